This is an optimization exercise on Yosys and OpenROAD, whose aim is small area, not a production implementation. Where RTL was checked, it was by simulation tests only, not by an equivalence proof against the original. Order is by start time. A run may have started before the one above it ended, and the first run may already hold edits. Some runs may be left out. An edit can pass the tests and still lose a function that they never use. No functional check of the RTL was part of runs 2 and 3. Power figures rest on the tool's default switching activity, not on a simulated workload.

==> flow/config.mk <==
export PLATFORM = sky130hd
export DESIGN_NAME = Game_Top
export DESIGN_NICKNAME = Game_Top
export VERILOG_FILES = /design/flow/design.v
export SDC_FILE = /design/flow/constraint.sdc
export NUM_CORES = 4
export LEC_CHECK = 0
export CAP_MARGIN = 20
export CELL_PAD_IN_SITES_DETAIL_PLACEMENT = 1
export CORE_MARGIN = 2
export CORE_UTILIZATION = 25
export PLACE_DENSITY = 0.35
export SLEW_MARGIN = 20
==> flow/constraint.sdc <==
create_clock -name core_clock -period 20.0 [get_ports {clk}]
set_input_delay 4.0000 -clock core_clock [delete_from_list [all_inputs] [get_ports {clk}]]
set_output_delay 4.0000 -clock core_clock [all_outputs]
set_load 0.01 [all_outputs]
==> flow/design.v <==
module Colon (
  input [6:0] x,
  input [5:0] y,
  output out
);
localparam GREEN = 16'h07E0;
localparam ORANGE = 16'hFFE0;  
localparam RED = 16'hF800;
localparam BLACK = 16'h0000;
localparam PURPLE = 16'hF81F;
localparam YELLOW = 16'hFC00;    
localparam BLUE = 16'h001F;
localparam WHITE = 16'hFFFF;
localparam CYAN = 16'hF81F;
localparam MAGENTA = 16'hF81F;
localparam BROWN = 16'h8204;
localparam SKYBLUE = 16'h5FFF;
parameter X = 0;
parameter Y = 0;
assign out = ((x >= X + 5 && x <= X + 6 ) && (y >= Y + 4 && y <= Y + 5)) || ((x >= X + 5 && x <= X + 6 ) && (y >= Y + 7 && y <= Y + 8));
endmodule
module Number (
  input [6:0] x,
  input [5:0] y,
  input [3:0] n,
  output out
);
localparam GREEN = 16'h07E0;
localparam ORANGE = 16'hFFE0;  
localparam RED = 16'hF800;
localparam BLACK = 16'h0000;
localparam PURPLE = 16'hF81F;
localparam YELLOW = 16'hFC00;    
localparam BLUE = 16'h001F; localparam WHITE = 16'hFFFF;
localparam CYAN = 16'hF81F;
localparam MAGENTA = 16'hF81F;
localparam BROWN = 16'h8204;
localparam SKYBLUE = 16'h5FFF;
parameter X = 0;
parameter Y = 0;
    wire zero = ((x >= X + 3 && x <= X + 7) && (y >= Y + 3 && y <= Y + 4)) || ((x >= X + 3 && x <= X+ 4) && (y >= Y + 3 && y <= Y + 10)) || ((x >= X + 3 && x <= X + 7) && (y >= Y + 9 && y <= Y + 10)) || ((x >= X + 6 && x <= X + 7) && (y >= Y + 3  && y <= Y + 10));
    wire one = ((x >= X + 6 && x <= X + 7)  && (y >= Y + 3 && y <= Y + 10));
    wire two = ((x >= X + 3 && x <= X + 7) && (y >= Y + 3 && y <= Y + 4)) || ((x >= X + 3 && x <= X + 7) && (y >= Y + 9 && y <= Y + 10)) || ((x >= X + 3 && x <= X + 7) && (y >= Y + 6 && y <= Y + 7)) || ((x >= X + 6 && x <= X + 7) && (y == Y + 5)) || ((x >= X + 3 && x <= X + 4) && (y == Y + 8));
    wire three = ((x >= X + 3 && x <= X + 7) && (y >= Y + 3 && y <= Y + 4)) || ((x >= X + 4 && x <= X + 7) && (y >= Y + 6 && y <= Y + 7)) || ((x >= X + 3 && x <= X + 7) && (y >= Y + 9 && y <= Y + 10)) || ((x >= X + 6 && x <= X + 7) && (y == Y + 5)) || ((x >= X + 6 && x <= X + 7) && (y == Y + 8));
    wire four = ((x >= X + 3 && x <= X + 4) && (y >= Y + 3 && y <= Y + 7)) || ((x >= X + 6 && x <= X + 7) && (y >= Y + 3 && y <= Y + 10)) || ((x >= X +3 && x <= X + 7) && (y >= Y + 6 && y <= Y + 7));
    wire five = ((x >= X + 3 && x <= X + 7) && (y >= Y + 3 && y <= Y + 4)) || ((x >= X + 3 && x <= X + 7) && (y >= Y + 9 && y <= Y + 10)) || ((x >= X + 3 && x <= X + 7) && (y >= Y + 6 && y <= Y + 7)) || ((x >= X + 6 && x <= X + 7) && (y == Y + 8)) || ((x >= X + 3 && x <= X + 4) && (y == Y + 5));
    wire six = ((x >= X + 3 && x <= X + 7) && (y >= Y + 3 && y <= Y + 4)) || ((x >= X + 3 && x <= X + 7) && (y >= Y + 9 && y <= Y + 10)) || ((x >= X + 3 && x <= X + 7) && (y >= Y + 6 && y <= Y + 7)) || ((x >= X + 6 && x <= X + 7) && (y == Y + 8)) || ((x >= X + 3 && x <= X + 4) && (y == Y + 5)) || ((x >= X + 3 && x <= X + 4) && (y == Y + 8));
    wire seven = ((x >= X + 6 && x <= X + 7) && (y >= Y + 3 && y <= Y + 10)) || ((x >= X + 3 && x <= X + 7) && (y >= Y + 3 && y <= Y + 4));
    wire eight = ((x >= X + 3 && x <= X + 7) && (y >= Y + 3 && y <= Y + 4)) || ((x >= X + 3 && x <= X + 7) && (y >= Y + 6 && y <= Y + 7)) || ((x >= X + 3 && x <= X + 7) && (y >= Y + 9 && y <= Y + 10)) || ((x >= X + 3 && x <= X + 4) && (y >= Y + 3 && y <= Y + 10)) || ((x >= X + 6 && x <= X + 7) && (y >= Y + 3 && y <= Y + 10));
    wire nine = ((x >= X + 6 && x <= X + 7) && (y >= Y + 3 && y <= Y + 10)) || ((x >= X + 3 && x <= X + 7) && (y >= Y + 3 && y <= Y + 4)) || ((x >= X + 3 && x <= X + 7) && (y >= Y + 6 && y <= Y + 7)) || ((x >= X + 3 && x <= X + 4) && (y >= Y + 3 && y <= Y + 7));
	assign out =  (  (zero && n == 4'd0) || (one && n == 4'd1) || (two && n == 4'd2) || (three && n == 4'd3) || (four && n == 4'd4) ||
                   (five && n == 4'd5) || (six && n == 4'd6) || (seven && n == 4'd7) || (eight && n == 4'd8) || (nine && n == 4'd9) );
endmodule
module Title(
  input [6:0] x,
  input [5:0] y,
  output reg [15:0] oled_data
);
localparam GREEN = 16'h07E0;
localparam ORANGE = 16'hFFE0;  
localparam RED = 16'hF800;
localparam BLACK = 16'h0000;
localparam PURPLE = 16'hF81F;
localparam YELLOW = 16'hFC00;    
localparam BLUE = 16'h001F;
localparam WHITE = 16'hFFFF;
localparam CYAN = 16'hF81F;
localparam MAGENTA = 16'hF81F;
localparam BROWN = 16'h8204;
localparam SKYBLUE = 16'h5FFF;
    wire FLASHING_CHAIR =((x == 20) && (y >= 28 && y <= 32)) || ((x >= 21 && x <= 23) && (y == 28)) || ((x >= 21 && x <= 22) && (y == 30)) ||
                         ((x == 25) && (y >= 28 && y <= 32)) || ((x >=26 && x <= 28) && (y == 32)) || 
                         ((x == 30) && (y >= 29 && y <= 32)) || ((x >= 31 && x <= 32) && (y == 28)) || ((x >= 31 && x <= 32) && (y == 30)) || ((x == 33) && (y >= 29 && y <= 32)) ||
                         ((x >= 36 && x <= 38) && (y == 28)) || ((x == 35) && (y == 29)) || ((x >= 36 && x <= 37) && (y == 30))  || ((x == 38) && (y == 31)) || ((x >= 35 && x <= 37) && (y == 32)) ||
                         ((x == 40) && (y >= 28 && y <= 32)) || ((x >= 41 && x <= 42) && (y == 30)) || ((x == 43) && (y >= 28 && y <= 32)) ||
                         ((x >= 45 && x <= 47) && (y == 28)) || ((x == 46) && (y >= 28 && y <= 32)) ||
                         ((x == 49) && (y >= 28 && y <= 32)) || ((x == 50) && (y == 29)) || ((x == 51) && (y == 30)) || ((x == 52) && (y >= 28 && y <= 32)) ||
                         ((x == 54) && (y >= 29 && y <= 31)) || ((x >= 55 && x <= 56) && (y == 28)) || ((x >= 55 && x <= 56) && (y == 32)) || ((x == 57) && (y >= 30 && y <= 31)) || ((x == 56) && (y == 30)) ||
                         ((x == 64) && (y == 29)) || ((x >= 62 && x <= 63) && (y == 28)) || ((x == 61) && (y >= 29 && y <= 31)) || ((x >= 62 && x <= 63) && (y == 32)) || ((x == 64) && (y == 31)) ||
                         ((x == 66) && (y >= 28 && y <= 32)) || ((x >= 67 && x <= 68) && (y == 30)) || ((x == 69) && (y >= 28 && y <= 32)) ||
                         ((x == 71) && (y >= 29 && y <= 32)) || ((x >= 72 && x <= 73) && (y == 28)) || ((x == 74) && (y >= 29 && y <= 32)) || ((x >= 72 && x <= 73) && (y == 30)) ||
                         ((x >= 76 && x <= 78) && (y == 28)) || ((x == 77) && (y >= 28 && y <= 32)) || ((x >= 76 && x <= 78) && (y == 32)) ||
                         ((x == 80) && (y >= 28 && y <= 32)) || ((x >= 81 && x <= 82) && (y == 28)) || ((x == 83) && (y == 29)) || ((x >= 81 && x <= 82) && (y == 30)) || ((x == 82) && (y == 31)) || ((x == 83) && (y == 32));
    wire GAME_CONTROL = ((x == 18) && (y == 42)) || ((x == 19) && (y == 43)) || ((x == 18) && (y == 44)) ||
                        ((x >= 22 && x <= 23) && (y == 41)) || ((x == 21) && (y >= 42 && y <= 44)) || ((x >= 22 && x <= 23) && (y == 45)) || ((x == 24) && (y >= 43 && y <= 44)) || ((x >= 23 && x <= 24) && (y == 43)) ||
                        ((x >= 27 && x <= 28) && (y == 41)) || ((x == 26) && (y >= 42 && y <= 45)) || ((x >= 26 && x <= 29) && (y == 43)) || ((x == 29) && (y >= 42 && y <= 45)) ||
                        ((x == 31) && (y >= 41 && y <= 45)) || ((x == 32) && (y == 42)) || ((x == 33) && (y == 43)) || ((x == 34) && (y == 42)) || ((x == 35) && (y >= 41 && y <= 45)) ||
                        ((x == 37) && (y >= 41 && y <= 45)) || ((x >= 37 && x <= 40) && (y == 41)) || ((x >= 37 && x <= 39) && (y == 43)) || ((x >= 37 && x <= 40) && (y == 45)) ||
                        ((x == 44) && (y >= 42 && y <= 44)) || ((x >=45 && x <= 46) && (y == 41)) || ((x >= 45 && x <= 46) && (y == 45)) || ((x == 47) && (y == 44)) || ((x == 47) && (y == 42)) ||
                        ((x == 49) && (y >= 42 && y <= 44)) || ((x >= 50 && x <= 51) && (y == 41)) || ((x == 52) && (y >= 42 && y <= 44)) || ((x >= 50 && x <= 51) && (y == 45)) ||
                        ((x == 54) && (y >= 41 && y <= 45)) || ((x == 55) && (y == 42)) || ((x == 56) && (y == 43)) || ((x == 57) && (y >= 41 && y <= 45)) ||
                        ((x >= 59 && x <= 63) && (y == 41)) || ((x == 61) && (y >= 41 && y <= 45)) ||
                        ((x == 65) && (y >= 41 && y <= 45)) || ((x >= 65 && x <= 67) && (y == 41)) || ((x == 68) && (y ==42)) || ((x == 67) && (y == 44)) || ((x >= 65 && x <= 67) && (y == 43)) || ((x == 68) && (y == 45)) ||
                        ((x >= 71 && x <= 72) && (y == 41)) || ((x == 70) && (y >= 42 && y <= 44)) || ((x >= 71 && x <= 72) && (y == 45)) || ((x == 73) && (y >= 42 && y <= 44)) ||
                        ((x == 75) && (y >= 41 && y <= 45)) || ((x >= 75 && x <= 78) && (y == 45)) ||
                        ((x == 81) && (y == 42)) || ((x == 80) && (y == 43)) || ((x == 81) && (y == 44));    
    wire blink = ((x == 12) && (y == 22)) || ((x == 16) && (y == 22)) ||
                 ((x == 12) && (y == 26)) || ((x == 13) && (y >= 25 && y <= 27)) || ((x == 14) && (y >= 24 && y <= 28)) || ((x == 15) && (y >= 25 && y <= 27)) || ((x == 16) && (y == 26)) ||
                 ((x == 12) && (y == 30)) || ((x == 16) && (y == 30)) ||
                 ((x == 12) && (y == 34)) || ((x == 13) && (y >= 33 && y <= 35)) || ((x == 14) && (y >= 32 && y <= 36)) || ((x == 15) && (y >= 33 && y <= 35)) || ((x == 16) && (y == 34)) ||
                 ((x == 12) && (y == 38)) || ((x == 16) && (y == 38)) ||
                 ((x == 20) && (y == 22)) || ((x == 21) && (y >= 21 && y <= 23)) || ((x == 22) && (y >= 20 && y <= 24)) || ((x == 23) && (y >= 21 && y <= 24)) || ((x == 24) && (y == 22)) ||
                 ((x == 26) && (y == 20)) || ((x == 26) && (y == 24)) ||
                 ((x == 28) && (y == 22)) || ((x == 29) && (y >= 21 && y <= 23)) || ((x == 30) && (y >= 20 && y <= 24)) || ((x == 31) && (y >= 21 && y <= 24)) || ((x == 32) && (y == 22)) ||
                 ((x == 34) && (y == 20)) || ((x == 34) && (y == 24));
    wire arrow1 = ((x == 86) && (y == 57)) || ((x == 87) && (y == 58)) || ((x == 86) && (y == 59)) ||
                  ((x == 89) && (y == 57)) || ((x == 90) && (y == 58)) || ((x == 89) && (y == 59)) ||
                  ((x == 92) && (y == 57)) || ((x == 93) && (y == 58)) || ((x == 92) && (y == 59));    
    always @ (*) begin
    oled_data = WHITE;
        if (FLASHING_CHAIR || GAME_CONTROL || blink) begin
            oled_data = BLACK;
        end
        else if (arrow1) begin
            oled_data = RED;
        end
    end 
endmodule
module Controls_1(
  input [6:0] x,
  input [5:0] y,
  output reg [15:0] oled_data
);
localparam GREEN = 16'h07E0;
localparam ORANGE = 16'hFFE0;  
localparam RED = 16'hF800;
localparam BLACK = 16'h0000;
localparam PURPLE = 16'hF81F;
localparam YELLOW = 16'hFC00;    
localparam BLUE = 16'h001F;
localparam WHITE = 16'hFFFF;
localparam CYAN = 16'hF81F;
localparam MAGENTA = 16'hF81F;
localparam BROWN = 16'h8204;
localparam SKYBLUE = 16'h5FFF;
    wire S1 = ((x >= 20 && x <= 21) && (y >= 5 && y <= 7)) || ((x >= 22 && x <= 23) && (y == 5)) || ((x >= 22 && x <= 23) && (y >= 7 && y <= 9)) || ((x >= 20 && x <= 21) && (y == 9)) ||
              ((x >= 25 && x <= 26) && (y >= 5 && y <= 9)) || ((x >= 27 && x <= 28) && (y == 5)) || ((x == 27) && (y == 7)) || ((x >= 27 && x <= 28) && (y == 9)) ||
              ((x >= 30 && x <= 33) && (y == 5)) || ((x >= 31 && x <= 32) && (y >= 5 && y <= 9)) ||
              ((x >= 35 && x <= 38) && (y == 5)) || ((x >= 36 && x <= 37) && (y >= 5 && y <= 9)) ||
              ((x >= 40 && x <= 43) && (y == 5)) || ((x >= 41 && x <= 42) && (y >= 5 && y <= 9)) || ((x >= 40 && x <= 43) && (y == 9)) ||
              ((x >= 45 && x <= 46) && (y >= 5 && y <= 9)) || ((x == 47) && (y == 5)) || ((x == 48) && (y >= 5 && y <= 9)) ||
              ((x >= 50 && x <= 51) && (y >= 5 && y <= 9)) || ((x >= 52 && x <= 53) && (y == 5)) || ((x == 52) && (y == 9)) || ((x == 53) && (y >= 7 && y <= 9)) ||
              ((x >= 57 && x <= 58) && (y >= 5 && y <= 9)) || ((x == 59) && (y == 5)) || ((x == 60) && (y >= 5 && y <= 9)) ||
              ((x >= 62 && x <= 63) && (y >= 5 && y <= 9)) || ((x == 64) && (y == 5)) || ((x == 64) && (y == 9)) || ((x == 65) && (y >= 5 && y <= 9)) ||
              ((x == 68) && (y == 9)) ||
              ((x == 73) && (y == 6)) || ((x >= 74 && x <= 75) && (y >= 5 && y <= 9)) || ((x == 73) && (y == 9)) || ((x == 76) && (y == 9));
    wire xrange_3tier_ob = x >= 43 && x <= 53;
    wire xrange_3tier_ib = x >= 47 && x <= 49;
    wire xrange_mid_ib_L = x >= 33 && x <= 35;
    wire xrange_mid_ib_R = x >= 61 && x <= 63;
    wire yrange_top_ob = y >= 18 && y <= 26;
    wire yrange_top_ib = y >= 21 && y <= 23;
    wire yrange_mid_ob = y >= 29 && y <= 37;
    wire yrange_mid_ib = y >= 32 && y <= 34; 
    wire yrange_bottom_ob = y >= 40 && y <= 48;
    wire yrange_bottom_ib = y >= 43 && y <= 45;
    wire BUTTONS = ((x == 43) && (yrange_top_ob)) || ((x == 53) && (yrange_top_ob)) || ((xrange_3tier_ob) && (y == 18)) || ((xrange_3tier_ob) && (y == 26)) ||
                   ((x == 45) && (y == 20)) || ((x == 45) && (y == 24)) || ((x == 51) && (y == 20)) || ((x == 51) && (y == 24)) ||
                   ((x == 47) && (yrange_top_ib)) || ((x == 49) && (yrange_top_ib)) || ((xrange_3tier_ib) && (y == 21)) || ((xrange_3tier_ib) && (y == 23)) ||
                   ((x == 48) && (y == 22)) ||      
                   ((x == 43) && (yrange_mid_ob)) || ((x == 53) && (yrange_mid_ob)) || ((xrange_3tier_ob) && (y == 29)) || ((xrange_3tier_ob) && (y == 37)) ||     
                   ((x == 45) && (y == 31)) || ((x == 45) && (y == 35)) || ((x == 51) && (y == 31)) || ((x == 51) && (y == 35)) ||
                   ((x == 47) && (yrange_mid_ib)) || ((x == 49) && (yrange_mid_ib)) || ((xrange_3tier_ib) && (y == 32)) || ((xrange_3tier_ib) && (y == 34)) ||
                   ((x == 48) && (y == 33)) ||
                   ((x == 43) && (yrange_bottom_ob)) || ((x == 53) && (yrange_bottom_ob)) || ((xrange_3tier_ob) && (y == 40)) || ((xrange_3tier_ob) && (y == 48)) ||
                   ((x == 45) && (y == 42)) || ((x == 45) && (y == 46)) || ((x == 51) && (y == 42)) || ((x == 51) && (y == 46)) ||
                   ((x == 47) && (yrange_bottom_ib)) || ((x == 49) && (yrange_bottom_ib)) || ((xrange_3tier_ib) && (y == 43)) || ((xrange_3tier_ib) && (y == 45)) ||      
                   ((x == 48) && (y == 44)) ||
                   ((x == 29) && (yrange_mid_ob)) || ((x == 39) && (yrange_mid_ob)) || ((x >= 29 && x <= 39) && (y == 29)) || ((x >= 29 && x <= 39) && (y == 37)) ||     
                   ((x == 31) && (y == 31)) || ((x == 31) && (y == 35)) || ((x == 37) && (y == 31)) || ((x == 37) && (y == 35)) ||
                   ((x == 33) && (yrange_mid_ib)) || ((x == 35) && (yrange_mid_ib)) || ((xrange_mid_ib_L) && (y == 32)) || ((xrange_mid_ib_L) && (y == 34)) ||      
                   ((x == 34) && (y == 33)) ||
                   ((x == 57) && (yrange_mid_ob)) || ((x == 67) && (yrange_mid_ob)) || ((x >= 57 && x <= 67) && (y == 29)) || ((x >= 57 && x <= 67) && (y == 37)) ||
                   ((x == 59) && (y == 31)) || ((x == 59) && (y == 35)) || ((x == 65) && (y == 31)) || ((x == 65) && (y == 35)) ||
                   ((x == 61) && (yrange_mid_ib)) || ((x == 63) && (yrange_mid_ib)) || ((xrange_mid_ib_R) && (y == 32)) || ((xrange_mid_ib_R) && (y == 34)) ||
                   ((x == 62) && (y == 33));      
    wire ENTER = ((x == 54) && (y == 38)) || ((x == 55) && (y == 39)) || ((x == 56) && (y == 40)) || ((x == 57) && (y == 41)) || ((x == 58) && (y == 44)) || ((x == 58) && (y == 42)) || 
                 ((x == 59) && (y >= 43 && y <= 44)) || ((x == 60) && (y >= 42 && y <= 44)) ||
                 ((x == 61) && (y >= 45 && y <= 49)) || ((x >= 61 && x <= 64) && (y == 45)) || ((x >= 61 && x <= 63) && (y == 47)) || ((x >= 61 && x <= 64) && (y == 49)) ||
                 ((x == 66) && (y >= 45 && y <= 49)) || ((x == 67) && (y == 46)) || ((x == 68) && (y == 47)) || ((x == 69) && (y >= 45 && y <= 49)) ||
                 ((x >= 71 && x <= 75) && (y == 45)) || ((x == 73) && (y >= 45 && y <= 49)) ||
                 ((x == 77) && (y >= 45 && y <= 49)) || ((x >= 77 && x <= 80) && (y == 45)) || ((x >= 77 && x <= 79) && (y == 47)) || ((x >= 77 && x <= 80) && (y == 49)) ||
                 ((x == 82) && (y >= 45 && y <= 49)) || ((x >= 82 && x <= 84) && (y == 45)) || ((x == 85) && (y == 46)) || ((x >= 82 && x <= 84) && (y == 47)) || ((x == 84) && (y == 48)) || ((x == 85) && (y == 49));
    wire NEXT = ((x == 62) && (y >= 24 && y <= 28)) || ((x >= 62 && x <= 67) && (y == 24)) || ((x == 68) && (y >= 22 && y <= 26)) || ((x == 69) && (y >= 23 && y <= 25)) || ((x == 70) && (y == 24)) ||
                ((x == 72) && (y >= 21 && y <= 25)) || ((x == 73) && (y == 22)) || ((x == 74) && (y == 23)) || ((x == 75) && (y >= 21 && y <= 25)) || 
                ((x == 77) && (y >= 21 && y <= 25)) || ((x >= 77 && x <= 80) && (y == 21)) || ((x >= 77 && x <= 79) && (y == 23)) || ((x >= 77 && x <= 80) && (y == 25)) ||
                ((x == 82) && (y >= 21 && y <= 22)) || ((x == 82) && (y >= 24 && y <= 25)) || ((x >= 83 && x <= 84) && (y == 23)) || ((x == 85) && (y >= 21 && y <= 22)) || ((x == 85) && (y >= 24 && y <= 25)) ||
                ((x >= 87 && x <= 91) && (y == 21)) || ((x == 89) && (y >= 21 && y <= 25));
    wire GRAB_CHAIR = ((x == 34) && (y >= 24 && y <= 29)) || ((x >= 29 && x <= 34) && (y == 24)) || ((x == 28) && (y >= 22 && y <= 26)) || ((x == 27) && (y >= 23 && y <= 25)) || ((x == 26) && (y == 24)) ||
                      ((x >= 6 && x <= 7) && (y == 21)) || ((x == 5) && (y >= 22 && y <= 24)) || ((x >= 6 && x <= 7) && (y == 25)) || ((x == 8) && (y >= 23 && y <= 24)) || ((x == 7) && (y == 23)) ||
                      ((x == 10) && (y >= 21 && y <= 25)) || ((x >= 10 && x <= 12) && (y == 21)) || ((x == 13) && (y == 22)) || ((x >= 11 && x <= 12) && (y == 23)) || ((x == 12) && (y == 24)) || ((x == 13) && (y == 25)) ||
                      ((x == 15) && (y >= 22 && y <= 25)) || ((x >= 16 && x <= 17) && (y == 21)) || ((x >= 15 && x <= 18) && (y == 23)) || ((x == 18) && (y >= 22 && y <= 25)) ||
                      ((x == 20) && (y >= 21 && y <= 25)) || ((x >= 20 && x <= 22) && (y == 21)) || ((x == 23) && (y == 22)) || ((x >= 20 && x <= 22) && (y == 23)) || ((x == 23) && (y == 24)) || ((x >= 20 && x <= 22) && (y == 25)) ||  
                      ((x == 8) && (y == 28)) || ((x >= 6 && x <= 7) && (y == 27)) || ((x == 5) && (y >= 28 && y <= 30)) || ((x >= 6 && x <= 7) && (y == 31)) || ((x == 8) && (y == 30)) ||
                      ((x == 10) && (y >= 27 && y <= 31)) || ((x >= 10 && x <= 13) && (y == 29)) || ((x == 13) && (y >= 27 && y <= 31)) ||
                      ((x == 15) && (y >= 28 && y <= 31)) || ((x >= 16 && x <= 17) && (y == 27)) || ((x == 18) && (y >= 28 && y <= 31)) || ((x >= 15 && x <= 18) && (y == 29)) ||
                      ((x >= 20 && x <= 22) && (y == 27)) || ((x == 21) && (y >= 27 && y <= 31)) || ((x >= 20 && x <= 22) && (y == 31)) ||
                      ((x == 24) && (y >= 27 && y <= 31)) || ((x >= 24 && x <= 26) && (y == 27)) || ((x == 27) && (y == 28)) || ((x >= 24 && x <= 26) && (y == 29)) || ((x == 26) && (y == 30)) || ((x == 27) && (y == 31));
    wire arrow2 = ((x == 86) && (y == 57)) || ((x == 87) && (y == 58)) || ((x == 86) && (y == 59)) ||
                  ((x == 89) && (y == 57)) || ((x == 90) && (y == 58)) || ((x == 89) && (y == 59)) ||
                  ((x == 92) && (y == 57)) || ((x == 93) && (y == 58)) || ((x == 92) && (y == 59));   
    always @ (*) begin
    oled_data = WHITE;
        if (S1 || BUTTONS || ENTER || NEXT || GRAB_CHAIR) begin
            oled_data = BLACK;
        end
        else if (arrow2) begin
            oled_data = RED;
        end
    end 
endmodule 
module Mic_Start(
  input [6:0] x,
  input [5:0] y,
  output reg [15:0] oled_data
);
localparam GREEN = 16'h07E0;
localparam ORANGE = 16'hFFE0;  
localparam RED = 16'hF800;
localparam BLACK = 16'h0000;
localparam PURPLE = 16'hF81F;
localparam YELLOW = 16'hFC00;    
localparam BLUE = 16'h001F;
localparam WHITE = 16'hFFFF;
localparam CYAN = 16'hF81F;
localparam MAGENTA = 16'hF81F;
localparam BROWN = 16'h8204;
localparam SKYBLUE = 16'h5FFF;    
localparam LIGHTGREEN = 16'hAFE5;
localparam DARKGREEN = 16'h632C;
    wire MIC_vLine = ((x == 27) && (y >= 34 && y <= 43)) || 
                     ((x == 28) && (y >= 32 && y <= 33)) ||
                     ((x == 29) && (y >= 30 && y <= 31)) || 
                     ((x == 34) && (y >= 26 && y <= 28)) ||
                     ((x >= 36 && x <= 37) && (y >= 30 && y <= 33)) || 
                     ((x == 36) && (y >= 33 && y <= 36)) ||
                     ((x == 35) && (y >= 37 && y <= 43)) ||
                     ((x == 38) && (y >= 26 && y <= 29)) ||
                     ((x == 46) && (y >= 22 && y <= 25));
    wire MIC_Body = 
                        ((x >= 30 && x <= 31) && (y == 29)) ||
                        ((x >= 30 && x <= 32) && (y == 31)) ||
                        ((x == 32) && (y == 28)) ||
                        ((x == 33) && (y == 27)) ||
                        ((x >= 33 && x <= 34) && (y == 30)) ||
                        ((x == 35) && (y == 26)) ||
                        ((x >= 35 && x <= 38) && (y == 29)) ||
                        ((x >= 36 && x <= 37) && (y == 25)) ||
                        ((x == 38) && (y == 24)) ||
                        ((x == 39) && (y == 23)) ||
                        ((x >= 39 && x <= 40) && (y == 28)) ||
                        ((x == 40) && (y == 22)) ||
                        ((x == 40) && (y == 24)) ||
                        ((x >= 41 && x <= 45) && (y == 21)) ||
                        ((x == 41) && (y == 25)) ||
                        ((x == 41 && x <= 43) && (y == 27)) ||
                        ((x == 42) && (y == 26)) ||
                        ((x >= 44 && x <= 45) && (y == 26));
    wire color_Mic_LG = ((x == 30) && (y == 30)) ||
                     ((x == 32) && (y == 29)) ||
                     ((x == 33) && (y == 28)) ||
                     ((x == 38) && (y == 25)) ||
                     ((x == 39) && (y == 24)) ||
                     ((x == 39) && (y == 27)) ||
                     ((x == 40) && (y == 26)) ||
                     ((x == 41) && (y == 23)) ||
                     ((x == 42) && (y == 22)) ||
                     ((x == 43) && (y == 26)) ||
                     ((x == 44) && (y == 25)) ||
                     ((x == 44) && (y == 22)) ||
                     ((x == 45) && (y == 22)) ||              
                     ((x == 45) && (y == 23));
    wire color_Mic_DG = ((x >= 31 && x <= 32) && (y == 30)) ||
                        ((x >= 33 && x <= 34) && (y == 29)) ||
                        ((x == 35) && (y >= 27 && y <= 28)) ||
                        ((x >= 36 && x <= 37) && (y >= 26 && y <= 28)) ||
                        ((x == 39) && (y >= 25 && y <= 26)) ||
                        ((x == 40) && (y == 25)) ||
                        ((x == 40) && (y == 27)) ||
                        ((x == 41) && (y == 26)) ||
                        ((x == 40) && (y == 23)) || 
                        ((x == 41) && (y == 22)) ||
                        ((x == 43) && (y == 22)) ||
                        ((x == 44) && (y >= 23 && y <= 24)) ||
                        ((x == 45) && (y >= 24 && y <= 25)) ||              
                        ((x >= 42 && x <= 43) && (y >= 23 && y <= 25)) ||                 
                        ((x == 41) && (y == 24));
    wire MIC_TEST = ((x == 47) && (y >= 30 && y <= 34)) || ((x == 48) && (y >= 29 && y <= 35)) || ((x == 49) && (y == 29)) || ((x == 49) && (y == 35)) || ((x == 51) && (y == 31)) || ((x == 50) && (y == 32)) || ((x == 52) && (y == 32)) || ((x >= 50 && x <= 52) && (y == 30)) || ((x >= 50 && x <= 52) && (y >= 33 && y <= 34)) || ((x == 53) && (y == 35)) || ((x >= 52 && x <= 53) && (y == 29)) || ((x == 54) && (y >= 30 && y <= 34)) ||
                    ((x == 56) && (y == 56)) || ((x == 56) && (y == 34)) || ((x == 57) && (y >= 29 && y <= 35)) || ((x == 58) && (y >= 31 && y <= 33)) || ((x == 60) && (y >= 31 && y <= 33)) || ((x >= 58 && x <= 60) && (y == 29)) || ((x >= 58 && x <= 60) && (y == 35)) || ((x == 61) && (y == 30)) || ((x == 61) && (y == 34)) ||
                    ((x == 63) && (y >= 31 && y <= 33))  || ((x == 64) && (y >= 30 && y <= 34)) || ((x == 65) && (y >= 29 && y <= 30)) || ((x == 65) && (y >= 34 && y <= 35)) || ((x >= 66 && x <= 67) && (y == 29)) || ((x >= 66 && x <= 67) && (y ==35)) || ((x == 68) && (y == 30)) || ((x == 68) && (y == 34)) || ((x == 66) && (y >= 31 && y <= 33)) || ((x == 67) && (y == 31)) || ((x == 67) && (y == 33)) ||
                    ((x == 47) && (y == 38)) || ((x == 48) && (y >= 37 && y <= 39)) || ((x >= 49 && x <= 53) && (y == 37)) || ((x == 54) && (y == 38)) || ((x == 53) && (y == 39)) || ((x == 52) && (y >= 39 && y <= 42)) || ((x == 51) && (y == 43)) || ((x >= 49 && x <= 50) && (y >= 39 && y <= 42)) ||
                    ((x == 56) && (y >= 38 && y <= 42)) || ((x == 57) && (y >= 37 && y <= 43)) || ((x >= 58 && x <= 61) && (y == 37)) || ((x >= 58 && x <= 61) && (y == 43)) || ((x == 62) && (y == 38)) || ((x == 62) && (y == 42)) || ((x == 61) && (y >= 39 && y <= 41)) || ((x >= 59 && x <= 60) && (y == 39)) || ((x >= 59 && x <= 60) && (y == 41)) ||
                    ((x == 64) && (y == 39)) || ((x == 64) && (y == 42)) || ((x == 65) && (y >= 38 && y <= 43)) || ((x == 66) && (y == 38)) || ((x >= 66 && x <= 69) && (y == 37)) || ((x == 70) && (y == 38)) || ((x >=67 && x <= 69) && (y == 39)) || ((x == 69) && (y == 40)) || ((x == 70) && (y == 41)) || ((x == 69) && (y == 42)) || ((x >= 66 && x <= 68) && (y == 43)) || ((x >= 66 && x <= 68) && (y == 41)) || ((x == 66) && (y == 40)) ||
                    ((x == 72) && (y == 38)) || ((x == 73) && (y >= 37 && y <= 39)) || ((x >= 74 && x <= 78) && (y == 37)) || ((x == 79) && (y == 38)) || ((x == 78) && (y == 39)) || ((x == 77) && (y >= 39 && y <= 42)) || ((x == 76) && (y == 43)) || ((x >= 74 && x <= 75) && (y >= 40 && y <= 42));   
    always @ (*) begin
    oled_data = WHITE;
        if (MIC_vLine || MIC_TEST || MIC_Body) begin
            oled_data = BLACK;
        end
        else if (color_Mic_LG) begin
            oled_data = LIGHTGREEN;
        end
        else if (color_Mic_DG) begin
            oled_data = DARKGREEN;
        end
    end  
endmodule
module Mic_Volume(
  input [6:0] x,
  input [5:0] y,
  input [1:0] theme_sw,
  input [4:0] volume,
  output reg [15:0] oled_data
);
localparam GREEN = 16'h07E0;
localparam ORANGE = 16'hFFE0;  
localparam RED = 16'hF800;
localparam BLACK = 16'h0000;
localparam WHITE = 16'hFFFF;
localparam BLUE = 16'h001F;
localparam SKYBLUE = 16'h5FFF;
localparam PURPLE = 16'hF81F;
localparam CYAN = 16'hF81F;
localparam MAGENTA = 16'hF81F;
localparam BROWN = 16'h8204;
localparam YELLOW = 16'hFC00;    
wire xrange_bar = (x >= 18 && x <= 77); 
wire green_bottom_bar = xrange_bar && (y >= 42 && y <= 46);
wire orange_bottom_bar = xrange_bar && (y >= 37 && y <= 41);
wire red_bottom_bar = xrange_bar && (y >= 32 && y <= 36);
wire red_top_bar = xrange_bar && (y >= 27 && y <= 31);
wire orange_top_bar = xrange_bar && (y >= 22 && y <= 26);    
wire green_top_bar = xrange_bar && (y >= 17 && y <= 21);
reg [15:0] green;
reg [15:0] orange;
reg [15:0] red;
reg [15:0] black;
wire [6:0] active_bars;
assign active_bars = { (volume == 0), (volume >= 1), (volume >= 3), (volume >= 6), (volume >= 9), (volume >= 12), (volume >= 14) };
always @ (*) begin
  case (theme_sw)
    2'b00: begin
             green = GREEN;
             orange = ORANGE;
             red = RED;
             black = BLACK;
           end
    2'b01: begin
             green = PURPLE;
             orange = BLUE;
             red = YELLOW;
             black = WHITE;
           end
    2'b10: begin
             green = ORANGE;
             orange = GREEN;
             red = CYAN;
             black = BLUE;
           end
    2'b11: begin
             green = BROWN;
             orange = MAGENTA;
             red = BLUE; 
             black = SKYBLUE;
           end
  endcase
  oled_data = black;
  if (active_bars[0] && green_top_bar) begin
    oled_data = green;
  end 
  else if (active_bars[5] && green_bottom_bar) begin
    oled_data = green;
  end 
  else if ( active_bars[1] && orange_top_bar) begin
    oled_data = orange;
  end 
  else if (active_bars[4] && orange_bottom_bar) begin
    oled_data = orange;
  end 
  else if (active_bars[2] && red_top_bar) begin
    oled_data = red;
  end 
  else if (active_bars[3] && red_bottom_bar) begin
    oled_data = red;  
  end 
  else if (active_bars[6] && (green_top_bar || green_bottom_bar)) begin
    oled_data = green;
  end 
  else if (active_bars[6] && (orange_top_bar || orange_bottom_bar)) begin
    oled_data = orange;
  end 
  else if (active_bars[6] && (red_top_bar || red_bottom_bar)) begin
    oled_data = red;
  end 
end
endmodule
module Record_Start(
  input [6:0] x,
  input [5:0] y,
  output reg [15:0] oled_data
);
localparam GREEN = 16'h07E0;
localparam ORANGE = 16'hFFE0;  
localparam RED = 16'hF800;
localparam BLACK = 16'h0000;
localparam PURPLE = 16'hF81F;
localparam YELLOW = 16'hFC00;    
localparam BLUE = 16'h001F;
localparam WHITE = 16'hFFFF;
localparam CYAN = 16'hF81F;
localparam MAGENTA = 16'hF81F;
localparam BROWN = 16'h8204;
localparam SKYBLUE = 16'h5FFF;
    wire Hand = ((x >= 34 && x <= 52) && (y >= 7 && y <= 8)) || ((x >= 34 && x <= 35) && (y >= 7 && y <= 12)) || ((x >= 51 && x <= 52) && (y >= 7 && y <= 12)) || 
                ((x >= 32 && x <= 33) && (y >= 13 && y <= 18)) || ((x >= 30 && x <= 31) && (y >= 19 && y <= 31)) || ((x >= 32 && x <= 33) && (y >= 32 && y <= 33)) ||
                ((x >= 34 && x <= 37) && (y >= 34 && y <= 35)) || ((x >= 36 && x <= 37) && (y >= 29 && y <= 35)) || ((x >= 38 && x <= 43) && (y >= 36 && y <= 37)) ||
                ((x >= 42 && x <= 43) && (y >= 30 && y <= 37)) || ((x >= 44 && x <= 49) && (y >= 38 && y <= 39)) || ((x >= 48 && x <= 49) && (y >= 30 && y <= 47)) || 
                ((x >= 50 && x <= 52) && (y >= 48 && y <= 49)) || ((x >= 53 && x <= 54) && (y >= 25 && y <= 47)) || ((x >= 53 && x <= 58) && (y >= 30 && y <= 31)) ||
                ((x >= 59 && x <= 60) && (y >= 25 && y <= 29)) || ((x >= 57 && x <= 58) && (y >= 21 && y <= 24)) || ((x >= 55 && x <= 56) && (y >= 17 && y <= 20)) ||
                ((x >= 53 && x <= 54) && (y >= 13 && y <= 16));
    wire pushbtn = ((x >= 46 && x <= 56) && (y == 53)) || ((x == 45) && (y == 54)) || ((x == 57) && (y == 54)) || ((x == 58) && (y >= 55 && y <= 59)) || 
                   ((x == 44) && (y >= 55 && y <= 59)) || ((x == 43) && (y == 59)) || ((x == 59) && (y == 59)) || ((x == 43) && (y == 60)) || 
                   ((x == 59) && (y == 60)) || ((x == 44) && (y == 61)) || ((x == 58) && (y == 61)) || ((x >= 45 && x <= 57) && (y == 62));
    wire pushbtnbar1 = ((x >= 45 && x<= 57) && (y >= 55 && y <= 59));
    wire pushbtnbar2 = ((x >= 46 && x<= 56) && (y == 54));
    wire PRESS = ((x == 3) && (y >= 12 && y <= 16)) || ((x >= 3 && x <= 5) && (y == 12)) || ((x == 6) && (y == 13)) || ((x >= 3 && x <= 5) && (y == 14)) ||
                 ((x == 8) && (y >= 12 && y <= 16)) || ((x >= 8 && x <= 10) && (y == 12)) || ((x == 11) && (y == 13)) || ((x >= 8 && x <= 10) && (y == 14)) || ((x == 10) && (y == 15)) || ((x == 11) && (y == 16)) ||
                 ((x == 13) && (y >= 12 && y <= 16 )) || ((x >= 13 && x <= 16) && (y == 12)) || ((x >= 13 && x <= 15) && (y == 14)) || ((x >= 13 && x <= 16) && (y == 16)) ||
                 ((x >= 19 && x <= 21) && (y == 12)) || ((x == 18) && (y == 13)) || ((x >= 19 && x <= 20) && (y == 14)) || ((x == 21) && (y == 15)) || ((x >= 18 && x <= 20) && (y == 16)) ||
                 ((x >= 24 && x <= 26) && (y == 12)) || ((x == 23) && (y == 13)) || ((x >= 24 && x <= 25) && (y == 14)) || ((x == 26) && (y == 15)) || ((x >= 23 && x <= 25) && (y == 16));
    wire HOLD = ((x == 3) && (y >= 24 && y <= 28)) || ((x >= 3 && x <= 6) && (y == 26)) || ((x == 6) && (y >= 24 && y <= 28)) || 
                ((x == 8) && (y >= 25 && y <= 27)) || ((x >= 9 && x <= 10) && (y == 24)) || ((x >= 9 && x <= 10) && (y == 28)) || ((x == 11) && (y >= 25 && y <= 27)) ||
                ((x == 13) && (y >= 24 && y <= 28)) || ((x >= 13 && x <= 16) && (y == 28)) ||
                ((x == 18) && (y >= 24 && y <= 28)) || ((x >= 18 && x <= 20) && (y == 24)) || ((x == 21) && (y >= 25 && y <= 27)) || ((x >= 18 && x <= 20) && (y == 28));
    wire ctr_btn = ((x == 61) && (y >= 56 && y <= 58)) || ((x >= 62 && x <= 63) && (y == 55)) || ((x >= 62 && x <= 63) && (y == 59)) || ((x == 64) && (y == 56)) || ((x == 64) && (y == 58)) ||
                   ((x >= 66 && x <= 70) && (y == 55)) || ((x == 68) && (y >= 55 && y <= 59)) ||
                   ((x == 72) && (y >= 55 && y <= 59)) || ((x >= 72 && x <= 74) && (y == 55)) || ((x == 75) && (y == 56)) || ((x >= 72 && x <= 74) && (y == 57)) || ((x == 74) && (y == 58)) || ((x == 75) && (y == 59)) ||
                   ((x == 79) && (y >= 55 && y <= 59)) || ((x >= 79 && x <= 81) && (y == 55)) || ((x == 82) && (y == 56)) || ((x >= 79 && x <= 81) && (y == 57)) ||  ((x == 82) && (y == 58)) || ((x >= 79 && x <= 81) && (y == 59)) ||  
                   ((x >= 84 && x< 88) && (y == 55)) || ((x == 86) && (y >= 55 && y <= 59)) ||
                   ((x == 90) && (y >= 55 && y <= 59)) || ((x == 91) && (y == 56)) || ((x == 92) && (y == 57)) || ((x == 93) && (y >= 55 && y <= 59));
    always @ (*) begin
    oled_data = WHITE;
        if (Hand || pushbtn || PRESS || HOLD || ctr_btn) begin
            oled_data = BLACK;
        end
        else if (pushbtnbar2) begin
            oled_data = SKYBLUE;
        end
        else if (pushbtnbar1) begin
            oled_data = BLUE;
        end
    end  
endmodule
module Record_Speak(
  input [6:0] x,
  input [5:0] y,
  input [79:0] volume,
  output reg [15:0] oled_data
);
localparam GREEN = 16'h07E0;
localparam ORANGE = 16'hFFE0;  
localparam RED = 16'hF800;
localparam BLACK = 16'h0000;
localparam PURPLE = 16'hF81F;
localparam YELLOW = 16'hFC00;    
localparam BLUE = 16'h001F;
localparam WHITE = 16'hFFFF;
localparam CYAN = 16'hF81F;
localparam MAGENTA = 16'hF81F;
localparam BROWN = 16'h8204;
localparam SKYBLUE = 16'h5FFF;
    wire SPEAK = ((x >= 4 && x <= 6) && (y == 36)) || ((x == 3) && (y == 37)) || ((x >= 4 && x <= 5) && (y == 38)) || ((x == 6) && (y == 39)) || ((x >= 3 && x <= 5) && (y == 40)) ||  
                 ((x == 8) && (y >= 36 && y <= 40)) || ((x >= 8 && x <= 10) && (y == 36)) || ((x == 11) && (y == 37)) || ((x >= 8 && x <=10) && (y == 38)) ||
                 ((x == 13) && (y >= 36 && y <= 40)) || ((x >= 13 && x <= 16) && (y == 36)) || ((x >= 13 && x <= 15) && (y == 38)) || ((x >= 13 && x <= 16) && (y == 40)) ||
                 ((x == 18) && (y >= 37 && y <= 40)) || ((x >= 19 && x <= 20) && (y == 36)) || ((x >= 18 && x <= 21) && (y == 38)) || ((x == 21) && (y >= 37 && y <= 40)) ||
                 ((x == 23) && (y >= 36 && y <= 40)) || ((x == 24) && (y == 38)) || ((x == 25) && (y == 37)) || ((x == 26) && (y == 36)) || ((x == 25) && (y == 39)) || ((x == 26) && (y == 40)); 
    wire AND = ((x >= 31 && x <= 34) && (y == 40)) || ((x == 30) && (y == 39)) || ((x == 33) && (y == 39)) || ((x == 34) && (y == 38)) || ((x == 32) && (y == 38)) || ((x == 32) && (y == 36)) || ((x == 31) && (y >= 37 && y <= 38)) || ((x == 33) && (y >= 36 && y <= 37));  
    wire RELEASE = ((x == 3) && (y >= 48 && y <= 52)) || ((x >= 3 && x <= 5) && (y == 48)) || ((x == 6) && (y == 49)) || ((x >= 3 && x <= 5) && (y == 50)) || ((x == 5) && (y == 51)) || ((x == 6) && (y == 52)) ||  
                   ((x == 8) && (y >= 48 && y <= 52)) || ((x >= 8 && x <= 11) && (y == 48)) || ((x >= 8 && x <= 10) && (y == 50)) || ((x >= 8 && x <= 11) && (y == 52)) ||
                   ((x == 13) && (y >= 48 && y <= 52)) || ((x >= 13 && x <= 16) && (y == 52)) ||
                   ((x == 18) && (y >= 48 && y <= 52)) || ((x >= 18 && x <= 21) && (y == 48)) || ((x >= 18 && x <= 20) && (y == 50)) || ((x >= 18 && x <= 21) && (y == 52)) ||
                   ((x == 23) && (y >= 49 && y <= 52)) || ((x >= 24 && x <= 25) && (y == 48)) || ((x >= 23 && x <= 26) && (y == 50)) || ((x == 26) && (y >= 49 && y <= 52)) ||
                   ((x >= 29 && x <= 31) && (y == 48)) || ((x == 28) && (y == 49)) || ((x >= 29 && x <= 30) && (y == 50)) || ((x == 31) && (y == 51)) || ((x >= 28 && x <= 30) && (y == 52)) ||
                   ((x == 33) && (y >= 48 && y <= 52)) || ((x >= 33 && x <= 36) && (y == 48)) || ((x >= 33 && x <= 35) && (y == 50)) || ((x >= 33 && x <= 36) && (y == 52));    
    wire xrange [15:0];
    assign xrange[0] = (x >= 43 && x <= 44);
    assign xrange[1] = (x >= 46 && x <= 47);
    assign xrange[2] = (x >= 49 && x <= 50);
    assign xrange[3] = (x >= 52 && x <= 53);
    assign xrange[4] = (x >= 55 && x <= 56);
    assign xrange[5] = (x >= 58 && x <= 59);
    assign xrange[6] = (x >= 61 && x <= 62);
    assign xrange[7] = (x >= 64 && x <= 65);
    assign xrange[8] = (x >= 67 && x <= 68);
    assign xrange[9] = (x >= 70 && x <= 71);
    assign xrange[10] = (x >= 73 && x <= 74);
    assign xrange[11] = (x >= 76 && x <= 77);
    assign xrange[12] = (x >= 79 && x <= 80);
    assign xrange[13] = (x >= 82 && x <= 83);
    assign xrange[14] = (x >= 85 && x <= 86);
    assign xrange[15] = (x >= 88 && x <= 89);
    wire yrange [15:0];
    assign yrange[0] = (y >= 51 && y <= 52); 
    assign yrange[1] = (y >= 48 && y <= 49);
    assign yrange[2] = (y >= 45 && y <= 46);
    assign yrange[3] = (y >= 42 && y <= 43);
    assign yrange[4] = (y >= 39 && y <= 40);
    assign yrange[5] = (y >= 36 && y <= 37);
    assign yrange[6] = (y >= 33 && y <= 34);
    assign yrange[7] = (y >= 30 && y <= 31);
    assign yrange[8] = (y >= 27 && y <= 28);
    assign yrange[9] = (y >= 24 && y <= 25);
    assign yrange[10] = (y >= 21 && y <= 22);
    assign yrange[11] = (y >= 18 && y <= 19);
    assign yrange[12] = (y >= 15 && y <= 16);
    assign yrange[13] = (y >= 12 && y <= 13);
    assign yrange[14] = (y >= 9 && y <= 10);
    assign yrange[15] = (y >= 6 && y <= 7);
  integer i;
  integer j;
  always @ (*) begin
    oled_data = WHITE;
    if (SPEAK || AND || RELEASE) begin
        oled_data = BLACK;
    end
    for (i = 0; i < 16; i = i + 1) begin   
      for (j = 0; j < 16; j = j + 1) begin  
        if (volume[(i*5) +: 5] >= j && xrange[i] && yrange[j]) begin
          if (j <= 1) begin
            oled_data = BROWN;
          end else if (j <= 3) begin
            oled_data = RED;
          end else if (j <= 5) begin
            oled_data = YELLOW;
          end else if (j <= 7) begin
            oled_data = ORANGE;
          end else if (j <= 9) begin
            oled_data = GREEN;
          end else if (j <= 11) begin
            oled_data = SKYBLUE;
          end else if (j <= 13) begin
            oled_data = BLUE;
          end else begin
            oled_data = PURPLE;
          end
        end
      end
    end
  end
endmodule
module Game_Start(
  input [6:0] x,
  input [5:0] y,
  input [2:0] cnt,
  output reg [15:0] oled_data
);
localparam GREEN = 16'h07E0;
localparam ORANGE = 16'hFFE0;  
localparam RED = 16'hF800;
localparam BLACK = 16'h0000;
localparam PURPLE = 16'hF81F;
localparam YELLOW = 16'hFC00;    
localparam BLUE = 16'h001F;
localparam WHITE = 16'hFFFF;
localparam CYAN = 16'hF81F;
localparam MAGENTA = 16'hF81F;
localparam BROWN = 16'h8204;
localparam SKYBLUE = 16'h5FFF;
localparam LIGHTGREEN = 16'hAFE5;
    wire LOADING_GAME = ((x == 10) && (y >= 17 && y <= 21)) || ((x >= 10 && x <= 13) && (y == 21)) ||
                        ((x == 15) && (y >= 18 && y <= 20)) || ((x >= 16 && x <= 17) && (y == 17)) || ((x == 18) && (y >= 18 && y <= 20)) || ((x >= 16 && x <= 17) && (y == 21)) ||
                        ((x == 20) && (y >= 18 && y <= 21)) || ((x >= 21 && x <= 22) && (y == 17)) || ((x >= 20 && x <= 23) && (y == 19)) || ((x == 23) && (y >= 18 && y <= 21)) ||
                        ((x == 25) && (y >= 17 && y <= 21)) || ((x >= 25 && x <= 27) && (y == 17)) ||  ((x >= 25 && x <= 27) && (y == 21)) || ((x == 28) && (y >= 18 && y <= 20)) ||
                        ((x >= 30 && x <= 32) && (y == 17)) || ((x == 31) && (y >= 17 && y <= 21)) || ((x >= 30 && x <= 32) && (y == 21)) ||
                        ((x == 34) && (y >= 17 && y <= 21)) || ((x == 35) && (y == 18)) || ((x == 36) && (y == 19)) || ((x == 37) && (y >= 17 && y <= 21)) ||
                        ((x == 39) && (y >= 18 && y <= 20)) || ((x >= 40 && x <= 41) && (y == 17)) || ((x >= 40 && x <= 41) && (y == 21)) || ((x == 42) && (y >= 19 && y <= 20)) || ((x >= 41 && x <= 42) && (y == 19)) ||  
                        ((x == 46) && (y >= 18 && y <= 20)) || ((x >= 47 && x <= 48) && (y == 17)) || ((x >= 47 && x <= 48) && (y == 21)) || ((x == 49) && (y >= 19 && y <= 20)) || ((x >= 48 && x <= 49) && (y == 19)) ||  
                        ((x == 51) && (y >= 18 && y <= 21)) || ((x >= 52 && x <= 53) && (y == 17)) || ((x >= 51 && x <= 54) && (y == 19)) || ((x == 54) && (y >= 18 && y <= 21)) ||
                        ((x == 56) && (y >= 17 && y <= 21)) || ((x == 57) && (y == 18)) || ((x == 58) && (y == 19)) || ((x == 59) && (y == 18)) || ((x == 60) && (y >= 17 && y <= 21)) ||
                        ((x == 62) && (y >= 17 && y <= 21)) || ((x >= 62 && x <= 65) && (y == 17)) || ((x >= 62 && x <= 64) && (y == 19)) || ((x >= 62 && x <= 65) && (y == 21));
    wire LOADING_BAR_OB = ((x >= 10 && x <= 12) && (y >= 29 && y <= 46)) || ((x >= 87 && x <= 89) && (y >= 29 && y <= 46)) ||
                          ((x >= 13 && x <= 86) && (y >= 26 && y <= 28)) || ((x >= 13 && x <= 86) && (y >= 47 && y <= 49));
    wire LOADING_BAR_1 = (x >= 14 && x <= 30) && (y >= 30 && y <= 45);
    wire LOADING_BAR_2 = (x >= 32 && x <= 49) && (y >= 30 && y <= 45);
    wire LOADING_BAR_3 = (x >= 51 && x <= 67) && (y >= 30 && y <= 45);
    wire LOADING_BAR_4 = (x >= 69 && x <= 85) && (y >= 30 && y <= 45);
    wire rule =  ((x >= 12 && x <= 13) && (y == 51)) || ((x >= 10 && x <= 11) && (y >= 51 && y <= 55)) || ((x >= 12 && x <= 13) && (y == 55)) || ((x == 13) && (y >= 53 && y <= 55)) ||
                 ((x >= 15 && x <= 16) && (y >= 51 && y <= 55)) || ((x == 17) && (y == 51)) || ((x == 17 ) && (y == 53)) || ((x == 18) && (y >= 51 && y <= 52)) || ((x == 18) && (y >= 54 && y <= 55)) ||
                 ((x >= 20 && x <= 21) && (y >= 51 && y <= 55)) || ((x == 22) && (y == 51)) || ((x == 22 ) && (y == 53)) || ((x == 23) && (y >= 51 && y <= 55)) ||
                 ((x >= 25 && x <= 26) && (y >= 51 && y <= 55)) || ((x == 27) && (y == 51)) || ((x == 27 ) && (y == 53)) || ((x == 27 ) && (y == 55)) || ((x == 28 ) && (y == 52)) || ((x == 28) && (y == 54)) ||
                 ((x >= 32 && x <= 35) && (y == 51)) || ((x >= 33 && x <= 34) && (y >= 51 && y <= 55)) ||
                 ((x >= 37 && x <= 38) && (y >= 51 && y <= 55)) || ((x == 39) && (y == 53)) || ((x == 40) && (y >= 51 && y <= 55)) || 
                 ((x >= 42 && x <= 43) && (y >= 51 && y <= 55)) || ((x == 44) && (y == 53)) || ((x >= 44 && x <= 45) && (y == 51)) || ((x >= 44 && x <= 45) && (y == 55)) || 
                 ((x == 49) && (y >= 52 && y <= 54)) || ((x == 50) && (y >= 51 && y <= 55)) || ((x >= 51 && x <= 52) && (y == 51)) || ((x >= 51 && x <= 52) && (y == 55)) || 
                 ((x >= 54 && x <= 55) && (y >= 51 && y <= 55)) || ((x == 56) && (y == 53)) || ((x == 57 )&& (y >= 51 && y <= 55)) ||
                 ((x >= 59 && x <= 60) && (y >= 51 && y <= 55)) || ((x == 61) && (y == 51)) || ((x == 61 ) && (y == 53)) || ((x == 62) && (y >= 51 && y <= 55)) ||
                 ((x >= 64 && x <= 67) && (y == 51)) || ((x >= 64 && x <= 67) && (y == 55)) || ((x >= 65 && x <= 66) && (y >= 51 && y < 55)) || 
                 ((x >= 69 && x <= 70) && (y >= 51 && y <= 55)) || ((x == 71 ) && (y == 51)) || ((x == 71 ) && (y == 53)) || ((x == 72) && (y >= 51 && y <= 52)) || ((x == 72) && (y >= 54 && y <= 55)) ||     
                 ((x >= 76 && x <= 77) && (y >= 51 && y <= 55)) || ((x == 78 ) && (y == 51)) || ((x == 78 ) && (y == 53)) || ((x == 78 ) && (y == 55)) || ((x == 79 ) && (y == 52)) || ((x == 79) && (y == 54)) ||
                 ((x == 81) && (y >= 51 && y <= 53)) || ((x == 82) && (y == 53)) || ((x >= 83 && x <= 84) && (y >= 51 && y <= 55)) ||
                 ((x >= 10 && x <= 13) && (y == 57)) || ((x >= 10 && x <= 13) && (y == 61)) || ((x >= 11 && x <= 12) && (y >= 57 && y <= 61)) ||
                 ((x >= 15 && x <= 18) && (y == 57)) || ((x >= 16 && x <= 17) && (y >= 57 && y <= 61)) ||
                 ((x >= 22 && x <= 23) && (y >= 57 && y <= 59)) || ((x >= 24 && x <= 25) && (y == 57)) || ((x >= 24 && x <= 25) && (y >= 59 && y <= 61)) || ((x >= 22 && x <= 23) && (y == 61)) ||
                 ((x >= 27 && x <= 30) && (y == 57)) || ((x >= 28 && x <= 29) && (y >= 57 && y <= 61)) || 
                 ((x >= 32 && x <= 33) && (y >= 57 && y <= 61)) || ((x == 34) && (y == 57)) || ((x == 34) && (y == 61)) || ((x == 35) && (y >= 57 && y <= 61)) || 
                 ((x >= 37 && x <= 38) && (y >= 57 && y <= 61)) || ((x == 39) && (y == 57)) || ((x == 39) && (y == 59)) || ((x == 40) && (y >= 57 && y <= 59)) ||
                 ((x >= 42 && x <= 43) && (y >= 57 && y <= 59)) || ((x >= 44 && x <= 45) && (y == 57)) || ((x >= 44 && x <= 45) && (y >= 59 && y <= 61)) || ((x >= 42 && x <= 43) && (y == 61)) ||
                 ((x >= 49 && x <= 50) && (y >= 57 && y <= 61)) || ((x >= 51 && x <= 52) && (y == 57)) || ((x == 51) && (y == 59)) ||
                 ((x >= 54 && x <= 55) && (y >= 57 && y <= 61)) || ((x >= 56 && x <= 57) && (y == 61)) ||
                 ((x >= 59 && x <= 60) && (y >= 57 && y <= 61)) || ((x == 61) && (y == 57)) || ((x == 61) && (y == 59)) || ((x == 62) && (y >= 57 && y <= 61)) ||
                 ((x >= 64 && x <= 65) && (y >= 57 && y <= 59)) || ((x >= 66 && x <= 67) && (y == 57)) || ((x >= 66 && x <= 67) && (y >= 59 && y <= 61)) || ((x >= 64 && x <= 65) && (y == 61)) ||
                 ((x >= 69 && x <= 70) && (y >= 57 && y <= 61)) || ((x == 71) && (y == 59)) || ((x == 72) && (y >= 57 && y <= 61)) || 
                 ((x >= 74 && x <= 77) && (y == 57)) || ((x >= 74 && x <= 77) && (y == 61)) || ((x >= 75 && x <= 76) && (y >= 57 && y <= 61)) ||
                 ((x >= 79 && x <= 80) && (y >= 57 && y <= 61)) || ((x == 81) && (y == 57)) || ((x == 82) && (y >= 57 && y <= 61)) ||
                 ((x >= 84 && x <= 85) && (y >= 57 && y <= 61)) || ((x == 86) && (y == 57)) || ((x == 86) && (y == 61)) || ((x == 87) && (y == 57)) || ((x == 87) && (y >= 59 && y <= 61));
    always @ (*) begin
    oled_data = WHITE;
        if (LOADING_GAME || LOADING_BAR_OB) begin
            oled_data = BLACK;
        end
        else if ((LOADING_BAR_1 && cnt == 3'd1) || (LOADING_BAR_2 && cnt == 3'd2) || (LOADING_BAR_3 && cnt == 3'd3) || (LOADING_BAR_4 && cnt == 3'd4)) begin
            oled_data = LIGHTGREEN; 
        end
        else if (rule) begin
            oled_data = RED;
        end
    end 
endmodule
module Game_Play(
  input clk,
  input rst,
  input en,
  input [6:0] x,
  input [5:0] y,
  input active,
  output reg [15:0] oled_data
);
reg [15:0] oled_background_data;
localparam GREEN = 16'h07E0;
localparam ORANGE = 16'hFFE0;  
localparam RED = 16'hF800;
localparam BLACK = 16'h0000;
localparam PURPLE = 16'hF81F;
localparam YELLOW = 16'hFC00;    
localparam BLUE = 16'h001F;
localparam WHITE = 16'hFFFF;
localparam CYAN = 16'hF81F;
localparam MAGENTA = 16'hF81F;
localparam BROWN = 16'h8204;
localparam SKYBLUE = 16'h5FFF;
    wire xrange_bar1 = (x >= 35 && x <= 62);
    wire yrange_stick1 = (y >= 12 && y <= 21);
    wire xrange_bar2 = (x >= 30 && x <= 67);
    wire yrange_stick2 = (y >= 37 && y <= 38);    
    wire xrange_bar3 = (x >= 40 && x <= 57);
    wire yrange_stick3 = (y >= 23 && y <= 35);
    wire yrange_stick4 = (y >= 22 && y <= 35);
    wire yrange_stick5 = (y >= 40 && y <= 56);
    wire yrange_stick6 = (y >= 40 && y <= 56);
    wire CHAIR = xrange_bar1 && (y >= 11 && y <= 12) || xrange_bar1 && (y >= 21 && y <= 22) || ((x >= 33 && x <= 34) && yrange_stick1) || ((x >= 64 && x <= 65) && yrange_stick1) || 
                 xrange_bar2 && (y >= 35 && y <= 36) || xrange_bar2 && (y >= 39 && y <= 40) || ((x >= 28 && x <= 29) && yrange_stick2) || ((x >= 68 && x <= 69) && yrange_stick2) || 
                 xrange_bar3 && (y >= 43 && y <= 44) || xrange_bar3 && (y >= 46 && y <= 47) || 
                 ((x >= 35 && x <= 39) && (y >= 55 && y <= 56)) || ((x >= 58 && x <= 62) && (y >= 55 && y <= 56)) ||
                 ((x >= 39 && x <= 40) && yrange_stick3)|| ((x >= 42 && x <= 43) && yrange_stick3) ||
                 ((x >= 54 && x <= 55) && yrange_stick4) || ((x >= 57 && x <= 58) && yrange_stick4) ||
                 ((x >= 35 && x <= 36) && yrange_stick5) || ((x >= 38 && x <= 39) && yrange_stick5) ||
                 ((x >= 58 && x <= 59) && yrange_stick6) || ((x >= 61 && x <= 62) && yrange_stick6);
    wire BROWN_CHAIR = xrange_bar1 && yrange_stick1 || xrange_bar2 && yrange_stick2 || xrange_bar3 && y == 45 || x == 41 && yrange_stick3 || x == 56 && yrange_stick4 || x == 37 && yrange_stick5 || x == 60 && yrange_stick6;
    always @ (*) begin
    oled_data = oled_background_data;
        if (CHAIR) begin
            oled_data = BLACK;
        end
        if (BROWN_CHAIR) begin
            oled_data = BROWN;
        end
    end 
    always @ (posedge clk) begin
      if (rst) begin
        oled_background_data <= WHITE;
      end else if (en) begin
      oled_background_data <= WHITE;
      if (active) begin
        oled_background_data <= (oled_background_data == MAGENTA) ? SKYBLUE : MAGENTA;
      end
      end
    end
endmodule
module Game_End_1(
  input [6:0] x,
  input [5:0] y,
  input [8:0] score,
  output reg [15:0] oled_data
);
localparam GREEN = 16'h07E0;
localparam ORANGE = 16'hFFE0;  
localparam RED = 16'hF800;
localparam BLACK = 16'h0000;
localparam PURPLE = 16'hF81F;
localparam YELLOW = 16'hFC00;    
localparam BLUE = 16'h001F;
localparam WHITE = 16'hFFFF;
localparam CYAN = 16'hF81F;
localparam MAGENTA = 16'hF81F;
localparam BROWN = 16'h8204;
localparam SKYBLUE = 16'h5FFF;
wire n1;
wire c;
wire n2;
wire n3;
wire [3:0] num1;
wire [3:0] num2;
wire [3:0] num3;
assign num1 = score / 100;
assign num2 = score % 10;
assign num3 = score % 100;
Number #(.X(3), .Y(3)) number1(x, y, num1, n1);
Colon #(.X(12), .Y(3)) colon(x, y, c);
Number #(.X(18), .Y(3)) number2(x, y, num2, n2);
Number #(.X(27), .Y(3)) number3(x, y, num3, n3);
    wire TIME_TAKEN = ((x == 9) && (y == 26)) || ((x == 16) && (y == 26)) || ((x == 15) && (y == 27)) || ((x == 10) && (y >= 25 && y <= 27)) || ((x >= 11 && x <= 12) && (y >= 27 && y <= 30)) || ((x == 14) && (y >= 27 && y <= 30)) ||  ((x >= 10 && x <= 15) && (y == 25)) || ((x == 13) && (y == 31)) ||
                      ((x == 18) && (y == 26)) || ((x == 18) && (y == 30)) || ((x == 23) && (y == 26)) || ((x == 23) && (y == 30)) || ((x == 19) && (y >= 25 && y <= 31)) || ((x == 20) && (y >= 27 && y <= 29)) ||  ((x == 22) && (y >= 27 && y <= 29)) || ((x >= 19 && x <= 22) && (y == 25)) || ((x >= 19 && x <= 22) && (y == 31)) ||
                      ((x == 25) && (y >= 26 && y <= 30)) || ((x == 26) && (y >= 25 && y <= 31)) || ((x == 32) && (y >= 26 && y <= 30)) || ((x == 28) && (y >= 28 && y <= 30)) || ((x == 29) && (y >= 29 && y <= 30)) || ((x == 30) && (y >= 28 && y <= 30)) || ((x == 27) && (y == 25)) || ((x == 27) && (y == 31)) || ((x == 29) && (y == 27)) || ((x == 31) && (y == 31)) ||  ((x >= 28 && x <= 30) && (y == 26)) ||  ((x >= 30 && x <= 31) && (y == 25)) ||
                      ((x == 34) && (y >= 26 && y <= 30)) || ((x == 35) && (y >= 25 && y <= 31)) || ((x >= 35 && x <= 39) && (y == 31)) || ((x >= 35 && x <= 39) && (y == 25)) || ((x >= 37 && x <= 39) && (y == 27)) || ((x >= 37 && x <= 39) && (y == 29)) || ((x == 39) && (y >= 27 && y <= 29)) || ((x == 40) && (y == 26)) || ((x == 40) && (y == 30)) || 
                      ((x == 44) && (y == 26)) || ((x == 51) && (y == 26)) || ((x == 45) && (y >= 25 && y <= 27)) || ((x >= 46 && x <= 47) && (y >= 27 && y <= 30)) || ((x == 49) && (y >= 27 && y <= 30)) ||  ((x >= 45 && x <= 50) && (y == 25)) || ((x == 50) && (y == 27)) || ((x == 48) && (y == 31)) ||                  
                      ((x == 53) && (y >= 27 && y <=30)) || ((x == 54) && (y >= 26 && y <= 31)) || ((x == 55) && (y >= 25 && y <= 26)) || ((x == 55) && (y == 31)) || ((x >= 55 && x <= 57) && (y == 25)) || ((x >= 56 && x <= 57) && (y == 27)) || ((x >= 56 && x <= 57) && (y >= 29 && y <= 30)) || ((x == 58) && (y == 26)) || ((x >= 57 && x <= 58) && (y == 31)) || ((x == 59) && (y >= 27 && y <= 30)) || 
                      ((x == 61) && (y >= 26 && y <=30)) || ((x == 62) && (y >= 25 && y <=31)) || ((x == 63) && (y == 25)) || ((x == 63) && (y == 31)) || ((x == 64) && (y >= 26 && y <= 27)) || ((x == 64) && (y >= 29 && y <= 30)) || ((x == 65) && (y >= 25 && y <= 26)) ||  ((x == 65) && (y >= 30 && y <= 31)) || ((x == 66) && (y == 25)) || ((x == 67) && (y == 26)) || ((x == 66) && (y == 27)) || ((x == 65) && (y == 28)) || ((x == 66) && (y == 29)) || ((x == 67) && (y == 30)) || ((x == 66) && (y == 31)) ||
                      ((x == 69) && (y >= 26 && y <= 30)) || ((x == 70) && (y >= 25 && y <= 31)) || ((x >= 70 && x <= 74) && (y == 31)) || ((x >= 70 && x <= 74) && (y == 25)) || ((x >= 72 && x <= 74) && (y == 27)) || ((x >= 72 && x <= 74) && (y == 29)) || ((x == 74) && (y >= 27 && y <= 29)) || ((x == 75) && (y == 26)) || ((x == 75) && (y == 30)) ||                       
                      ((x == 77) && (y >= 26 && y <= 30)) || ((x == 78) && (y >= 25 && y <= 31)) || ((x == 79) && (y == 25)) || ((x == 79) && (y == 31)) || ((x == 80) && (y == 26)) || ((x == 80) && (y >= 28 && y <= 30)) || ((x == 81) && (y >= 25 && y <= 27)) || ((x == 82) && (y == 25)) || ((x == 82) && (y == 31)) || ((x == 81) && (y >= 29 && y <= 30)) || ((x == 83) && (y >= 26 && y <= 30));
    always @ (*) begin
    oled_data = WHITE;
        if (TIME_TAKEN || n1 || c || n2 || n3) begin
            oled_data = BLACK;
        end
    end 
endmodule
module Game_End_2(
  input [6:0] x,
  input [5:0] y,
  output reg [15:0] oled_data
);
localparam GREEN = 16'h07E0;
localparam ORANGE = 16'hFFE0;  
localparam RED = 16'hF800;
localparam BLACK = 16'h0000;
localparam PURPLE = 16'hF81F;
localparam YELLOW = 16'hFC00;    
localparam BLUE = 16'h001F;
localparam WHITE = 16'hFFFF;
localparam CYAN = 16'hF81F;
localparam MAGENTA = 16'hF81F;
localparam BROWN = 16'h8204;
localparam SKYBLUE = 16'h5FFF;
localparam LIGHTGREEN = 16'hAFE5;
    wire too_early = ((x >= 8 && x <= 20) && (y >= 9 && y <= 11)) || ((x >= 12 && x <= 17) && (y >= 12 && y <= 23)) ||
                     ((x >= 24 && x <= 29) && (y >= 9 && y <= 23)) || ((x >= 30 && x <= 32) && (y >= 9 && y <= 11)) || ((x >= 30 && x <= 32) && (y >= 21 && y <= 23)) || ((x >= 33 && x <= 35) && (y >= 9 && y <= 23)) ||
                     ((x >= 39 && x <= 44) && (y >= 9 && y <= 23)) || ((x >= 45 && x <= 47) && (y >= 9 && y <= 11)) || ((x >= 45 && x <= 47) && (y >= 21 && y <= 23)) || ((x >= 48 && x <= 50) && (y >= 9 && y <= 23)) ||
                     ((x >= 9 && x <= 14) && (y >= 39 && y <= 53)) || ((x >= 15 && x <= 20) && (y >= 39 && y <= 41)) || ((x >= 15 && x <= 17) && (y >= 45 && y <= 47)) || ((x >= 15 && x <= 20) && (y >= 51 && y <= 53)) ||
                     ((x >= 24 && x <= 29) && (y >= 39 && y <= 53)) || ((x>= 30 && x <= 32) && (y >= 39 && y <= 41)) || ((x >= 30 && x <= 32) && (y >= 45 && y <= 47)) || ((x >= 33 &&x <= 35) && (y >= 39 && y <= 53)) ||
                     ((x >= 39 && x <= 44) && (y >= 39 && y <= 53)) || ((x >= 45 && x <= 47) && (y >= 39 && y <= 41)) || ((x >= 45 && x <= 47) && (y >= 45 && y <= 47)) || ((x >= 48 && x <= 50) && (y >= 39 && y <= 44)) || ((x >= 48 && x <= 50) && (y >= 48 && y <= 53)) ||
                     ((x >= 54 && x <= 59) && (y >= 39 && y <= 50)) || ((x >= 54 && x <= 65) && (y >= 51 && y <= 53)) ||
                     ((x >= 69 && x <= 71) && (y >= 39 && y <= 44)) || ((x >= 78 && x <= 80) && (y >= 39 && y <= 44)) || ((x >= 72 && x <= 77) && (y >= 45 && y <= 53));  
    always @ (*) begin
    oled_data = WHITE;
        if (too_early) begin
            oled_data = BLACK;
        end
    end 
endmodule
module Game_End_3(
  input [6:0] x,
  input [5:0] y,
  output reg [15:0] oled_data
);
localparam GREEN = 16'h07E0;
localparam ORANGE = 16'hFFE0;  
localparam RED = 16'hF800;
localparam BLACK = 16'h0000;
localparam PURPLE = 16'hF81F;
localparam YELLOW = 16'hFC00;    
localparam BLUE = 16'h001F;
localparam WHITE = 16'hFFFF;
localparam CYAN = 16'hF81F;
localparam MAGENTA = 16'hF81F;
localparam BROWN = 16'h8204;
localparam SKYBLUE = 16'h5FFF;
localparam LIGHTGREEN = 16'hAFE5;
    wire too_late = ((x >= 8 && x <= 20) && (y >= 9 && y <= 11)) || ((x >= 12 && x <= 17) && (y >= 12 && y <= 23)) ||
                    ((x >= 24 && x <= 29) && (y >= 9 && y <= 23)) || ((x >= 30 && x <= 32) && (y >= 9 && y <= 11)) || ((x >= 30 && x <= 32) && (y >= 21 && y <= 23)) || ((x >= 33 && x <= 35) && (y >= 9 && y <= 23)) ||
                    ((x >= 39 && x <= 44) && (y >= 9 && y <= 23)) || ((x >= 45 && x <= 47) && (y >= 9 && y <= 11)) || ((x >= 45 && x <= 47) && (y >= 21 && y <= 23)) || ((x >= 48 && x <= 50) && (y >= 9 && y <= 23)) ||
                    ((x >= 9 && x <= 14) && (y >= 39 && y <= 50)) || ((x >= 9 && x <= 20) && (y >= 51 && y <= 53)) ||
                    ((x >= 24 && x <= 29) && (y >= 39 && y <= 53)) || ((x>= 30 && x <= 32) && (y >= 39 && y <= 41)) || ((x >= 30 && x <= 32) && (y >= 45 && y <= 47)) || ((x >= 33 &&x <= 35) && (y >= 39 && y <= 53)) ||
                    ((x >= 39 && x <= 50) && (y >= 39 && y <= 41)) || ((x >= 42 && x <= 47) && (y >= 42 && y <= 53)) ||
                    ((x >= 54 && x <= 59) && (y >= 39 && y <= 53)) || ((x >= 60 && x <= 65) && (y >= 39 && y <= 41)) || ((x >= 60 && x <= 62) && (y >= 45 && y <= 47)) || ((x >= 60 && x <= 65) && (y >= 51 && y <= 53));
    always @ (*) begin
    oled_data = WHITE;
        if (too_late) begin
            oled_data = BLACK;
        end
    end 
endmodule
module LFSR(
  input clk,
  input init,
  input [8:0] seed,
  output [8:0] out
);
reg [9:1] lfsr;
wire x;
always @ (posedge clk) begin
  if (init) begin
    lfsr <= seed;
  end else begin
    lfsr <= { lfsr[8:1], x };
  end
end
assign x = lfsr[9] ^~ lfsr[5];
assign out = lfsr[9:1];
endmodule
module Slow_Clock(
  input clk,
  input rst,
  output reg slow_clk,
  output tick
);
localparam CLOCK_FREQUENCY = 3000;
parameter SLOW_CLOCK_FREQUENCY = 1;
localparam MAX_COUNT = CLOCK_FREQUENCY / SLOW_CLOCK_FREQUENCY;
reg [31:0] cnt;
assign tick = (cnt >= (MAX_COUNT - 1)) && !slow_clk;
always @ (posedge clk) begin
  if (rst) begin
    cnt <= 32'b0;
    slow_clk <= 1'b0;
  end else begin
    cnt <= cnt + 31'b1;
    if (cnt >= (MAX_COUNT - 1)) begin
      cnt <= 31'b0;
      slow_clk <= ~slow_clk;
    end
  end
end
endmodule
module Game(
  input clk,
  input rst,
  input [6:0] x,
  input [5:0] y,
  input btnL,
  input btnR,
  input btnC,
  input sw,
  input [1:0] theme_sw,
  input [4:0] volume,
  output reg [15:0] oled_data
);
localparam IDLE = 4'b0000;
localparam TITLE = 4'b0001;
localparam CONTROLS_1 = 4'b0010;
localparam CONTROLS_2 = 4'b0011;
localparam SETTINGS = 4'b0100;
localparam MIC_START = 4'b0101;
localparam MIC_VOLUME = 4'b0110;
localparam RECORD_START = 4'b0111;
localparam RECORD_SPEAK = 4'b1000;
localparam GAME_START = 4'b1010;
localparam GAME_PLAY = 4'b1011;
localparam GAME_END_1 = 4'b1100;
localparam GAME_END_2 = 4'b1101;
localparam GAME_END_3 = 4'b1110;
localparam GAME_REPLAY = 4'b1111;
localparam OLED_BLANK = 16'h0000;
localparam GAME_PLAY_ACTIVE_MIN_CNT = 9'd100;
localparam GAME_PLAY_TIMEOUT_CNT = 9'd300;
reg [3:0] state;
reg [3:0] next_state;
wire clk_1hz;
wire clk_6hz;
wire clk_10hz;
wire clk_20hz;
wire clk_100hz;
wire tick_1hz;
wire tick_6hz;
wire tick_10hz;
wire tick_20hz;
wire tick_100hz;
Slow_Clock #(.SLOW_CLOCK_FREQUENCY(1)) slow_clock_1_hz(clk, rst, clk_1hz, tick_1hz);
Slow_Clock #(.SLOW_CLOCK_FREQUENCY(6)) slow_clock_6_hz(clk, rst, clk_6hz, tick_6hz);
Slow_Clock #(.SLOW_CLOCK_FREQUENCY(10)) slow_clock_10_hz(clk, rst, clk_10hz, tick_10hz);
Slow_Clock #(.SLOW_CLOCK_FREQUENCY(20)) slow_clock_30_hz(clk, rst, clk_20hz, tick_20hz);
Slow_Clock #(.SLOW_CLOCK_FREQUENCY(100)) slow_clock_100_hz(clk, rst, clk_100hz, tick_100hz);
reg btnR_pulse [2:0];
reg [8:0] record_cnt;
reg [4:0] record_volume [15:0]; 
reg [79:0] record_volume_flattened;
reg [8:0] record_total_volume; 
wire lfsr_init;
wire [8:0] lfsr_seed;
reg [8:0] lfsr_cnt;
wire [8:0] lfsr_out;
reg [2:0] game_start_cnt;
reg [8:0] game_play_active_cnt;
reg [8:0] game_play_timeout_cnt;
wire game_play_active;
wire game_play_timeout;
wire [8:0] game_play_score_cnt;
assign lfsr_init = state == RECORD_SPEAK;
assign lfsr_seed = record_cnt ^ record_total_volume ^ lfsr_cnt;
LFSR lfsr(clk, lfsr_init, lfsr_seed, lfsr_out);
assign game_play_active = |game_play_active_cnt;
assign game_play_timeout = !(|game_play_timeout_cnt);
assign game_play_score_cnt = GAME_PLAY_TIMEOUT_CNT - game_play_timeout_cnt;
integer i;
always @ (*) begin
  record_total_volume = 9'd0;
  for (i = 0; i < 16; i = i + 1) begin
    record_total_volume = record_total_volume + record_volume[i];
    record_volume_flattened[(i*5) +: 5] = record_volume[i];
  end
end
always @ (posedge clk) begin
  if (rst) begin
    btnR_pulse[0] <= 1'b0;
    btnR_pulse[1] <= 1'b0;
    btnR_pulse[2] <= 1'b0;
    lfsr_cnt <= 9'd0;
  end else begin
    btnR_pulse[0] <= btnR;
    btnR_pulse[1] <= btnR_pulse[0];
    btnR_pulse[2] <= btnR_pulse[0] & ~btnR_pulse[1];
    lfsr_cnt <= lfsr_cnt + 9'd1;
  end
end
always @ (posedge clk) begin
  if (rst) begin
    record_cnt <= 9'd0;
    for (i = 0; i < 16; i = i + 1) begin
      record_volume[i] <= 5'd0;
    end
  end else if (tick_6hz) case (state)
    RECORD_START: begin
                 record_cnt <= 9'd0;
                 for (i = 0; i < 16; i = i + 1) begin
                   record_volume[i] <= 5'd0;
                 end
               end
    RECORD_SPEAK: begin
                 record_cnt <= record_cnt + 9'd1;
                 record_volume[0] <= volume;
                 for (i = 1; i < 16; i = i + 1) begin
                   record_volume[i] <= record_volume[i-1];
                 end
               end
  endcase
end
always @ (posedge clk) begin
  if (rst) begin
    game_play_active_cnt <= 9'd0;
    game_play_timeout_cnt <= 9'd0;
  end else if (tick_100hz) case (state)
    GAME_START: begin
                  game_play_active_cnt <= lfsr_out < GAME_PLAY_ACTIVE_MIN_CNT ? lfsr_out + GAME_PLAY_ACTIVE_MIN_CNT : lfsr_out;
                  game_play_timeout_cnt <= GAME_PLAY_TIMEOUT_CNT;
                end
    GAME_PLAY: begin
                 if (game_play_active) game_play_active_cnt <= game_play_active_cnt - 9'd1;
                 else if (!game_play_timeout) game_play_timeout_cnt <= game_play_timeout_cnt - 9'd1;
               end
  endcase
end
always @ (posedge clk) begin
  if (rst) begin
    game_start_cnt <= 3'b0;
  end else if (tick_1hz) case (state)
    RECORD_SPEAK: game_start_cnt <= 3'b0;
    GAME_START: game_start_cnt <= game_start_cnt + 3'b1;
  endcase
end
wire [15:0] title_oled_data;
wire [15:0] controls_1_oled_data;
wire [15:0] mic_start_oled_data;
wire [15:0] mic_volume_oled_data;
wire [15:0] record_start_oled_data;
wire [15:0] record_speak_oled_data;
wire [15:0] game_start_oled_data;
wire [15:0] game_play_oled_data;
wire [15:0] game_end_1_oled_data;
wire [15:0] game_end_2_oled_data;
wire [15:0] game_end_3_oled_data;
Title title(x, y, title_oled_data);
Controls_1 controls_1(x, y, controls_1_oled_data);
Mic_Start mic_start(x, y, mic_start_oled_data);
Mic_Volume mic_volume(x, y, theme_sw, volume, mic_volume_oled_data);
Record_Start record_start(x, y, record_start_oled_data);
Record_Speak record_speak(x, y, record_volume_flattened, record_speak_oled_data);
Game_Start game_start(x, y, game_start_cnt, game_start_oled_data);
Game_Play game_play(clk, rst, tick_20hz, x, y, game_play_active, game_play_oled_data);
Game_End_1 game_end_1(x, y, game_play_score_cnt, game_end_1_oled_data);
Game_End_2 game_end_2(x, y, game_end_2_oled_data);
Game_End_3 game_end_3(x, y, game_end_3_oled_data);
always @ (*) begin
  oled_data = OLED_BLANK;
  case (state)
    TITLE: oled_data = title_oled_data;
    CONTROLS_1: oled_data = controls_1_oled_data;
    MIC_START: oled_data = mic_start_oled_data;
    MIC_VOLUME: oled_data = mic_volume_oled_data;
    RECORD_START: oled_data = record_start_oled_data;
    RECORD_SPEAK: oled_data = record_speak_oled_data;
    GAME_START: oled_data = game_start_oled_data;
    GAME_PLAY: oled_data = game_play_oled_data;
    GAME_END_1: oled_data = game_end_1_oled_data;
    GAME_END_2: oled_data = game_end_2_oled_data;
    GAME_END_3: oled_data = game_end_3_oled_data;
  endcase
end
always @ (posedge clk) begin
  if (rst) state <= IDLE;
  else state <= next_state;
end
always @ (*) begin
  next_state = state;
  case (next_state)
    IDLE: if (sw) next_state = TITLE;
    TITLE: if (btnR_pulse[2]) next_state = CONTROLS_1;
    CONTROLS_1: if (btnR_pulse[2]) next_state = CONTROLS_2;
    CONTROLS_2: if (btnR_pulse[2]) next_state = SETTINGS;
    SETTINGS: if (btnL || btnR_pulse[2]) next_state = MIC_START;
    MIC_START: if (btnR_pulse[2]) next_state = MIC_VOLUME;
    MIC_VOLUME: if (btnR_pulse[2]) next_state = RECORD_START;
    RECORD_START: if (btnC) next_state = RECORD_SPEAK;
    RECORD_SPEAK: if (~btnC) next_state = GAME_START;
    GAME_START: if (game_start_cnt > 3'd4) next_state = GAME_PLAY;
    GAME_PLAY: begin
                 if (game_play_timeout) next_state = GAME_END_3;
                 else if (btnL) next_state = game_play_active ? GAME_END_2 : GAME_END_1;  
               end
  endcase
  if (~sw) begin
    next_state = IDLE;
  end
end
endmodule
module Volume_Screen(
  input [6:0] x,
  input [5:0] y,
  input [1:0] theme_sw,
  input [5:0] display_sw,
  input [4:0] volume,
  output reg [15:0] oled_data
);
localparam GREEN = 16'h07E0;
localparam ORANGE = 16'hFFE0;  
localparam RED = 16'hF800;
localparam BLACK = 16'h0000;
localparam WHITE = 16'hFFFF;
localparam BLUE = 16'h001F;
localparam SKYBLUE = 16'h5FFF;
localparam PURPLE = 16'hF81F;
localparam CYAN = 16'hF81F;
localparam MAGENTA = 16'hF81F;
localparam BROWN = 16'h8204;
localparam YELLOW = 16'hFC00;    
wire green_left_border = (x == 1) && (y >= 1 && y <= 62); 
wire green_right_border = (x == 94) && (y >= 1 && y <= 62); 
wire green_top_border = (x >= 1 && x <= 94) && (y == 62); 
wire green_bottom_border = (x >= 1 && x <= 94) && (y == 1);
wire orange_left_border = (x == 3) && (y >= 3 && y <= 60);
wire orange_right_border = (x == 92) && (y >= 3 && y <= 60);
wire orange_top_border = (x >= 3 && x <= 92) && (y == 60);
wire orange_bottom_border = (x >= 3 && x <= 92) && (y == 3);
wire red_left_border = (x == 5) && (y >= 5 && y <= 58);
wire red_right_border = (x == 90) && (y >= 5 && y <= 58);
wire red_top_border = (x >= 5 && x <= 90) && (y == 58);
wire red_bottom_border = (x >= 5 && x <= 90) && (y == 5);
wire xrange_bar = (x >= 18 && x <= 77); 
wire green_bottom_bar = xrange_bar && (y >= 42 && y <= 46);
wire orange_bottom_bar = xrange_bar && (y >= 37 && y <= 41);
wire red_bottom_bar = xrange_bar && (y >= 32 && y <= 36);
wire red_top_bar = xrange_bar && (y >= 27 && y <= 31);
wire orange_top_bar = xrange_bar && (y >= 22 && y <= 26);    
wire green_top_bar = xrange_bar && (y >= 17 && y <= 21);
reg [15:0] green;
reg [15:0] orange;
reg [15:0] red;
reg [15:0] black;
wire [6:0] active_bars;
assign active_bars = { (volume == 0), (volume >= 1), (volume >= 3), (volume >= 6), (volume >= 9), (volume >= 12), (volume >= 14) };
always @ (*) begin
  case (theme_sw)
    2'b00: begin
             green = GREEN;
             orange = ORANGE;
             red = RED;
             black = BLACK;
           end
    2'b01: begin
             green = PURPLE;
             orange = BLUE;
             red = YELLOW;
             black = WHITE;
           end
    2'b10: begin
             green = ORANGE;
             orange = GREEN;
             red = CYAN;
             black = BLUE;
           end
    2'b11: begin
             green = BROWN;
             orange = MAGENTA;
             red = BLUE; 
             black = SKYBLUE;
           end
  endcase
  oled_data = black;
  if (display_sw[2] && (green_left_border || green_right_border || green_top_border || green_bottom_border)) begin
    oled_data = green;
  end 
  else if (display_sw[1] && (orange_left_border || orange_right_border || orange_top_border || orange_bottom_border)) begin
    oled_data = orange;
  end 
  else if (display_sw[0] && (red_left_border || red_right_border || red_top_border || red_bottom_border)) begin
    oled_data = red;
  end 
  else if (display_sw[5] && active_bars[0] && green_top_bar) begin
    oled_data = green;
  end 
  else if (display_sw[5] && active_bars[5] && green_bottom_bar) begin
    oled_data = green;
  end 
  else if (display_sw[4] && active_bars[1] && orange_top_bar) begin
    oled_data = orange;
  end 
  else if (display_sw[4] && active_bars[4] && orange_bottom_bar) begin
    oled_data = orange;
  end 
  else if (display_sw[3] && active_bars[2] && red_top_bar) begin
    oled_data = red;
  end 
  else if (display_sw[3] && active_bars[3] && red_bottom_bar) begin
    oled_data = red;  
  end 
  else if (display_sw[5] && active_bars[6] && (green_top_bar || green_bottom_bar)) begin
    oled_data = green;
  end 
  else if (display_sw[4] && active_bars[6] && (orange_top_bar || orange_bottom_bar)) begin
    oled_data = orange;
  end 
  else if (display_sw[3] && active_bars[6] && (red_top_bar || red_bottom_bar)) begin
    oled_data = red;
  end 
end
endmodule
module Game_Top (
    input clk,
    input rst,
    input [12:0] pixel_index,
    input game_sw,
    input [8:1] VOLUME_SW,
    input btnL,
    input btnR,
    input btnC,
    input [4:0] volume,
    output [15:0] oled_data
    );
    wire [15:0] game_oled_data;
    wire [15:0] volume_oled_data;
    wire [6:0] x;
    assign x [6:0] = pixel_index % 96;
    wire [5:0] y;
    assign y [5:0] = pixel_index / 96;
    Volume_Screen v0(x, y, VOLUME_SW[2:1], VOLUME_SW[8:3], volume, volume_oled_data);
    Game game(clk, rst, x, y, btnL, btnR, btnC, game_sw, VOLUME_SW[2:1], volume, game_oled_data);
    assign oled_data = game_sw ? game_oled_data : volume_oled_data;
endmodule
==> flow/run.sh <==
#!/bin/bash
# synth_recipe.tcl (not shown) runs the flow's synth.tcl, then flattens the netlist and writes it again
# the make line also repeats each setting of config.mk as NAME=value (left out here)
make -C /OpenROAD-flow-scripts/flow DESIGN_CONFIG=/design/flow/config.mk WORK_HOME=/design/flow/orfs CLKGATE_MAP_FILE= SYNTH_SCRIPT=/design/flow/synth_recipe.tcl finish
==> qor.yml, run 1 <==
first_iter_violations: 5706
grt_pass1_vias: 38600
post_cts_resized: 0
cts-root-buf: "clkbuf_16"
synth_area_sq_um: 29000
synthArstFlopShare_pct: 0
power.density_nw_per_um2: 59.4
min-delay-start: "game.btnR_pulse[1]"
clk_path_buf_depth: 3
dp_hpwl_mm: 201
relSlewSlack_pct: 8.53
hp-class: "reg -> reg"
postCtsSetupBuffers: 0
synthTopCellsByArea: "dfxtp_1, nor2_1, a21oi_1"
nets: 4480
stdcell_count: 5889
p_sw_share_pct: 47.6
clkTransAtPathRegs_ns: 0.06
finalHoldViolCount: 0
p_seq_share_pct: 27.6
track_usage_pct: 43.0
p_sw_uw: 952
intPower_uw: 1050
ys_seq_area_share_pct: 18.6
slew_viol_final: 0
worst_pin_slew_ns: 1.36
h-tree-depth: 1
cp_top_family: "compound AO/OA/AOI/OAI gates"
ff2ff_path_depth: 20
clock-sinks: 269
critical_path.cell_chain: "clkdlybuf4s50_1 > ha_1 > nand2b_1 > a311oi_2 > nand2_1 > o21ai_1 > nand3_2 > o211ai_1 > o21ai_4 > buf_4 > o211ai_2 > nand2_1 > a22oi_1 > o32ai_1 > nor4_1 > buf_4 > o21ai_0 > nor4_1 > buf_4 > nand2_1 > o2111a_1 > a21oi_1 > clkdlybuf4s50_1"
dp_slack_ns: 2.46
min_to: "game.btnR_pulse[2]"
pin_count: 48
fp.dieArea_sq_um: 119000
final_antenna_net_count: 0
routed_via_density: 6.92
antenna_found_initial: 39
cap_violations: 0
layout_setup_ws_ns: 2.12
cts_tree: "done"
areaGrowthSynthToFinish_pct: 16.2
synth_edf_count: 0
wl_per_cell_um: 44.7
setup_violations: 0
grt_overflow_total: 0
syn-instance-count: 4236
largest_register_ffs: 80
post-route-drc-count: 0
fin_crit_ns: 17.88
cp.arrival_ns: 13.88
synth_top_area_share_pct: 18.6
place_inst: 5809
finalWirelength_mm: 263
ys_types: 115
postCtsHoldBufs: 0
crit_type: "in -> out"
rows: 124
syn_area_per_cell_sq_um: 6.84
nFillCells: 14100
insertion_delay_ns: 0.62
place.port_buffers: 47
top_register: "game.record_volume"
end_kind: "output port"
drt_first_pass_iters: 9
drive_gt1_share_pct: 10.5
finalSetupTns_ns: 0
ys_seq_elements: 269
comb_power_share_pct: 43.9
die_y_um: 345
initial_core_util_pct: 25.3
timing.rr.start: "game.record_volume[0][0]"
r2r_slack_ns: 13.38
hold_path_depth: 1
timing.rr.end: "game.lfsr.lfsr[9]"
worstSetupStartpointType: "input pin"
yosys_most_used_dff: "dfxtp_1"
yosys_warnings: 21
synth_top_cell_by_area: "dfxtp_1"
gp_congestion: 1.18
p_leak_uw: 0.0119
grt_pass1_wl_mm: 350
cts_buffers: 31
peakVddDrop_uv: 61.1
worst-path-buf-inv: 5
coreArea_sq_um: 115000
max_stage_delay_ns: 0.99
crit_required_ns: 16.00
clock.fmax_mhz: 55.9
cpMaxStageDelayCell: "clkdlybuf4s50_1"
status: "no timing/DRC/antenna violations"
rsz0062_at_grt: "no"
fin_skew_ns: 0.0278
path_max_fanout: 26
num_vias: 40700
clock_power_share_pct: 28.5
chipWidth_um: 345
grt_max_degree: 74
fin_crit_sh_pct: 89.4
-- routing by layer --
metal  vias up  GRT usage [%]  wire length, um  part of all wire, %
met4        40           34.5            25900                  9.8
met2      2961           60.2           104000                   40
met1     20500           50.7            99400                   38
li1      16200              -                -                    -
met3      1069           18.8            33200                   13
met5         -           1.24              663                 0.25
-- area by class of cell --
cell class	instances	area (sq um)	share of cell area [%]
multi-input cells	3592	22400	66.6
repair buffers	298	2360	7.01
clock buffers	38	832	2.47
flip-flops and latches	269	5390	16.0
inverters	141	529	1.57
clock inverters	20	200	0.594
diodes	19	47.5	0.141
well taps	1512	1890	5.62
-- cell usage in the layout (no fill, tap or decap), drive strengths merged, types with 23 or more instances in the layout --
master         count
nand4             77
nor2             551
nand2            431
buf              256
fa                63
nand3            144
o41ai             25
a2111oi           31
a211oi            68
o221ai            37
nor3             143
a32oi             29
inv              140
conb              93
a21oi            338
xor2              46
and2              32
nor4              70
o211ai            72
a311oi            24
o31ai             46
clkdlybuf4s50     41
o22ai             74
nand2b            43
a22oi            125
a21o              37
a31oi             85
a221oi            30
o21a              24
o2111ai           26
or3               30
ha                52
o32ai             23
xnor2             51
clkbuf            39
dfxtp            269
o21ai            337
-- synth_stat cells (68+ instances only) --
cell type,count
a211oi_1,68
a21oi_1,334
a22oi_1,123
a31oi_1,85
clkbuf_1,236
dfxtp_1,269
inv_1,136
nand2_1,430
nand3_1,143
nand4_1,76
nor2_1,549
nor3_1,141
nor4_1,69
o211ai_1,70
o21ai_0,315
o22ai_1,74
-- worst max path at each step --
stage,cells past startpoint,endpoint,start,slack (ns)
after floorplan,22,oled_data[4],pixel_index[11],6.68
after global placement,22,oled_data[1],pixel_index[12],2.26
after detailed placement,23,oled_data[7],pixel_index[12],2.46
after CTS,23,oled_data[7],pixel_index[12],2.45
after global routing,22,oled_data[4],pixel_index[12],1.88
final,23,oled_data[8],pixel_index[12],2.12
-- power by group through the flow --
stage	logic (uW)	registers [uW]	clock network [uW]
finish	878	552	569
CTS	797	552	596
global route	846	553	610
floorplan	351	562	0
global placement	807	564	0
detailed placement	795	564	0
-- worst reg2reg max path, stage by stage (launching register included) --
cell,delay (ns)
dfxtp_1,0.46
ha_1,0.32
fa_1,0.41
xnor2_1,0.15
fa_1,0.48
inv_1,0.05
fa_1,0.51
fa_1,0.70
fa_1,0.47
fa_1,0.54
inv_1,0.05
fa_1,0.52
inv_1,0.04
ha_1,0.22
fa_1,0.42
a21o_1,0.17
a21oi_1,0.27
o21bai_1,0.10
a21oi_1,0.28
xnor2_1,0.19
o21ai_0,0.11
-- kinds of logic (layout without fill, tap and decap cells) --
group | after synthesis | in the layout | share of synthesized area [%]
AND/OR/NAND/NOR | 1641 | 1641 | 26.4
AO/OA/AOI/OAI | 1620 | 1620 | 38.1
buffers and inverters | 467 | 497 | 6.45
flip-flops | 269 | 269 | 18.6
adder cells (fa/ha/maj) | 120 | 120 | 6.77
XOR/XNOR | 97 | 97 | 2.93
multiplexers | 21 | 21 | 0.760
other | 1 | 112 | 0.0129
-- metrics by stage --
step                      instance area [sq um]  utilization, %  power (uW)  hold WS [ns]
after detailed placement                  32500            28.4        1360         0.392
final                                     33700            29.4        2000         0.389
after floorplan                           29300               -         913         0.367
after CTS                                 33600            29.3        1940         0.396
after global routing                      33600            29.3        2010         0.400
after global placement                    32500            28.3        1370         0.381
==> run 2: too many edits to list; what changed since run 1 <==
flow/design.v: 1176 -> 3157 lines; modules unchanged: 0
  Glyph: new, 314 lines
  Masks: new, 2533 lines, shown in part
  Game_Top: edited, 22 -> 310 lines, not shown
  removed: Colon, Number, Title, Controls_1, Mic_Start, Mic_Volume, Record_Start, Record_Speak, Game_Start, Game_Play, Game_End_1, Game_End_2, Game_End_3, LFSR, Slow_Clock, Game, Volume_Screen
==> module Glyph as of run 2 <==
module Glyph(input [3:0] n, input [2:0] dx, input [2:0] dy, output reg g);
always @* begin
  g = 1'b0;
  case ({n,dx,dy})
    10'd0: g = 1'b1;
    10'd1: g = 1'b1;
    10'd2: g = 1'b1;
    10'd3: g = 1'b1;
    10'd4: g = 1'b1;
    10'd5: g = 1'b1;
    10'd6: g = 1'b1;
    10'd7: g = 1'b1;
    10'd8: g = 1'b1;
    10'd9: g = 1'b1;
    10'd10: g = 1'b1;
    10'd11: g = 1'b1;
    10'd12: g = 1'b1;
    10'd13: g = 1'b1;
    10'd14: g = 1'b1;
    10'd15: g = 1'b1;
    10'd16: g = 1'b1;
    10'd17: g = 1'b1;
    10'd22: g = 1'b1;
    10'd23: g = 1'b1;
    10'd24: g = 1'b1;
    10'd25: g = 1'b1;
    10'd26: g = 1'b1;
    10'd27: g = 1'b1;
    10'd28: g = 1'b1;
    10'd29: g = 1'b1;
    10'd30: g = 1'b1;
    10'd31: g = 1'b1;
    10'd32: g = 1'b1;
    10'd33: g = 1'b1;
    10'd34: g = 1'b1;
    10'd35: g = 1'b1;
    10'd36: g = 1'b1;
    10'd37: g = 1'b1;
    10'd38: g = 1'b1;
    10'd39: g = 1'b1;
    10'd88: g = 1'b1;
    10'd89: g = 1'b1;
    10'd90: g = 1'b1;
    10'd91: g = 1'b1;
    10'd92: g = 1'b1;
    10'd93: g = 1'b1;
    10'd94: g = 1'b1;
    10'd95: g = 1'b1;
    10'd96: g = 1'b1;
    10'd97: g = 1'b1;
    10'd98: g = 1'b1;
    10'd99: g = 1'b1;
    10'd100: g = 1'b1;
    10'd101: g = 1'b1;
    10'd102: g = 1'b1;
    10'd103: g = 1'b1;
    10'd128: g = 1'b1;
    10'd129: g = 1'b1;
    10'd131: g = 1'b1;
    10'd132: g = 1'b1;
    10'd133: g = 1'b1;
    10'd134: g = 1'b1;
    10'd135: g = 1'b1;
    10'd136: g = 1'b1;
    10'd137: g = 1'b1;
    10'd139: g = 1'b1;
    10'd140: g = 1'b1;
    10'd141: g = 1'b1;
    10'd142: g = 1'b1;
    10'd143: g = 1'b1;
    10'd144: g = 1'b1;
    10'd145: g = 1'b1;
    10'd147: g = 1'b1;
    10'd148: g = 1'b1;
    10'd150: g = 1'b1;
    10'd151: g = 1'b1;
    10'd152: g = 1'b1;
    10'd153: g = 1'b1;
    10'd154: g = 1'b1;
    10'd155: g = 1'b1;
    10'd156: g = 1'b1;
    10'd158: g = 1'b1;
    10'd159: g = 1'b1;
    10'd160: g = 1'b1;
    10'd161: g = 1'b1;
    10'd162: g = 1'b1;
    10'd163: g = 1'b1;
    10'd164: g = 1'b1;
    10'd166: g = 1'b1;
    10'd167: g = 1'b1;
    10'd192: g = 1'b1;
    10'd193: g = 1'b1;
    10'd198: g = 1'b1;
    10'd199: g = 1'b1;
    10'd200: g = 1'b1;
    10'd201: g = 1'b1;
    10'd203: g = 1'b1;
    10'd204: g = 1'b1;
    10'd206: g = 1'b1;
    10'd207: g = 1'b1;
    10'd208: g = 1'b1;
    10'd209: g = 1'b1;
    10'd211: g = 1'b1;
    10'd212: g = 1'b1;
    10'd214: g = 1'b1;
    10'd215: g = 1'b1;
    10'd216: g = 1'b1;
    10'd217: g = 1'b1;
    10'd218: g = 1'b1;
    10'd219: g = 1'b1;
    10'd220: g = 1'b1;
    10'd221: g = 1'b1;
    10'd222: g = 1'b1;
    10'd223: g = 1'b1;
    10'd224: g = 1'b1;
    10'd225: g = 1'b1;
    10'd226: g = 1'b1;
    10'd227: g = 1'b1;
    10'd228: g = 1'b1;
    10'd229: g = 1'b1;
    10'd230: g = 1'b1;
    10'd231: g = 1'b1;
    10'd256: g = 1'b1;
    10'd257: g = 1'b1;
    10'd258: g = 1'b1;
    10'd259: g = 1'b1;
    10'd260: g = 1'b1;
    10'd264: g = 1'b1;
    10'd265: g = 1'b1;
    10'd266: g = 1'b1;
    10'd267: g = 1'b1;
    10'd268: g = 1'b1;
    10'd275: g = 1'b1;
    10'd276: g = 1'b1;
    10'd280: g = 1'b1;
    10'd281: g = 1'b1;
    10'd282: g = 1'b1;
    10'd283: g = 1'b1;
    10'd284: g = 1'b1;
    10'd285: g = 1'b1;
    10'd286: g = 1'b1;
    10'd287: g = 1'b1;
    10'd288: g = 1'b1;
    10'd289: g = 1'b1;
    10'd290: g = 1'b1;
    10'd291: g = 1'b1;
    10'd292: g = 1'b1;
    10'd293: g = 1'b1;
    10'd294: g = 1'b1;
    10'd295: g = 1'b1;
    10'd320: g = 1'b1;
    10'd321: g = 1'b1;
    10'd322: g = 1'b1;
    10'd323: g = 1'b1;
    10'd324: g = 1'b1;
    10'd326: g = 1'b1;
    10'd327: g = 1'b1;
    10'd328: g = 1'b1;
    10'd329: g = 1'b1;
    10'd330: g = 1'b1;
    10'd331: g = 1'b1;
    10'd332: g = 1'b1;
    10'd334: g = 1'b1;
    10'd335: g = 1'b1;
    10'd336: g = 1'b1;
    10'd337: g = 1'b1;
    10'd339: g = 1'b1;
    10'd340: g = 1'b1;
    10'd342: g = 1'b1;
    10'd343: g = 1'b1;
    10'd344: g = 1'b1;
    10'd345: g = 1'b1;
    10'd347: g = 1'b1;
    10'd348: g = 1'b1;
    10'd349: g = 1'b1;
    10'd350: g = 1'b1;
    10'd351: g = 1'b1;
    10'd352: g = 1'b1;
    10'd353: g = 1'b1;
    10'd355: g = 1'b1;
    10'd356: g = 1'b1;
    10'd357: g = 1'b1;
    10'd358: g = 1'b1;
    10'd359: g = 1'b1;
    10'd384: g = 1'b1;
    10'd385: g = 1'b1;
    10'd386: g = 1'b1;
    10'd387: g = 1'b1;
    10'd388: g = 1'b1;
    10'd389: g = 1'b1;
    10'd390: g = 1'b1;
    10'd391: g = 1'b1;
    10'd392: g = 1'b1;
    10'd393: g = 1'b1;
    10'd394: g = 1'b1;
    10'd395: g = 1'b1;
    10'd396: g = 1'b1;
    10'd397: g = 1'b1;
    10'd398: g = 1'b1;
    10'd399: g = 1'b1;
    10'd400: g = 1'b1;
    10'd401: g = 1'b1;
    10'd403: g = 1'b1;
    10'd404: g = 1'b1;
    10'd406: g = 1'b1;
    10'd407: g = 1'b1;
    10'd408: g = 1'b1;
    10'd409: g = 1'b1;
    10'd411: g = 1'b1;
    10'd412: g = 1'b1;
    10'd413: g = 1'b1;
    10'd414: g = 1'b1;
    10'd415: g = 1'b1;
    10'd416: g = 1'b1;
    10'd417: g = 1'b1;
    10'd419: g = 1'b1;
    10'd420: g = 1'b1;
    10'd421: g = 1'b1;
    10'd422: g = 1'b1;
    10'd423: g = 1'b1;
    10'd448: g = 1'b1;
    10'd449: g = 1'b1;
    10'd456: g = 1'b1;
    10'd457: g = 1'b1;
    10'd464: g = 1'b1;
    10'd465: g = 1'b1;
    10'd472: g = 1'b1;
    10'd473: g = 1'b1;
    10'd474: g = 1'b1;
    10'd475: g = 1'b1;
    10'd476: g = 1'b1;
    10'd477: g = 1'b1;
    10'd478: g = 1'b1;
    10'd479: g = 1'b1;
    10'd480: g = 1'b1;
    10'd481: g = 1'b1;
    10'd482: g = 1'b1;
    10'd483: g = 1'b1;
    10'd484: g = 1'b1;
    10'd485: g = 1'b1;
    10'd486: g = 1'b1;
    10'd487: g = 1'b1;
    10'd512: g = 1'b1;
    10'd513: g = 1'b1;
    10'd514: g = 1'b1;
    10'd515: g = 1'b1;
    10'd516: g = 1'b1;
    10'd517: g = 1'b1;
    10'd518: g = 1'b1;
    10'd519: g = 1'b1;
    10'd520: g = 1'b1;
    10'd521: g = 1'b1;
    10'd522: g = 1'b1;
    10'd523: g = 1'b1;
    10'd524: g = 1'b1;
    10'd525: g = 1'b1;
    10'd526: g = 1'b1;
    10'd527: g = 1'b1;
    10'd528: g = 1'b1;
    10'd529: g = 1'b1;
    10'd531: g = 1'b1;
    10'd532: g = 1'b1;
    10'd534: g = 1'b1;
    10'd535: g = 1'b1;
    10'd536: g = 1'b1;
    10'd537: g = 1'b1;
    10'd538: g = 1'b1;
    10'd539: g = 1'b1;
    10'd540: g = 1'b1;
    10'd541: g = 1'b1;
    10'd542: g = 1'b1;
    10'd543: g = 1'b1;
    10'd544: g = 1'b1;
    10'd545: g = 1'b1;
    10'd546: g = 1'b1;
    10'd547: g = 1'b1;
    10'd548: g = 1'b1;
    10'd549: g = 1'b1;
    10'd550: g = 1'b1;
    10'd551: g = 1'b1;
    10'd576: g = 1'b1;
    10'd577: g = 1'b1;
    10'd578: g = 1'b1;
    10'd579: g = 1'b1;
    10'd580: g = 1'b1;
    10'd584: g = 1'b1;
    10'd585: g = 1'b1;
    10'd586: g = 1'b1;
    10'd587: g = 1'b1;
    10'd588: g = 1'b1;
    10'd592: g = 1'b1;
    10'd593: g = 1'b1;
    10'd595: g = 1'b1;
    10'd596: g = 1'b1;
    10'd600: g = 1'b1;
    10'd601: g = 1'b1;
    10'd602: g = 1'b1;
    10'd603: g = 1'b1;
    10'd604: g = 1'b1;
    10'd605: g = 1'b1;
    10'd606: g = 1'b1;
    10'd607: g = 1'b1;
    10'd608: g = 1'b1;
    10'd609: g = 1'b1;
    10'd610: g = 1'b1;
    10'd611: g = 1'b1;
    10'd612: g = 1'b1;
    10'd613: g = 1'b1;
    10'd614: g = 1'b1;
    10'd615: g = 1'b1;
    default: g = 1'b0;
  endcase
end
endmodule
==> module Masks as of run 2, first 26 of 2533 lines <==
module Masks ( 
    y5, y4, y3, y2, y1, y0, x6, x5, x4, x3, x2, x1, x0,
    ti_B, ti_R, c1_B, c1_R, ms_B, ms_LG, ms_DG, rs_B, rs_SB, rs_BL, gs_B,
    gs_R, gs_bar1, gs_bar2, gs_bar3, gs_bar4, ge1_B, ge2_B, ge3_B, rsp_B,
    gp_BR, gp_B  );
  input  y5, y4, y3, y2, y1, y0, x6, x5, x4, x3, x2, x1, x0;
  output ti_B, ti_R, c1_B, c1_R, ms_B, ms_LG, ms_DG, rs_B, rs_SB, rs_BL, gs_B,
    gs_R, gs_bar1, gs_bar2, gs_bar3, gs_bar4, ge1_B, ge2_B, ge3_B, rsp_B,
    gp_BR, gp_B;
  wire new_n36, new_n37, new_n38, new_n39, new_n40, new_n41, new_n42,
    new_n43, new_n44, new_n45, new_n46, new_n47, new_n48, new_n49, new_n50,
    new_n51, new_n52, new_n53, new_n54, new_n55, new_n56, new_n57, new_n58,
    new_n59, new_n60, new_n61, new_n62, new_n63, new_n64, new_n65, new_n66,
    new_n67, new_n68, new_n69, new_n70, new_n71, new_n72, new_n73, new_n74,
    new_n75, new_n76, new_n77, new_n78, new_n79, new_n80, new_n81, new_n82,
    new_n83, new_n84, new_n85, new_n86, new_n87, new_n88, new_n89, new_n90,
    new_n91, new_n92, new_n93, new_n94, new_n95, new_n96, new_n97, new_n98,
    new_n99, new_n100, new_n101, new_n102, new_n103, new_n104, new_n105,
    new_n106, new_n107, new_n108, new_n109, new_n110, new_n111, new_n112,
    new_n113, new_n114, new_n115, new_n116, new_n117, new_n118, new_n119,
    new_n120, new_n121, new_n122, new_n123, new_n124, new_n125, new_n126,
    new_n127, new_n128, new_n129, new_n130, new_n131, new_n132, new_n133,
    new_n134, new_n135, new_n136, new_n137, new_n138, new_n139, new_n140,
    new_n141, new_n142, new_n143, new_n144, new_n145, new_n146, new_n147,
    new_n148, new_n149, new_n150, new_n151, new_n152, new_n153, new_n154,
    new_n155, new_n156, new_n157, new_n158, new_n159, new_n160, new_n161,
--- a/flow/config.mk
+++ b/flow/config.mk
@@ -5,9 +5,10 @@
 export SDC_FILE = /design/flow/constraint.sdc
 export NUM_CORES = 4
 export LEC_CHECK = 0
+export ABC_AREA = 1
 export CAP_MARGIN = 20
 export CELL_PAD_IN_SITES_DETAIL_PLACEMENT = 1
 export CORE_MARGIN = 2
-export CORE_UTILIZATION = 25
-export PLACE_DENSITY = 0.35
+export CORE_UTILIZATION = 50
+export PLACE_DENSITY = 0.6
 export SLEW_MARGIN = 20
==> qor.yml, run 2 <==
clk_path_buf_depth: 2  # -1
syn_area_per_cell_sq_um: 5.38  # -21%
status: "stopped before the end"
rows: 74  # -40%
synth.most_common_cell: "nand2_1"
dp_slack_ns: 1.68  # -0.782 ns
postCtsHoldBufs: 0  # unchanged
synth_edf_count: 0  # unchanged
pin_count: 48  # unchanged
synth_top_cell_by_area: "nand2_1"
lastStage: "global routing (5_1_grt)"
synthArstFlopShare_pct: 0  # unchanged
die_y_um: 208  # -39%
cts_buffers: 17  # -45%
initial_core_util_pct: 50.9  # +26 points
synthTopCellsByCount: "nand2_1, nor2_1, inv_1"
ys_types: 75  # -35%
yosys_most_used_dff: "dfxtp_1"
cts-root-buf: "clkbuf_16"
grt_max_degree: 100
post_cts_resized: 0  # unchanged
synth_area_sq_um: 20900  # -28%
place.port_buffers: 47  # unchanged
ys_seq_area_share_pct: 15.1  # -3.4 points
gp_congestion: 1.53  # +29%
ys_seq_elements: 158  # -41%
chipWidth_um: 208  # -39%
synth_top_area_share_pct: 16.7  # -1.9 points
postCtsSetupBuffers: 0  # unchanged
dp_hpwl_mm: 127  # -37%
clock-sinks: 158  # -41%
h-tree-depth: 4  # +3
toolErrorMsg: "[ERROR GRT-0116] Global routing finished with congestion. Check the congestion regions in the DRC Viewer."
syn-instance-count: 3887  # -8.2%
yosys_warnings: 3  # -86%
synthTopCellsByArea: "nand2_1, dfxtp_1, nor2_1"
## run 2: changes by cell type after synthesis, sizes merged, moves of 79 or more
cell,delta
a21oi,-79
a22oi,-114
clkbuf,-146
dfxtp,-111
inv,+391
nand2,+523
nor2,+114
## run 2: logic make-up after synthesis
group,Yosys count,synth area share [%]
simple gates,2092,42.5
compound gates,851,23.9
buf+inv,684,12.7
flops,158,15.1
fa+ha+maj,70,4.37
xor+xnor,31,1.30
mux,1,0.0479
## run 2: metrics by stage
stage                     hold WS, ns  cell area (sq um)  total power [uW]  instances
after floorplan                 0.373              20900               815       3887
after global placement          0.382              22100              1140       4417
after detailed placement        0.413              22100              1190       4417
after CTS                       0.427              22700              1560       4449
## run 2: how the worst max path moves through the flow
stage	to	slack, ns	depth (start not counted)
after CTS	oled_data[3]	1.45	64
after detailed placement	oled_data[3]	1.68	64
after floorplan	oled_data[4]	5.36	50
after global placement	oled_data[1]	2.30	64
## run 2: power groups by stage
| stage | Clock, uW | Sequential (uW) | Combinational (uW) |
|---|---|---|---|
| after detailed placement | 0 | 356 | 838 |
| after CTS | 353 | 351 | 859 |
| after floorplan | 0 | 348 | 467 |
| after global placement | 0 | 352 | 784 |
==> run 3: changes to the inputs <==
--- a/flow/config.mk
+++ b/flow/config.mk
@@ -9,6 +9,6 @@
 export CAP_MARGIN = 20
 export CELL_PAD_IN_SITES_DETAIL_PLACEMENT = 1
 export CORE_MARGIN = 2
-export CORE_UTILIZATION = 50
-export PLACE_DENSITY = 0.6
+export CORE_UTILIZATION = 30
+export PLACE_DENSITY = 0.4
 export SLEW_MARGIN = 20
==> qor.yml, run 3 <==
comb_power_share_pct: 58.8
p_sw_share_pct: 55.8
crit_type: "in -> out"
peakVddDrop_uv: 48.7
max_stage_delay_ns: 0.74
min_to: "btnR_pulse"
fin_crit_sh_pct: 95.9
setup_violations: 0
postCtsSetupBuffers: 0  # unchanged
relSlewSlack_pct: 5.97
wl_per_cell_um: 39.7
cts_tree: "done"
synthTopCellsByCount: "nand2_1, nor2_1, inv_1"
final_common_cell: "nand2_1"
fp.dieArea_sq_um: 71800
postCtsHoldBufs: 0  # unchanged
final_antenna_net_count: 0
status: "no timing/DRC/antenna violations"
grt_overflow_total: 0
first_iter_violations: 5312
top_register: "rv"
grt_pass1_wl_mm: 262
power.density_nw_per_um2: 71.9
yosys_most_used_dff: "dfxtp_1"
min-delay-start: "btnR_d1"
grt_pass1_vias: 31500
cts_buffers: 17  # unchanged
ys_seq_area_share_pct: 15.1  # unchanged
areaGrowthSynthToFinish_pct: 13.5
finalSetupTns_ns: 0
crit_required_ns: 16.00
worst-path-buf-inv: 8
grt_max_degree: 92
intPower_uw: 754
hold_path_depth: 1
routed_via_density: 6.72
synthTopCellsByArea: "nand2_1, dfxtp_1, nor2_1"
finalWirelength_mm: 195
clock.fmax_mhz: 52.1
hp-class: "reg -> reg"
h-tree-depth: 4  # unchanged
worstSetupStartpointType: "input pin"
fin_skew_ns: 0.0245
synth_area_sq_um: 20900  # unchanged
yosys_warnings: 3  # unchanged
cpMaxStageDelayCell: "clkdlybuf4s50_1"
initial_core_util_pct: 30.4  # -21 points
p_leak_uw: 0.0102
insertion_delay_ns: 0.46
place.port_buffers: 47  # unchanged
cts-root-buf: "clkbuf_16"
syn-instance-count: 3887  # unchanged
ys_types: 75  # unchanged
track_usage_pct: 53.3
p_sw_uw: 950
synth_top_cell_by_area: "nand2_1"
post_cts_resized: 0  # unchanged
synth_top_area_share_pct: 16.7  # unchanged
cp_top_family: "simple AND/OR/NAND/NOR gates"
cp.arrival_ns: 15.18
synth_edf_count: 0  # unchanged
rsz0062_at_grt: "no"
largest_register_ffs: 80
finalHoldViolCount: 0
antenna_found_initial: 33
r2r_slack_ns: 16.27
timing.rr.end: "rv_sum[5]"
timing.rr.start: "state[3]"
gp_congestion: 1.24  # -19%
ys_seq_elements: 158  # unchanged
slew_viol_final: 0
worst_pin_slew_ns: 1.41
clk_path_buf_depth: 2  # unchanged
die_y_um: 268  # +29%
pin_count: 48  # unchanged
chipWidth_um: 268  # +29%
clkTransAtPathRegs_ns: 0.08
drive_gt1_share_pct: 6.99
drt_first_pass_iters: 10
clock_power_share_pct: 20.9
dp_hpwl_mm: 150  # +18%
cap_violations: 0
nets: 4054
coreArea_sq_um: 68800
synthArstFlopShare_pct: 0  # unchanged
p_seq_share_pct: 20.3
fin_hold_ws_ns: 0.401
num_vias: 33100
ff2ff_path_depth: 13
fin_crit_ns: 19.18
path_max_fanout: 20
post-route-drc-count: 0
end_kind: "output port"
final_cell_mix: "nand2_1, nor2_1, inv_1"
clock-sinks: 158  # unchanged
rows: 96  # +30%
syn_area_per_cell_sq_um: 5.38  # unchanged
critPathMostFrequentCell: "nand4_1"
synth.most_common_cell: "nand2_1"
## run 3: cell counts after synthesis
No cell type changed its count.
## run 3: worst max-delay path by stage
stage / startpoint / depth (start not counted) / endpoint
after floorplan: pixel_index[5] / 50 / oled_data[4]
after CTS: pixel_index[6] / 65 / oled_data[6]
final: pixel_index[6] / 65 / oled_data[6]
after global routing: pixel_index[6] / 65 / oled_data[6]
after global placement: pixel_index[6] / 66 / oled_data[14]
after detailed placement: pixel_index[6] / 65 / oled_data[6]
## run 3: layer usage
metal	track usage, %	share of wire [%]	vias up
met4	42.8	10	18
met2	72.0	38	3016
met1	60.5	36	15900
met5	4.80	0.28	-
met3	30.2	16	1050
li1	-	-	13100
## run 3: final cells by class
type                       instances  area, sq um
antenna                           27         67.6
clock buffer                      17          425
clock inverter                    14          175
fill                            9493        45100
inverter                         548         2060
multi-input combinational       3045        15200
sequential                       158         3160
tap                              931         1160
timing repair buffer             182         1480
## run 3: power groups by stage
stage	Combinational, uW	Clock [uW]	Sequential [uW]
finish	1000	356	347
CTS	905	362	347
detailed placement	901	0	354
global route	1000	367	349
global placement	904	0	353
floorplan	467	0	348
## run 3: cells by family (layout without fill, tap and decap cells)
| kind of cell | count (synthesis) | count (layout) | synth area share (%) |
|---|---|---|---|
| simple gates | 2092 | 2092 | 42.5 |
| compound gates | 851 | 851 | 23.9 |
| buf+inv | 684 | 761 | 12.7 |
| flops | 158 | 158 | 15.1 |
| fa+ha+maj | 70 | 70 | 4.37 |
| xor+xnor | 31 | 31 | 1.30 |
| mux | 1 | 1 | 0.0479 |
| other cells | 0 | 27 | 0 |
## run 3: worst register-to-register path, stage by stage (launching register included)
cell     delay, ns
dfxtp_1       0.42
inv_1         0.10
nor2_1        0.09
inv_1         0.09
nor2_1        0.45
inv_1         0.49
nand2_1       0.45
nand2_4       0.19
nor2_4        0.11
buf_4         0.67
inv_1         0.22
nor2_1        0.14
o21ai_0       0.08
a21oi_1       0.12
## run 3: stage by stage
stage / worst slack, ns / area [sq um] / power (uW) / instances / util (%)
detailed placement: 1.51 / 23000 / 1260 / 4864 / 33.4
global placement: 1.67 / 23000 / 1260 / 4864 / 33.4
floorplan: 5.36 / 20900 / 815 / 3887 / -
finish: 0.819 / 23700 / 1700 / 4922 / 34.5
CTS: 1.44 / 23600 / 1610 / 4895 / 34.3
global route: 0.498 / 23700 / 1720 / 4901 / 34.4
## Run 4: large edit since run 3, in outline
flow/design.v: 3157 -> 2591 lines; modules unchanged: 0
  Glyph: edited, 314 -> 63 lines
  Masks: edited, 2533 -> 1924 lines, shown in part
  YDec: new, 62 lines
  XDec: new, 92 lines
  YDec2: new, 64 lines
  VReg: new, 94 lines, not shown
  Game_Top: edited, 310 -> 292 lines, not shown
==> module Glyph as of run 4 <==
module Glyph(
  input [3:0] n,
  input [2:0] dx,
  input [2:0] dy,
  output [0:0] g
);
  wire new_n12, new_n13, new_n14, new_n15, new_n16, new_n17, new_n18,
    new_n19, new_n20, new_n21, new_n22, new_n23, new_n24, new_n25, new_n26,
    new_n27, new_n28, new_n29, new_n30, new_n31, new_n32, new_n33, new_n34,
    new_n35, new_n36, new_n37, new_n38, new_n39, new_n40, new_n41, new_n42,
    new_n43, new_n44, new_n45, new_n46, new_n47, new_n48, new_n49, new_n50,
    new_n51, new_n52, new_n53, new_n54, new_n55, new_n56, new_n57, new_n58,
    new_n59;
  assign new_n12 = ~n[2] & ~n[1];
  assign new_n13 = n[3] & ~new_n12;
  assign new_n14 = ~n[0] & ~dx[1];
  assign new_n15 = ~dy[2] & new_n14;
  assign new_n16 = dy[2] & dy[1];
  assign new_n17 = ~dy[2] & ~dy[1];
  assign new_n18 = ~new_n16 & ~new_n17;
  assign new_n19 = ~n[0] & new_n18;
  assign new_n20 = dy[2] & dy[0];
  assign new_n21 = new_n19 & ~new_n20;
  assign new_n22 = n[1] & ~new_n17;
  assign new_n23 = n[0] & ~new_n22;
  assign new_n24 = n[1] & ~n[0];
  assign new_n25 = ~new_n23 & ~new_n24;
  assign new_n26 = n[2] & new_n25;
  assign new_n27 = ~new_n21 & new_n26;
  assign new_n28 = n[1] & dx[1];
  assign new_n29 = ~n[3] & ~n[2];
  assign new_n30 = ~dx[0] & new_n29;
  assign new_n31 = ~new_n28 & new_n30;
  assign new_n32 = ~new_n20 & ~new_n31;
  assign new_n33 = ~new_n14 & new_n18;
  assign new_n34 = ~new_n32 & new_n33;
  assign new_n35 = ~new_n27 & ~new_n34;
  assign new_n36 = ~new_n15 & ~new_n35;
  assign new_n37 = n[3] & ~new_n16;
  assign new_n38 = n[0] & new_n12;
  assign new_n39 = ~new_n37 & new_n38;
  assign new_n40 = ~dy[2] & dy[1];
  assign new_n41 = ~dy[0] & new_n40;
  assign new_n42 = ~n[2] & n[1];
  assign new_n43 = ~dx[1] & ~new_n42;
  assign new_n44 = new_n41 & ~new_n43;
  assign new_n45 = ~dx[2] & ~new_n44;
  assign new_n46 = ~new_n39 & new_n45;
  assign new_n47 = ~new_n36 & new_n46;
  assign new_n48 = n[2] & new_n41;
  assign new_n49 = ~new_n25 & new_n48;
  assign new_n50 = dx[2] & ~dx[1];
  assign new_n51 = ~dx[0] & new_n50;
  assign new_n52 = ~dx[2] & dx[1];
  assign new_n53 = dx[0] & new_n52;
  assign new_n54 = ~new_n51 & ~new_n53;
  assign new_n55 = new_n20 & new_n42;
  assign new_n56 = new_n19 & new_n55;
  assign new_n57 = ~new_n54 & ~new_n56;
  assign new_n58 = ~new_n49 & new_n57;
  assign new_n59 = ~new_n47 & ~new_n58;
  assign g[0] = ~new_n13 & ~new_n59;
endmodule
==> module Masks, changes in run 4, first 32 of 4370 lines <==
@@ -1,12 +1,8 @@
-module Masks ( 
-    y5, y4, y3, y2, y1, y0, x6, x5, x4, x3, x2, x1, x0,
-    ti_B, ti_R, c1_B, c1_R, ms_B, ms_LG, ms_DG, rs_B, rs_SB, rs_BL, gs_B,
-    gs_R, gs_bar1, gs_bar2, gs_bar3, gs_bar4, ge1_B, ge2_B, ge3_B, rsp_B,
-    gp_BR, gp_B  );
-  input  y5, y4, y3, y2, y1, y0, x6, x5, x4, x3, x2, x1, x0;
-  output ti_B, ti_R, c1_B, c1_R, ms_B, ms_LG, ms_DG, rs_B, rs_SB, rs_BL, gs_B,
-    gs_R, gs_bar1, gs_bar2, gs_bar3, gs_bar4, ge1_B, ge2_B, ge3_B, rsp_B,
-    gp_BR, gp_B;
+module Masks(
+  input [5:0] y,
+  input [6:0] x,
+  output [21:0] m
+);
   wire new_n36, new_n37, new_n38, new_n39, new_n40, new_n41, new_n42,
     new_n43, new_n44, new_n45, new_n46, new_n47, new_n48, new_n49, new_n50,
     new_n51, new_n52, new_n53, new_n54, new_n55, new_n56, new_n57, new_n58,
@@ -24,175 +20,173 @@
     new_n141, new_n142, new_n143, new_n144, new_n145, new_n146, new_n147,
     new_n148, new_n149, new_n150, new_n151, new_n152, new_n153, new_n154,
     new_n155, new_n156, new_n157, new_n158, new_n159, new_n160, new_n161,
-    new_n162, new_n163, new_n164, new_n165, new_n166, new_n167, new_n168,
-    new_n169, new_n170, new_n171, new_n172, new_n173, new_n174, new_n175,
-    new_n176, new_n177, new_n178, new_n179, new_n180, new_n181, new_n182,
-    new_n183, new_n184, new_n185, new_n186, new_n187, new_n188, new_n189,
-    new_n190, new_n191, new_n192, new_n193, new_n194, new_n195, new_n196,
-    new_n197, new_n198, new_n199, new_n200, new_n201, new_n202, new_n203,
-    new_n204, new_n205, new_n206, new_n207, new_n208, new_n209, new_n210,
-    new_n211, new_n212, new_n213, new_n214, new_n215, new_n216, new_n217,
-    new_n218, new_n219, new_n220, new_n221, new_n222, new_n223, new_n224,
-    new_n225, new_n226, new_n227, new_n228, new_n229, new_n230, new_n231,
==> module YDec as of run 4 <==
module YDec(
  input [7:0] q,
  output [5:0] y,
  output [1:0] xh
);
  wire new_n17, new_n18, new_n19, new_n20, new_n21, new_n22, new_n23,
    new_n24, new_n25, new_n27, new_n29, new_n30, new_n31, new_n32, new_n33,
    new_n34, new_n36, new_n37, new_n38, new_n39, new_n40, new_n41, new_n42,
    new_n43, new_n45, new_n46, new_n47, new_n48, new_n49, new_n50, new_n51,
    new_n53, new_n54, new_n55, new_n56, new_n57, new_n58, new_n60, new_n61,
    new_n63, new_n64, new_n65;
  assign new_n17 = q[7] & ~q[6];
  assign new_n18 = ~q[7] & ~q[5];
  assign new_n19 = q[6] & new_n18;
  assign new_n20 = q[5] & new_n17;
  assign new_n21 = ~new_n19 & ~new_n20;
  assign new_n22 = ~q[6] & ~new_n18;
  assign new_n23 = new_n21 & ~new_n22;
  assign new_n24 = ~q[7] & new_n23;
  assign new_n25 = q[5] & new_n24;
  assign y[5] = new_n17 | new_n25;
  assign new_n27 = ~q[4] & new_n21;
  assign y[4] = ~new_n23 & ~new_n27;
  assign new_n29 = q[4] & ~new_n24;
  assign new_n30 = ~new_n27 & ~new_n29;
  assign new_n31 = q[3] & new_n30;
  assign new_n32 = q[4] & ~new_n21;
  assign new_n33 = ~new_n27 & ~new_n32;
  assign new_n34 = ~new_n23 & ~new_n33;
  assign y[3] = new_n31 | new_n34;
  assign new_n36 = ~q[3] & ~new_n30;
  assign new_n37 = ~new_n31 & ~new_n36;
  assign new_n38 = ~new_n34 & ~new_n37;
  assign new_n39 = q[3] & ~new_n34;
  assign new_n40 = ~new_n36 & ~new_n39;
  assign new_n41 = q[7] & q[6];
  assign new_n42 = q[2] & ~new_n41;
  assign new_n43 = ~new_n40 & ~new_n42;
  assign y[2] = ~new_n38 & ~new_n43;
  assign new_n45 = ~new_n38 & new_n42;
  assign new_n46 = ~new_n43 & ~new_n45;
  assign new_n47 = q[1] & new_n46;
  assign new_n48 = ~new_n41 & ~new_n46;
  assign new_n49 = q[2] & ~new_n40;
  assign new_n50 = ~new_n38 & ~new_n49;
  assign new_n51 = new_n48 & new_n50;
  assign y[1] = new_n47 | new_n51;
  assign new_n53 = q[1] & new_n48;
  assign new_n54 = ~new_n51 & ~new_n53;
  assign new_n55 = q[0] & ~new_n54;
  assign new_n56 = q[1] & ~new_n51;
  assign new_n57 = ~q[1] & ~new_n46;
  assign new_n58 = ~new_n56 & ~new_n57;
  assign y[0] = new_n55 | new_n58;
  assign new_n60 = q[0] & new_n58;
  assign new_n61 = ~new_n54 & ~y[0];
  assign xh[1] = new_n60 | new_n61;
  assign new_n63 = q[0] & ~new_n41;
  assign new_n64 = ~y[0] & ~new_n63;
  assign new_n65 = y[0] & new_n63;
  assign xh[0] = ~new_n64 & ~new_n65;
endmodule
==> module XDec as of run 4 <==
module XDec(
  input [6:0] x,
  output [3:0] bi,
  output [0:0] bxv,
  output [2:0] ds,
  output [2:0] dx
);
  wire new_n19, new_n20, new_n21, new_n22, new_n23, new_n24, new_n25,
    new_n26, new_n27, new_n28, new_n29, new_n30, new_n31, new_n32, new_n33,
    new_n34, new_n35, new_n36, new_n37, new_n38, new_n39, new_n40, new_n41,
    new_n42, new_n43, new_n44, new_n45, new_n46, new_n47, new_n48, new_n49,
    new_n50, new_n51, new_n52, new_n53, new_n55, new_n57, new_n59, new_n60,
    new_n61, new_n62, new_n63, new_n65, new_n66, new_n67, new_n68, new_n70,
    new_n71, new_n72, new_n73, new_n74, new_n75, new_n77, new_n78, new_n80,
    new_n81, new_n83, new_n84, new_n85, new_n86, new_n88, new_n89, new_n91,
    new_n92;
  assign new_n19 = x[6] & ~x[5];
  assign new_n20 = ~x[4] & ~x[0];
  assign new_n21 = x[3] & x[1];
  assign new_n22 = ~x[2] & ~new_n21;
  assign new_n23 = new_n20 & new_n22;
  assign new_n24 = x[3] & ~new_n22;
  assign new_n25 = x[4] & ~new_n24;
  assign new_n26 = ~x[3] & ~x[1];
  assign new_n27 = ~x[4] & ~new_n26;
  assign new_n28 = ~new_n20 & ~new_n27;
  assign new_n29 = ~new_n25 & new_n28;
  assign new_n30 = ~new_n23 & ~new_n29;
  assign new_n31 = new_n19 & new_n30;
  assign new_n32 = ~new_n21 & ~new_n26;
  assign new_n33 = ~new_n20 & new_n32;
  assign new_n34 = ~x[4] & ~x[3];
  assign new_n35 = ~x[2] & ~x[0];
  assign new_n36 = x[2] & x[0];
  assign new_n37 = ~new_n35 & ~new_n36;
  assign new_n38 = ~new_n34 & new_n37;
  assign new_n39 = ~new_n33 & new_n38;
  assign new_n40 = x[4] & new_n32;
  assign new_n41 = ~new_n37 & new_n40;
  assign new_n42 = ~new_n39 & ~new_n41;
  assign new_n43 = new_n31 & new_n42;
  assign new_n44 = x[4] & x[2];
  assign new_n45 = ~x[4] & ~x[2];
  assign new_n46 = ~new_n44 & ~new_n45;
  assign new_n47 = ~new_n26 & ~new_n46;
  assign new_n48 = ~x[6] & x[5];
  assign new_n49 = ~new_n21 & ~new_n44;
  assign new_n50 = new_n48 & ~new_n49;
  assign new_n51 = ~new_n32 & ~new_n45;
  assign new_n52 = new_n19 & ~new_n51;
  assign new_n53 = ~new_n50 & ~new_n52;
  assign bi[0] = ~new_n47 & ~new_n53;
  assign new_n55 = ~new_n43 & ~bi[0];
  assign bi[3] = new_n31 & ~new_n55;
  assign new_n57 = ~new_n42 & new_n48;
  assign bxv[0] = ~new_n55 | new_n57;
  assign new_n59 = ~x[1] & ~x[0];
  assign new_n60 = ~bi[0] & ~new_n59;
  assign new_n61 = ~x[2] & ~new_n60;
  assign new_n62 = x[2] & new_n60;
  assign new_n63 = ~new_n61 & ~new_n62;
  assign bi[2] = bxv[0] & ~new_n63;
  assign new_n65 = ~x[0] & ~bi[0];
  assign new_n66 = x[1] & ~new_n65;
  assign new_n67 = ~x[1] & new_n65;
  assign new_n68 = ~new_n66 & ~new_n67;
  assign bi[1] = bxv[0] & new_n68;
  assign new_n70 = ~x[3] & ~x[2];
  assign new_n71 = new_n48 & new_n70;
  assign new_n72 = ~x[6] & ~x[5];
  assign new_n73 = x[2] & x[1];
  assign new_n74 = new_n72 & new_n73;
  assign new_n75 = ~new_n71 & ~new_n74;
  assign ds[2] = ~new_n30 & ~new_n75;
  assign new_n77 = ~new_n70 & new_n72;
  assign new_n78 = new_n25 & new_n77;
  assign ds[1] = ~new_n39 & new_n78;
  assign new_n80 = new_n24 & ~new_n35;
  assign new_n81 = new_n27 & new_n77;
  assign ds[0] = ~new_n80 & new_n81;
  assign new_n83 = ~ds[2] & ~ds[0];
  assign new_n84 = x[1] & ~new_n83;
  assign new_n85 = x[0] & new_n78;
  assign new_n86 = ~new_n84 & ~new_n85;
  assign dx[2] = ~x[2] & ~new_n86;
  assign new_n88 = ~x[1] & ~new_n83;
  assign new_n89 = new_n41 & new_n78;
  assign dx[1] = new_n88 | new_n89;
  assign new_n91 = x[0] & ~new_n83;
  assign new_n92 = ~x[0] & ds[1];
  assign dx[0] = new_n91 | new_n92;
endmodule
==> module YDec2 as of run 4 <==
module YDec2(
  input [5:0] y,
  output [3:0] bj,
  output [0:0] byv,
  output [0:0] dyok,
  output [2:0] dy
);
  wire new_n16, new_n17, new_n18, new_n19, new_n20, new_n21, new_n22,
    new_n23, new_n24, new_n25, new_n26, new_n27, new_n28, new_n29, new_n30,
    new_n31, new_n32, new_n33, new_n34, new_n35, new_n36, new_n37, new_n38,
    new_n40, new_n41, new_n42, new_n43, new_n44, new_n45, new_n46, new_n47,
    new_n48, new_n49, new_n50, new_n52, new_n54, new_n55, new_n56, new_n59,
    new_n60, new_n61;
  assign new_n16 = y[4] & y[3];
  assign new_n17 = y[5] & y[3];
  assign new_n18 = ~y[4] & ~new_n17;
  assign new_n19 = ~y[2] & new_n18;
  assign new_n20 = y[2] & ~new_n18;
  assign new_n21 = ~new_n19 & ~new_n20;
  assign new_n22 = ~new_n16 & ~new_n21;
  assign new_n23 = y[1] & y[0];
  assign new_n24 = y[2] & y[1];
  assign new_n25 = ~y[4] & ~y[3];
  assign new_n26 = ~new_n24 & new_n25;
  assign new_n27 = ~new_n16 & ~new_n26;
  assign new_n28 = ~y[5] & ~y[3];
  assign new_n29 = ~new_n17 & ~new_n28;
  assign new_n30 = ~y[2] & ~y[1];
  assign new_n31 = ~new_n29 & ~new_n30;
  assign new_n32 = new_n27 & new_n31;
  assign new_n33 = ~new_n22 & new_n32;
  assign new_n34 = ~y[1] & new_n29;
  assign new_n35 = new_n21 & new_n34;
  assign new_n36 = new_n16 & new_n24;
  assign new_n37 = ~y[5] & new_n36;
  assign new_n38 = ~new_n35 & ~new_n37;
  assign bj[0] = new_n33 | ~new_n38;
  assign new_n40 = ~new_n23 & ~bj[0];
  assign new_n41 = new_n22 & ~new_n40;
  assign new_n42 = ~new_n27 & ~new_n29;
  assign new_n43 = ~y[1] & ~y[0];
  assign new_n44 = ~new_n19 & ~new_n36;
  assign new_n45 = ~new_n31 & new_n44;
  assign new_n46 = new_n43 & ~new_n45;
  assign new_n47 = ~new_n42 & ~new_n46;
  assign new_n48 = ~new_n41 & new_n47;
  assign new_n49 = ~new_n43 & new_n45;
  assign new_n50 = new_n40 & new_n49;
  assign byv[0] = new_n48 & ~new_n50;
  assign new_n52 = ~y[5] & ~new_n36;
  assign bj[3] = byv[0] & new_n52;
  assign new_n54 = ~y[2] & ~new_n40;
  assign new_n55 = y[2] & new_n40;
  assign new_n56 = ~new_n54 & ~new_n55;
  assign bj[2] = byv[0] & new_n56;
  assign bj[1] = ~new_n45 & new_n48;
  assign new_n59 = y[3] & new_n18;
  assign new_n60 = ~new_n24 & new_n59;
  assign new_n61 = y[2] & new_n33;
  assign dyok[0] = new_n60 | new_n61;
  assign dy[2] = ~new_n30 & new_n60;
  assign dy[1] = ~y[1] & new_n59;
  assign dy[0] = y[0] & dyok[0];
endmodule
==> qor.yml, run 4 <==
yosys_warnings: 2  # -1
final_cell_mix: "nand2_1, inv_1, nor2_1"
ys_types: 69  # -8.0%
first_iter_violations: 2905  # -45%
h-tree-depth: 4  # unchanged
clkTransAtPathRegs_ns: 0.08  # about the same
hp-class: "reg -> reg"
antenna_found_initial: 10  # -70%
peakVddDrop_uv: 67.0  # +37%
top_register: "rv"
max_stage_delay_ns: 0.56  # -0.18 ns
gp_congestion: 1.13  # -9.0%
syn-instance-count: 2970  # -24%
crit_required_ns: 16.00  # about the same
ys_seq_area_share_pct: 18.5  # +3.4 points
synth_area_sq_um: 17100  # -18%
clock.fmax_mhz: 61.5  # +18%
p_sw_uw: 801  # -16%
syn_area_per_cell_sq_um: 5.76  # +7.1%
final_common_cell: "nand2_1"
final_antenna_net_count: 0  # unchanged
largest_register_ffs: 80  # unchanged
post_cts_resized: 0  # unchanged
cts_tree: "done"
areaGrowthSynthToFinish_pct: 11.2
power.density_nw_per_um2: 79.8  # +11%
nFillCells: 7515  # -21%
cpMaxStageDelayCell: "clkdlybuf4s50_1"
p_seq_share_pct: 23.0  # +2.7 points
routed_via_density: 6.11  # -9.0%
track_usage_pct: 40.6  # -13 points
drive_gt1_share_pct: 6.03  # -0.95 points
num_vias: 22900  # -31%
coreArea_sq_um: 56400  # -18%
fin_crit_sh_pct: 81.3  # -15 points
nets: 3115  # -23%
initial_core_util_pct: 30.3  # -0.036 points
rsz0062_at_grt: "no"
synthTopCellsByArea: "dfxtp_1, nand2_1, ha_1"
synth_top_area_share_pct: 18.5  # +1.8 points
yosys_most_used_dff: "dfxtp_1"
fp.dieArea_sq_um: 58900  # -18%
rows: 87  # -9.4%
synth_top_cell_by_area: "dfxtp_1"
finalSetupTns_ns: 0  # unchanged
cap_violations: 0  # unchanged
comb_power_share_pct: 54.0  # -4.8 points
place.port_buffers: 47  # unchanged
cts-root-buf: "clkbuf_16"
relSlewSlack_pct: 8.37  # +2.4 points
critPathMostFrequentCell: "nand2_1"
drt_first_pass_iters: 6  # -4
insertion_delay_ns: 0.48  # +0.02 ns
grt_max_degree: 95  # +3.3%
intPower_uw: 715  # -5.1%
synthArstFlopShare_pct: 0  # unchanged
postCtsSetupBuffers: 0  # unchanged
path_max_fanout: 22  # +10%
clock-sinks: 158  # unchanged
dp_hpwl_mm: 91.5  # -39%
finalHoldViolCount: 0  # unchanged
r2r_slack_ns: 15.78  # -0.49 ns
pin_count: 48  # unchanged
end_kind: "output port"
fin_crit_ns: 16.26  # -2.92 ns
synthTopCellsByCount: "nand2_1, inv_1, nor2_1"
status: "no timing/DRC/antenna violations"
crit_type: "in -> out"
p_sw_share_pct: 52.8  # -2.9 points
die_y_um: 243  # -9.4%
worst_pin_slew_ns: 1.36  # -0.0412 ns
wl_per_cell_um: 32.5  # -18%
fin_hold_ws_ns: 0.407  # +0.00667 ns
cp.arrival_ns: 12.26  # -2.92 ns
cts_buffers: 17  # unchanged
chipWidth_um: 243  # -9.4%
post-route-drc-count: 0  # unchanged
ys_seq_elements: 158  # unchanged
setup_violations: 0  # unchanged
grt_pass1_vias: 22900  # -27%
grt_overflow_total: 0  # unchanged
slew_viol_final: 0  # unchanged
fin_skew_ns: 0.0167  # -0.00777 ns
worstSetupStartpointType: "input pin"
synth_edf_count: 0  # unchanged
grt_pass1_wl_mm: 171  # -35%
p_leak_uw: 0.00843  # -18%
synth.most_common_cell: "nand2_1"
clk_path_buf_depth: 2  # unchanged
postCtsHoldBufs: 0  # unchanged
clock_power_share_pct: 23.0  # +2.1 points
finalWirelength_mm: 122  # -38%
run 4: final timing paths:
path | startpoint | cells after the start | end
worst min register to register | btnR_d1 | 1 | btnR_pulse
worst max register to register | state[2] | 14 | rv_sum[6]
worst max-delay path | pixel_index[12] | 42 | oled_data[4]
worst min-delay path | btnR_d1 | 1 | btnR_pulse
run 4: through the flow:
step / cell area [sq um] / setup slack, ns / util [%] / std cells / power, uW
global route: 19000 / 3.32 / 33.7 / 3739 / 1570
global placement: 18400 / 4.37 / 32.6 / 3707 / 1120
detailed placement: 18400 / 4.00 / 32.6 / 3707 / 1130
floorplan: 17100 / 6.62 / - / 2970 / 783
CTS: 19000 / 3.98 / 33.7 / 3739 / 1480
finish: 19000 / 3.74 / 33.7 / 3745 / 1520
run 4: area by class of cell:
type / instances / area (sq um) / share of cell area, %
clock inverters: 15 / 175 / 0.921
repair buffers: 99 / 858 / 4.51
clock buffers: 17 / 425 / 2.24
well taps: 756 / 946 / 4.98
flip-flops and latches: 158 / 3160 / 16.6
inverters: 355 / 1340 / 7.02
multi-input cells: 2339 / 12100 / 63.6
diodes: 6 / 15.0 / 0.0790
run 4: metal layers:
layer / track usage, % / wire length, um
met3: 12.9 / 12800
met5: 0 / 125
met4: 28.7 / 10600
met1: 48.6 / 47200
met2: 61.4 / 51000
run 4: cells by family after synthesis:
kind of cell,after synthesis,synth area share (%)
DFF,158,18.5
buffers and inverters,473,10.9
AOI/OAI and AO/OA,604,20.3
xor gates and xnor gates,33,1.69
and+or+nand+nor,1589,40.1
adders and majority gates,113,8.49
run 4: critical path, delay by kind of cell:
family                     cells  cell delay, ns
and+or+nand+nor               21            2.86
buffers and inverters         11            3.11
adders and majority gates      4            1.22
AOI/OAI and AO/OA              6            1.04
run 4: power groups by stage:
stage	Sequential [uW]	Combinational (uW)	Clock, uW
after floorplan	347	436	0
after global placement	354	768	0
after detailed placement	355	770	0
after CTS	348	774	359
after global routing	351	848	371
final	349	819	348
--- run 5: outline of the changes from run 4 ---
flow/design.v: 2591 -> 6005 lines; modules unchanged: 0
  Game_Top: edited, 292 -> 6005 lines, shown in part
  removed: Glyph, Masks, YDec, XDec, YDec2, VReg
==> module Game_Top as of run 5, first 99 of 6005 lines <==
module Game_Top(clk, rst, pixel_index, game_sw, VOLUME_SW, btnL, btnR, btnC, volume, oled_data);
  input clk;
  wire clk;
  input rst;
  wire rst;
  input [12:0] pixel_index;
  wire [12:0] pixel_index;
  input game_sw;
  wire game_sw;
  input [8:1] VOLUME_SW;
  wire [8:1] VOLUME_SW;
  input btnL;
  wire btnL;
  input btnR;
  wire btnR;
  input btnC;
  wire btnC;
  input [4:0] volume;
  wire [4:0] volume;
  output [15:0] oled_data;
  wire [15:0] oled_data;
  wire [8:0] pre_0000;
  wire pre_0001;
  wire pre_0002;
  wire pre_0003;
  wire pre_0004;
  wire pre_0005;
  wire pre_0006;
  wire pre_0007;
  wire pre_0008;
  wire pre_0009;
  wire pre_0010;
  wire pre_0011;
  wire pre_0012;
  wire pre_0013;
  wire pre_0014;
  wire pre_0015;
  wire pre_0016;
  wire pre_0017;
  wire pre_0018;
  wire pre_0019;
  wire pre_0020;
  wire pre_0021;
  wire pre_0022;
  wire pre_0023;
  wire pre_0024;
  wire pre_0025;
  wire pre_0026;
  wire pre_0027;
  wire pre_0028;
  wire pre_0029;
  wire pre_0030;
  wire pre_0031;
  wire pre_0032;
  wire pre_0033;
  wire pre_0034;
  wire pre_0035;
  wire pre_0036;
  wire pre_0037;
  wire pre_0038;
  wire pre_0039;
  wire pre_0040;
  wire pre_0041;
  wire pre_0042;
  wire pre_0043;
  wire pre_0044;
  wire pre_0045;
  wire pre_0046;
  wire pre_0047;
  wire pre_0048;
  wire pre_0049;
  wire pre_0050;
  wire pre_0051;
  wire pre_0052;
  wire pre_0053;
  wire pre_0054;
  wire pre_0055;
  wire pre_0056;
  wire pre_0057;
  wire pre_0058;
  wire pre_0059;
  wire pre_0060;
  wire pre_0061;
  wire pre_0062;
  wire pre_0063;
  wire pre_0064;
  wire pre_0065;
  wire pre_0066;
  wire pre_0067;
  wire pre_0068;
  wire pre_0069;
  wire pre_0070;
  wire pre_0071;
  wire pre_0072;
  wire pre_0073;
  wire pre_0074;
  wire pre_0075;
  wire pre_0076;
  wire pre_0077;
removed: flow/run.sh
==> flow/flow/run.sh (new file) <==
#!/bin/bash
# Own flow: the standard layout (standard.sh), with one change: ABC maps
# the combinational logic with its area-oriented &nf mapper (flow/abc_area.script)
# instead of ORFS's abc_area.script, whose buffer/upsize steps add area.
# Everything else, including the register mapping, is ORFS's synthesis as
# standard.sh runs it.
set -euo pipefail
WORK=$(pwd)
rm -rf "$WORK/scripts_own"
cp -r "$FLOW_HOME/scripts" "$WORK/scripts_own"
cp "$WORK/flow/abc_area.script" "$WORK/scripts_own/abc_area.script"
bash "$WORK/standard.sh" "SCRIPTS_DIR=$WORK/scripts_own" finish > "$WORK/standard_flow.log" 2>&1
==> flow/flow/abc_area.script (new file) <==
strash
dch -f
&get -n
&nf -R 1000
&put
topo
==> flow/standard.sh (new file) <==
#!/bin/bash
# synth_recipe.tcl (not shown) runs the flow's synth.tcl, then flattens the netlist and writes it again
# the make line also repeats each setting of config.mk as NAME=value (left out here)
make -C /OpenROAD-flow-scripts/flow DESIGN_CONFIG=/design/flow/config.mk WORK_HOME=/design/flow/orfs CLKGATE_MAP_FILE= SYNTH_SCRIPT=/design/flow/synth_recipe.tcl "${@:-finish}"
==> qor.yml, run 5 <==
h-tree-depth: 4  # unchanged
ys_seq_area_share_pct: 22.2  # +3.7 points
worstSetupStartpointType: "input pin"
clk_path_buf_depth: 2  # unchanged
final_antenna_net_count: 0  # unchanged
peakVddDrop_uv: 73.6  # +9.9%
yosys_warnings: 1  # -1
post_cts_resized: 0  # unchanged
end_kind: "output port"
cts-root-buf: "clkbuf_16"
relSlewSlack_pct: 4.71  # -3.7 points
yosys_most_used_dff: "dfxtp_1"
dp_hpwl_mm: 76.4  # -16%
r2r_slack_ns: 16.11  # +0.33 ns
crit_required_ns: 16.00  # about the same
place.port_buffers: 47  # unchanged
fin_skew_ns: 0.00839  # -0.00829 ns
crit_type: "in -> out"
synthTopCellsByCount: "nor2_1, nand2_1, a21oi_1"
status: "no timing/DRC/antenna violations"
finalWirelength_mm: 108  # -11%
nets: 2312  # -26%
post-route-drc-count: 0  # unchanged
largest_register_ffs: 80  # unchanged
grt_pass1_wl_mm: 150  # -12%
die_y_um: 222  # -8.6%
areaGrowthSynthToFinish_pct: 17.7
grt_pass1_vias: 19500  # -15%
worst_pin_slew_ns: 1.41  # +0.0475 ns
p_sw_uw: 597  # -26%
p_leak_uw: 0.00599  # -29%
insertion_delay_ns: 0.46  # -0.02 ns
fp.dieArea_sq_um: 49200  # -16%
wl_per_cell_um: 38.5  # +19%
timing.rr.start: "state[3]"
fin_crit_ns: 18.70  # +2.44 ns
critPathMostFrequentCell: "a21oi_1"
clkTransAtPathRegs_ns: 0.06  # -0.02 ns
finalSetupTns_ns: 0  # unchanged
gp_congestion: 1.10  # -2.4%
ys_types: 64  # -7.2%
cap_violations: 0  # unchanged
clock_power_share_pct: 26.2  # +3.2 points
rows: 79  # -9.2%
grt_overflow_total: 0  # unchanged
stdcell_count: 2800  # -25%
ys_seq_elements: 158  # unchanged
synth_top_area_share_pct: 22.2  # +3.7 points
top_register: "rv"
coreArea_sq_um: 46800  # -17%
cpMaxStageDelayCell: "a311oi_1"
postCtsHoldBufs: 0  # unchanged
grt_max_degree: 96  # +1.1%
synth_area_sq_um: 14200  # -17%
postCtsSetupBuffers: 0  # unchanged
cp.arrival_ns: 14.70  # +2.44 ns
p_seq_share_pct: 25.9  # +2.9 points
synthTopCellsByArea: "dfxtp_1, ha_1, nor2_1"
synth_top_cell_by_area: "dfxtp_1"
intPower_uw: 646  # -9.7%
slew_viol_final: 0  # unchanged
setup_violations: 0  # unchanged
drt_first_pass_iters: 6  # unchanged
fin_crit_sh_pct: 93.5  # +12 points
final_common_cell: "nor2_1"
synthArstFlopShare_pct: 0  # unchanged
track_usage_pct: 43.0  # +2.4 points
syn_area_per_cell_sq_um: 7.05  # +22%
antenna_found_initial: 13  # +3
initial_core_util_pct: 30.5  # +0.14 points
clock-sinks: 158  # unchanged
min-delay-start: "btnR_d1"
rsz0062_at_grt: "no"
first_iter_violations: 2704  # -6.9%
clock.fmax_mhz: 53.5  # -13%
routed_via_density: 7.08  # +16%
pin_count: 48  # unchanged
fin_hold_ws_ns: 0.383  # -0.0240 ns
synth.most_common_cell: "nor2_1"
num_vias: 19800  # -13%
finalHoldViolCount: 0  # unchanged
nFillCells: 5896  # -22%
cts_buffers: 17  # unchanged
path_max_fanout: 40  # +82%
cp-startpoint: "pixel_index[12]"
p_sw_share_pct: 48.0  # -4.8 points
max_stage_delay_ns: 0.92  # +0.36 ns
cts_tree: "done"
place_inst: 2761  # -26%
syn-instance-count: 2021  # -32%
comb_power_share_pct: 47.9  # -6.1 points
drive_gt1_share_pct: 6.08  # +0.050 points
power.density_nw_per_um2: 74.1  # -7.0%
hp-class: "reg -> reg"
final_cell_mix: "nor2_1, nand2_1, a21oi_1"
chipWidth_um: 222  # -8.6%
synth_edf_count: 0  # unchanged
## run 5: cell types whose count changed after synthesis, moves of 63 or more
cell	delta
a21oi_1	-63
a22oi_1	+110
clkbuf_1	-77
clkinv_1	+74
inv_1	-329
nand2_1	-562
nand3_1	-182
## run 5: final cells by class
cell class / count / area (sq um) / share of cell area [%]
sequential: 158 / 3160 / 18.9
multi-input combinational: 1779 / 10800 / 64.5
inverter: 81 / 304 / 1.81
clock inverter: 12 / 123 / 0.732
tap: 607 / 759 / 4.53
clock buffer: 20 / 457 / 2.73
antenna: 7 / 17.5 / 0.105
timing repair buffer: 136 / 1130 / 6.73
## run 5: power by group through the flow
stage | logic (uW) | clock network, uW | registers, uW
2_1_floorplan | 255 | 0 | 328
3_3_place_gp | 551 | 0 | 329
3_5_place_dp | 547 | 0 | 329
4_1_cts | 549 | 334 | 322
5_1_grt | 593 | 345 | 322
6_report | 595 | 326 | 322
## run 5: path summary, 6_finish.rpt
check / end / cells past startpoint
worst max-delay path: oled_data[9] / 38
worst min-delay path: btnR_pulse / 1
worst max register to register: record_cnt[3] / 9
worst min register to register: btnR_pulse / 1
## run 5: metal layers
| layer | routed length (um) | track usage [%] |
|---|---|---|
| met5 | 59 | 0 |
| met4 | 10200 | 32.6 |
| met3 | 13500 | 17.6 |
| met2 | 43900 | 62.5 |
| met1 | 40200 | 50.3 |
## run 5: critical path: cells and delay by family
kind	cells	cell delay, ns
simple gates	13	3.31
fa+ha+maj	2	0.55
compound gates	17	4.90
buf+inv	6	1.93
## run 5: per-stage QoR
step / worst slack (ns) / cell area [sq um] / power (uW) / utilization, %
after global placement: 1.94 / 16100 / 879 / 34.5
after floorplan: 2.80 / 14200 / 583 / -
after global routing: 0.738 / 16700 / 1260 / 35.8
after CTS: 1.85 / 16700 / 1210 / 35.8
after detailed placement: 1.91 / 16100 / 876 / 34.5
final: 1.30 / 16800 / 1240 / 35.8
## run 5: cell families after synthesis
group           after synthesis  share of synthesized area (%)
simple gates                893                           28.6
compound gates              744                           34.9
flops                       158                           22.2
fa+ha+maj                   107                           9.72
buf+inv                      84                           2.29
xor+xnor                     23                           1.41
mux                          12                          0.896
==> run 6: changes to the inputs <==
--- a/flow/flow/run.sh
+++ b/flow/flow/run.sh
@@ -9,4 +9,4 @@
 rm -rf "$WORK/scripts_own"
 cp -r "$FLOW_HOME/scripts" "$WORK/scripts_own"
 cp "$WORK/flow/abc_area.script" "$WORK/scripts_own/abc_area.script"
-bash "$WORK/standard.sh" "SCRIPTS_DIR=$WORK/scripts_own" finish > "$WORK/standard_flow.log" 2>&1
+bash "$WORK/standard.sh" "SCRIPTS_DIR=$WORK/scripts_own" "BUFFER_PORTS_ARGS=-buffer_cell sky130_fd_sc_hd__buf_1" finish > "$WORK/standard_flow.log" 2>&1
--- a/flow/config.mk
+++ b/flow/config.mk
@@ -10,5 +10,7 @@
 export CELL_PAD_IN_SITES_DETAIL_PLACEMENT = 1
 export CORE_MARGIN = 2
 export CORE_UTILIZATION = 30
+export CTS_BUF_LIST = sky130_fd_sc_hd__clkbuf_8
+export GPL_TIMING_DRIVEN = 0
 export PLACE_DENSITY = 0.4
 export SLEW_MARGIN = 20
==> qor.yml, run 6 <==
status: "no timing/DRC/antenna violations"
max_stage_delay_ns: 0.57  # -0.35 ns
synthMuxAreaShare_pct: 0.896  # unchanged
synth-xor-area-share_pct: 1.41  # unchanged
syn-instance-count: 2021  # unchanged
synth_top_family_by_area: "compound AO/OA/AOI/OAI gates"
clk_path_buf_depth: 2  # unchanged
fin_crit_sh_pct: 96.1  # +2.6 points
ys_types: 64  # unchanged
final_cell_mix: "nor2_1, nand2_1, a21oi_1"
final_common_cell: "nor2_1"
synthTopCellsByArea: "dfxtp_1, ha_1, nor2_1"
synthTopCellsByCount: "nor2_1, nand2_1, a21oi_1"
fin_skew_ns: 0.0342  # +0.0258 ns
chipWidth_um: 222  # unchanged
synth.most_common_cell: "nor2_1"
finalWirelength_mm: 101  # -6.4%
clock-sinks: 158  # unchanged
path_max_fanout: 29  # -28%
finalSetupTns_ns: 0  # unchanged
yosys.area_share.simple_pct: 28.6  # unchanged
worst-path-buf-inv: 9  # +3
cap_violations: 0  # unchanged
postLayoutCellArea_sq_um: 16300  # -2.8%
pin_count: 48  # unchanged
syn_area_per_cell_sq_um: 7.05  # unchanged
finalHoldViolCount: 0  # unchanged
h-tree-depth: 4  # unchanged
die_y_um: 222  # unchanged
hp-class: "reg -> reg"
grt_overflow_total: 0  # unchanged
ys_seq_elements: 158  # unchanged
fin_crit_ns: 19.23  # +0.528 ns
top_register: "rv"
cts_tree: "done"
antenna_found_initial: 8  # -5
crit_required_ns: 16.00  # about the same
first_iter_violations: 2578  # -4.7%
clkTransAtPathRegs_ns: 0.09  # +0.03 ns
fin_hold_ws_ns: 0.387  # +0.00425 ns
met2_usage_pct: 58.6  # -3.9 points
cp_top_family: "compound AO/OA/AOI/OAI gates"
clock.fmax_mhz: 52.0  # -2.7%
grt_pass1_vias: 18400  # -5.9%
grt_max_degree: 64  # -33%
cts_buffers: 17  # unchanged
largest_register_ffs: 80  # unchanged
crit_type: "in -> out"
multi_input_area_sq_um: 10900  # +0.94%
synth_top_cell_by_area: "dfxtp_1"
synthArstFlopShare_pct: 0  # unchanged
wl_per_cell_um: 36.8  # -4.4%
initial_core_util_pct: 30.5  # unchanged
synth_compound_area_share_pct: 34.9  # unchanged
setup_violations: 0  # unchanged
place.port_buffers: 47  # unchanged
seq_area_sq_um: 3160  # unchanged
drive_gt1_share_pct: 4.84  # -1.2 points
routed_via_density: 7.02  # -0.82%
grt_pass1_wl_mm: 142  # -5.8%
yosys_most_used_dff: "dfxtp_1"
gr-usage-met1_pct: 49.7  # -0.65 points
cts-root-buf: "clkbuf_8"
gp_congestion: 1.08  # -1.5%
rsz0062_at_grt: "no"
areaGrowthSynthToFinish_pct: 14.4
cp.arrival_ns: 15.23  # +0.53 ns
insertion_delay_ns: 0.56  # +0.10 ns
nets: 2254  # -2.5%
ys_seq_area_share_pct: 22.2  # unchanged
place_inst: 2702  # -2.1%
track_usage_pct: 40.2  # -2.8 points
synth_top_area_share_pct: 22.2  # unchanged
end_kind: "output port"
drt_first_pass_iters: 6  # unchanged
p_leak_uw: 0.00566  # -5.4%
synth_edf_count: 0  # unchanged
num_vias: 19300  # -2.9%
yosys_warnings: 1  # unchanged
post-route-drc-count: 0  # unchanged
cpMaxStageDelayCell: "a21oi_4"
rows: 79  # unchanged
coreArea_sq_um: 46800  # unchanged
fp.dieArea_sq_um: 49200  # unchanged
gr-usage-met3_pct: 14.0  # -3.6 points
final_antenna_net_count: 0  # unchanged
nFillCells: 5843  # -0.90%
dp_hpwl_mm: 72.7  # -4.8%
stdcell_count: 2741  # -2.1%
synth_area_sq_um: 14200  # unchanged
grt-busiest-layer: "met2"
worst_pin_slew_ns: 1.24  # -0.172 ns
worstSetupStartpointType: "input pin"
power.density_nw_per_um2: 69.9  # -5.7%
slew_viol_final: 0  # unchanged
peakVddDrop_uv: 61.9  # -16%
placed_area_sq_um: 15800  # -1.8%
synth_adder_area_share_pct: 9.72  # unchanged
relSlewSlack_pct: 16.5  # +12 points
==> run 6: cells by family after synthesis <==
| family | after synthesis |
|---|---|
| flops | 158 |
| mux | 12 |
| buf+inv | 84 |
| xor+xnor | 23 |
| simple gates | 893 |
| compound gates | 744 |
| fa+ha+maj | 107 |
==> run 6: worst register-to-register path: stages, from the launching register on <==
cell and delay (ns):
dfxtp_1 0.55, nor2b_1 0.75, nand2_1 0.33, or3_1 0.51
a21oi_1 0.65, a21boi_0 0.96, nand2b_1 0.39, a221o_1 0.43
==> run 6: final cells by class <==
cell class              count  share of cell area, %
diodes                      6                 0.0921
plain buffers               3                  0.138
clock buffers              17                   1.44
clock inverters            15                  0.906
inverters                  81                   1.90
multi-input cells        1779                   66.9
flip-flops and latches    158                   19.4
well taps                 607                   4.66
repair buffers             75                   4.51
==> run 6: repair_timing <==
action,CTS,global route
endpoints found under the setup margin,0,16
buffers inserted,0,0
gates resized for setup,0,9
hold buffers,0,0
==> run 6: path summary, 6_finish.rpt <==
kind                                       from            to  slack (ns)  depth (start not counted)
worst max register to register         state[3]       sc_h[1]       15.33                          7
worst min register to register          btnR_d1    btnR_pulse        0.39                          1
worst max-delay path            pixel_index[12]  oled_data[4]        0.77                         43
worst min-delay path                    btnR_d1    btnR_pulse        0.39                          1
==> run 6: per-stage QoR <==
step / power (uW) / worst slack, ns / util [%]
final: 1140 / 0.773 / 34.9
after floorplan: 583 / 2.80 / -
after global placement: 835 / -5.35 / 32.5
after CTS: 1110 / 0.0219 / 34.7
after detailed placement: 855 / 0.105 / 33.9
after global routing: 1160 / 0.121 / 34.8
==> run 6: power by group <==
part	switching, uW	internal, uW
clock network	151	92.6
registers	3.69	318
logic	436	138
==> run 6: routing by layer <==
| layer | share of wire (%) | up-vias |
|---|---|---|
| li1 | - | 7939 |
| met1 | 39 | 9479 |
| met2 | 41 | 1395 |
| met3 | 12 | 429 |
| met4 | 8.0 | 8 |
| met5 | 0.053 | - |
==> run 7: changes to the inputs <==
--- a/flow/flow/run.sh
+++ b/flow/flow/run.sh
@@ -9,4 +9,4 @@
 rm -rf "$WORK/scripts_own"
 cp -r "$FLOW_HOME/scripts" "$WORK/scripts_own"
 cp "$WORK/flow/abc_area.script" "$WORK/scripts_own/abc_area.script"
-bash "$WORK/standard.sh" "SCRIPTS_DIR=$WORK/scripts_own" "BUFFER_PORTS_ARGS=-buffer_cell sky130_fd_sc_hd__buf_1" finish > "$WORK/standard_flow.log" 2>&1
+bash "$WORK/standard.sh" "SCRIPTS_DIR=$WORK/scripts_own" "BUFFER_PORTS_ARGS=-buffer_cell sky130_fd_sc_hd__buf_1" "CTS_ARGS=-sink_clustering_enable -repair_clock_nets -dont_use_dummy_load -sink_clustering_size 30 -sink_clustering_max_diameter 150" finish > "$WORK/standard_flow.log" 2>&1
--- a/flow/config.mk
+++ b/flow/config.mk
@@ -10,7 +10,6 @@
 export CELL_PAD_IN_SITES_DETAIL_PLACEMENT = 1
 export CORE_MARGIN = 2
 export CORE_UTILIZATION = 30
-export CTS_BUF_LIST = sky130_fd_sc_hd__clkbuf_8
 export GPL_TIMING_DRIVEN = 0
 export PLACE_DENSITY = 0.4
 export SLEW_MARGIN = 20
==> qor.yml, run 7 <==
grt_overflow_total: 0  # unchanged
wl_per_cell_um: 37.0  # +0.32%
num_vias: 19200  # -0.27%
nFillCells: 5823  # -0.34%
insertion_delay_ns: 0.49  # -0.07 ns
first_iter_violations: 2819  # +9.3%
nets: 2254  # unchanged
cts-root-buf: "clkbuf_16"
synth_edf_count: 0  # unchanged
antenna_found_initial: 6  # -2
yosys_warnings: 1  # unchanged
max_stage_delay_ns: 0.62  # +0.05 ns
drive_gt1_share_pct: 4.26  # -0.58 points
place.port_buffers: 47  # unchanged
largest_register_ffs: 80  # unchanged
track_usage_pct: 40.1  # -0.045 points
clkTransAtPathRegs_ns: 0.05  # -0.04 ns
routed_via_density: 7.05  # +0.39%
drt-met1-wl_mm: 39.6  # +0.51%
h-tree-depth: 4  # unchanged
setup_violations: 0  # unchanged
clock-sinks: 158  # unchanged
multi_input_area_sq_um: 10900  # about the same
worst_pin_slew_ns: 1.22  # -0.0163 ns
gp_congestion: 1.08  # unchanged
worstSetupStartpointType: "input pin"
final_cell_mix: "nor2_1, nand2_1, a21oi_1"
finalSetupTns_ns: 0  # unchanged
cp.arrival_ns: 15.65  # +0.42 ns
postCtsHoldBufs: 0  # unchanged
clk_path_buf_depth: 2  # unchanged
grt_pass1_vias: 18300  # -0.23%
synthTopCellsByArea: "dfxtp_1, ha_1, nor2_1"
wl_met3_mm: 11.7  # -2.5%
crit_type: "in -> out"
syn_area_per_cell_sq_um: 7.05  # unchanged
ys_seq_elements: 158  # unchanged
clock.fmax_mhz: 50.9  # -2.1%
yosys_most_used_dff: "dfxtp_1"
stdcell_count: 2723  # -0.66%
finalWirelength_mm: 101  # -0.34%
fin_crit_sh_pct: 98.2  # +2.1 points
p_leak_uw: 0.00568  # +0.34%
initial_core_util_pct: 30.5  # unchanged
seq_area_sq_um: 3160  # unchanged
syn-instance-count: 2021  # unchanged
synthTopCellsByCount: "nor2_1, nand2_1, a21oi_1"
synth_top_area_share_pct: 22.2  # unchanged
ys_seq_area_share_pct: 22.2  # unchanged
cts_tree: "done"
chipWidth_um: 222  # unchanged
grt_pass1_wl_mm: 141  # -0.21%
cts_buffers: 17  # unchanged
fin_crit_ns: 19.65  # +0.420 ns
status: "no timing/DRC/antenna violations"
cap_violations: 0  # unchanged
crit_required_ns: 16.00  # about the same
final_common_cell: "nor2_1"
synth.most_common_cell: "nor2_1"
ys_types: 64  # unchanged
die_y_um: 222  # unchanged
top_register: "rv"
coreArea_sq_um: 46800  # unchanged
post-route-drc-count: 0  # unchanged
end_kind: "output port"
drt_first_pass_iters: 8  # +2
path_max_fanout: 29  # unchanged
finalHoldViolCount: 0  # unchanged
synthArstFlopShare_pct: 0  # unchanged
dp_hpwl_mm: 72.7  # unchanged
peakVddDrop_uv: 60.5  # -2.3%
fin_hold_ws_ns: 0.382  # -0.00500 ns
wl_met2_mm: 41.3  # -0.71%
hp-class: "reg -> reg"
slew_viol_final: 0  # unchanged
synth_area_sq_um: 14200  # unchanged
final_antenna_net_count: 0  # unchanged
fin_skew_ns: 0.0369  # +0.00271 ns
rsz0062_at_grt: "no"
grt_max_degree: 64  # unchanged
place_inst: 2702  # unchanged
relSlewSlack_pct: 18.1  # +1.7 points
areaGrowthSynthToFinish_pct: 14.7
synth_top_cell_by_area: "dfxtp_1"
fp.dieArea_sq_um: 49200  # unchanged
cpMaxStageDelayCell: "nand2_1"
pin_count: 48  # unchanged
power.density_nw_per_um2: 71.4  # +2.1%
routed.top_layer: "met5"
rows: 79  # unchanged
run 7: worst paths after layout:
check                       start      endpoint  slack [ns]  cells past startpoint
setup / recovery  pixel_index[12]  oled_data[4]        0.35                     43
hold / removal            btnR_d1    btnR_pulse        0.38                      1
setup reg to reg         state[3]       sc_h[1]       15.37                      7
hold reg to reg           btnR_d1    btnR_pulse        0.38                      1
run 7: cell type report:
class / count / area share [%]
Antenna cell: 3 / 0.0460
Clock buffer: 17 / 2.60
Multi-Input combinational cell: 1779 / 66.8
Inverter: 81 / 1.90
Tap cell: 607 / 4.65
Buffer: 3 / 0.138
Sequential cell: 158 / 19.4
Timing Repair Buffer: 75 / 4.50
run 7: kinds of logic (layout without fill, tap and decap cells):
family | count (synthesis) | after routing | synth area share, %
XOR/XNOR | 23 | 23 | 1.41
adder cells (fa/ha/maj) | 107 | 107 | 9.72
buffers and inverters | 84 | 176 | 2.29
other | 0 | 3 | 0
flip-flops | 158 | 158 | 22.2
multiplexers | 12 | 12 | 0.896
AO/OA/AOI/OAI | 744 | 744 | 34.9
AND/OR/NAND/NOR | 893 | 893 | 28.6
run 7: what timing repair did:
| action | in CTS | in global routing |
|---|---|---|
| endpoints found under the hold margin | 0 | 0 |
| setup buffers | 0 | 0 |
| gates resized for setup | 0 | 10 |
| endpoints found under the setup margin | 0 | 16 |
run 7: power breakdown:
group	switching, uW	internal (uW)	total (uW)
logic	435	138	572
registers	3.69	318	322
clock network	125	147	272
run 7: routing by layer:
metal	up-vias	track usage [%]
met5	-	0
met1	9445	50.4
met2	1412	57.9
met4	8	27.3
met3	401	13.3
li1	7932	-
run 7: stage by stage:
step | setup slack [ns] | util, % | power [uW] | cell area (sq um)
after global placement | -5.35 | 32.5 | 835 | 15200
after detailed placement | 0.105 | 33.9 | 855 | 15800
after CTS | 0.0214 | 34.8 | 1130 | 16300
final | 0.353 | 34.9 | 1170 | 16300
after global routing | 0.0285 | 34.9 | 1190 | 16300
after floorplan | 2.80 | - | 583 | 14200
run 7: worst max-delay path: cells and delay by family:
kind / cells / cell delay (ns)
compound gates: 18 / 5.32
simple gates: 15 / 4.30
buf+inv: 9 / 1.64
fa+ha+maj: 1 / 0.24
==> run 8: changes to the inputs <==
--- a/flow/flow/run.sh
+++ b/flow/flow/run.sh
@@ -9,4 +9,4 @@
 rm -rf "$WORK/scripts_own"
 cp -r "$FLOW_HOME/scripts" "$WORK/scripts_own"
 cp "$WORK/flow/abc_area.script" "$WORK/scripts_own/abc_area.script"
-bash "$WORK/standard.sh" "SCRIPTS_DIR=$WORK/scripts_own" "BUFFER_PORTS_ARGS=-buffer_cell sky130_fd_sc_hd__buf_1" "CTS_ARGS=-sink_clustering_enable -repair_clock_nets -dont_use_dummy_load -sink_clustering_size 30 -sink_clustering_max_diameter 150" finish > "$WORK/standard_flow.log" 2>&1
+bash "$WORK/standard.sh" "SCRIPTS_DIR=$WORK/scripts_own" "BUFFER_PORTS_ARGS=-buffer_cell sky130_fd_sc_hd__buf_1" "CTS_ARGS=-sink_clustering_enable -repair_clock_nets -dont_use_dummy_load -buf_list sky130_fd_sc_hd__clkbuf_8 -root_buf sky130_fd_sc_hd__clkbuf_16 -sink_clustering_size 12 -sink_clustering_max_diameter 80" finish > "$WORK/standard_flow.log" 2>&1
==> qor.yml, run 8 <==
status: "no timing/DRC/antenna violations"
largest_register_ffs: 80  # unchanged
finalSetupTns_ns: 0  # unchanged
cts_buffers: 17  # unchanged
drt-met1-wl_mm: 39.8  # +0.49%
fin_crit_ns: 19.57  # -0.0781 ns
crit_end: "oled_data[4]"
drt_first_pass_iters: 8  # unchanged
finalHoldViolCount: 0  # unchanged
p_leak_uw: 0.00560  # -1.4%
cp-startpoint: "pixel_index[12]"
power.density_nw_per_um2: 67.4  # -5.5%
yosys_warnings: 1  # unchanged
worstSetupStartpointType: "input pin"
final_util_pct: 34.5  # -0.39 points
fp.dieArea_sq_um: 49200  # unchanged
path_max_fanout: 29  # unchanged
die_y_um: 222  # unchanged
cts-root-buf: "clkbuf_16"
crit_required_ns: 16.00  # about the same
cp.arrival_ns: 15.57  # -0.08 ns
wl_met2_mm: 41.0  # -0.62%
fin_skew_ns: 0.0588  # +0.0219 ns
synth_area_sq_um: 14200  # unchanged
ys_seq_area_share_pct: 22.2  # unchanged
end_kind: "output port"
synthArstFlopShare_pct: 0  # unchanged
initial_core_util_pct: 30.5  # unchanged
clkTransAtPathRegs_ns: 0.06  # about the same
h-tree-depth: 4  # unchanged
synthTopCellsByArea: "dfxtp_1, ha_1, nor2_1"
chipWidth_um: 222  # unchanged
max_stage_delay_ns: 0.65  # +0.03 ns
synth_top_area_share_pct: 22.2  # unchanged
insertion_delay_ns: 0.45  # -0.04 ns
hp-class: "reg -> reg"
ys_seq_elements: 158  # unchanged
routed_via_density: 7.03  # -0.30%
clock.fmax_mhz: 51.1  # +0.40%
timing.rr.start: "state[3]"
ys_types: 64  # unchanged
num_vias: 19100  # -0.33%
synth_edf_count: 0  # unchanged
place.port_buffers: 47  # unchanged
rsz0062_at_grt: "no"
pin_count: 48  # unchanged
postCtsSetupBuffers: 0  # unchanged
grt_pass1_wl_mm: 141  # about the same
nets: 2254  # unchanged
wl_per_cell_um: 37.0  # +0.11%
grt_overflow_total: 0  # unchanged
crit_type: "in -> out"
post-route-drc-count: 0  # unchanged
fin_crit_sh_pct: 97.8  # -0.39 points
cpMaxStageDelayCell: "nand2_1"
track_usage_pct: 40.1  # about the same
routed.top_layer: "met5"
first_iter_violations: 2776  # -1.5%
grt_pass1_vias: 18300  # -0.23%
peakVddDrop_uv: 49.1  # -19%
gp_congestion: 1.08  # unchanged
syn_area_per_cell_sq_um: 7.05  # unchanged
final_cell_mix: "nor2_1, nand2_1, a21oi_1"
top_register: "rv"
cap_violations: 0  # unchanged
areaGrowthSynthToFinish_pct: 13.4
timing.rr.end: "sc_h[1]"
wl_met3_mm: 11.7  # about the same
rows: 79  # unchanged
clk_path_buf_depth: 2  # unchanged
yosys_most_used_dff: "dfxtp_1"
synthTopCellsByCount: "nor2_1, nand2_1, a21oi_1"
finalWirelength_mm: 101  # about the same
drive_gt1_share_pct: 4.26  # unchanged
worst_pin_slew_ns: 1.28  # +0.0578 ns
synth_top_cell_by_area: "dfxtp_1"
slew_viol_final: 0  # unchanged
antenna_found_initial: 6  # unchanged
postLayoutCellArea_sq_um: 16200  # -1.1%
min-delay-start: "btnR_d1"
synth.most_common_cell: "nor2_1"
r2r_slack_ns: 15.34  # -0.03 ns
coreArea_sq_um: 46800  # unchanged
ff2ff_path_depth: 7  # unchanged
syn-instance-count: 2021  # unchanged
relSlewSlack_pct: 13.2  # -4.9 points
grt_max_degree: 64  # unchanged
cts_tree: "done"
dp_hpwl_mm: 72.7  # unchanged
placed_area_sq_um: 15800  # unchanged
setup_violations: 0  # unchanged
clock-sinks: 158  # unchanged
final_antenna_net_count: 0  # unchanged
final_common_cell: "nor2_1"
-- run 8: cell counts after synthesis --
Identical to the previous run, type by type.
-- run 8: worst min-delay path by stage --
stage,end,slack [ns],cells after the start
after global routing,btnR_pulse,0.41,1
after floorplan,btnR_pulse,0.37,1
after global placement,btnR_pulse,0.37,1
after detailed placement,btnR_pulse,0.38,1
after CTS,btnR_pulse,0.39,1
final,btnR_pulse,0.38,1
-- run 8: cells by family after synthesis --
group | synth area share, %
flops | 22.2
simple gates | 28.6
xor+xnor | 1.41
mux | 0.896
buf+inv | 2.29
fa+ha+maj | 9.72
compound gates | 34.9
-- run 8: final cells by class --
| class | count | area (sq um) |
|---|---|---|
| fill | 5857 | 30600 |
| antenna | 2 | 5.00 |
| clock buffer | 17 | 245 |
| multi-input combinational | 1779 | 10900 |
| tap | 607 | 759 |
| inverter | 81 | 310 |
| sequential | 158 | 3160 |
| buffer | 3 | 22.5 |
| timing repair buffer | 75 | 736 |
-- run 8: critical path, delay by kind of cell --
kind,cells,cell delay (ns)
AND/OR/NAND/NOR,15,4.34
buffers and inverters,9,1.63
adder cells (fa/ha/maj),1,0.24
AO/OA/AOI/OAI,18,5.23
-- run 8: report_power, final --
group | internal [uW] | total (uW) | switching (uW) | leakage (uW)
combinational | 138 | 572 | 435 | 0.00420
sequential | 318 | 322 | 3.68 | 0.00128
clock | 79.9 | 195 | 115 | 0.000127
total | 536 | 1090 | 554 | 0.00560
-- run 8: routing by layer --
| layer | up-vias | track usage [%] |
|---|---|---|
| met2 | 1327 | 57.8 |
| met1 | 9453 | 50.5 |
| met3 | 431 | 13.1 |
| met5 | - | 0 |
| met4 | 8 | 27.5 |
| li1 | 7915 | - |
-- run 8: through the flow --
stage               setup WS, ns  hold WS (ns)  instances  total power, uW
floorplan                   2.80         0.367       2021              583
global placement           -5.35         0.372       2675              835
detailed placement         0.105         0.380       2702              855
CTS                       0.0219         0.389       2719             1060
global route              0.0275         0.405       2720             1110
finish                     0.431         0.383       2722             1090
-- run 8: what timing repair did --
action / in CTS / in global routing
endpoints found under the setup margin: 0 / 16
resized for setup: 0 / 10
hold buffers: 0 / 0
==> run 9: changes to the inputs <==
==> flow/flow/run.sh (replaced) <==
#!/bin/bash
# Own flow: the standard layout (standard.sh) with these changes:
# - ABC maps the combinational logic with its area-oriented &nf mapper
#   (flow/abc_area.script) instead of ORFS's abc_area.script, whose
#   buffer/upsize steps add area. The rest of synthesis, including the
#   register mapping, is ORFS's synthesis as standard.sh runs it.
# - every port still gets a buffer, but a buf_1 (BUFFER_PORTS_ARGS);
# - clock tree synthesis without dummy loads, clkbuf_8 buffers under a
#   clkbuf_16 root, clusters of at most 12 sinks (CTS_ARGS).
# The tools' full output goes to standard_flow.log here and to ORFS's logs.
set -euo pipefail
WORK=$(pwd)
rm -rf "$WORK/scripts_own"
cp -r "$FLOW_HOME/scripts" "$WORK/scripts_own"
cp "$WORK/flow/abc_area.script" "$WORK/scripts_own/abc_area.script"
bash "$WORK/standard.sh" "SCRIPTS_DIR=$WORK/scripts_own" \
  "BUFFER_PORTS_ARGS=-buffer_cell sky130_fd_sc_hd__buf_1" \
  "CTS_ARGS=-sink_clustering_enable -repair_clock_nets -dont_use_dummy_load -buf_list sky130_fd_sc_hd__clkbuf_8 -root_buf sky130_fd_sc_hd__clkbuf_16 -sink_clustering_size 12 -sink_clustering_max_diameter 80" \
  finish > "$WORK/standard_flow.log" 2>&1
==> qor.yml, run 9 <==
p_leak_uw: 0.00560  # unchanged
crit_required_ns: 16.00  # about the same
crit_type: "in -> out"
die_y_um: 222  # unchanged
fin_crit_ns: 19.57  # unchanged
yosys_most_used_dff: "dfxtp_1"
power.density_nw_per_um2: 67.4  # unchanged
layout_setup_ws_ns: 0.431  # unchanged
gp_congestion: 1.08  # unchanged
cp.arrival_ns: 15.57  # about the same
dp_hpwl_mm: 72.7  # unchanged
final_antenna_net_count: 0  # unchanged
postCtsHoldBufs: 0  # unchanged
fp.dieArea_sq_um: 49200  # unchanged
rsz0062_at_grt: "no"
finalHoldViolCount: 0  # unchanged
track_usage_pct: 40.1  # unchanged
areaGrowthSynthToFinish_pct: 13.4  # unchanged
status: "no timing/DRC/antenna violations"
grt_overflow_total: 0  # unchanged
clock-sinks: 158  # unchanged
final_cell_mix: "nor2_1, nand2_1, a21oi_1"
place.port_buffers: 47  # unchanged
ys_seq_area_share_pct: 22.2  # unchanged
nets: 2254  # unchanged
fin_skew_ns: 0.0588  # unchanged
syn-instance-count: 2021  # unchanged
largest_register_ffs: 80  # unchanged
synth_top_area_share_pct: 22.2  # unchanged
final_util_pct: 34.5  # unchanged
worst_pin_slew_ns: 1.28  # unchanged
wl_per_cell_um: 37.0  # unchanged
ys_seq_elements: 158  # unchanged
h-tree-depth: 4  # unchanged
cap_violations: 0  # unchanged
fin_crit_sh_pct: 97.8  # unchanged
antenna_found_initial: 6  # unchanged
top_register: "rv"
cts_tree: "done"
setup_violations: 0  # unchanged
ys_types: 64  # unchanged
max_stage_delay_ns: 0.65  # about the same
hp-class: "reg -> reg"
rows: 79  # unchanged
relSlewSlack_pct: 13.2  # unchanged
grt_pass1_vias: 18300  # unchanged
cpMaxStageDelayCell: "nand2_1"
clk_path_buf_depth: 2  # unchanged
synthTopCellsByArea: "dfxtp_1, ha_1, nor2_1"
clkTransAtPathRegs_ns: 0.06  # about the same
clock.fmax_mhz: 51.1  # unchanged
coreArea_sq_um: 46800  # unchanged
finalSetupTns_ns: 0  # unchanged
synth.most_common_cell: "nor2_1"
routed_via_density: 7.03  # unchanged
synth_area_sq_um: 14200  # unchanged
yosys_warnings: 1  # unchanged
post-route-drc-count: 0  # unchanged
cts-root-buf: "clkbuf_16"
nFillCells: 5857  # unchanged
synth_top_cell_by_area: "dfxtp_1"
fin_hold_ws_ns: 0.383  # unchanged
end_kind: "output port"
initial_core_util_pct: 30.5  # unchanged
finalWirelength_mm: 101  # unchanged
syn_area_per_cell_sq_um: 7.05  # unchanged
peakVddDrop_uv: 49.1  # unchanged
worstSetupStartpointType: "input pin"
postCtsSetupBuffers: 0  # unchanged
dp_slack_ns: 0.105  # unchanged
pin_count: 48  # unchanged
insertion_delay_ns: 0.45  # about the same
grt_pass1_wl_mm: 141  # unchanged
path_max_fanout: 29  # unchanged
cts_buffers: 17  # unchanged
grt_max_degree: 64  # unchanged
slew_viol_final: 0  # unchanged
final_common_cell: "nor2_1"
synth_edf_count: 0  # unchanged
drive_gt1_share_pct: 4.26  # unchanged
first_iter_violations: 2776  # unchanged
drt_first_pass_iters: 8  # unchanged
num_vias: 19100  # unchanged
power.total_uw: 1090  # unchanged
chipWidth_um: 222  # unchanged
synthArstFlopShare_pct: 0  # unchanged
synthTopCellsByCount: "nor2_1, nand2_1, a21oi_1"
## run 9: cell counts in the layout (fill, tap and decap cells not counted)
Identical to the previous run, type by type.
## run 9: cell type report
class | count | area, sq um | area share (%)
Antenna cell | 2 | 5.00 | 0.0310
Buffer | 3 | 22.5 | 0.139
Clock buffer | 17 | 245 | 1.52
Inverter | 81 | 310 | 1.92
Multi-Input combinational cell | 1779 | 10900 | 67.5
Sequential cell | 158 | 3160 | 19.6
Tap cell | 607 | 759 | 4.70
Timing Repair Buffer | 75 | 736 | 4.56
## run 9: cell families after synthesis
kind of cell	Yosys count	synth area share (%)
fa+ha+maj	107	9.72
simple gates	893	28.6
xor+xnor	23	1.41
flops	158	22.2
compound gates	744	34.9
buf+inv	84	2.29
mux	12	0.896
## run 9: path summary, 6_finish.rpt
check / from / end / slack [ns] / cells after the start
max: pixel_index[12] / oled_data[4] / 0.43 / 43
min: btnR_d1 / btnR_pulse / 0.38 / 1
max reg2reg: state[3] / sc_h[1] / 15.34 / 7
min reg2reg: btnR_d1 / btnR_pulse / 0.38 / 1
## run 9: worst max-delay path, delay by kind of cell
kind	cells	cell delay (ns)
compound gates	18	5.23
simple gates	15	4.34
buf+inv	9	1.63
fa+ha+maj	1	0.24
## run 9: timing repair
item / in CTS / in global routing
endpoints found under the setup margin: 0 / 16
gates resized for setup: 0 / 10
endpoints found under the hold margin: 0 / 0
## run 9: report_power, final
group	total (uW)	leakage [uW]	switching (uW)	internal, uW
Clock	195	0.000127	115	79.9
Combinational	572	0.00420	435	138
Sequential	322	0.00128	3.68	318
## run 9: metrics by stage
step | cell area, sq um | cells
2_1_floorplan | 14200 | 2021
3_3_place_gp | 15200 | 2675
3_5_place_dp | 15800 | 2702
4_1_cts | 16100 | 2719
5_1_grt | 16100 | 2720
6_report | 16200 | 2722
## run 9: per-layer routing
layer / routed length (um) / vias to the layer above / part of all wire (%) / global-route usage (%)
met1: 39800 / 9453 / 39 / 50.5
met5: 48 / - / 0.048 / 0
met4: 8230 / 8 / 8.2 / 27.5
li1: - / 7915 / - / -
met2: 41000 / 1327 / 41 / 57.8
met3: 11700 / 431 / 12 / 13.1
--- run 10: outline of the changes from run 9 ---
flow/design.v: 6005 -> 5867 lines; modules unchanged: 0
  Game_Top: edited, 6005 -> 5867 lines, shown in part
==> module Game_Top as of run 10, first 99 of 5867 lines <==
module Game_Top(clk, rst, pixel_index, game_sw, VOLUME_SW, btnL, btnR, btnC, volume, oled_data);
  input clk;
  wire clk;
  input rst;
  wire rst;
  input [12:0] pixel_index;
  wire [12:0] pixel_index;
  input game_sw;
  wire game_sw;
  input [8:1] VOLUME_SW;
  wire [8:1] VOLUME_SW;
  input btnL;
  wire btnL;
  input btnR;
  wire btnR;
  input btnC;
  wire btnC;
  input [4:0] volume;
  wire [4:0] volume;
  output [15:0] oled_data;
  wire [15:0] oled_data;
  reg [8:0] active_cnt;
  reg bg_on;
  reg bg_sb;
  reg btnR_d0;
  reg btnR_d1;
  reg btnR_pulse;
  reg [1:0] c3;
  reg [2:0] d0;
  reg [2:0] d1;
  reg [2:0] d2;
  wire game_play_active;
  reg [2:0] game_start_cnt;
  reg [9:1] lfsr;
  reg [8:0] lfsr_cnt;
  wire [3:0] num3;
  wire pre_0;
  wire pre_1;
  wire pre_10;
  wire pre_100;
  wire pre_1000;
  wire pre_1001;
  wire pre_1002;
  wire pre_1003;
  wire pre_1004;
  wire pre_1005;
  wire pre_1006;
  wire pre_1007;
  wire pre_1008;
  wire pre_1009;
  wire pre_101;
  wire pre_1010;
  wire pre_1011;
  wire pre_1012;
  wire pre_1013;
  wire pre_1014;
  wire pre_1015;
  wire pre_1016;
  wire pre_1017;
  wire pre_1018;
  wire pre_1019;
  wire pre_102;
  wire pre_1020;
  wire pre_1021;
  wire pre_1022;
  wire pre_1023;
  wire pre_1024;
  wire pre_1025;
  wire pre_1026;
  wire pre_1027;
  wire pre_1028;
  wire pre_1029;
  wire pre_103;
  wire pre_1030;
  wire pre_1031;
  wire pre_1032;
  wire pre_1033;
  wire pre_1034;
  wire pre_1035;
  wire pre_1036;
  wire pre_1037;
  wire pre_1038;
  wire pre_1039;
  wire pre_104;
  wire pre_1040;
  wire pre_1041;
  wire pre_1042;
  wire pre_1043;
  wire pre_1044;
  wire pre_1045;
  wire pre_1046;
  wire pre_1047;
  wire pre_1048;
  wire pre_1049;
  wire pre_105;
  wire pre_1050;
  wire pre_1051;
  wire pre_1052;
  wire pre_1053;
==> qor.yml, run 10 <==
cpMaxStageDelayCell: "a2111oi_0"
stdcell_count: 2729  # +0.26%
worst_pin_slew_ns: 1.24  # -0.0388 ns
gp_congestion: 1.06  # -2.1%
fin_skew_ns: 0.0449  # -0.0139 ns
grt_max_degree: 57  # -11%
syn_area_per_cell_sq_um: 6.90  # -2.1%
clk_path_buf_depth: 2  # unchanged
final_cell_mix: "nor2_1, nand2_1, a21oi_1"
synth.most_common_cell: "nor2_1"
postCtsSetupBuffers: 0  # unchanged
synth_top_cell_by_area: "dfxtp_1"
place.port_buffers: 47  # unchanged
areaGrowthSynthToFinish_pct: 12.9
clock-sinks: 158  # unchanged
fin_crit_sh_pct: 96.8  # -1.0 points
final_antenna_net_count: 0  # unchanged
critPathMostFrequentCell: "o21ai_0"
final_util_pct: 34.1  # -0.42 points
slew_viol_final: 0  # unchanged
max_stage_delay_ns: 0.84  # +0.19 ns
cts-root-buf: "clkbuf_16"
postCtsHoldBufs: 0  # unchanged
first_iter_violations: 2343  # -16%
post-route-drc-count: 0  # unchanged
grt_pass1_wl_mm: 137  # -2.9%
track_usage_pct: 40.4  # +0.27 points
relSlewSlack_pct: 17.2  # +3.9 points
status: "no timing/DRC/antenna violations"
fin_crit_ns: 19.36  # -0.204 ns
synthTopCellsByArea: "dfxtp_1, nor2_1, ha_1"
ys_seq_area_share_pct: 22.6  # +0.37 points
wl_per_cell_um: 35.9  # -3.0%
synthArstFlopShare_pct: 0  # unchanged
yosys_warnings: 1  # unchanged
p_leak_uw: 0.00567  # +1.2%
power.density_nw_per_um2: 67.4  # -0.11%
insertion_delay_ns: 0.45  # about the same
finalHoldViolCount: 0  # unchanged
top_register: "rv"
synth_area_sq_um: 14000  # -1.6%
peakVddDrop_uv: 44.5  # -9.3%
power.total_uw: 1070  # -2.1%
coreArea_sq_um: 46400  # -0.85%
synthTopCellsByCount: "nor2_1, nand2_1, a21oi_1"
final_common_cell: "nor2_1"
synth_edf_count: 0  # unchanged
fp.dieArea_sq_um: 48400  # -1.6%
largest_register_ffs: 80  # unchanged
chipWidth_um: 220  # -0.81%
cts_tree: "done"
ys_seq_elements: 158  # unchanged
worstSetupStartpointType: "input pin"
place_inst: 2708  # +0.22%
syn-instance-count: 2030  # +0.45%
die_y_um: 220  # -0.81%
pin_count: 48  # unchanged
num_vias: 18600  # -2.9%
cts_buffers: 17  # unchanged
cap_violations: 0  # unchanged
finalWirelength_mm: 98.0  # -2.7%
rows: 79  # unchanged
h-tree-depth: 4  # unchanged
crit_type: "in -> out"
initial_core_util_pct: 30.2  # -0.24 points
dp_hpwl_mm: 70.4  # -3.2%
finalSetupTns_ns: 0  # unchanged
synth_top_area_share_pct: 22.6  # +0.37 points
ys_types: 67  # +4.7%
setup_violations: 0  # unchanged
drt_first_pass_iters: 6  # -2
crit_required_ns: 16.00  # about the same
nets: 2264  # +0.44%
grt_overflow_total: 0  # unchanged
path_max_fanout: 14  # -52%
clock.fmax_mhz: 51.6  # +1.1%
post_cts_resized: 0  # unchanged
drive_gt1_share_pct: 4.06  # -0.20 points
cp.arrival_ns: 15.36  # -0.21 ns
antenna_found_initial: 10  # +4
clkTransAtPathRegs_ns: 0.08  # +0.02 ns
rsz0062_at_grt: "no"
end_kind: "output port"
grt_pass1_vias: 18000  # -1.4%
yosys_most_used_dff: "dfxtp_1"
routed_via_density: 6.81  # -3.2%
hp-class: "reg -> reg"
run 10: cell types whose count changed after synthesis, sizes merged, moves of 7 or more:
cell	delta
a21oi	+14
a22oi	-82
a31oi	-13
nand2	-19
nand2b	-9
nand3	-9
nand4	-11
nor2	+56
nor3	+73
o2111ai	-8
o21ai	+9
or3	+7
run 10: worst max-delay path, delay by kind of cell:
kind / cells / cell delay [ns]
simple gates: 14 / 5.19
compound gates: 15 / 5.01
buf+inv: 4 / 0.83
fa+ha+maj: 1 / 0.32
run 10: path summary, 6_finish.rpt:
path / end / slack, ns / from / cells after the start
setup / recovery: oled_data[8] / 0.64 / pixel_index[12] / 34
hold / removal: btnR_pulse / 0.38 / btnR_d1 / 1
setup reg to reg: record_cnt[8] / 16.28 / state[3] / 10
hold reg to reg: btnR_pulse / 0.38 / btnR_d1 / 1
run 10: cells by family (layout without fill, tap and decap cells):
kind of cell / count (synthesis) / in the layout / share of synthesized area, %
DFF: 158 / 158 / 22.6
and+or+nand+nor: 970 / 970 / 31.1
other: 0 / 4 / 0
xor gates and xnor gates: 25 / 25 / 1.56
AOI/OAI and AO/OA: 663 / 663 / 30.9
muxes: 13 / 13 / 0.956
buffers and inverters: 89 / 177 / 2.47
adders and majority gates: 112 / 112 / 10.4
run 10: area by class of cell:
type	instances	area, sq um
fillers	5854	30500
clock buffers	17	245
multi-input cells	1783	10600
repair buffers	71	648
well taps	607	759
flip-flops and latches	158	3160
plain buffers	3	22.5
diodes	4	10.0
inverters	86	329
run 10: layer usage:
metal | vias up | GRT usage (%) | wire [um]
li1 | 7803 | - | -
met1 | 9054 | 50.0 | 38100
met2 | 1303 | 60.2 | 40900
met3 | 405 | 12.5 | 11100
met4 | 6 | 26.2 | 7860
met5 | - | 0 | 31
run 10: through the flow:
stage          hold slack, ns  cell area, sq um  setup WS, ns
3_3_place_gp            0.374             14900         -1.57
5_1_grt                 0.412             15800         0.243
6_report                0.385             15800         0.635
4_1_cts                 0.392             15800          1.20
2_1_floorplan           0.367             14000          4.68
3_5_place_dp            0.389             15500          1.24
run 10: report_power, final:
part | internal [uW] | total [uW] | leakage [uW] | switching (uW)
combinational | 130 | 553 | 0.00426 | 422
sequential | 317 | 320 | 0.00128 | 2.25
clock | 80.0 | 193 | 0.000127 | 113
total | 528 | 1070 | 0.00567 | 538
--- run 11: outline of the changes from run 10 ---
flow/design.v: 5867 -> 5857 lines; modules unchanged: 0
  Game_Top: edited, 5867 -> 5857 lines, shown in part
==> module Game_Top, changes in run 11, first 91 of 6223 lines <==
@@ -19,7 +19,6 @@
   wire [4:0] volume;
   output [15:0] oled_data;
   wire [15:0] oled_data;
-  reg [8:0] active_cnt;
   reg bg_on;
   reg bg_sb;
   reg btnR_d0;
@@ -29,11 +28,12 @@
   reg [2:0] d0;
   reg [2:0] d1;
   reg [2:0] d2;
-  wire game_play_active;
+  reg game_play_active;
   reg [2:0] game_start_cnt;
+  reg [9:0] gp_cnt;
+  reg gp_ext;
   reg [9:1] lfsr;
   reg [8:0] lfsr_cnt;
-  wire [3:0] num3;
   wire pre_0;
   wire pre_1;
   wire pre_10;
@@ -1453,14 +1453,14 @@
   wire pre_2272;
   wire pre_2273;
   wire pre_2274;
-  wire [1:0] pre_2275;
+  wire pre_2275;
   wire pre_2276;
   wire pre_2277;
   wire pre_2278;
   wire pre_2279;
   wire pre_228;
   wire pre_2280;
-  wire [3:0] pre_2281;
+  wire pre_2281;
   wire pre_2282;
   wire pre_2283;
   wire pre_2284;
@@ -1468,7 +1468,7 @@
   wire pre_2286;
   wire pre_2287;
   wire pre_2288;
-  wire [2:0] pre_2289;
+  wire pre_2289;
   wire pre_229;
   wire pre_2290;
   wire pre_2291;
@@ -1483,7 +1483,7 @@
   wire pre_23;
   wire pre_230;
   wire pre_2300;
-  wire pre_2301;
+  wire [2:0] pre_2301;
   wire pre_2302;
   wire pre_2303;
   wire pre_2304;
@@ -1498,11 +1498,11 @@
   wire pre_2312;
   wire pre_2313;
   wire pre_2314;
-  wire pre_2315;
-  wire [8:0] pre_2316;
-  wire [1:0] pre_2317;
-  wire [8:0] pre_2318;
-  wire [2:0] pre_2319;
+  wire [8:0] pre_2315;
+  wire pre_2316;
+  wire pre_2317;
+  wire pre_2318;
+  wire pre_2319;
   wire pre_232;
   wire pre_2320;
   wire pre_2321;
@@ -1528,11 +1528,11 @@
   wire pre_234;
   wire pre_2340;
   wire pre_2341;
-  wire pre_2342;
-  wire pre_2343;
-  wire pre_2344;
-  wire pre_2345;
-  wire pre_2346;
+  wire [1:0] pre_2342;
+  wire [8:0] pre_2343;
+  wire [3:0] pre_2344;
+  wire [2:0] pre_2345;
+  wire [1:0] pre_2346;
   wire pre_2347;
   wire pre_2348;
--- a/flow/config.mk
+++ b/flow/config.mk
@@ -12,4 +12,5 @@
 export CORE_UTILIZATION = 30
 export GPL_TIMING_DRIVEN = 0
 export PLACE_DENSITY = 0.4
+export SETUP_SLACK_MARGIN = 0.4
 export SLEW_MARGIN = 20
==> qor.yml, run 11 <==
status: "no timing/DRC/antenna violations"
fin_crit_ns: 19.16  # -0.207 ns
worstSetupStartpointType: "input pin"
ys_seq_area_share_pct: 22.0  # -0.55 points
slew_viol_final: 0  # unchanged
final_antenna_net_count: 0  # unchanged
wl_per_cell_um: 36.9  # +2.7%
fp.dieArea_sq_um: 47500  # -2.0%
final_common_cell: "nor2_1"
routed_via_density: 6.86  # +0.75%
fin_skew_ns: 0.0257  # -0.0193 ns
finalWirelength_mm: 98.3  # +0.38%
crit_type: "in -> out"
power.density_nw_per_um2: 70.2  # +4.2%
clkTransAtPathRegs_ns: 0.05  # -0.03 ns
clk_path_buf_depth: 2  # unchanged
synthTopCellsByArea: "dfxtp_1, nor2_1, ha_1"
timing.rr.end: "gp_cnt[8]"
crit_required_ns: 16.00  # about the same
peakVddDrop_uv: 54.7  # +23%
cp.arrival_ns: 15.16  # -0.20 ns
num_vias: 18300  # -1.5%
hp-class: "reg -> reg"
rsz0062_at_grt: "no"
cts-root-buf: "clkbuf_16"
die_y_um: 218  # -1.0%
drive_gt1_share_pct: 4.36  # +0.30 points
rows: 78  # -1.3%
finalHoldViolCount: 0  # unchanged
syn-instance-count: 1965  # -3.2%
h-tree-depth: 4  # unchanged
ys_types: 69  # +3.0%
place.port_buffers: 47  # unchanged
yosys.area_share.simple_pct: 29.1  # -2.0 points
synth_area_sq_um: 13700  # -2.0%
cap_violations: 0  # unchanged
synth_top_family_by_area: "compound AO/OA/AOI/OAI gates"
hold_path_depth: 1  # unchanged
critPathMostFrequentCell: "a21oi_1"
path_max_fanout: 21  # +7
finalSetupTns_ns: 0  # unchanged
timing.rr.start: "state[1]"
ff2ff_path_depth: 9  # -1
cpMaxStageDelayCell: "nand2_1"
nets: 2199  # -2.9%
synth_top_area_share_pct: 22.0  # -0.55 points
dp_hpwl_mm: 73.2  # +4.0%
grt_max_degree: 44  # -23%
relSlewSlack_pct: 17.2  # +0.061 points
worst_pin_slew_ns: 1.24  # -0.000916 ns
clock.fmax_mhz: 52.2  # +1.1%
pin_count: 48  # unchanged
top_register: "rv"
synth_edf_count: 0  # unchanged
cts_buffers: 17  # unchanged
synth_compound_area_share_pct: 34.3  # +3.4 points
yosys_most_used_dff: "dfxtp_1"
synthArstFlopShare_pct: 0  # unchanged
max_stage_delay_ns: 0.87  # +0.03 ns
final_cell_mix: "nor2_1, nand2_1, a21oi_1"
post_cts_resized: 0  # unchanged
areaGrowthSynthToFinish_pct: 13.8
antenna_found_initial: 5  # -5
yosys_warnings: 1  # unchanged
largest_register_ffs: 80  # unchanged
end_kind: "output port"
fin_crit_sh_pct: 95.8  # -1.0 points
dp_slack_ns: 0.811  # -0.425 ns
synth.most_common_cell: "nor2_1"
final_util_pct: 34.5  # +0.35 points
track_usage_pct: 40.9  # +0.55 points
synth-xor-area-share_pct: 1.98  # +0.42 points
insertion_delay_ns: 0.39  # -0.06 ns
postCtsHoldBufs: 0  # unchanged
p_leak_uw: 0.00541  # -4.5%
synth_adder_area_share_pct: 9.44  # -0.99 points
grt_pass1_vias: 18300  # +1.2%
chipWidth_um: 218  # -1.0%
gp_congestion: 1.01  # -4.7%
post-route-drc-count: 0  # unchanged
min-delay-start: "btnR_d1"
setup_violations: 0  # unchanged
synth_top_cell_by_area: "dfxtp_1"
clock-sinks: 151  # -4.4%
reg.largest.list: "rv x80, gp_cnt x10"
layout_setup_ws_ns: 0.842  # +0.207 ns
drt_first_pass_iters: 5  # -1
grt_pass1_wl_mm: 138  # +0.63%
cts_tree: "done"
synthMuxAreaShare_pct: 0.830  # -0.13 points
syn_area_per_cell_sq_um: 6.98  # +1.2%
min_to: "btnR_pulse"
r2r_slack_ns: 16.42  # +0.14 ns
ys_seq_elements: 151  # -4.4%
coreArea_sq_um: 45300  # -2.3%
postCtsSetupBuffers: 0  # unchanged
first_iter_violations: 2299  # -1.9%
initial_core_util_pct: 30.3  # +0.090 points
synthTopCellsByCount: "nor2_1, nand2_1, a21oi_1"
grt_overflow_total: 0  # unchanged
==> run 11: power breakdown <==
| part | leakage, uW | internal (uW) | switching (uW) |
|---|---|---|---|
| clock network | 0.000127 | 80.1 | 97.4 |
| registers | 0.00122 | 314 | 14.4 |
| logic | 0.00406 | 144 | 446 |
| total | 0.00541 | 539 | 558 |
==> run 11: cell type report <==
cell class / instances / area [sq um]
Antenna cell: 3 / 7.51
Buffer: 3 / 22.5
Clock buffer: 17 / 245
Fill cell: 5745 / 29700
Inverter: 78 / 297
Multi-Input combinational cell: 1733 / 10500
Sequential cell: 151 / 3020
Tap cell: 600 / 751
Timing Repair Buffer: 83 / 783
==> run 11: cells by family (layout without fill, tap and decap cells) <==
group	after synthesis	count (layout)
simple gates	880	880
compound gates	711	711
flops	151	151
fa+ha+maj	100	100
buf+inv	81	181
xor+xnor	31	31
mux	11	11
other cells	0	3
==> run 11: layer usage <==
| layer | global-route usage (%) | vias to the layer above | routed length [um] |
|---|---|---|---|
| li1 | - | 7681 | - |
| met1 | 49.1 | 9085 | 37700 |
| met2 | 63.1 | 1130 | 42500 |
| met3 | 9.54 | 390 | 9140 |
| met4 | 31.3 | 6 | 8950 |
| met5 | 0 | - | 37 |
==> run 11: how the worst max path moves through the flow <==
| stage | slack [ns] | endpoint | from |
|---|---|---|---|
| finish | 0.84 | oled_data[14] | pixel_index[11] |
| global route | 0.68 | oled_data[14] | pixel_index[11] |
| CTS | 0.82 | oled_data[14] | pixel_index[11] |
| detailed placement | 0.81 | oled_data[14] | pixel_index[11] |
| global placement | -4.55 | oled_data[4] | pixel_index[11] |
| floorplan | 3.30 | oled_data[14] | pixel_index[12] |
==> run 11: stage by stage <==
step	hold WS [ns]	std cells	area, sq um	power, uW
final	0.390	2668	15600	1100
after global routing	0.415	2665	15600	1120
after CTS	0.394	2663	15600	1070
after detailed placement	0.387	2646	15300	886
after global placement	0.376	2612	14700	863
after floorplan	0.367	1965	13700	598
==> run 11: worst max-delay path: cells and delay by family <==
kind	cells	cell delay [ns]
AOI/OAI and AO/OA	18	4.08
buffers and inverters	3	0.61
and+or+nand+nor	23	6.39
==> run 12: changes to the inputs <==
--- a/flow/config.mk
+++ b/flow/config.mk
@@ -10,7 +10,6 @@
 export CELL_PAD_IN_SITES_DETAIL_PLACEMENT = 1
 export CORE_MARGIN = 2
 export CORE_UTILIZATION = 30
-export GPL_TIMING_DRIVEN = 0
 export PLACE_DENSITY = 0.4
 export SETUP_SLACK_MARGIN = 0.4
 export SLEW_MARGIN = 20
==> qor.yml, run 12 <==
status: "no timing/DRC/antenna violations"
place.port_buffers: 47  # unchanged
ys_types: 69  # unchanged
fp.dieArea_sq_um: 47500  # unchanged
ys_seq_area_share_pct: 22.0  # unchanged
ys_seq_elements: 151  # unchanged
first_iter_violations: 2483  # +8.0%
cts_buffers: 17  # unchanged
crit_required_ns: 16.00  # about the same
clock-sinks: 151  # unchanged
yosys_most_used_dff: "dfxtp_1"
coreArea_sq_um: 45300  # unchanged
p_leak_uw: 0.00548  # +1.3%
clkTransAtPathRegs_ns: 0.06  # about the same
syn_area_per_cell_sq_um: 6.98  # unchanged
areaGrowthSynthToFinish_pct: 13.0
synth_edf_count: 0  # unchanged
placed_area_sq_um: 15200  # -0.60%
synth.most_common_cell: "nor2_1"
reg.largest.list: "rv x80, gp_cnt x10"
insertion_delay_ns: 0.39  # about the same
fin_crit_sh_pct: 91.5  # -4.3 points
synthTopCellsByCount: "nor2_1, nand2_1, a21oi_1"
ff2ff_path_depth: 11  # +2
drive_gt1_share_pct: 5.14  # +0.78 points
hold_path_depth: 1  # unchanged
h-tree-depth: 4  # unchanged
cts_tree: "done"
finalWirelength_mm: 104  # +5.8%
critPathMostFrequentCell: "a21oi_1"
nFillCells: 5815  # +1.2%
timing.rr.start: "d0[0]"
timing.rr.end: "gp_cnt[8]"
path_max_fanout: 13  # -38%
largest_register_ffs: 80  # unchanged
crit_type: "in -> out"
clock.fmax_mhz: 54.6  # +4.6%
die_y_um: 218  # unchanged
slew_viol_final: 0  # unchanged
synth_area_sq_um: 13700  # unchanged
final_cell_mix: "nor2_1, nand2_1, a21oi_1"
postLayoutCellArea_sq_um: 15500  # -0.64%
cp_top_family: "compound AO/OA/AOI/OAI gates"
end_kind: "output port"
post_cts_resized: 0  # unchanged
finalHoldViolCount: 0  # unchanged
antenna_found_initial: 14  # +9
grt_pass1_vias: 18700  # +2.3%
clk_path_buf_depth: 2  # unchanged
track_usage_pct: 43.2  # +2.3 points
rsz0062_at_grt: "no"
cap_violations: 0  # unchanged
postCtsSetupBuffers: 0  # unchanged
worst_pin_slew_ns: 1.25  # +0.00962 ns
grt_overflow_total: 0  # unchanged
setup_violations: 0  # unchanged
gp_congestion: 1.08  # +6.8%
synthArstFlopShare_pct: 0  # unchanged
hp-class: "reg -> reg"
final_common_cell: "nor2_1"
synthTopCellsByArea: "dfxtp_1, nor2_1, ha_1"
synth_top_area_share_pct: 22.0  # unchanged
min_to: "btnR_pulse"
wl_per_cell_um: 38.4  # +4.3%
min-delay-start: "btnR_d1"
top_register: "rv"
nets: 2237  # +1.7%
cp.arrival_ns: 14.31  # -0.85 ns
synth_top_cell_by_area: "dfxtp_1"
routed_via_density: 7.01  # +2.3%
fin_skew_ns: 0.0337  # +0.00808 ns
rows: 78  # unchanged
worst-path-buf-inv: 5  # +2
syn-instance-count: 1965  # unchanged
postCtsHoldBufs: 0  # unchanged
chipWidth_um: 218  # unchanged
relSlewSlack_pct: 15.4  # -1.8 points
num_vias: 19000  # +3.8%
post-route-drc-count: 0  # unchanged
initial_core_util_pct: 30.3  # unchanged
dp_hpwl_mm: 74.3  # +1.5%
max_stage_delay_ns: 0.76  # -0.11 ns
fin_crit_ns: 18.31  # -0.850 ns
pin_count: 48  # unchanged
cts-root-buf: "clkbuf_16"
yosys_warnings: 1  # unchanged
final_antenna_net_count: 0  # unchanged
worstSetupStartpointType: "input pin"
grt_pass1_wl_mm: 145  # +4.9%
drt_first_pass_iters: 6  # +1
cpMaxStageDelayCell: "nor3_1"
r2r_slack_ns: 16.66  # +0.24 ns
power.density_nw_per_um2: 71.2  # +1.5%
finalSetupTns_ns: 0  # unchanged
grt_max_degree: 93  # +110%
peakVddDrop_uv: 61.1  # +12%
==> run 12: changes by cell type in the layout (fill, tap and decap cells not counted), moves of 5 or more <==
cell and delta:
buf_4 +64, buf_16 -10, buf_2 -8, clkbuf_2 +5, nor2_2 -6, nor2_1 +5
buf_12 -8
==> run 12: report_power, final <==
part	total [uW]	internal (uW)	switching [uW]
sequential	331	314	16.7
combinational	596	138	458
clock	178	80.2	98.0
total	1110	532	573
==> run 12: worst max path at each step <==
stage | end | startpoint | slack (ns) | cells past startpoint
global placement | oled_data[14] | pixel_index[11] | 2.65 | 46
finish | oled_data[14] | pixel_index[11] | 1.69 | 46
floorplan | oled_data[14] | pixel_index[12] | 3.30 | 36
CTS | oled_data[14] | pixel_index[11] | 2.25 | 46
global route | oled_data[14] | pixel_index[11] | 1.30 | 46
detailed placement | oled_data[14] | pixel_index[11] | 2.27 | 46
==> run 12: metal layers <==
layer  track usage (%)  wire length [um]  share of wire [%]
met3              15.3             11700                 11
met2              64.7             43600                 42
met5                 0               125               0.12
met4              33.7              9880                9.5
met1              50.1             38800                 37
==> run 12: final cells by class <==
class / count / area [sq um] / share of cell area, %
repair buffers: 124 / 764 / 4.93
diodes: 4 / 10.0 / 0.0645
clock buffers: 17 / 245 / 1.58
well taps: 600 / 751 / 4.84
flip-flops and latches: 151 / 3020 / 19.5
inverters: 78 / 293 / 1.89
multi-input cells: 1733 / 10400 / 67.2
==> run 12: cells by family (layout without fill, tap and decap cells) <==
kind of cell | after synthesis | in the layout | share of synthesized area [%]
other | 0 | 4 | 0
buffers and inverters | 81 | 219 | 2.30
xor gates and xnor gates | 31 | 31 | 1.98
and+or+nand+nor | 880 | 880 | 29.1
DFF | 151 | 151 | 22.0
muxes | 11 | 11 | 0.830
adders and majority gates | 100 | 100 | 9.44
AOI/OAI and AO/OA | 711 | 711 | 34.3
==> run 12: metrics by stage <==
stage	hold WS (ns)	setup slack, ns	power, uW	cells	util [%]
after floorplan	0.367	3.30	598	1965	-
after global placement	0.375	2.65	887	2685	33.7
after detailed placement	0.377	2.27	882	2685	33.7
after CTS	0.387	2.25	1060	2702	34.2
after global routing	0.411	1.30	1130	2704	34.2
final	0.384	1.69	1110	2707	34.3
==> run 12: worst register-to-register path, delay by kind of cell, from the launching register on <==
family	cells	cell delay [ns]
AO/OA/AOI/OAI	5	1.41
AND/OR/NAND/NOR	4	1.25
flip-flops	1	0.33
buffers and inverters	1	0.05
adder cells (fa/ha/maj)	1	0.16
==> run 13: changes to the inputs <==
--- a/flow/flow/run.sh
+++ b/flow/flow/run.sh
@@ -14,6 +14,6 @@
 cp -r "$FLOW_HOME/scripts" "$WORK/scripts_own"
 cp "$WORK/flow/abc_area.script" "$WORK/scripts_own/abc_area.script"
 bash "$WORK/standard.sh" "SCRIPTS_DIR=$WORK/scripts_own" \
-  "BUFFER_PORTS_ARGS=-buffer_cell sky130_fd_sc_hd__buf_1" \
+  "BUFFER_PORTS_ARGS=-buffer_cell sky130_fd_sc_hd__buf_4" \
   "CTS_ARGS=-sink_clustering_enable -repair_clock_nets -dont_use_dummy_load -buf_list sky130_fd_sc_hd__clkbuf_8 -root_buf sky130_fd_sc_hd__clkbuf_16 -sink_clustering_size 12 -sink_clustering_max_diameter 80" \
   finish > "$WORK/standard_flow.log" 2>&1
==> qor.yml, run 13 <==
first_iter_violations: 2409  # -3.0%
areaGrowthSynthToFinish_pct: 14.1
fin_crit_sh_pct: 88.7  # -2.9 points
nets: 2233  # -0.18%
die_y_um: 218  # unchanged
stdcell_count: 2703  # -0.15%
dp_hpwl_mm: 74.3  # about the same
yosys_warnings: 1  # unchanged
finalHoldViolCount: 0  # unchanged
synth_top_cell_by_area: "dfxtp_1"
finalSetupTns_ns: 0  # unchanged
setup_violations: 0  # unchanged
top_register: "rv"
cap_violations: 0  # unchanged
gp_congestion: 1.09  # +0.91%
clkTransAtPathRegs_ns: 0.08  # +0.02 ns
final_cell_mix: "nor2_1, nand2_1, a21oi_1"
fin_hold_ws_ns: 0.408  # +0.0237 ns
crit_required_ns: 16.00  # about the same
max_stage_delay_ns: 1.05  # +0.29 ns
grt_pass1_vias: 18700  # -0.12%
post_cts_resized: 0  # unchanged
crit_type: "in -> out"
cts_buffers: 17  # unchanged
insertion_delay_ns: 0.40  # about the same
pin_count: 48  # unchanged
worst_pin_slew_ns: 1.33  # +0.0770 ns
grt_overflow_total: 0  # unchanged
peakVddDrop_uv: 61.9  # +1.3%
synth_area_sq_um: 13700  # unchanged
ys_seq_elements: 151  # unchanged
final_util_pct: 34.6  # +0.31 points
ff2ff_path_depth: 9  # -2
clk_path_buf_depth: 2  # unchanged
synth.most_common_cell: "nor2_1"
postCtsHoldBufs: 0  # unchanged
post-route-drc-count: 0  # unchanged
cpMaxStageDelayCell: "a21oi_1"
syn-instance-count: 1965  # unchanged
min-delay-start: "btnR_d1"
coreArea_sq_um: 45300  # unchanged
routed_via_density: 6.95  # -0.86%
finalWirelength_mm: 103  # -1.4%
min_to: "btnR_pulse"
p_leak_uw: 0.00562  # +2.5%
synthTopCellsByCount: "nor2_1, nand2_1, a21oi_1"
hp-class: "reg -> reg"
cp.arrival_ns: 13.74  # -0.57 ns
fin_skew_ns: 0.0326  # -0.00117 ns
largest_register_ffs: 80  # unchanged
place.port_buffers: 47  # unchanged
path_max_fanout: 26  # +13
cts_tree: "done"
cts-root-buf: "clkbuf_16"
chipWidth_um: 218  # unchanged
final_common_cell: "nor2_1"
place_inst: 2681  # -0.15%
track_usage_pct: 42.8  # -0.41 points
synth_edf_count: 0  # unchanged
final_antenna_net_count: 0  # unchanged
antenna_found_initial: 8  # -6
synthTopCellsByArea: "dfxtp_1, nor2_1, ha_1"
synthArstFlopShare_pct: 0  # unchanged
clock.fmax_mhz: 56.4  # +3.2%
timing.rr.end: "gp_cnt[8]"
reg.largest.list: "rv x80, gp_cnt x10"
initial_core_util_pct: 30.3  # unchanged
ys_seq_area_share_pct: 22.0  # unchanged
slew_viol_final: 0  # unchanged
status: "no timing/DRC/antenna violations"
rsz0062_at_grt: "no"
syn_area_per_cell_sq_um: 6.98  # unchanged
relSlewSlack_pct: 11.3  # -4.1 points
rows: 78  # unchanged
ys_types: 69  # unchanged
wl_per_cell_um: 37.9  # -1.3%
drive_gt1_share_pct: 7.00  # +1.9 points
r2r_slack_ns: 16.42  # -0.24 ns
fin_crit_ns: 17.74  # -0.572 ns
grt_max_degree: 93  # unchanged
drt_first_pass_iters: 8  # +2
critPathMostFrequentCell: "nor2_1"
synth_top_area_share_pct: 22.0  # unchanged
hold_path_depth: 1  # unchanged
postCtsSetupBuffers: 0  # unchanged
timing.rr.start: "state[1]"
yosys_most_used_dff: "dfxtp_1"
num_vias: 18800  # -1.0%
h-tree-depth: 4  # unchanged
end_kind: "output port"
power.density_nw_per_um2: 71.2  # about the same
grt_pass1_wl_mm: 143  # -0.88%
worstSetupStartpointType: "input pin"
fp.dieArea_sq_um: 47500  # unchanged
clock-sinks: 151  # unchanged
## run 13: cell counts after synthesis
Identical to the previous run, type by type.
## run 13: kinds of logic (layout without fill, tap and decap cells)
family | count (synthesis) | in the layout | share of synthesized area, %
adder cells (fa/ha/maj) | 100 | 100 | 9.44
flip-flops | 151 | 151 | 22.0
multiplexers | 11 | 11 | 0.830
other | 0 | 4 | 0
buffers and inverters | 81 | 215 | 2.30
XOR/XNOR | 31 | 31 | 1.98
AO/OA/AOI/OAI | 711 | 711 | 34.3
AND/OR/NAND/NOR | 880 | 880 | 29.1
## run 13: layout make-up
cell class | count | area [sq um]
inverter | 78 | 293
tap | 600 | 751
fill | 5739 | 29600
timing repair buffer | 120 | 901
multi-input combinational | 1733 | 10400
antenna | 4 | 10.0
sequential | 151 | 3020
clock buffer | 17 | 245
## run 13: worst max path at each step
stage / slack [ns] / end / depth (start not counted) / startpoint
floorplan: 3.30 / oled_data[14] / 36 / pixel_index[12]
global placement: 2.45 / oled_data[14] / 45 / pixel_index[12]
detailed placement: 2.76 / oled_data[14] / 40 / pixel_index[12]
CTS: 2.74 / oled_data[14] / 40 / pixel_index[12]
global route: 1.88 / oled_data[14] / 40 / pixel_index[12]
finish: 2.26 / oled_data[14] / 36 / pixel_index[12]
## run 13: routing by layer
metal  wire, um  vias up  track usage [%]
li1           -     7748                -
met1      38400     9259             49.3
met2      43800     1301             64.7
met3      10900      476             14.6
met4       9360        4             33.8
met5         27        -                0
## run 13: critical path: cells and delay by family
kind                       cells  cell delay [ns]
buffers and inverters          4             1.38
and+or+nand+nor               14             3.11
AOI/OAI and AO/OA             17             4.42
adders and majority gates      1             0.77
## run 13: stage by stage
stage	cell area, sq um	worst slack (ns)	total power, uW
finish	15700	2.26	1110
global route	15600	1.88	1140
CTS	15600	2.74	1070
detailed placement	15400	2.76	891
global placement	15400	2.45	900
floorplan	13700	3.30	598
## run 13: report_power, final
group          switching [uW]  total, uW  internal (uW)  leakage [uW]
clock network            99.1        179           80.0      0.000127
registers                13.8        328            314       0.00122
logic                     459        607            148       0.00427
total                     571       1110            543       0.00562
==> run 14: changes to the inputs <==
--- a/flow/flow/run.sh
+++ b/flow/flow/run.sh
@@ -14,6 +14,6 @@
 cp -r "$FLOW_HOME/scripts" "$WORK/scripts_own"
 cp "$WORK/flow/abc_area.script" "$WORK/scripts_own/abc_area.script"
 bash "$WORK/standard.sh" "SCRIPTS_DIR=$WORK/scripts_own" \
-  "BUFFER_PORTS_ARGS=-buffer_cell sky130_fd_sc_hd__buf_4" \
+  "BUFFER_PORTS_ARGS=-buffer_cell sky130_fd_sc_hd__buf_1" \
   "CTS_ARGS=-sink_clustering_enable -repair_clock_nets -dont_use_dummy_load -buf_list sky130_fd_sc_hd__clkbuf_8 -root_buf sky130_fd_sc_hd__clkbuf_16 -sink_clustering_size 12 -sink_clustering_max_diameter 80" \
   finish > "$WORK/standard_flow.log" 2>&1
--- a/flow/config.mk
+++ b/flow/config.mk
@@ -9,7 +9,7 @@
 export CAP_MARGIN = 20
 export CELL_PAD_IN_SITES_DETAIL_PLACEMENT = 1
 export CORE_MARGIN = 2
-export CORE_UTILIZATION = 30
-export PLACE_DENSITY = 0.4
+export CORE_UTILIZATION = 35
+export PLACE_DENSITY = 0.45
 export SETUP_SLACK_MARGIN = 0.4
 export SLEW_MARGIN = 20
==> qor.yml, run 14 <==
gr-usage-met3_pct: 23.0  # +8.4 points
pin_count: 48  # unchanged
gp_congestion: 1.10  # +1.1%
fp.dieArea_sq_um: 40800  # -14%
top_register: "rv"
clock.fmax_mhz: 54.8  # -2.8%
grt-busiest-layer: "met2"
first_iter_violations: 2681  # +11%
ys_seq_area_share_pct: 22.0  # unchanged
num_vias: 19200  # +2.2%
grt_pass1_wl_mm: 143  # about the same
status: "no timing/DRC/antenna violations"
place_inst: 2593  # -3.3%
multi_input_area_sq_um: 10400  # unchanged
synth_area_sq_um: 13700  # unchanged
yosys_warnings: 1  # unchanged
routed_via_density: 7.32  # +5.3%
max_stage_delay_ns: 0.83  # -0.22 ns
hp-class: "reg -> reg"
reg.largest.list: "rv x80, gp_cnt x10"
stdcell_count: 2623  # -3.0%
cts_tree: "done"
grt_max_degree: 93  # unchanged
insertion_delay_ns: 0.39  # about the same
power.density_nw_per_um2: 71.3  # +0.24%
fin_skew_ns: 0.0242  # -0.00836 ns
final_antenna_net_count: 0  # unchanged
cap_violations: 0  # unchanged
post_cts_resized: 0  # unchanged
r2r_slack_ns: 16.48  # +0.06 ns
worst_pin_slew_ns: 1.23  # -0.0947 ns
synthTopCellsByArea: "dfxtp_1, nor2_1, ha_1"
cts-root-buf: "clkbuf_16"
cpMaxStageDelayCell: "nor3_1"
power.total_uw: 1100  # -1.6%
path_max_fanout: 39  # +50%
clk_path_buf_depth: 2  # unchanged
syn-instance-count: 1965  # unchanged
drive_gt1_share_pct: 4.82  # -2.2 points
synth_top_area_share_pct: 22.0  # unchanged
final_common_cell: "nor2_1"
slew_viol_final: 0  # unchanged
ys_types: 69  # unchanged
initial_core_util_pct: 35.5  # +5.2 points
nFillCells: 4996  # -13%
drt_first_pass_iters: 6  # -2
gr-usage-met1_pct: 54.3  # +5.0 points
postCtsSetupBuffers: 0  # unchanged
worstSetupStartpointType: "input pin"
largest_register_ffs: 80  # unchanged
seq_area_sq_um: 3020  # unchanged
ys_seq_elements: 151  # unchanged
cts_buffers: 17  # unchanged
die_y_um: 202  # -7.3%
areaGrowthSynthToFinish_pct: 12.0
cp.arrival_ns: 14.24  # +0.50 ns
clkTransAtPathRegs_ns: 0.06  # -0.02 ns
h-tree-depth: 4  # unchanged
relSlewSlack_pct: 17.8  # +6.5 points
wl_per_cell_um: 38.4  # +1.1%
critPathMostFrequentCell: "a21oi_1"
synthArstFlopShare_pct: 0  # unchanged
final_cell_mix: "nor2_1, nand2_1, a21oi_1"
fin_crit_ns: 18.24  # +0.507 ns
p_leak_uw: 0.00544  # -3.2%
place.port_buffers: 47  # unchanged
dp_hpwl_mm: 71.6  # -3.7%
crit_type: "in -> out"
end_kind: "output port"
rsz0062_at_grt: "no"
finalHoldViolCount: 0  # unchanged
setup_violations: 0  # unchanged
fin_hold_ws_ns: 0.377  # -0.0305 ns
coreArea_sq_um: 38600  # -15%
finalSetupTns_ns: 0  # unchanged
syn_area_per_cell_sq_um: 6.98  # unchanged
fin_crit_sh_pct: 91.2  # +2.5 points
nets: 2229  # -0.18%
peakVddDrop_uv: 79.9  # +29%
synth.most_common_cell: "nor2_1"
crit_required_ns: 16.00  # about the same
finalWirelength_mm: 101  # -1.9%
grt_overflow_total: 0  # unchanged
yosys_most_used_dff: "dfxtp_1"
synthTopCellsByCount: "nor2_1, nand2_1, a21oi_1"
synth_edf_count: 0  # unchanged
track_usage_pct: 49.3  # +6.5 points
antenna_found_initial: 13  # +5
chipWidth_um: 202  # -7.3%
synth_top_cell_by_area: "dfxtp_1"
postCtsHoldBufs: 0  # unchanged
met2_usage_pct: 73.4  # +8.7 points
post-route-drc-count: 0  # unchanged
rows: 72  # -7.7%
clock-sinks: 151  # unchanged
grt_pass1_vias: 19000  # +1.6%
[run 14: cell counts after synthesis]
No cell type changed its count.
[run 14: final timing paths]
| kind | cells past startpoint | startpoint | to |
|---|---|---|---|
| max | 40 | pixel_index[11] | oled_data[4] |
| min | 1 | btnR_d1 | btnR_pulse |
| max reg2reg | 9 | state[3] | rv[13][0] |
| min reg2reg | 1 | btnR_d1 | btnR_pulse |
[run 14: worst max-delay path: cells and delay by family]
family	cells	cell delay (ns)
buffers and inverters	6	1.87
AOI/OAI and AO/OA	19	4.57
and+or+nand+nor	15	3.69
[run 14: layout make-up]
class	count	share of cell area, %
repair buffers	116	4.58
inverters	78	1.91
diodes	10	0.163
flip-flops and latches	151	19.7
multi-input cells	1733	67.9
well taps	518	4.22
clock buffers	17	1.60
[run 14: routing by layer]
metal / part of all wire (%) / vias up / wire length (um)
met5: 0.12 / - / 124
met4: 9.2 / 10 / 9290
met3: 13 / 547 / 13300
met2: 42 / 1516 / 42400
met1: 35 / 9368 / 35500
li1: - / 7754 / -
[run 14: kinds of logic after synthesis]
group	after synthesis	share of synthesized area (%)
and+or+nand+nor	880	29.1
AOI/OAI and AO/OA	711	34.3
DFF	151	22.0
adders and majority gates	100	9.44
buffers and inverters	81	2.30
xor gates and xnor gates	31	1.98
muxes	11	0.830
[run 14: through the flow]
step / cell area, sq um / setup WS [ns] / util (%)
3_3_place_gp: 15000 / 2.63 / 38.9
3_5_place_dp: 15100 / 2.33 / 39.0
6_report: 15400 / 1.76 / 39.8
5_1_grt: 15400 / 1.25 / 39.7
2_1_floorplan: 13700 / 3.30 / -
4_1_cts: 15300 / 2.31 / 39.6
[run 14: report_power, final]
part	total, uW	switching [uW]	internal (uW)
combinational	589	453	136
clock	179	98.5	80.1
sequential	328	14.2	314
total	1100	566	531
==> run 15: changes to the inputs <==
--- a/flow/config.mk
+++ b/flow/config.mk
@@ -9,7 +9,7 @@
 export CAP_MARGIN = 20
 export CELL_PAD_IN_SITES_DETAIL_PLACEMENT = 1
 export CORE_MARGIN = 2
-export CORE_UTILIZATION = 35
-export PLACE_DENSITY = 0.45
-export SETUP_SLACK_MARGIN = 0.4
+export CORE_UTILIZATION = 30
+export PLACE_DENSITY = 0.4
+export SETUP_SLACK_MARGIN = 0.2
 export SLEW_MARGIN = 20
==> qor.yml, run 15 <==
fin_crit_sh_pct: 91.5  # +0.32 points
cpMaxStageDelayCell: "nor3_1"
synthTopCellsByCount: "nor2_1, nand2_1, a21oi_1"
h-tree-depth: 4  # unchanged
final_antenna_net_count: 0  # unchanged
status: "no timing/DRC/antenna violations"
grt_overflow_total: 0  # unchanged
finalWirelength_mm: 104  # +3.4%
crit_required_ns: 16.00  # about the same
areaGrowthSynthToFinish_pct: 13.0
ys_types: 69  # unchanged
postCtsSetupBuffers: 0  # unchanged
clock.fmax_mhz: 54.6  # -0.36%
worst_pin_slew_ns: 1.25  # +0.0177 ns
gp_congestion: 1.08  # -2.0%
worst-path-stages: 46  # +15%
dp_hpwl_mm: 74.3  # +3.8%
nets: 2237  # +0.36%
drt_first_pass_iters: 6  # unchanged
fin_hold_ws_ns: 0.384  # +0.00681 ns
timing.rr.end: "gp_cnt[8]"
finalSetupTns_ns: 0  # unchanged
gr-usage-met1_pct: 50.1  # -4.2 points
clock-sinks: 151  # unchanged
multi_input_area_sq_um: 10400  # about the same
final_cell_mix: "nor2_1, nand2_1, a21oi_1"
cap_violations: 0  # unchanged
grt_max_degree: 93  # unchanged
synth_top_cell_by_area: "dfxtp_1"
nFillCells: 5815  # +16%
cts_tree: "done"
post-route-drc-count: 0  # unchanged
relSlewSlack_pct: 15.4  # -2.4 points
top_register: "rv"
finalHoldViolCount: 0  # unchanged
synthTopCellsByArea: "dfxtp_1, nor2_1, ha_1"
pin_count: 48  # unchanged
slew_viol_final: 0  # unchanged
gr-usage-met3_pct: 15.3  # -7.8 points
synth.most_common_cell: "nor2_1"
grt-busiest-layer: "met2"
reg.largest.list: "rv x80, gp_cnt x10"
post_cts_resized: 0  # unchanged
place_inst: 2685  # +3.5%
antenna_found_initial: 14  # +1
hp-class: "reg -> reg"
cts_buffers: 17  # unchanged
routed_via_density: 7.01  # -4.2%
worst-path-buf-inv: 5  # -1
place.port_buffers: 47  # unchanged
comb_power_share_pct: 53.9  # +0.2 points
clock_power_share_pct: 16.1  # -0.2 points
ys_seq_area_share_pct: 22.0  # unchanged
ys_seq_elements: 151  # unchanged
rsz0062_at_grt: "no"
peakVddDrop_uv: 61.1  # -24%
p_seq_share_pct: 29.9  # about the same
min_to: "btnR_pulse"
clk_path_buf_depth: 2  # unchanged
met2_usage_pct: 64.7  # -8.7 points
initial_core_util_pct: 30.3  # -5.2 points
fin_skew_ns: 0.0337  # +0.00953 ns
synthArstFlopShare_pct: 0  # unchanged
timing.rr.start: "d0[0]"
num_vias: 19000  # -1.1%
worstSetupStartpointType: "input pin"
critPathMostFrequentCell: "a21oi_1"
syn_area_per_cell_sq_um: 6.98  # unchanged
insertion_delay_ns: 0.39  # about the same
power.density_nw_per_um2: 71.2  # -0.15%
chipWidth_um: 218  # +7.9%
first_iter_violations: 2483  # -7.4%
p_sw_uw: 573  # +1.2%
wl_per_cell_um: 38.4  # +0.19%
stdcell_count: 2707  # +3.2%
fp.dieArea_sq_um: 47500  # +16%
yosys_most_used_dff: "dfxtp_1"
synth_top_area_share_pct: 22.0  # unchanged
ff2ff_path_depth: 11  # +2
largest_register_ffs: 80  # unchanged
max_stage_delay_ns: 0.76  # -0.07 ns
p_leak_uw: 0.00548  # +0.73%
hold_path_depth: 1  # unchanged
power.total_uw: 1110  # +0.79%
synth_area_sq_um: 13700  # unchanged
final_util_pct: 34.3  # -5.5 points
end_kind: "output port"
seq_area_sq_um: 3020  # unchanged
cts-root-buf: "clkbuf_16"
path_max_fanout: 13  # -67%
cp.arrival_ns: 14.31  # +0.07 ns
coreArea_sq_um: 45300  # +17%
grt_pass1_vias: 18700  # -1.5%
rows: 78  # +8.3%
cp_top_family: "compound AO/OA/AOI/OAI gates"
die_y_um: 218  # +7.9%
track_usage_pct: 43.2  # -6.1 points
r2r_slack_ns: 16.66  # +0.18 ns
synth_edf_count: 0  # unchanged
grt_pass1_wl_mm: 145  # +0.93%
yosys_warnings: 1  # unchanged
setup_violations: 0  # unchanged
final_common_cell: "nor2_1"
clkTransAtPathRegs_ns: 0.06  # about the same
fin_crit_ns: 18.31  # +0.0650 ns
postCtsHoldBufs: 0  # unchanged
drive_gt1_share_pct: 5.14  # +0.31 points
syn-instance-count: 1965  # unchanged
intPower_uw: 532  # +0.36%
min-delay-start: "btnR_d1"
p_sw_share_pct: 51.8  # +0.21 points
crit_type: "in -> out"
[run 15: power by group through the flow]
stage	registers, uW	logic, uW	clock network [uW]
after detailed placement	338	544	0
final	331	596	178
after global routing	333	599	197
after floorplan	329	269	0
after CTS	331	546	186
after global placement	338	550	0
[run 15: final cells by class]
type / instances / area share [%]
Timing Repair Buffer: 124 / 4.93
Multi-Input combinational cell: 1733 / 67.2
Sequential cell: 151 / 19.5
Clock buffer: 17 / 1.58
Tap cell: 600 / 4.84
Inverter: 78 / 1.89
Antenna cell: 4 / 0.0645
[run 15: logic make-up (layout without fill, tap and decap cells)]
group,Yosys count,after routing,share of synthesized area [%]
XOR/XNOR,31,31,1.98
flip-flops,151,151,22.0
AO/OA/AOI/OAI,711,711,34.3
buffers and inverters,81,219,2.30
adder cells (fa/ha/maj),100,100,9.44
other,0,4,0
multiplexers,11,11,0.830
AND/OR/NAND/NOR,880,880,29.1
[run 15: worst max path at each step]
stage,from,to,slack (ns)
final,pixel_index[11],oled_data[14],1.69
after global routing,pixel_index[11],oled_data[14],1.30
after CTS,pixel_index[11],oled_data[14],2.25
after detailed placement,pixel_index[11],oled_data[14],2.27
after global placement,pixel_index[11],oled_data[14],2.65
after floorplan,pixel_index[12],oled_data[14],3.30
[run 15: through the flow]
stage	setup WS, ns	area, sq um
global route	1.30	15500
finish	1.69	15500
floorplan	3.30	13700
detailed placement	2.27	15200
CTS	2.25	15500
global placement	2.65	15200
[run 15: per-layer routing]
layer	share of wire [%]	vias up
met1	37	9340
met3	11	516
met4	9.5	16
li1	-	7753
met2	42	1354
met5	0.12	-
## Run 16: large edit since run 15, in outline
flow/design.v: 5857 -> 6370 lines; modules unchanged: 0
  Game_Top: edited, 5857 -> 6370 lines, shown in part
==> module Game_Top, changes in run 16, first 96 of 6884 lines <==
@@ -1483,7 +1483,7 @@
   wire pre_23;
   wire pre_230;
   wire pre_2300;
-  wire [2:0] pre_2301;
+  wire pre_2301;
   wire pre_2302;
   wire pre_2303;
   wire pre_2304;
@@ -1498,7 +1498,7 @@
   wire pre_2312;
   wire pre_2313;
   wire pre_2314;
-  wire [8:0] pre_2315;
+  wire pre_2315;
   wire pre_2316;
   wire pre_2317;
   wire pre_2318;
@@ -1528,11 +1528,11 @@
   wire pre_234;
   wire pre_2340;
   wire pre_2341;
-  wire [1:0] pre_2342;
-  wire [8:0] pre_2343;
-  wire [3:0] pre_2344;
-  wire [2:0] pre_2345;
-  wire [1:0] pre_2346;
+  wire pre_2342;
+  wire pre_2343;
+  wire pre_2344;
+  wire pre_2345;
+  wire pre_2346;
   wire pre_2347;
   wire pre_2348;
   wire pre_2349;
@@ -1716,7 +1716,7 @@
   wire pre_2509;
   wire pre_251;
   wire pre_2510;
-  wire [8:0] pre_2511;
+  wire pre_2511;
   wire pre_2512;
   wire pre_2513;
   wire pre_2514;
@@ -1878,43 +1878,380 @@
   wire pre_2655;
   wire pre_2656;
   wire pre_2657;
+  wire pre_2658;
+  wire pre_2659;
   wire pre_266;
+  wire pre_2660;
+  wire pre_2661;
+  wire pre_2662;
+  wire pre_2663;
+  wire pre_2664;
+  wire pre_2665;
+  wire pre_2666;
+  wire pre_2667;
+  wire pre_2668;
+  wire pre_2669;
   wire pre_267;
+  wire pre_2670;
+  wire pre_2671;
+  wire pre_2672;
+  wire pre_2673;
+  wire pre_2674;
+  wire pre_2675;
+  wire pre_2676;
+  wire pre_2677;
+  wire pre_2678;
+  wire pre_2679;
   wire pre_268;
+  wire pre_2680;
+  wire pre_2681;
+  wire pre_2682;
+  wire pre_2683;
+  wire pre_2684;
+  wire pre_2685;
+  wire pre_2686;
+  wire pre_2687;
+  wire pre_2688;
+  wire pre_2689;
   wire pre_269;
+  wire pre_2690;
+  wire pre_2691;
+  wire pre_2692;
+  wire pre_2693;
+  wire pre_2694;
+  wire pre_2695;
+  wire pre_2696;
+  wire pre_2697;
+  wire pre_2698;
+  wire pre_2699;
   wire pre_27;
   wire pre_270;
--- a/flow/config.mk
+++ b/flow/config.mk
@@ -9,7 +9,7 @@
 export CAP_MARGIN = 20
 export CELL_PAD_IN_SITES_DETAIL_PLACEMENT = 1
 export CORE_MARGIN = 2
-export CORE_UTILIZATION = 30
-export PLACE_DENSITY = 0.4
-export SETUP_SLACK_MARGIN = 0.2
+export CORE_UTILIZATION = 35
+export PLACE_DENSITY = 0.45
+export SETUP_SLACK_MARGIN = 0.4
 export SLEW_MARGIN = 20
==> qor.yml, run 16 <==
nFillCells: 4812  # -17%
cts-root-buf: "clkbuf_16"
h-tree-depth: 4  # unchanged
postCtsHoldBufs: 0  # unchanged
largest_register_ffs: 80  # unchanged
synthTopCellsByCount: "nand2_1, nor2_1, a21oi_1"
drive_gt1_share_pct: 5.38  # +0.24 points
top_register: "rv"
nets: 2131  # -4.7%
track_usage_pct: 51.2  # +8.0 points
postCtsSetupBuffers: 0  # unchanged
fin_crit_ns: 18.76  # +0.449 ns
relSlewSlack_pct: 11.2  # -4.2 points
insertion_delay_ns: 0.40  # about the same
syn-instance-count: 1872  # -4.7%
final_cell_mix: "nand2_1, nor2_1, a21oi_1"
timing.rr.start: "state[3]"
slew_viol_final: 0  # unchanged
status: "no timing/DRC/antenna violations"
ff2ff_path_depth: 8  # -3
routed_via_density: 7.63  # +8.8%
place.port_buffers: 47  # unchanged
final_antenna_net_count: 0  # unchanged
r2r_slack_ns: 16.05  # -0.61 ns
synthArstFlopShare_pct: 0  # unchanged
postLayoutCellArea_sq_um: 15100  # -2.5%
initial_core_util_pct: 35.6  # +5.3 points
rsz0062_at_grt: "no"
synth_top_area_share_pct: 22.5  # +0.49 points
cp-startpoint: "pixel_index[11]"
areaGrowthSynthToFinish_pct: 12.7
yosys_warnings: 1  # unchanged
first_iter_violations: 3431  # +38%
fp.dieArea_sq_um: 39900  # -16%
final_util_pct: 40.1  # +5.8 points
pin_count: 48  # unchanged
reg.largest.list: "rv x80, gp_cnt x10"
end_kind: "output port"
ys_types: 64  # -7.2%
final_common_cell: "nand2_1"
worst_pin_slew_ns: 1.32  # +0.0674 ns
hp-class: "reg -> reg"
synthTopCellsByArea: "dfxtp_1, ha_1, nand2_1"
grt_pass1_vias: 18600  # -0.32%
clock-sinks: 151  # unchanged
grt_max_degree: 88  # -5.4%
cp.arrival_ns: 14.76  # +0.45 ns
post-route-drc-count: 0  # unchanged
fin_crit_sh_pct: 93.8  # +2.2 points
ys_seq_elements: 151  # unchanged
worstSetupStartpointType: "input pin"
die_y_um: 200  # -8.3%
coreArea_sq_um: 37800  # -17%
critPathMostFrequentCell: "o21ai_0"
setup_violations: 0  # unchanged
wl_per_cell_um: 40.1  # +4.4%
p_leak_uw: 0.00544  # -0.67%
gp_congestion: 1.15  # +6.7%
clock.fmax_mhz: 53.3  # -2.4%
synth_edf_count: 0  # unchanged
cts_buffers: 17  # unchanged
cts_tree: "done"
finalWirelength_mm: 102  # -2.3%
power.total_uw: 1080  # -1.9%
path_max_fanout: 28  # +15
num_vias: 19300  # +1.7%
finalSetupTns_ns: 0  # unchanged
crit_required_ns: 16.00  # about the same
chipWidth_um: 200  # -8.3%
synth_top_cell_by_area: "dfxtp_1"
post_cts_resized: 0  # unchanged
clkTransAtPathRegs_ns: 0.08  # +0.02 ns
crit_type: "in -> out"
clk_path_buf_depth: 2  # unchanged
finalHoldViolCount: 0  # unchanged
placed_area_sq_um: 14800  # -2.8%
fin_skew_ns: 0.0319  # -0.00189 ns
ys_seq_area_share_pct: 22.5  # +0.49 points
dp_hpwl_mm: 71.8  # -3.4%
max_stage_delay_ns: 0.92  # +0.16 ns
grt_pass1_wl_mm: 142  # -1.8%
cpMaxStageDelayCell: "ha_2"
cap_violations: 0  # unchanged
hold_path_depth: 1  # unchanged
min-delay-start: "btnR_d1"
power.density_nw_per_um2: 71.7  # +0.66%
yosys_most_used_dff: "dfxtp_1"
antenna_found_initial: 20  # +6
syn_area_per_cell_sq_um: 7.17  # +2.7%
synth_area_sq_um: 13400  # -2.2%
grt_overflow_total: 0  # unchanged
rows: 71  # -9.0%
peakVddDrop_uv: 49.3  # -19%
drt_first_pass_iters: 9  # +3
[run 16: cell count changes in the layout (fill, tap and decap cells not counted), moves of 8 or more]
cell       change
nand3_1        -9
ha_1          -11
nor3_1        -26
o221ai_1       +8
o22ai_1       +11
a22oi_1       -94
o31ai_1        +8
a2111oi_0      +9
a22o_1        +76
o21ai_0       +16
nor2_1        -88
diode_2        +8
a31oi_1       +13
[run 16: worst max-delay path, delay by kind of cell]
kind            cells  cell delay (ns)
buf+inv             7             2.02
simple gates       16             3.65
fa+ha+maj           2             1.13
compound gates     16             3.93
[run 16: power breakdown]
| part | internal (uW) | switching (uW) | total, uW |
|---|---|---|---|
| clock network | 80.2 | 106 | 186 |
| logic | 131 | 462 | 593 |
| registers | 303 | 2.75 | 305 |
[run 16: worst paths after layout]
path / endpoint
max: oled_data[9]
min reg2reg: btnR_pulse
min: btnR_pulse
max reg2reg: gp_cnt[3]
[run 16: final cells by class]
type	count	area [sq um]	area share (%)
Clock buffer	17	245	1.62
Timing Repair Buffer	123	754	4.99
Sequential cell	151	3020	20.0
Tap cell	511	639	4.23
Antenna cell	12	30.0	0.199
Multi-Input combinational cell	1643	10200	67.1
Inverter	75	282	1.86
[run 16: cell families (layout without fill, tap and decap cells)]
family / Yosys count / after routing / share of synthesized area (%)
flops: 151 / 151 / 22.5
mux: 8 / 8 / 0.615
buf+inv: 78 / 215 / 2.26
fa+ha+maj: 88 / 88 / 8.48
compound gates: 753 / 753 / 37.8
simple gates: 763 / 763 / 26.3
xor+xnor: 31 / 31 / 2.02
other cells: 0 / 12 / 0
[run 16: through the flow]
step,setup WS (ns),cells,hold slack (ns)
floorplan,2.75,1872,0.367
global placement,2.33,2502,0.375
detailed placement,1.84,2502,0.383
CTS,1.80,2519,0.398
global route,0.833,2520,0.411
finish,1.24,2532,0.400
[run 16: layer usage]
metal	GRT usage [%]	wire length (um)
met5	0.741	77
met4	36.1	9180
met3	30.1	15600
met2	71.1	39900
met1	58.1	36800

[re-timing with driven ports]
In the flow no input, the clock included, has a driving cell. The finished layouts below were timed again as built, in two steps.
Step 1: set_driving_cell puts a clkbuf_16 on clk and a buf_2 on each other input, an assumption about the parent block.
Step 2 also shifts input and output timing later by t, the mid clock arrival at the registers, as if the neighbouring blocks saw the same clock.
a / b / c = ideal / step 1 / step 2; a / b = the first two.
run | t, ns | slack for setup (ns) | hold WS [ns] | worst slew at a driven data input, ns
run 1 | 0.675 | 2.118 / 2.093 / 2.093 | 0.389 / 0.389 / 0.389 | 0.04
run 3 | 0.512 | 0.819 / 0.795 / 0.795 | 0.401 / 0.401 / 0.401 | 0.04
run 4 | 0.535 | 3.737 / 3.705 / 3.705 | 0.407 / 0.407 / 0.407 | 0.06
run 5 | 0.512 | 1.301 / 1.273 / 1.273 | 0.383 / 0.383 / 0.383 | 0.07
run 6 | 0.605 | 0.773 / 0.746 / 0.746 | 0.387 / 0.387 / 0.387 | 0.08
run 7 | 0.530 | 0.353 / 0.326 / 0.326 | 0.382 / 0.382 / 0.382 | 0.08
run 8 | 0.489 | 0.431 / 0.404 / 0.404 | 0.383 / 0.383 / 0.383 | 0.08
run 9 | 0.489 | 0.431 / 0.404 / 0.404 | 0.383 / 0.383 / 0.383 | 0.08
run 10 | 0.485 | 0.635 / 0.610 / 0.610 | 0.385 / 0.385 / 0.385 | 0.06
run 11 | 0.421 | 0.842 / 0.811 / 0.811 | 0.390 / 0.390 / 0.390 | 0.10
run 12 | 0.425 | 1.692 / 1.670 / 1.670 | 0.384 / 0.384 / 0.384 | 0.06
run 13 | 0.431 | 2.264 / 2.238 / 2.238 | 0.408 / 0.408 / 0.408 | 0.06
run 14 | 0.418 | 1.757 / 1.733 / 1.733 | 0.377 / 0.377 / 0.377 | 0.09
run 15 | 0.425 | 1.692 / 1.670 / 1.670 | 0.384 / 0.384 / 0.384 | 0.06
run 16 | 0.441 | 1.243 / 1.220 / 1.220 | 0.400 / 0.400 / 0.400 | 0.04
After both steps setup and hold are still met in every run listed. For run 4, which loses most, drivers alone change the setup slack by -0.032 ns; drivers and shift together by -0.032 ns.
